This is an optimization exercise on Yosys and OpenROAD, whose aim is small area, not a production implementation. At most, simulation tests tie the RTL to the original design; equivalence was not proved. The runs stand in the order in which they began. Some may have run side by side, so a run need not build on the results above it, and the first need not be the original design. Some runs may be left out. An edit can pass the tests and still lose a function that they never use. Function not checked in runs 4, 21 and 22: the RTL went through the layout flow alone. Power is estimated from default activity; no workload was simulated.

File: design/flow/design.v
`timescale 1us/1ns
module sd2(clk, rst, sd_in, bs_out);
parameter BW = 16;
input clk;
input rst;                       
input signed [BW-1:0] sd_in;     
output bs_out;                   
wire signed [BW-1:0] feedback;   
reg signed [BW+1:0] sd_reg1;
reg signed [BW+1:0] sd_reg2;
assign bs_out = sd_reg1[BW+1] ? 0 : 1;
assign feedback = sd_reg1[BW+1] ? -(2**(BW-1)) : (2**(BW-1) - 1);
always@(posedge clk) begin
	if (rst) begin
		sd_reg1 <= 0;
		sd_reg2 <= 0;
	end else begin
		sd_reg1 <= sd_reg1 + sd_reg2 + sd_in - (feedback <<< 1);
		sd_reg2 <= sd_reg2 + sd_in - feedback;
	end
end
endmodule
`timescale 1ns/1ps
module modulator #(
    parameter WIDTH = 16,        
    parameter THRESHOLD = 32   
)(
    input  wire              clk,
    input  wire              rst,      
    input  wire              sd_bs,    
    output reg               pwm
);
    reg signed [WIDTH-1:0] int1;
    reg signed [WIDTH-1:0] int2;
    reg signed [WIDTH-1:0] error;
    always @(posedge clk) begin
        if (rst) begin
            int1  <= 0;
            int2  <= 0;
            error <= 0;
            pwm   <= 1'b0;
        end else begin
            int1 <= int1 + (sd_bs ?    16'sd1 : - 16'sd1 );
            int2 <= int2 + (pwm ? 16'sd1: -16'sd1);
            error <= int1 - int2;
            if (error > THRESHOLD)
                pwm <= 1'b1;
            else if (error < THRESHOLD)
                pwm <= 1'b0;
        end
    end
endmodule
`timescale 1ns/1ps
module counter_modulator #(
    parameter PERIOD = 60
)(
    input  wire        clk,
    input  wire        rst,      
    input  wire        sd_bs,    
    output reg         count
);
    localparam WIDTH = 6;
    reg [WIDTH-1:0] sum;           
    reg [WIDTH-1:0] period_cnt;    
    reg [WIDTH-1:0] phase;         
    reg [WIDTH-1:0] latched_sum;   
    always @(posedge clk) begin
        if (rst) begin
            sum         <= 0;
            period_cnt  <= 0;
            latched_sum <= 0;
            count       <= 1'b0;
        end else begin
        if(period_cnt == PERIOD-1) begin
            latched_sum <= sum + sd_bs;
            sum         <= 0;
            period_cnt  <= 0;
        end else begin
            sum <= sum + sd_bs;
            period_cnt <= period_cnt + 1;
        end
        count <= (period_cnt < latched_sum);
        end
    end
endmodule
`timescale 1us/1ns
module three_phase_shape(
    clk, rst, omega, phaseA, phaseB, phaseC, phaseAx, phaseBx, phaseCx, pwmA, pwmB, pwmC, countA, countB, countC);
parameter SD_IN_BW = 16;                         
parameter INT_SCALE = 20;                        
parameter OMEGA_BW = 16;                         
localparam REG_BW = SD_IN_BW + INT_SCALE + 1;    
input clk;
input rst;                            
input signed [OMEGA_BW-1:0] omega;    
output phaseA, phaseB, phaseC;        
output signed [SD_IN_BW-1:0] phaseAx, phaseBx, phaseCx;  
output pwmA, pwmB, pwmC;
output countA, countB, countC;
wire signed [SD_IN_BW-1:0] sd_in_0, sd_in_1, sd_in_2;
wire signed [REG_BW-1:0] omega_gain;
wire signed [REG_BW-1:0] fbA, fbB, fbC;
wire signed [REG_BW-1:0] next_f0, next_f1, next_f2;
reg signed [REG_BW-1:0] f0, f1, f2;
sd2 #(.BW(SD_IN_BW)) sd_A (.clk(clk), .rst(rst), .sd_in(sd_in_0), .bs_out(phaseA));
sd2 #(.BW(SD_IN_BW)) sd_B (.clk(clk), .rst(rst), .sd_in(sd_in_1), .bs_out(phaseB));
sd2 #(.BW(SD_IN_BW)) sd_C (.clk(clk), .rst(rst), .sd_in(sd_in_2), .bs_out(phaseC));
modulator modulator_A (.clk(clk), .rst(rst), .sd_bs(phaseA), .pwm(pwmA));
modulator modulator_B (.clk(clk), .rst(rst), .sd_bs(phaseB), .pwm(pwmB));
modulator modulator_C (.clk(clk), .rst(rst), .sd_bs(phaseC), .pwm(pwmC));
counter_modulator modulator_Ac (.clk(clk), .rst(rst), .sd_bs(phaseA), .count(countA));
counter_modulator modulator_Bc (.clk(clk), .rst(rst), .sd_bs(phaseB), .count(countB));
counter_modulator modulator_Cc (.clk(clk), .rst(rst), .sd_bs(phaseC), .count(countC));
assign sd_in_0 = {f0[REG_BW-1], f0[REG_BW-3:INT_SCALE]};
assign sd_in_1 = {f1[REG_BW-1], f1[REG_BW-3:INT_SCALE]};
assign sd_in_2 = {f2[REG_BW-1], f2[REG_BW-3:INT_SCALE]};
assign phaseAx = sd_in_0;
assign phaseBx = sd_in_1;
assign phaseCx = sd_in_2;
assign omega_gain = omega <<< SD_IN_BW;
assign fbA = (phaseB ? omega_gain : -omega_gain) - (phaseC ? omega_gain : -omega_gain);
assign fbB = (phaseC ? omega_gain : -omega_gain) - (phaseA ? omega_gain : -omega_gain);
assign fbC = (phaseA ? omega_gain : -omega_gain) - (phaseB ? omega_gain : -omega_gain);
assign next_f0 = f0 + fbA;
assign next_f1 = f1 + fbB;
assign next_f2 = f2 + fbC;
always @(posedge clk) begin
  if (rst) begin
    f0 <=  (2**(REG_BW-3)) - 1;                      
    f1 <= -((2**(REG_BW-3)) - 1) >>> 1;              
    f2 <= -((2**(REG_BW-3)) - 1) >>> 1;              
  end else begin
    if (next_f0 > ((2**(REG_BW-3)) - 1))
        f0 <= (2**(REG_BW-3)) - 1;
    else if (next_f0 < -(2**(REG_BW-3)))
        f0 <= -(2**(REG_BW-3));
    else
        f0 <= next_f0;
    if (next_f1 > ((2**(REG_BW-3)) - 1))
        f1 <= (2**(REG_BW-3)) - 1;
    else if (next_f1 < -(2**(REG_BW-3)))
        f1 <= -(2**(REG_BW-3));
    else
        f1 <= next_f1;
    if (next_f2 > ((2**(REG_BW-3)) - 1))
        f2 <= (2**(REG_BW-3)) - 1;
    else if (next_f2 < -(2**(REG_BW-3)))
        f2 <= -(2**(REG_BW-3));
    else
        f2 <= next_f2;
  end
end
endmodule
File: design/flow/constraint.sdc
create_clock -name core_clock -period 10.0 [get_ports {clk}]
set_input_delay 2.0000 -clock core_clock [delete_from_list [all_inputs] [get_ports {clk}]]
set_output_delay 2.0000 -clock core_clock [all_outputs]
set_load 0.01 [all_outputs]
File: design/flow/config.mk
export PLATFORM = sky130hd
export DESIGN_NAME = three_phase_shape
export DESIGN_NICKNAME = three_phase_shape
export VERILOG_FILES = /design/flow/design.v
export SDC_FILE = /design/flow/constraint.sdc
export NUM_CORES = 4
export LEC_CHECK = 0
export CAP_MARGIN = 20
export CORE_MARGIN = 2
export CORE_UTILIZATION = 40
export SLEW_MARGIN = 20
File: design/flow/run.sh
#!/bin/bash
# synth_recipe.tcl (not shown) runs the flow's synth.tcl, then flattens the netlist and writes it again
# the make line also repeats each setting of config.mk as NAME=value (left out here)
make -C /OpenROAD-flow-scripts/flow DESIGN_CONFIG=/design/flow/config.mk WORK_HOME=/design/flow/orfs CLKGATE_MAP_FILE= SYNTH_SCRIPT=/design/flow/synth_recipe.tcl finish
==> results of run 1 <==
## Yosys cell counts (all sizes together), types with 98 or more instances
cell type	n	area share, %
a21o	105	2.3
a21oi	219	3.3
clkbuf	98	1.1
dfxtp	420	25
fa	163	9.7
ha	390	14
inv	329	3.7
nand2	267	3.0
nor2	438	4.9
nor3	119	1.8
o21ai	220	3.3
xnor2	160	4.2
xor2	159	4.1
## per-stage QoR
step           setup slack (ps)  std cells  area [µm²]  utilization, %
6_report                   1092       5061       36770           44.08
5_1_grt                   691.1       5061       36770           44.08
4_1_cts                    1126       5061       36770           44.08
3_5_place_dp              549.2       4968       35040           42.00
3_3_place_gp              615.7       4967       35030           41.99
2_1_floorplan              1623       3965       33660               -
## worst max-delay path, cell delays in order
cell and delay, ps:
clkdlybuf4s50_1 590, or3_1 510, or3_1 380, or3_1 370, or3_1 400, or3_1 400, or3_1 390, or3_1 380
nor2b_1 220, a21oi_1 370, fa_1 500, ha_1 470, nand2_1 150, o31a_1 330, xnor2_1 470, nand3_1 150
ha_1 320, or2_2 440, or3b_2 500, o21ai_1 80
## kinds of logic after synthesis
logic type | count (synthesis)
AND/OR/NAND/NOR | 1231
buffers and inverters | 495
adder cells (fa/ha/maj) | 553
AO/OA/AOI/OAI | 930
XOR/XNOR | 319
multiplexers | 17
flip-flops | 420
## registers in the layout, summed over array words and instances, names as in the netlist, 18 cells and up
register / count
f2: 36
sd_A.sd_reg2: 18
sd_B.sd_reg1: 18
sd_A.sd_reg1: 18
sd_C.sd_reg1: 18
sd_B.sd_reg2: 18
f1: 36
f0: 36
sd_C.sd_reg2: 18
## worst paths after layout
| path | startpoint | endpoint | slack (ps) | cells past startpoint |
|---|---|---|---|---|
| setup / recovery | omega[0] | f1[9] | 1090 | 20 |
| setup reg to reg | sd_B.sd_reg1[17] | f0[2] | 3880 | 16 |
| hold reg to reg | modulator_B.error[15] | modulator_B.pwm | 400 | 1 |
| hold / removal | modulator_B.error[15] | modulator_B.pwm | 400 | 1 |
## final cells by class
cell class                      instances  area, µm²
Fill cell                            8199      46650
Multi-Input combinational cell       3050      23170
Sequential cell                       420       8412
Clock buffer                           70       1486
Tap cell                             1080       1351
Inverter                              330       1239
Timing Repair Buffer                   88      863.3
Clock inverter                         23      244.0
## routing by layer
metal / wire [µm] / part of all wire, % / global-route usage (%)
met1: 40020 / 49 / 27.00
met3: 3974 / 4.8 / 2.606
met4: 1689 / 2.1 / 4.293
met2: 36300 / 44 / 30.61
met5: 0 / 0 / 0
==> impl_metrics.env, run 1 <==
export IMPL_outcome="no timing/DRC/antenna violations"
export IMPL_initial_core_util_pct=40.35
export IMPL_yosys_area_share_simple_pct=17.35
export IMPL_synthCells=3965
export IMPL_synth_mux_area_share_pct=0.5241
export IMPL_min_period_over_period_pct=89.09
export IMPL_worstPathArrival_ps=9450
export IMPL_yosys_warnings=4
export IMPL_critPathKind="in -> reg"
export IMPL_whs_ps=401.0
export IMPL_critPathCaptureType="flip-flop"
export IMPL_final_cell_mix="437 x nor2_1, 417 x dfxtp_1, 390 x ha_1, 328 x inv_1, 267 x nand2_1"
export IMPL_finClkSkew_ps=29.04
export IMPL_synth_top_family_by_area="adder cells"
export IMPL_die_h_um=294.1
export IMPL_cap_violations=0
export IMPL_final_common_cell="nor2_1"
export IMPL_slew_viol_final=0
export IMPL_max_slew_margin_pct=36.47
export IMPL_period_needed_ps=8909
export IMPL_setup_viol_count_final=0
export IMPL_antenna_found_initial=0
export IMPL_ys_ff_latch=420
export IMPL_clock_sinks=420
export IMPL_htreeDepth=2
export IMPL_die_w_um=294.1
export IMPL_grt_max_degree=179
export IMPL_path_clk_slew_ps=60
export IMPL_first_pass_iters=6
export IMPL_clk_path_buf_depth=3
export IMPL_overflow=0
export IMPL_gp_congestion=0.9068
export IMPL_required_ps=10540
export IMPL_viasPerCell=5.325
export IMPL_num_antenna_cells=0
export IMPL_hpwl_um=63100
export IMPL_fin_nets=4511
export IMPL_hold_viol=0
export IMPL_grt_pass1_vias=25890
export IMPL_synth_edff_count=0
export IMPL_cts_setup_buffers=0
export IMPL_tns_ps=0
export IMPL_async_reset_ff_share_pct=0
export IMPL_numCtsBuffers=50
export IMPL_synthDistinctLibCells=90
export IMPL_synth_nets=4536
export IMPL_synth_compound_area_share_pct=18.42
export IMPL_drive_above_1_share_pct=3.969
export IMPL_postRouteAntennaNets=0
export IMPL_yosysSeqAreaShare_pct=24.98
export IMPL_grt_pass1_wl_um=135000
export IMPL_grt_usage_pct=19.04
export IMPL_area_growth_pct=9.229
export IMPL_drc=0
export IMPL_fp_row_count=106
export IMPL_dieArea_um2=86490
export IMPL_rsz0062_at_grt="no"
export IMPL_io_buffers=74
export IMPL_startpoint_type="primary input"
export IMPL_wire_per_inst_um=16.20
export IMPL_clkLatencyLatePin_ps=610
export IMPL_wl_um=81990
export IMPL_cts_resized=0
export IMPL_core_area_um2=83420
export IMPL_path_max_fanout=11
export IMPL_syn_area_um2=33660
export IMPL_fmax_mhz=112.3
export IMPL_ys_flop_type="dfxtp_1"
export IMPL_cts_hold_buf=0
export IMPL_drtIter0Drc=1681
export IMPL_ioPinCount=75
export IMPL_synthAdderAreaFrac_pct=24.19
export IMPL_root_buffer="clkbuf_16"
export IMPL_cts_tree="done"
export IMPL_synth_xor_xnor_area_share_pct=8.300
export IMPL_synth_avg_cell_area_um2=8.490
export IMPL_hp_class="reg -> reg"
export IMPL_tightestPinTransition_ps=947.3
export IMPL_vias=26950
Power of run 1 is left out: the tool's default activity adds up to more than one toggle a clock period on the data nets, which glitch-free logic cannot reach.
==> run 2: changes to the inputs <==
==> design/flow/design.v (replaced) <==
`timescale 1us/1ns
module sd2(clk, rst, sd_in, bs_out);
input clk;
input rst;                       
input signed [15:0] sd_in;       
output bs_out;                   
reg signed [17:0] sd_reg1;
reg signed [17:0] sd_reg2;
wire s = sd_reg1[17];
assign bs_out = ~s;
wire signed [17:0] nfb = s ? 18'sd32768 : -18'sd32767;
wire signed [17:0] r2 = sd_reg2 + sd_in + nfb;
always @(posedge clk) begin
	if (rst) begin
		sd_reg1 <= 0;
		sd_reg2 <= 0;
	end else begin
		sd_reg1 <= sd_reg1 + r2 + nfb;
		sd_reg2 <= r2;
	end
end
endmodule
`timescale 1ns/1ps
module modulator(
    input  wire              clk,
    input  wire              rst,      
    input  wire              sd_bs,    
    output reg               pwm
);
    reg [4:0] dh;
    reg       gt, lt;
    always @(posedge clk) begin
        if (rst) begin
            dh  <= 0;
            gt  <= 1'b0;
            lt  <= 1'b1;
            pwm <= 1'b0;
        end else begin
            dh  <= dh + sd_bs - pwm;
            gt  <= dh > 5'd16;
            lt  <= dh < 5'd16;
            if (gt)
                pwm <= 1'b1;
            else if (lt)
                pwm <= 1'b0;
        end
    end
endmodule
`timescale 1ns/1ps
module counter_modulator(
    input  wire clk,
    input  wire rst,      
    input  wire sd_a, sd_b, sd_c,
    output wire count_a, count_b, count_c
);
    reg [5:0] period_cnt;
    wire last = (period_cnt == 6'd59);
    always @(posedge clk) begin
        if (rst)
            period_cnt <= 0;
        else if (last)
            period_cnt <= 0;
        else
            period_cnt <= period_cnt + 1'b1;
    end
    window_count wa (.clk(clk), .rst(rst), .sd_bs(sd_a), .last(last), .period_cnt(period_cnt), .count(count_a));
    window_count wb (.clk(clk), .rst(rst), .sd_bs(sd_b), .last(last), .period_cnt(period_cnt), .count(count_b));
    window_count wc (.clk(clk), .rst(rst), .sd_bs(sd_c), .last(last), .period_cnt(period_cnt), .count(count_c));
endmodule
module window_count(
    input  wire       clk,
    input  wire       rst,
    input  wire       sd_bs,
    input  wire       last,
    input  wire [5:0] period_cnt,
    output reg        count
);
    reg [5:0] sum;
    reg [5:0] latched_sum;
    always @(posedge clk) begin
        if (rst) begin
            sum         <= 0;
            latched_sum <= 0;
            count       <= 1'b0;
        end else begin
            if (last) begin
                latched_sum <= sum + sd_bs;
                sum         <= 0;
            end else begin
                sum <= sum + sd_bs;
            end
            count <= (period_cnt < latched_sum);
        end
    end
endmodule
`timescale 1us/1ns
module three_phase_shape(
    clk, rst, omega, phaseA, phaseB, phaseC, phaseAx, phaseBx, phaseCx, pwmA, pwmB, pwmC, countA, countB, countC);
input clk;
input rst;                            
input signed [15:0] omega;            
output phaseA, phaseB, phaseC;        
output signed [15:0] phaseAx, phaseBx, phaseCx;  
output pwmA, pwmB, pwmC;
output countA, countB, countC;
reg signed [17:0] g0, g1, g2;
wire [17:0] n0, n1, n2;
assign phaseAx = {g0[17], g0[17:3]};
assign phaseBx = {g1[17], g1[17:3]};
assign phaseCx = {g2[17], g2[17:3]};
sd2 sd_A (.clk(clk), .rst(rst), .sd_in(phaseAx), .bs_out(phaseA));
sd2 sd_B (.clk(clk), .rst(rst), .sd_in(phaseBx), .bs_out(phaseB));
sd2 sd_C (.clk(clk), .rst(rst), .sd_in(phaseCx), .bs_out(phaseC));
modulator modulator_A (.clk(clk), .rst(rst), .sd_bs(phaseA), .pwm(pwmA));
modulator modulator_B (.clk(clk), .rst(rst), .sd_bs(phaseB), .pwm(pwmB));
modulator modulator_C (.clk(clk), .rst(rst), .sd_bs(phaseC), .pwm(pwmC));
counter_modulator modulator_c (.clk(clk), .rst(rst), .sd_a(phaseA), .sd_b(phaseB), .sd_c(phaseC),
                               .count_a(countA), .count_b(countB), .count_c(countC));
integ i0 (.g(g0), .omega(omega), .up(phaseB & ~phaseC), .dn(~phaseB & phaseC), .g_next(n0));
integ i1 (.g(g1), .omega(omega), .up(phaseC & ~phaseA), .dn(~phaseC & phaseA), .g_next(n1));
integ i2 (.g(g2), .omega(omega), .up(phaseA & ~phaseB), .dn(~phaseA & phaseB), .g_next(n2));
always @(posedge clk) begin
  if (rst) begin
    g0 <= 18'sh1ffff;    
    g1 <= 18'sh30000;    
    g2 <= 18'sh30000;    
  end else begin
    g0 <= n0;
    g1 <= n1;
    g2 <= n2;
  end
end
endmodule
module integ(g, omega, up, dn, g_next);
input signed [17:0] g;
input signed [15:0] omega;
input up, dn;
output [17:0] g_next;
wire signed [18:0] step = up ? omega : dn ? -omega : 19'sd0;
wire signed [18:0] s = g + step;
assign g_next = (s[18] == s[17]) ? s[17:0] : {s[18], {17{~s[18]}}};
endmodule
==> impl_metrics.env, run 2 <==
export IMPL_startpoint_type="primary input"
export IMPL_gp_congestion=0.8711
export IMPL_fill_cells=4086
export IMPL_first_pass_iters=4
export IMPL_core_area_um2=41760
export IMPL_yosysMostFrequentCell="ha_1"
export IMPL_min_delay_path_depth=1
export IMPL_whs_ps=418.1
export IMPL_ioPinCount=75
export IMPL_antenna_found_initial=0
export IMPL_wire_per_inst_um=15.53
export IMPL_grt_max_degree=78
export IMPL_initial_core_util_pct=40.38
export IMPL_clkLatencyLatePin_ps=580
export IMPL_slew_viol_final=0
export IMPL_grt_pass1_wl_um=63540
export IMPL_place_worst_setup_slack_ps=2874
export IMPL_yosys_area_top_type="dfxtp_1"
export IMPL_met1_length_um=18490
export IMPL_final_common_cell="ha_1"
export IMPL_worst_path_largest_cell_delay_ps=700
export IMPL_ys_ff_latch=231
export IMPL_grt_pass1_vias=12680
export IMPL_die_w_um=209.3
export IMPL_overflow=0
export IMPL_cts_resized=0
export IMPL_path_max_fanout=16
export IMPL_yosys_area_share_simple_pct=13.27
export IMPL_final_cell_mix="287 x ha_1, 231 x dfxtp_1, 151 x nor2_1, 121 x inv_1, 110 x a21oi_1"
export IMPL_vias=13110
export IMPL_dpl_instance_area_um2=17830
export IMPL_area_growth_pct=11.41
export IMPL_cp_cell_sequence="clkdlybuf4s50_1 > or3_4 > nor3_1 > nand2b_1 > nor3_1 > xnor2_1 > a22o_1 > ha_1 > and3_1 > and3_1 > a211o_1 > a2111oi_0 > a311oi_2 > o21ai_2 > o31ai_1"
export IMPL_r2r_setup_slack_ps=4630
export IMPL_reg2reg_to="sd_C.sd_reg1[17]"
export IMPL_outcome="no timing/DRC/antenna violations"
export IMPL_tns_ps=0
export IMPL_htreeDepth=1
export IMPL_numCtsBuffers=28
export IMPL_hp_class="reg -> reg"
export IMPL_min_from="modulator_C.dh[4]"
export IMPL_synth_top_family_by_area="adder cells"
export IMPL_async_reset_ff_share_pct=0
export IMPL_synth_xor_xnor_area_share_pct=8.659
export IMPL_cap_violations=0
export IMPL_multi_input_area_um2=11260
export IMPL_r2r_start="sd_C.sd_reg1[17]"
export IMPL_finClkSkew_ps=17.77
export IMPL_synth_avg_cell_area_um2=9.046
export IMPL_synthDistinctLibCells=72
export IMPL_ys_top_cells_by_area="dfxtp_1 27%, ha_1 21%, xnor2_1 4.5%"
export IMPL_final_setup_worst_slack_ps=3454
export IMPL_num_antenna_cells=0
export IMPL_hpwl_um=29110
export IMPL_crit_start="omega[2]"
export IMPL_path_clk_slew_ps=60
export IMPL_critPathCaptureType="flip-flop"
export IMPL_fin_nets=2218
export IMPL_viasPerCell=5.348
export IMPL_yosys_warnings=5
export IMPL_drtIter0Drc=732
export IMPL_route_met2_wl_um=17260
export IMPL_required_ps=10410
export IMPL_drive_above_1_share_pct=4.969
export IMPL_period_needed_ps=6546
export IMPL_dieArea_um2=43810
export IMPL_synth_top_area_share_pct=27.42
export IMPL_clock_sinks=231
export IMPL_hold_viol=0
export IMPL_tightestPinTransition_ps=1127
export IMPL_critPathKind="in -> reg"
export IMPL_clk_path_buf_depth=3
export IMPL_fmax_mhz=152.8
export IMPL_worstPathArrival_ps=6960
export IMPL_min_period_over_period_pct=65.46
export IMPL_max_slew_margin_pct=24.17
export IMPL_drc=0
export IMPL_yosysSeqAreaShare_pct=27.42
export IMPL_postRouteAntennaNets=0
export IMPL_die_h_um=209.3
export IMPL_synth_mux_area_share_pct=0.8162
export IMPL_synth_compound_area_share_pct=20.15
export IMPL_netlist_top_cells_count="287 x ha_1, 231 x dfxtp_1, 152 x nor2_1, 122 x inv_1, 110 x a21oi_1"
export IMPL_dr_wl_met3_um=1498
export IMPL_ff2ff_path_depth=19
export IMPL_synth_edff_count=0
export IMPL_synthAdderAreaFrac_pct=23.79
export IMPL_cts_hold_buf=0
export IMPL_cp_slowest_cell="o21ai_2"
export IMPL_rsz0062_at_grt="no"
export IMPL_syn_area_um2=16860
export IMPL_setup_viol_count_final=0
export IMPL_min_to="modulator_C.lt"
export IMPL_cts_setup_buffers=0
export IMPL_regArea_um2=4624
export IMPL_grt_usage_pct=17.59
export IMPL_wl_um=38070
export IMPL_fp_row_count=75
export IMPL_synthCells=1864
export IMPL_highest_layer="met4"
export IMPL_final_area_um2=18790
export IMPL_root_buffer="clkbuf_16"
export IMPL_cts_tree="done"
export IMPL_io_buffers=74
export IMPL_ys_flop_type="dfxtp_1"
export IMPL_synth_nets=2190
[run 2: cell types whose count changed after synthesis, moves of 112 or more]
cell     change
dfxtp_1    -189
fa_1       -142
inv_1      -207
nand2_1    -227
nor2_1     -285
o21ai_0    -112
[run 2: layer usage]
metal / vias up / GRT usage (%)
met3: 44 / 2.828
met4: 0 / 4.310
met1: 6157 / 24.06
met2: 204 / 29.00
li1: 6704 / -
met5: - / 0
[run 2: final cells by class]
| class | instances | share of cell area (%) |
|---|---|---|
| clock buffer | 38 | 4.143 |
| clock inverter | 12 | 0.8791 |
| inverter | 122 | 2.438 |
| multi-input combinational | 1423 | 59.93 |
| sequential | 231 | 24.62 |
| tap | 539 | 3.590 |
| timing repair buffer | 86 | 4.409 |
[run 2: cells by family after synthesis]
family,after synthesis
AOI/OAI and AO/OA,502
xor gates and xnor gates,165
adders and majority gates,308
buffers and inverters,210
DFF,231
muxes,13
and+or+nand+nor,435
[run 2: critical path, delay by kind of cell]
family          cells  cell delay, ps
fa+ha+maj           1             340
xor+xnor            1             200
buf+inv             1             530
compound gates      6            2110
simple gates        6            1750
[run 2: how the worst max path moves through the flow]
stage	cells after the start	slack (ps)	end
finish	15	3450	g2[9]
global route	15	3070	g2[9]
CTS	17	3450	g0[2]
detailed placement	17	2870	g0[2]
global placement	17	2980	g0[2]
floorplan	18	4070	g0[11]
[run 2: stage by stage]
step / cells / util (%)
after floorplan: 1864 / -
after global placement: 2401 / 42.70
after detailed placement: 2401 / 42.70
after CTS: 2451 / 44.96
after global routing: 2451 / 44.99
final: 2451 / 44.99
Power of run 2 is left out for the same reason.
==> run 3: changes to the inputs <==
--- a/design/flow/design.v
+++ b/design/flow/design.v
@@ -5,10 +5,14 @@
 input signed [15:0] sd_in;       
 output bs_out;                   
-reg signed [17:0] sd_reg1;
-reg signed [17:0] sd_reg2;
+reg [17:0] sd_reg1;
+reg [17:0] sd_reg2;
 wire s = sd_reg1[17];
 assign bs_out = ~s;
-wire signed [17:0] nfb = s ? 18'sd32768 : -18'sd32767;
-wire signed [17:0] r2 = sd_reg2 + sd_in + nfb;
+wire [17:0] y = {~s, ~s, ~sd_in[15], sd_in[14:0]};
+wire [2:0] a_top = sd_reg1[17:15] + {~s, ~s, 1'b1};
+wire [17:0] a = {a_top, sd_reg1[14:0]};
+wire [17:0] r2, r1;
+rca #(18) add2 (.a(sd_reg2), .b(y), .ci(~s), .s(r2));
+rca #(18) add1 (.a(a), .b(r2), .ci(~s), .s(r1));
 always @(posedge clk) begin
 	if (rst) begin
@@ -16,8 +20,27 @@
 		sd_reg2 <= 0;
 	end else begin
-		sd_reg1 <= sd_reg1 + r2 + nfb;
+		sd_reg1 <= r1;
 		sd_reg2 <= r2;
 	end
 end
+endmodule
+module rca #(parameter W = 8) (
+    input  wire [W-1:0] a,
+    input  wire [W-1:0] b,
+    input  wire         ci,
+    output wire [W-1:0] s
+);
+    function [W-1:0] add;
+        input [W-1:0] x, y;
+        input         c;
+        integer i;
+        begin
+            for (i = 0; i < W; i = i + 1) begin
+                add[i] = x[i] ^ y[i] ^ c;
+                c      = (x[i] & y[i]) | (c & (x[i] ^ y[i]));
+            end
+        end
+    endfunction
+    assign s = add(a, b, ci);
 endmodule
 `timescale 1ns/1ps
@@ -137,6 +160,7 @@
 input up, dn;
 output [17:0] g_next;
-wire signed [18:0] step = up ? omega : dn ? -omega : 19'sd0;
-wire signed [18:0] s = g + step;
+wire [18:0] b = {19{up | dn}} & ({{3{omega[15]}}, omega} ^ {19{dn}});
+wire [18:0] s;
+rca #(19) add (.a({g[17], g}), .b(b), .ci(dn), .s(s));
 assign g_next = (s[18] == s[17]) ? s[17:0] : {s[18], {17{~s[18]}}};
 endmodule
==> impl_metrics.env, run 3 <==
export IMPL_outcome="no timing/DRC/antenna violations"
export IMPL_grt_pass1_wl_um=39450
export IMPL_async_reset_ff_share_pct=0
export IMPL_wire_per_inst_um=14.02
export IMPL_grt_max_degree=79
export IMPL_cts_tree="done"
export IMPL_numCtsBuffers=27
export IMPL_clk_path_buf_depth=3
export IMPL_synth_nets=1399
export IMPL_ys_top_cells_by_area="dfxtp_1 37%, fa_1 26%, inv_1 6.4%"
export IMPL_synthCells=1176
export IMPL_drive_above_1_share_pct=8.058
export IMPL_hpwl_um=17130
export IMPL_yosys_area_top_type="dfxtp_1"
export IMPL_synthAdderAreaFrac_pct=30.32
export IMPL_yosys_warnings=7
export IMPL_initial_core_util_pct=40.52
export IMPL_synth_edff_count=0
export IMPL_clkLatencyLatePin_ps=530
export IMPL_overflow=0
export IMPL_dieArea_um2=32410
export IMPL_wl_um=22950
export IMPL_synth_avg_cell_area_um2=10.54
export IMPL_area_growth_pct=15.31
export IMPL_max_slew_margin_pct=45.63
export IMPL_antenna_found_initial=0
export IMPL_core_area_um2=30590
export IMPL_tightestPinTransition_ps=815.6
export IMPL_ioPinCount=75
export IMPL_synth_xor_xnor_area_share_pct=6.218
export IMPL_grt_usage_pct=14.76
export IMPL_hold_viol=0
export IMPL_yosysMostFrequentCell="dfxtp_1"
export IMPL_cts_hold_buf=0
export IMPL_drtIter0Drc=305
export IMPL_root_buffer="clkbuf_16"
export IMPL_startpoint_type="primary input"
export IMPL_synth_top_family_by_area="adder cells"
export IMPL_die_h_um=180.0
export IMPL_postRouteAntennaNets=0
export IMPL_critPathKind="in -> reg"
export IMPL_first_pass_iters=4
export IMPL_cap_violations=0
export IMPL_fin_nets=1443
export IMPL_num_antenna_cells=0
export IMPL_path_clk_slew_ps=60
export IMPL_final_common_cell="dfxtp_1"
export IMPL_fmax_mhz=102.6
export IMPL_critPathCaptureType="flip-flop"
export IMPL_fp_row_count=64
export IMPL_ys_ff_latch=231
export IMPL_syn_area_um2=12400
export IMPL_slew_viol_final=0
export IMPL_cts_setup_buffers=0
export IMPL_whs_ps=433.9
export IMPL_synthDistinctLibCells=38
export IMPL_ys_flop_type="dfxtp_1"
export IMPL_finClkSkew_ps=17.04
export IMPL_viasPerCell=4.465
export IMPL_final_cell_mix="231 x dfxtp_1, 210 x inv_1, 147 x fa_1, 128 x nor2_1, 73 x clkdlybuf4s50_1"
export IMPL_drc=0
export IMPL_path_max_fanout=8
export IMPL_synth_top_area_share_pct=37.31
export IMPL_netlist_top_cells_count="231 x dfxtp_1, 210 x inv_1, 159 x fa_1, 128 x nor2_1, 61 x xor2_1"
export IMPL_min_period_over_period_pct=97.46
export IMPL_htreeDepth=1
export IMPL_clock_sinks=231
export IMPL_synth_mux_area_share_pct=0.2423
export IMPL_required_ps=10430
export IMPL_vias=7309
export IMPL_yosysSeqAreaShare_pct=37.31
export IMPL_grt_pass1_vias=7748
export IMPL_io_buffers=74
export IMPL_period_needed_ps=9746
export IMPL_gp_congestion=0.7708
export IMPL_yosys_area_share_simple_pct=9.771
export IMPL_setup_viol_count_final=0
export IMPL_worstPathArrival_ps=10170
export IMPL_hp_class="reg -> reg"
export IMPL_synth_compound_area_share_pct=5.481
export IMPL_die_w_um=180.0
[run 3: changes by cell type in the layout (fill, tap and decap cells not counted), sizes merged, moves of 49 or more]
cell and change:
inv +90, fa +138, and2 -49, xnor2 -60, o21ai -88, a21oi -61
a21o -68, ha -241
[run 3: path summary, 6_finish.rpt]
path / depth (start not counted) / end / start / slack [ps]
hold reg to reg: 1 / modulator_C.lt / modulator_C.dh[4] / 430
setup reg to reg: 24 / sd_C.sd_reg1[17] / sd_C.sd_reg1[17] / 1050
setup / recovery: 26 / g1[3] / omega[0] / 250
hold / removal: 1 / modulator_C.lt / modulator_C.dh[4] / 430
[run 3: worst max-delay path, stage by stage]
cell	delay, ps
clkdlybuf4s50_1	460
buf_4	140
xor2_1	160
nand2b_1	100
fa_1	390
fa_1	390
fa_1	390
fa_2	360
fa_1	400
fa_2	350
fa_1	380
fa_1	390
fa_1	380
fa_1	380
fa_1	390
fa_1	400
fa_1	390
fa_1	390
fa_1	390
fa_1	360
inv_1	80
fa_2	200
fa_2	480
o21bai_4	190
buf_6	160
a21oi_1	50
[run 3: cell families (layout without fill, tap and decap cells)]
kind of cell,count (synthesis),count (layout)
fa+ha+maj,205,205
mux,3,3
buf+inv,294,359
compound gates,105,105
simple gates,250,250
xor+xnor,88,88
flops,231,231
[run 3: area by class of cell]
type	instances	area (µm²)
fillers	2877	16300
multi-input cells	651	6499
well taps	396	495.5
clock inverters	15	163.9
inverters	210	788.3
repair buffers	99	967.2
clock buffers	35	755.7
flip-flops and latches	231	4624
[run 3: metrics by stage]
| stage | instance area (µm²) | TNS [ps] | worst slack (ps) | instances | utilization, % |
|---|---|---|---|---|---|
| 4_1_cts | 14200 | 0 | 199.4 | 1633 | 46.42 |
| 6_report | 14290 | 0 | 254.4 | 1637 | 46.73 |
| 3_5_place_dp | 13280 | -16920 | -356.5 | 1583 | 43.41 |
| 2_1_floorplan | 12400 | 0 | 247.5 | 1176 | - |
| 3_3_place_gp | 13280 | -9418 | -207.2 | 1583 | 43.41 |
| 5_1_grt | 14290 | -58.05 | -13.79 | 1637 | 46.73 |
[run 3: routing by layer]
| layer | global-route usage [%] | wire [µm] | up-vias |
|---|---|---|---|
| met4 | 3.452 | 465 | 0 |
| met3 | 2.162 | 897 | 36 |
| met5 | 0 | 0 | - |
| met1 | 19.48 | 10300 | 3590 |
| li1 | - | - | 3570 |
| met2 | 25.67 | 11280 | 113 |
[run 3: timing repair]
item / in CTS / in global routing
resized for setup: 0 / 29
endpoints found under the hold margin: 0 / 0
endpoints found under the setup margin: 0 / 50
Power of run 3 is not shown: the default activity estimate is doubtful for this run.
==> run 4: changes to the inputs <==
--- a/design/flow/design.v
+++ b/design/flow/design.v
@@ -45,26 +45,20 @@
 endmodule
 `timescale 1ns/1ps
-module modulator(
-    input  wire              clk,
-    input  wire              rst,      
-    input  wire              sd_bs,    
-    output reg               pwm
-);
-    reg [4:0] dh;
-    reg       gt, lt;
+module modulator(input wire clk, input wire rst, input wire sd_bs, output reg pwm);
+    reg [4:0] k;  
+    reg q;
+    wire en = sd_bs ^ pwm;
+    wire up = sd_bs;
+    wire t1 = en & (k[0] ~^ up);
+    wire t2 = t1 & (k[1] ~^ up);
+    wire t3 = t2 & (k[2] ~^ up);
+    wire t4 = t3 & (k[3] ~^ up);
     always @(posedge clk) begin
-        if (rst) begin
-            dh  <= 0;
-            gt  <= 1'b0;
-            lt  <= 1'b1;
-            pwm <= 1'b0;
-        end else begin
-            dh  <= dh + sd_bs - pwm;
-            gt  <= dh > 5'd16;
-            lt  <= dh < 5'd16;
-            if (gt)
-                pwm <= 1'b1;
-            else if (lt)
-                pwm <= 1'b0;
+        if (rst) begin k <= 5'b10000; q <= 0; pwm <= 0; end
+        else begin
+            k <= k ^ {t4, t3, t2, t1, en};
+            pwm <= q;
+            if (!k[4] && k != 0) q <= 1'b1;
+            else if (k[4]) q <= 1'b0;
         end
     end
@@ -73,5 +67,5 @@
 module counter_modulator(
     input  wire clk,
-    input  wire rst,      
+    input  wire rst,
     input  wire sd_a, sd_b, sd_c,
     output wire count_a, count_b, count_c
@@ -79,15 +73,12 @@
     reg [5:0] period_cnt;
     wire last = (period_cnt == 6'd59);
+    wire first = (period_cnt == 6'd0);
     always @(posedge clk) begin
-        if (rst)
-            period_cnt <= 0;
-        else if (last)
-            period_cnt <= 0;
-        else
-            period_cnt <= period_cnt + 1'b1;
+        if (rst | last) period_cnt <= 0;
+        else period_cnt <= period_cnt + 1'b1;
     end
-    window_count wa (.clk(clk), .rst(rst), .sd_bs(sd_a), .last(last), .period_cnt(period_cnt), .count(count_a));
-    window_count wb (.clk(clk), .rst(rst), .sd_bs(sd_b), .last(last), .period_cnt(period_cnt), .count(count_b));
-    window_count wc (.clk(clk), .rst(rst), .sd_bs(sd_c), .last(last), .period_cnt(period_cnt), .count(count_c));
+    window_count wa (.clk(clk), .rst(rst), .sd_bs(sd_a), .last(last), .first(first), .period_cnt(period_cnt), .count(count_a));
+    window_count wb (.clk(clk), .rst(rst), .sd_bs(sd_b), .last(last), .first(first), .period_cnt(period_cnt), .count(count_b));
+    window_count wc (.clk(clk), .rst(rst), .sd_bs(sd_c), .last(last), .first(first), .period_cnt(period_cnt), .count(count_c));
 endmodule
 module window_count(
@@ -96,4 +87,5 @@
     input  wire       sd_bs,
     input  wire       last,
+    input  wire       first,
     input  wire [5:0] period_cnt,
     output reg        count
@@ -103,15 +95,12 @@
     always @(posedge clk) begin
         if (rst) begin
-            sum         <= 0;
-            latched_sum <= 0;
-            count       <= 1'b0;
+            sum <= 0; latched_sum <= 0; count <= 1'b0;
         end else begin
             if (last) begin
                 latched_sum <= sum + sd_bs;
-                sum         <= 0;
-            end else begin
+                sum <= 0;
+            end else
                 sum <= sum + sd_bs;
-            end
-            count <= (period_cnt < latched_sum);
+            count <= first ? (latched_sum != 0) : (count & (period_cnt != latched_sum));
         end
     end
--- a/design/flow/config.mk
+++ b/design/flow/config.mk
@@ -6,4 +6,5 @@
 export NUM_CORES = 4
 export LEC_CHECK = 0
+export ABC_AREA = 1
 export CAP_MARGIN = 20
 export CORE_MARGIN = 2
==> impl_metrics.env, run 4 <==
export IMPL_outcome="no timing/DRC/antenna violations"
export IMPL_synth_nets=1522
export IMPL_dp_cells=1720
export IMPL_grt_usage_pct=15.50
export IMPL_synth_mux_area_share_pct=0
export IMPL_netlist_top_cells_count="252 x inv_1, 228 x dfxtp_1, 179 x nor2_1, 156 x fa_1, 133 x nand2_1"
export IMPL_io_buffers=74
export IMPL_vias=7928
export IMPL_final_area_um2=13910
export IMPL_ys_ff_latch=228
export IMPL_cap_violations=0
export IMPL_synthAdderAreaFrac_pct=27.04
export IMPL_final_cell_mix="252 x inv_1, 228 x dfxtp_1, 179 x nor2_1, 156 x fa_1, 133 x nand2_1"
export IMPL_dieArea_um2=31900
export IMPL_dpl_instance_area_um2=13000
export IMPL_cts_tree="done"
export IMPL_hold_viol=0
export IMPL_async_reset_ff_share_pct=0
export IMPL_rsz0062_at_grt="no"
export IMPL_fp_row_count=63
export IMPL_die_w_um=178.6
export IMPL_synthDistinctLibCells=30
export IMPL_yosysSeqAreaShare_pct=37.43
export IMPL_viasPerCell=4.482
export IMPL_yosys_warnings=7
export IMPL_clkLatencyLatePin_ps=520
export IMPL_drc=0
export IMPL_synth_compound_area_share_pct=8.259
export IMPL_ioPinCount=75
export IMPL_synthCells=1334
export IMPL_die_h_um=178.6
export IMPL_setup_viol_count_final=0
export IMPL_clk_path_buf_depth=3
export IMPL_drtIter0Drc=321
export IMPL_path_max_fanout=16
export IMPL_slew_viol_final=0
export IMPL_synth_top_area_share_pct=37.43
export IMPL_clock_sinks=228
export IMPL_synth_xor_xnor_area_share_pct=2.267
export IMPL_max_slew_margin_pct=41.87
export IMPL_grt_pass1_wl_um=39610
export IMPL_grt_pass1_vias=8088
export IMPL_ys_flop_type="dfxtp_1"
export IMPL_worst_path_largest_cell_delay_ps=520
export IMPL_route_met2_wl_um=11050
export IMPL_grt_max_degree=77
export IMPL_synth_avg_cell_area_um2=9.142
export IMPL_area_growth_pct=14.08
export IMPL_ys_top_cells_by_area="dfxtp_1 37%, fa_1 26%, inv_1 7.8%"
export IMPL_final_common_cell="inv_1"
export IMPL_critPathKind="in -> reg"
export IMPL_finClkSkew_ps=8.565
export IMPL_cp_common_cell="fa_1"
export IMPL_syn_area_um2=12200
export IMPL_synth_top_family_by_area="adder cells"
export IMPL_wire_per_inst_um=13.18
export IMPL_numCtsBuffers=27
export IMPL_tightestPinTransition_ps=871.9
export IMPL_yosys_area_share_simple_pct=12.29
export IMPL_hp_class="reg -> reg"
export IMPL_gp_congestion=0.8301
export IMPL_htreeDepth=1
export IMPL_path_clk_slew_ps=60
export IMPL_drive_above_1_share_pct=6.019
export IMPL_critPathCaptureType="flip-flop"
export IMPL_worstPathArrival_ps=10090
export IMPL_wl_um=23310
export IMPL_period_needed_ps=9680
export IMPL_overflow=0
export IMPL_min_period_over_period_pct=96.80
export IMPL_dr_wl_met3_um=1016
export IMPL_yosys_area_top_type="dfxtp_1"
export IMPL_postRouteAntennaNets=0
export IMPL_fin_nets=1547
export IMPL_highest_layer="met4"
export IMPL_initial_core_util_pct=40.93
export IMPL_cts_setup_buffers=0
export IMPL_synth_edff_count=0
export IMPL_startpoint_type="primary input"
export IMPL_antenna_found_initial=0
export IMPL_root_buffer="clkbuf_16"
export IMPL_first_pass_iters=4
export IMPL_num_antenna_cells=0
export IMPL_fmax_mhz=103.3
export IMPL_layoutNonFillerInstCount=1769
export IMPL_required_ps=10410
export IMPL_hpwl_um=17240
export IMPL_yosysMostFrequentCell="inv_1"
export IMPL_core_area_um2=29800
export IMPL_met1_length_um=10760
export IMPL_cts_hold_buf=0
export IMPL_cp_slowest_cell="clkdlybuf4s50_1"
run 4: cell count changes after synthesis, sizes merged, moves of 45 or more:
cell	change
nand2	+127
a21oi	+48
o21ai	+76
nand2b	-57
nor2	+53
inv	+45
run 4: kinds of logic after synthesis:
family          count (synthesis)
fa+ha+maj                     170
compound gates                193
flops                         228
simple gates                  367
buf+inv                       347
xor+xnor                       29
run 4: final timing paths:
kind                    start              end  slack (ps)  cells after the start
max                  omega[1]            g1[5]         320                     25
min             modulator_C.q  modulator_C.pwm         430                      2
max reg2reg  sd_A.sd_reg1[17]            g1[5]         630                     27
min reg2reg     modulator_C.q  modulator_C.pwm         430                      2
run 4: what timing repair did:
item                                    4_1_cts  5_1_grt
endpoints found under the setup margin        0       51
endpoints found under the hold margin         0        0
gates resized for setup                       0        1
run 4: stage by stage:
step	setup WS [ps]	hold WS (ps)	TNS, ps	utilization [%]
floorplan	272.8	410.5	0	-
global placement	-345.2	423.0	-15370	43.62
detailed placement	-512.8	420.6	-22010	43.62
CTS	38.15	434.0	0	46.68
global route	48.93	467.4	0	46.69
finish	319.7	434.3	0	46.69
run 4: layout make-up:
| cell class | instances | area, µm² |
|---|---|---|
| fill | 2864 | 15880 |
| clock inverter | 11 | 166.4 |
| tap | 390 | 488.0 |
| clock buffer | 38 | 747.0 |
| inverter | 255 | 957.2 |
| sequential | 228 | 4564 |
| multi-input combinational | 759 | 6081 |
| timing repair buffer | 88 | 908.4 |
run 4: per-layer routing:
layer / global-route usage [%] / vias up
li1: - / 4016
met1: 20.92 / 3765
met2: 26.14 / 111
met3: 2.558 / 36
met4: 3.523 / 0
met5: 0 / -
run 4: critical path, delay by kind of cell:
family | cells | cell delay, ps
AOI/OAI and AO/OA | 3 | 390
adders and majority gates | 17 | 6550
buffers and inverters | 3 | 760
and+or+nand+nor | 2 | 410
Power of run 4 is not shown: the default activity estimate is doubtful for this run.
==> run 5: changes to the inputs <==
--- a/design/flow/design.v
+++ b/design/flow/design.v
@@ -116,6 +116,5 @@
 output pwmA, pwmB, pwmC;
 output countA, countB, countC;
-reg signed [17:0] g0, g1, g2;
-wire [17:0] n0, n1, n2;
+wire [17:0] g0, g1, g2;
 assign phaseAx = {g0[17], g0[17:3]};
 assign phaseBx = {g1[17], g1[17:3]};
@@ -129,27 +128,31 @@
 counter_modulator modulator_c (.clk(clk), .rst(rst), .sd_a(phaseA), .sd_b(phaseB), .sd_c(phaseC),
                                .count_a(countA), .count_b(countB), .count_c(countC));
-integ i0 (.g(g0), .omega(omega), .up(phaseB & ~phaseC), .dn(~phaseB & phaseC), .g_next(n0));
-integ i1 (.g(g1), .omega(omega), .up(phaseC & ~phaseA), .dn(~phaseC & phaseA), .g_next(n1));
-integ i2 (.g(g2), .omega(omega), .up(phaseA & ~phaseB), .dn(~phaseA & phaseB), .g_next(n2));
+wire [15:0] om_n = ~omega;
+integ #(.RST(18'h1ffff)) i0 (.clk(clk), .rst(rst), .omega(omega), .omega_n(om_n),
+                             .up(phaseB & ~phaseC), .dn(~phaseB & phaseC), .g(g0));
+integ #(.RST(18'h30000)) i1 (.clk(clk), .rst(rst), .omega(omega), .omega_n(om_n),
+                             .up(phaseC & ~phaseA), .dn(~phaseC & phaseA), .g(g1));
+integ #(.RST(18'h30000)) i2 (.clk(clk), .rst(rst), .omega(omega), .omega_n(om_n),
+                             .up(phaseA & ~phaseB), .dn(~phaseA & phaseB), .g(g2));
+endmodule
+module integ #(parameter [17:0] RST = 18'h0) (
+    input  wire        clk,
+    input  wire        rst,
+    input  wire [15:0] omega,
+    input  wire [15:0] omega_n,
+    input  wire        up,
+    input  wire        dn,
+    output reg  [17:0] g
+);
+wire [15:0] b = ({16{up}} & omega) | ({16{dn}} & omega_n);
+wire [18:0] s;
+rca #(19) add (.a({g[17], g}), .b({{3{b[15]}}, b}), .ci(dn), .s(s));
+wire pos_ovf = ~s[18] & s[17];
+wire neg_ovf = s[18] & ~s[17];
 always @(posedge clk) begin
-  if (rst) begin
-    g0 <= 18'sh1ffff;    
-    g1 <= 18'sh30000;    
-    g2 <= 18'sh30000;    
-  end else begin
-    g0 <= n0;
-    g1 <= n1;
-    g2 <= n2;
-  end
+  if (rst)
+    g <= RST;
+  else
+    g <= {s[18], (s[16:0] & {17{~neg_ovf}}) | {17{pos_ovf}}};
 end
 endmodule
-module integ(g, omega, up, dn, g_next);
-input signed [17:0] g;
-input signed [15:0] omega;
-input up, dn;
-output [17:0] g_next;
-wire [18:0] b = {19{up | dn}} & ({{3{omega[15]}}, omega} ^ {19{dn}});
-wire [18:0] s;
-rca #(19) add (.a({g[17], g}), .b(b), .ci(dn), .s(s));
-assign g_next = (s[18] == s[17]) ? s[17:0] : {s[18], {17{~s[18]}}};
-endmodule
--- a/design/flow/config.mk
+++ b/design/flow/config.mk
@@ -6,7 +6,9 @@
 export NUM_CORES = 4
 export LEC_CHECK = 0
-export ABC_AREA = 1
 export CAP_MARGIN = 20
 export CORE_MARGIN = 2
 export CORE_UTILIZATION = 40
+export CTS_BUF_LIST = sky130_fd_sc_hd__clkbuf_4
+export CTS_CLUSTER_DIAMETER = 60
+export CTS_CLUSTER_SIZE = 10
 export SLEW_MARGIN = 20
==> impl_metrics.env, run 5 <==
export IMPL_worstPathArrival_ps=10230
export IMPL_critPathBufInv=5
export IMPL_finClkSkew_ps=41.49
export IMPL_yosys_warnings=8
export IMPL_startpoint_type="primary input"
export IMPL_yosys_area_top_type="dfxtp_1"
export IMPL_cap_violations=0
export IMPL_ys_ff_latch=228
export IMPL_r2r_setup_slack_ps=1140
export IMPL_ir_drop_mv=0.1147
export IMPL_critPathKind="in -> reg"
export IMPL_cp_common_cell="fa_1"
export IMPL_clock_sinks=228
export IMPL_rsz0062_at_grt="no"
export IMPL_final_cell_mix="228 x dfxtp_1, 160 x inv_1, 159 x fa_1, 158 x nor2_1, 73 x clkdlybuf4s50_1"
export IMPL_powerDensity_nw_per_um2=329.5
export IMPL_final_area_um2=13050
export IMPL_place_worst_setup_slack_ps=-261.1
export IMPL_dieArea_um2=31470
export IMPL_met1_length_um=10180
export IMPL_viasPerCell=4.574
export IMPL_crit_end="i2.g[10]"
export IMPL_async_reset_ff_share_pct=0
export IMPL_min_period_over_period_pct=96.03
export IMPL_grt_pass1_vias=7503
export IMPL_drc=0
export IMPL_max_slew_margin_pct=39.05
export IMPL_worst_path_largest_cell_delay_ps=580
export IMPL_cts_hold_buf=0
export IMPL_highest_layer="met4"
export IMPL_first_pass_iters=5
export IMPL_ys_top_cells_by_area="dfxtp_1 38%, fa_1 26%, inv_1 5.0%"
export IMPL_crit_start="omega[0]"
export IMPL_cp_num_cells=26
export IMPL_critPathCaptureType="flip-flop"
export IMPL_drive_above_1_share_pct=4.929
export IMPL_required_ps=10630
export IMPL_htreeDepth=1
export IMPL_overflow=0
export IMPL_layoutNonFillerInstCount=1588
export IMPL_period_needed_ps=9603
export IMPL_wire_per_inst_um=13.81
export IMPL_dpl_instance_area_um2=12820
export IMPL_area_growth_pct=8.480
export IMPL_r2r_start="sd_A.sd_reg1[17]"
export IMPL_initial_core_util_pct=40.57
export IMPL_wl_um=21930
export IMPL_drtIter0Drc=416
export IMPL_grt_usage_pct=14.83
export IMPL_synth_avg_cell_area_um2=10.30
export IMPL_ys_flop_type="dfxtp_1"
export IMPL_route_met2_wl_um=10250
export IMPL_fin_util_pct=44.01
export IMPL_clk_path_buf_depth=3
export IMPL_cts_setup_buffers=0
export IMPL_final_setup_worst_slack_ps=396.9
export IMPL_die_h_um=177.4
export IMPL_hp_class="reg -> reg"
export IMPL_netlist_top_cells_count="228 x dfxtp_1, 160 x inv_1, 159 x fa_1, 158 x nor2_1"
export IMPL_yosysSeqAreaShare_pct=37.96
export IMPL_reg2reg_to="sd_A.sd_reg1[17]"
export IMPL_synth_edff_count=0
export IMPL_path_clk_slew_ps=110
export IMPL_fin_nets=1383
export IMPL_synthDistinctLibCells=39
export IMPL_die_w_um=177.4
export IMPL_synth_top_area_share_pct=37.96
export IMPL_postRouteAntennaNets=0
export IMPL_synthCells=1167
export IMPL_vias=7264
export IMPL_core_area_um2=29640
export IMPL_yosysMostFrequentCell="dfxtp_1"
export IMPL_grt_pass1_wl_um=37810
export IMPL_hold_viol=0
export IMPL_fp_row_count=63
export IMPL_syn_area_um2=12030
export IMPL_fmax_mhz=104.1
export IMPL_tightestPinTransition_ps=911.0
export IMPL_p_leak_uw=0.005122
export IMPL_final_common_cell="dfxtp_1"
export IMPL_cts_tree="done"
export IMPL_dp_cells=1556
export IMPL_slew_viol_final=0
export IMPL_dr_wl_met3_um=1096
export IMPL_clkLatencyLatePin_ps=680
export IMPL_grt_max_degree=75
export IMPL_hpwl_um=16430
export IMPL_antenna_found_initial=1
export IMPL_cp_slowest_cell="clkdlybuf4s50_1"
export IMPL_io_buffers=74
export IMPL_synth_nets=1355
export IMPL_root_buffer="clkbuf_4"
export IMPL_setup_viol_count_final=0
export IMPL_gp_congestion=0.8091
export IMPL_outcome="no timing/DRC/antenna violations"
export IMPL_cts_resized=0
export IMPL_ioPinCount=75
export IMPL_ff2ff_path_depth=25
export IMPL_cp_top_family="adder cells"
export IMPL_numCtsBuffers=27
export IMPL_path_max_fanout=16
[run 5: changes by cell type after synthesis, sizes merged, moves of 8 or more]
cell	change
inv	-94
a21oi	-88
nand2	-82
o21ai	-37
xnor2	+37
o21a	+35
nor2	-23
nand3	-20
nor2b	+19
a21o	+17
a211oi	+15
nor4	+10
and2	+8
[run 5: kinds of logic (layout without fill, tap and decap cells)]
group                      after synthesis  after routing  synth area share [%]
AOI/OAI and AO/OA                      137            137                 7.179
xor gates and xnor gates                70             70                 5.098
adders and majority gates              170            170                 27.61
buffers and inverters                  254            284                 9.895
DFF                                    228            228                 37.96
muxes                                    6              6                0.4994
other                                    0              1                     0
and+or+nand+nor                        302            302                 11.76
[run 5: through the flow]
step	power, µW	setup TNS (ps)	hold WS [ps]
6_report	4298	0	446.1
5_1_grt	4859	0	469.3
4_1_cts	4401	0	453.8
3_5_place_dp	3936	-10410	439.2
3_3_place_gp	3863	-2743	432.5
2_1_floorplan	3351	0	416.8
[run 5: routing by layer]
metal,up-vias,global-route usage [%]
met5,-,0
met4,0,3.142
met3,44,2.785
met2,114,24.61
met1,3523,20.26
li1,3583,-
[run 5: power breakdown]
group	leakage, µW	switching (µW)	internal, µW
clock	0.000131	299	127
combinational	0.00311	1300	1200
sequential	0.00188	154	1210
[run 5: worst min-delay path by stage]
| stage | from | to | cells past startpoint |
|---|---|---|---|
| after detailed placement | modulator_B.k[4] | modulator_B.q | 1 |
| after global placement | modulator_C.k[4] | modulator_C.q | 1 |
| after floorplan | modulator_A.k[4] | modulator_A.q | 1 |
| after CTS | modulator_B.k[4] | modulator_B.q | 1 |
| after global routing | modulator_B.k[4] | modulator_B.q | 1 |
| final | modulator_B.k[4] | modulator_B.q | 1 |
[run 5: area by class of cell]
type                            instances  area (µm²)
Antenna cell                            1       2.502
Clock buffer                           27       202.7
Inverter                              161       604.3
Tap cell                              390       488.0
Clock inverter                          4       20.02
Sequential cell                       228        4564
Multi-Input combinational cell        685        6277
Timing Repair Buffer                   92       885.9
Fill cell                            2879       16590
==> run 6: changes to the inputs <==
==> design/flow/flow/run.sh (new file) <==
#!/bin/bash
# Standard layout, but with the smallest buffer on the ports.
set -euo pipefail
export BUFFER_PORTS_ARGS="-buffer_cell sky130_fd_sc_hd__buf_1"
bash standard.sh synth > synth.log 2>&1
bash standard.sh > layout.log 2>&1
==> design/flow/standard.sh (new file) <==
#!/bin/bash
# synth_recipe.tcl (not shown) runs the flow's synth.tcl, then flattens the netlist and writes it again
# the make line also repeats each setting of config.mk as NAME=value (left out here)
make -C /OpenROAD-flow-scripts/flow DESIGN_CONFIG=/design/flow/config.mk WORK_HOME=/design/flow/orfs CLKGATE_MAP_FILE= SYNTH_SCRIPT=/design/flow/synth_recipe.tcl "${@:-finish}"
removed: design/flow/run.sh
==> impl_metrics.env, run 6 <==
export IMPL_ys_top_cells_by_area="dfxtp_1 38%, fa_1 26%, inv_1 5.0%"
export IMPL_drtIter0Drc=386
export IMPL_fin_util_pct=42.45
export IMPL_wl_um=21860
export IMPL_grt_usage_pct=14.87
export IMPL_root_buffer="clkbuf_4"
export IMPL_drc=0
export IMPL_powerDensity_nw_per_um2=336.6
export IMPL_hpwl_um=16520
export IMPL_gp_congestion=0.7864
export IMPL_hold_viol=0
export IMPL_grt_pass1_vias=7731
export IMPL_whs_ps=443.7
export IMPL_fmax_mhz=108.3
export IMPL_htreeDepth=1
export IMPL_clk_path_buf_depth=3
export IMPL_io_buffers=74
export IMPL_worstPathArrival_ps=9860
export IMPL_outcome="no timing/DRC/antenna violations"
export IMPL_cts_hold_buf=0
export IMPL_max_slew_margin_pct=37.11
export IMPL_syn_area_um2=12030
export IMPL_netlist_top_cells_count="228 x dfxtp_1, 160 x inv_1, 159 x fa_1, 158 x nor2_1"
export IMPL_ioPinCount=75
export IMPL_cts_setup_buffers=0
export IMPL_viasPerCell=4.586
export IMPL_fin_nets=1378
export IMPL_dieArea_um2=31470
export IMPL_fp_row_count=63
export IMPL_path_clk_slew_ps=100
export IMPL_first_pass_iters=7
export IMPL_clock_sinks=228
export IMPL_slew_viol_final=0
export IMPL_synthDistinctLibCells=39
export IMPL_required_ps=10630
export IMPL_clkLatencyLatePin_ps=690
export IMPL_rsz0062_at_grt="no"
export IMPL_period_needed_ps=9232
export IMPL_yosys_area_top_type="dfxtp_1"
export IMPL_final_cell_mix="228 x dfxtp_1, 160 x inv_1, 159 x fa_1, 158 x nor2_1, 73 x buf_1"
export IMPL_cts_resized=0
export IMPL_synthCells=1167
export IMPL_finClkSkew_ps=58.57
export IMPL_numCtsBuffers=27
export IMPL_cap_violations=0
export IMPL_ys_ff_latch=228
export IMPL_core_area_um2=29640
export IMPL_p_leak_uw=0.004920
export IMPL_setup_viol_count_final=0
export IMPL_async_reset_ff_share_pct=0
export IMPL_overflow=0
export IMPL_postRouteAntennaNets=0
export IMPL_tns_ps=0
export IMPL_ys_flop_type="dfxtp_1"
export IMPL_final_common_cell="dfxtp_1"
export IMPL_die_w_um=177.4
export IMPL_critPathCaptureType="flip-flop"
export IMPL_yosysMostFrequentCell="dfxtp_1"
export IMPL_synth_edff_count=0
export IMPL_min_period_over_period_pct=92.32
export IMPL_cts_tree="done"
export IMPL_startpoint_type="primary input"
export IMPL_synth_top_area_share_pct=37.96
export IMPL_vias=7273
export IMPL_drive_above_1_share_pct=4.686
export IMPL_grt_max_degree=73
export IMPL_yosysSeqAreaShare_pct=37.96
export IMPL_grt_pass1_wl_um=38130
export IMPL_initial_core_util_pct=40.57
export IMPL_ir_drop_mv=0.1215
export IMPL_area_growth_pct=4.630
export IMPL_tightestPinTransition_ps=939.9
export IMPL_critPathKind="in -> reg"
export IMPL_path_max_fanout=16
export IMPL_hp_class="reg -> reg"
export IMPL_synth_avg_cell_area_um2=10.30
export IMPL_wire_per_inst_um=13.78
export IMPL_die_h_um=177.4
export IMPL_yosys_warnings=8
export IMPL_synth_nets=1355
export IMPL_antenna_found_initial=2
[run 6: cell count changes in the layout (fill, tap and decap cells not counted), sizes merged]
| cell | previous run | this run |
|---|---|---|
| buf | 19 | 86 |
| clkbuf | 27 | 30 |
| clkdlybuf4s50 | 73 | 0 |
| bufinv | 0 | 1 |
[run 6: path summary, 6_finish.rpt]
kind	startpoint	to	slack, ps	depth (start not counted)
worst max-delay path	omega[0]	i1.g[14]	770	26
worst min-delay path	modulator_B.k[4]	modulator_B.q	440	1
worst max register to register	sd_C.sd_reg1[17]	sd_C.sd_reg1[17]	1180	24
worst min register to register	modulator_B.k[4]	modulator_B.q	440	1
[run 6: final cells by class]
cell class	instances	area, µm²
Multi-Input combinational cell	685	6277
Clock inverter	5	48.80
Tap cell	390	488.0
Timing Repair Buffer	87	379.1
Sequential cell	228	4564
Clock buffer	29	217.7
Inverter	161	604.3
Antenna cell	1	2.502
Fill cell	2916	17060
[run 6: logic make-up after synthesis]
kind of cell,synth area share (%)
AO/OA/AOI/OAI,7.179
adder cells (fa/ha/maj),27.61
AND/OR/NAND/NOR,11.76
XOR/XNOR,5.098
flip-flops,37.96
multiplexers,0.4994
buffers and inverters,9.895
[run 6: critical path, cell delays in order]
cell	delay, ps
buf_1	190
o21ai_0	160
fa_1	440
fa_1	400
fa_1	400
fa_1	400
fa_1	400
fa_1	400
fa_1	390
fa_1	390
fa_1	390
fa_1	390
fa_1	390
fa_1	380
fa_1	410
fa_1	380
inv_1	70
fa_1	150
inv_1	50
fa_1	350
inv_1	70
fa_1	220
fa_1	470
a21oi_1	170
buf_4	230
and2_1	160
[run 6: layer usage]
| metal | vias up | track usage (%) | wire length, µm |
|---|---|---|---|
| met5 | - | 0 | 13 |
| met4 | 2 | 3.415 | 450 |
| met3 | 39 | 2.464 | 1086 |
| met2 | 124 | 25.00 | 10370 |
| met1 | 3537 | 20.13 | 9938 |
| li1 | 3571 | - | - |
[run 6: power by group]
| part | internal (µW) | switching, µW | total [µW] |
|---|---|---|---|
| combinational | 1110 | 1300 | 2410 |
| sequential | 1210 | 152 | 1360 |
| clock | 161 | 301 | 462 |
[run 6: stage by stage]
step / cells / total power (µW) / setup WS, ps / instance area [µm²]
detailed placement: 1551 / 3839 / 77.24 / 12310
finish: 1586 / 4235 / 767.7 / 12580
global placement: 1551 / 3769 / 257.3 / 12310
CTS: 1585 / 4342 / 822.0 / 12580
global route: 1586 / 4796 / 402.1 / 12580
floorplan: 1167 / 3351 / 327.9 / 12030
==> run 7: changes to the inputs <==
--- a/design/flow/config.mk
+++ b/design/flow/config.mk
@@ -6,4 +6,5 @@
 export NUM_CORES = 4
 export LEC_CHECK = 0
+export ABC_AREA = 1
 export CAP_MARGIN = 20
 export CORE_MARGIN = 2
==> impl_metrics.env, run 7 <==
export IMPL_outcome="no timing/DRC/antenna violations"
export IMPL_numCtsBuffers=26
export IMPL_async_reset_ff_share_pct=0
export IMPL_startpoint_type="primary input"
export IMPL_synthCells=1378
export IMPL_max_slew_margin_pct=42.71
export IMPL_hold_viol=0
export IMPL_dpl_instance_area_um2=12530
export IMPL_yosys_area_top_type="dfxtp_1"
export IMPL_overflow=0
export IMPL_yosysMostFrequentCell="inv_1"
export IMPL_required_ps=10570
export IMPL_route_met2_wl_um=10560
export IMPL_core_area_um2=30430
export IMPL_gp_congestion=0.8113
export IMPL_htreeDepth=1
export IMPL_synthDistinctLibCells=31
export IMPL_grt_pass1_vias=7995
export IMPL_antenna_found_initial=1
export IMPL_cts_resized=0
export IMPL_postRouteAntennaNets=0
export IMPL_r2r_start="sd_A.sd_reg1[17]"
export IMPL_fp_row_count=64
export IMPL_wire_per_inst_um=12.74
export IMPL_synth_edff_count=0
export IMPL_yosys_warnings=8
export IMPL_place_worst_setup_slack_ps=-5.054
export IMPL_fin_nets=1587
export IMPL_period_needed_ps=9374
export IMPL_finClkSkew_ps=25.98
export IMPL_area_growth_pct=3.760
export IMPL_worstPathArrival_ps=9940
export IMPL_highest_layer="met4"
export IMPL_ioPinCount=75
export IMPL_path_max_fanout=16
export IMPL_die_h_um=179.2
export IMPL_hpwl_um=17630
export IMPL_yosysSeqAreaShare_pct=37.17
export IMPL_cts_hold_buf=0
export IMPL_clkLatencyLatePin_ps=670
export IMPL_cap_violations=0
export IMPL_r2r_setup_slack_ps=950
export IMPL_vias=7970
export IMPL_drive_above_1_share_pct=4.146
export IMPL_viasPerCell=4.438
export IMPL_final_cell_mix="288 x inv_1, 228 x dfxtp_1, 204 x nand2_1, 169 x nor2_1, 159 x fa_1"
export IMPL_met1_length_um=10680
export IMPL_min_to="modulator_B.pwm"
export IMPL_final_area_um2=12740
export IMPL_grt_pass1_wl_um=38920
export IMPL_ys_ff_latch=228
export IMPL_io_buffers=74
export IMPL_drtIter0Drc=447
export IMPL_wl_um=22880
export IMPL_critPathCaptureType="flip-flop"
export IMPL_grt_usage_pct=15.20
export IMPL_slew_viol_final=0
export IMPL_die_w_um=179.2
export IMPL_dp_cells=1767
export IMPL_synth_avg_cell_area_um2=8.911
export IMPL_rsz0062_at_grt="no"
export IMPL_initial_core_util_pct=40.35
export IMPL_final_setup_worst_slack_ps=626.3
export IMPL_setup_viol_count_final=0
export IMPL_dieArea_um2=32120
export IMPL_dr_wl_met3_um=1113
export IMPL_first_pass_iters=5
export IMPL_drc=0
export IMPL_ys_flop_type="dfxtp_1"
export IMPL_final_common_cell="inv_1"
export IMPL_critPathKind="in -> reg"
export IMPL_grt_max_degree=66
export IMPL_clk_path_buf_depth=3
export IMPL_fmax_mhz=106.7
export IMPL_cts_tree="done"
export IMPL_root_buffer="clkbuf_4"
export IMPL_tightestPinTransition_ps=850.4
export IMPL_hp_class="reg -> reg"
export IMPL_min_period_over_period_pct=93.74
export IMPL_reg2reg_to="i2.g[14]"
export IMPL_netlist_top_cells_count="288 x inv_1, 228 x dfxtp_1, 204 x nand2_1, 169 x nor2_1, 159 x fa_1"
export IMPL_cts_setup_buffers=0
export IMPL_ff2ff_path_depth=27
export IMPL_synth_top_area_share_pct=37.17
export IMPL_clock_sinks=228
export IMPL_tns_ps=0
export IMPL_min_from="modulator_B.q"
export IMPL_ys_top_cells_by_area="dfxtp_1 37%, fa_1 26%, inv_1 8.8%"
export IMPL_synth_nets=1566
export IMPL_syn_area_um2=12280
export IMPL_path_clk_slew_ps=110
export IMPL_layoutNonFillerInstCount=1796
export IMPL_min_delay_path_depth=2
run 7: cell types whose count changed in the layout (fill, tap and decap cells not counted), sizes merged, moves of 26 or more:
cell	previous run	this run
xnor2	46	9
o21a	35	1
nand2	54	207
inv	161	294
o21ai	56	82
a21oi	9	53
run 7: worst max-delay path by stage:
| stage | start | to | slack, ps | depth (start not counted) |
|---|---|---|---|---|
| final | omega[0] | i1.g[2] | 630 | 27 |
| after floorplan | omega[0] | i1.g[14] | 370 | 27 |
| after detailed placement | omega[0] | i1.g[2] | -5 | 27 |
| after global placement | omega[0] | i1.g[10] | 140 | 27 |
| after global routing | omega[0] | i1.g[13] | 240 | 27 |
| after CTS | omega[0] | i1.g[2] | 710 | 27 |
run 7: stage by stage:
stage          hold slack, ps  utilization [%]
2_1_floorplan           410.5                -
3_3_place_gp            423.5            41.18
3_5_place_dp            423.4            41.18
4_1_cts                 438.0            41.86
5_1_grt                 451.6            41.87
6_report                434.8            41.87
run 7: cell families (layout without fill, tap and decap cells):
group	Yosys count	count (layout)	synth area share, %
AO/OA/AOI/OAI	141	141	5.900
buffers and inverters	379	400	13.52
XOR/XNOR	28	28	2.119
adder cells (fa/ha/maj)	170	170	27.04
flip-flops	228	228	37.17
other	0	1	0
AND/OR/NAND/NOR	432	432	14.24
run 7: cell type report:
class,instances,area (µm²)
Tap cell,396,495.5
Clock inverter,1,3.754
Timing Repair Buffer,78,311.5
Sequential cell,228,4564
Fill cell,3058,17690
Inverter,294,1106
Multi-Input combinational cell,771,6055
Clock buffer,27,202.7
Antenna cell,1,2.502
run 7: critical path: stages:
cell	delay [ps]
buf_1	70
inv_1	160
o21ai_0	170
fa_1	440
fa_1	390
fa_1	400
fa_1	430
fa_1	400
fa_1	390
fa_1	390
fa_1	390
fa_1	390
fa_1	390
fa_1	380
fa_1	390
fa_1	390
fa_1	360
inv_1	70
fa_1	150
inv_1	50
fa_1	350
inv_1	70
fa_1	220
fa_1	430
nand2_1	100
nand2_1	300
a21oi_1	250
run 7: per-layer routing:
layer	vias up	global-route usage [%]
li1	4019	-
met1	3802	20.88
met2	112	24.52
met3	37	3.053
met4	0	4.066
met5	-	0
Power of run 7 is not shown: the default activity estimate is doubtful for this run.
==> run 8: changes to the inputs <==
==> design/flow/flow/run.sh (replaced) <==
#!/bin/bash
# Standard synthesis, then the combinational logic between the registers
# (and the adder cells) re-mapped by ABC for area, then the standard layout
# with the smallest buffer on the ports.  Registers, adder cells and their
# names are kept as the standard synthesis made them.
set -euo pipefail
export BUFFER_PORTS_ARGS="-buffer_cell sky130_fd_sc_hd__buf_1"
bash standard.sh synth > synth.log 2>&1

R=orfs/results/${FLOW_PLATFORM}/three_phase_shape/base
LIB=$FLOW_HOME/platforms/sky130hd/lib/sky130_fd_sc_hd__tt_025C_1v80.lib
YOSYS=$FLOW_HOME/../tools/install/yosys/bin/yosys
[[ -x $YOSYS ]] || YOSYS=yosys
DU=$(sed -n '/DONT_USE_CELLS/,/^$/p' $FLOW_HOME/platforms/sky130hd/config.mk | grep -o "sky130_fd_sc_hd__[a-z0-9_]*" | sed 's/^/-dont_use /' | tr '\n' ' ')
cp $R/1_2_yosys.v std_synth.v
cat > reopt.ys <<EOS
read_liberty -ignore_miss_func $LIB
blackbox sky130_fd_sc_hd__dfxtp_1 sky130_fd_sc_hd__fa_1 sky130_fd_sc_hd__ha_1 sky130_fd_sc_hd__conb_1
read_verilog std_synth.v
hierarchy -top $FLOW_TOP
flatten
opt_clean -purge
abc -liberty $LIB $DU -script +strash;&get,-n;&dch,-f;&nf,-R,1000;&put;
opt_clean -purge
insbuf -buf sky130_fd_sc_hd__buf_1 A X
hilomap -singleton -hicell sky130_fd_sc_hd__conb_1 HI -locell sky130_fd_sc_hd__conb_1 LO
opt_clean -purge
tee -o reopt_stat.txt stat -liberty $LIB $FLOW_TOP
write_verilog -noattr -noexpr -nohex -nodec -selected reopt.v
EOS
$YOSYS -s reopt.ys > reopt.log 2>&1
cp reopt.v $R/1_2_yosys.v
rm -f $R/1_synth.odb $R/1_synth.sdc
bash standard.sh > layout.log 2>&1
--- a/design/flow/config.mk
+++ b/design/flow/config.mk
@@ -6,5 +6,4 @@
 export NUM_CORES = 4
 export LEC_CHECK = 0
-export ABC_AREA = 1
 export CAP_MARGIN = 20
 export CORE_MARGIN = 2
==> impl_metrics.env, run 8 <==
export IMPL_r2r_start="sd_C.sd_reg1[17]"
export IMPL_numCtsBuffers=28
export IMPL_core_area_um2=27930
export IMPL_whs_ps=456.6
export IMPL_overflow=0
export IMPL_first_pass_iters=5
export IMPL_viasPerCell=4.570
export IMPL_fmax_mhz=108.3
export IMPL_postRouteAntennaNets=0
export IMPL_die_w_um=173.0
export IMPL_dieArea_um2=29920
export IMPL_cts_hold_buf=0
export IMPL_min_period_over_period_pct=92.37
export IMPL_path_max_fanout=16
export IMPL_critPathKind="in -> reg"
export IMPL_fill_cells=2718
export IMPL_fp_row_count=61
export IMPL_ir_drop_mv=0.1501
export IMPL_grt_usage_pct=15.20
export IMPL_ioPinCount=75
export IMPL_wl_um=21510
export IMPL_drc=0
export IMPL_setup_viol_count_final=0
export IMPL_clock_sinks=228
export IMPL_grt_max_degree=58
export IMPL_hold_viol=0
export IMPL_synth_avg_cell_area_um2=10.28
export IMPL_startpoint_type="primary input"
export IMPL_area_growth_pct=8.961
export IMPL_worstPathArrival_ps=9840
export IMPL_initial_core_util_pct=40.89
export IMPL_cts_resized=0
export IMPL_vias=7202
export IMPL_cts_setup_buffers=0
export IMPL_finClkSkew_ps=21.67
export IMPL_critPathCaptureType="flip-flop"
export IMPL_synth_nets=1299
export IMPL_synthCells=1111
export IMPL_tns_ps=0
export IMPL_path_clk_slew_ps=100
export IMPL_io_buffers=74
export IMPL_multi_input_area_um2=6078
export IMPL_syn_area_um2=11420
export IMPL_period_needed_ps=9237
export IMPL_drive_above_1_share_pct=4.610
export IMPL_clkLatencyLatePin_ps=670
export IMPL_regArea_um2=4564
export IMPL_rsz0062_at_grt="no"
export IMPL_final_cell_mix="228 x dfxtp_1, 181 x nor2_1, 164 x clkinv_1, 159 x fa_1, 73 x buf_1"
export IMPL_wire_per_inst_um=13.65
export IMPL_root_buffer="clkbuf_4"
export IMPL_hpwl_um=16270
export IMPL_min_from="modulator_B.k[4]"
export IMPL_cts_tree="done"
export IMPL_htreeDepth=1
export IMPL_max_slew_margin_pct=32.90
export IMPL_grt_pass1_vias=7185
export IMPL_powerDensity_nw_per_um2=346.8
export IMPL_clk_path_buf_depth=3
export IMPL_outcome="no timing/DRC/antenna violations"
export IMPL_yosys_warnings=8
export IMPL_drtIter0Drc=352
export IMPL_fin_nets=1373
export IMPL_antenna_found_initial=1
export IMPL_gp_congestion=0.7792
export IMPL_crit_start="omega[0]"
export IMPL_die_h_um=173.0
export IMPL_slew_viol_final=0
export IMPL_tightestPinTransition_ps=1003
export IMPL_p_leak_uw=0.004851
export IMPL_cap_violations=0
export IMPL_grt_pass1_wl_um=37070
export IMPL_required_ps=10610
export IMPL_fin_util_pct=44.55
export IMPL_hp_class="reg -> reg"
export IMPL_final_common_cell="dfxtp_1"
## run 8: changes by cell type in the layout (fill, tap and decap cells not counted), moves of 12 or more
cell / previous run / this run
inv_1: 288 / 0
nor2b_1: 0 / 19
a21o_1: 0 / 45
nor2_1: 169 / 181
o21ai_0: 76 / 28
nand3_1: 28 / 12
clkinv_1: 1 / 164
xnor2_1: 7 / 40
buf_4: 4 / 18
nand2_1: 204 / 29
## run 8: metrics by stage
step                setup slack, ps  cell area, µm²  total power, µW  std cells
finish                        762.5           12440             4316       1576
global route                  423.9           12440             4879       1576
CTS                           827.4           12430             4421       1571
detailed placement            103.3           12130             3902       1533
global placement              228.6           12130             3823       1533
floorplan                     249.0           11420             3350       1111
## run 8: layout make-up
| cell class | count | share of cell area, % |
|---|---|---|
| sequential | 228 | 36.68 |
| inverter | 161 | 4.856 |
| clock buffer | 32 | 1.930 |
| tap | 378 | 3.801 |
| antenna | 5 | 0.1005 |
| clock inverter | 6 | 0.4424 |
| timing repair buffer | 92 | 3.348 |
| multi-input combinational | 674 | 48.84 |
## run 8: final timing paths
| path | cells after the start | slack, ps | to |
|---|---|---|---|
| hold reg to reg | 1 | 460 | modulator_B.q |
| hold / removal | 1 | 460 | modulator_B.q |
| setup reg to reg | 27 | 1080 | i1.g[9] |
| setup / recovery | 26 | 760 | i2.g[6] |
## run 8: worst max-delay path, stage by stage
cell      delay (ps)
buf_1            230
a21oi_1          140
fa_1             420
fa_1             400
fa_1             420
fa_1             410
fa_1             400
fa_1             390
fa_1             390
fa_1             380
fa_1             390
fa_1             390
fa_1             390
fa_1             380
fa_1             380
fa_1             380
clkinv_1          70
fa_1             160
clkinv_1          70
fa_1             360
clkinv_1          60
fa_1             210
fa_1             490
a21oi_1          170
buf_4            230
a21o_1           140
## run 8: routing by layer
layer | up-vias | part of all wire, % | global-route usage [%]
met3 | 39 | 4.9 | 3.100
met1 | 3485 | 47 | 21.28
met5 | - | 0 | 0
met4 | 0 | 2.2 | 3.743
li1 | 3555 | - | -
met2 | 123 | 45 | 24.23
## run 8: where the power goes
part           switching, µW  total (µW)  internal, µW
Combinational           1310        2440          1130
Sequential               176        1400          1220
Clock                    308         484           176
Total                   1790        4320          2520
==> run 9: changes to the inputs <==
--- a/design/flow/config.mk
+++ b/design/flow/config.mk
@@ -9,6 +9,6 @@
 export CORE_MARGIN = 2
 export CORE_UTILIZATION = 40
-export CTS_BUF_LIST = sky130_fd_sc_hd__clkbuf_4
+export CTS_BUF_LIST = sky130_fd_sc_hd__clkbuf_2 sky130_fd_sc_hd__clkbuf_4
 export CTS_CLUSTER_DIAMETER = 60
-export CTS_CLUSTER_SIZE = 10
+export CTS_CLUSTER_SIZE = 8
 export SLEW_MARGIN = 20
==> impl_metrics.env, run 9 <==
export IMPL_grt_pass1_vias=7244
export IMPL_finClkSkew_ps=39.32
export IMPL_fmax_mhz=107.5
export IMPL_fin_nets=1379
export IMPL_ir_drop_mv=0.1516
export IMPL_wl_um=21470
export IMPL_antenna_found_initial=1
export IMPL_synth_nets=1299
export IMPL_die_w_um=173.0
export IMPL_grt_usage_pct=15.36
export IMPL_cts_tree="done"
export IMPL_drc=0
export IMPL_clk_path_buf_depth=3
export IMPL_final_area_um2=12490
export IMPL_p_leak_uw=0.004877
export IMPL_synth_avg_cell_area_um2=10.28
export IMPL_swShare_pct=41.11
export IMPL_grt_pass1_wl_um=37180
export IMPL_first_pass_iters=4
export IMPL_syn_area_um2=11420
export IMPL_fin_util_pct=44.71
export IMPL_postRouteAntennaNets=0
export IMPL_path_clk_slew_ps=90
export IMPL_overflow=0
export IMPL_max_slew_margin_pct=34.19
export IMPL_synthCells=1111
export IMPL_tightestPinTransition_ps=983.5
export IMPL_worstPathArrival_ps=9860
export IMPL_ioPinCount=75
export IMPL_wire_per_inst_um=13.61
export IMPL_final_common_cell="dfxtp_1"
export IMPL_hpwl_um=16270
export IMPL_p_comb_share_pct=55.8
export IMPL_hold_viol=0
export IMPL_route_met2_wl_um=9718
export IMPL_regArea_um2=4564
export IMPL_cts_resized=0
export IMPL_rsz0062_at_grt="no"
export IMPL_slew_viol_final=0
export IMPL_hp_class="reg -> reg"
export IMPL_fp_row_count=61
export IMPL_die_h_um=173.0
export IMPL_htreeDepth=2
export IMPL_drive_above_1_share_pct=4.937
export IMPL_vias=7189
export IMPL_clkLatencyLatePin_ps=630
export IMPL_cts_hold_buf=0
export IMPL_intPower_uw=2570
export IMPL_final_cell_mix="228 x dfxtp_1, 181 x nor2_1, 162 x clkinv_1, 159 x fa_1, 73 x buf_1"
export IMPL_p_seq_share_pct=32.0
export IMPL_tns_ps=0
export IMPL_cap_violations=0
export IMPL_initial_core_util_pct=40.89
export IMPL_core_area_um2=27930
export IMPL_min_period_over_period_pct=93.03
export IMPL_startpoint_type="primary input"
export IMPL_numCtsBuffers=34
export IMPL_cts_setup_buffers=0
export IMPL_critPathKind="in -> reg"
export IMPL_multi_input_area_um2=6078
export IMPL_grt_max_degree=58
export IMPL_r2r_setup_slack_ps=1080
export IMPL_highest_layer="met4"
export IMPL_powerDensity_nw_per_um2=349.4
export IMPL_gp_congestion=0.7792
export IMPL_clock_sinks=228
export IMPL_fill_cells=2721
export IMPL_area_growth_pct=9.367
export IMPL_root_buffer="clkbuf_4"
export IMPL_dr_wl_met3_um=1073
export IMPL_period_needed_ps=9303
export IMPL_viasPerCell=4.556
export IMPL_outcome="no timing/DRC/antenna violations"
export IMPL_dpl_instance_area_um2=12130
export IMPL_dieArea_um2=29920
export IMPL_clkPwrFrac_pct=12.2
export IMPL_met1_length_um=10230
export IMPL_critPathCaptureType="flip-flop"
export IMPL_setup_viol_count_final=0
export IMPL_required_ps=10560
export IMPL_io_buffers=74
export IMPL_drtIter0Drc=423
export IMPL_switchingPower_uw=1794
export IMPL_path_max_fanout=16
export IMPL_yosys_warnings=8
[run 9: per-layer routing]
layer | vias to the layer above | track usage, %
met5 | - | 0
met4 | 0 | 4.343
met3 | 38 | 3.474
met2 | 113 | 24.20
met1 | 3462 | 21.29
li1 | 3576 | -
[run 9: critical path: stages]
cell and delay [ps]:
buf_1 230, a21oi_1 140, fa_1 420, fa_1 400
fa_1 420, fa_1 410, fa_1 400, fa_1 390
fa_1 390, fa_1 380, fa_1 390, fa_1 390
fa_1 390, fa_1 380, fa_1 380, fa_1 380
clkinv_1 70, fa_1 160, clkinv_1 70, fa_1 360
clkinv_1 60, fa_1 210, fa_1 490, a21oi_1 170
buf_4 220, a21o_1 140
[run 9: metrics by stage]
stage / hold WS, ps / setup WS, ps / power, µW / instances
6_report: 446.9 / 697.3 / 4365 / 1578
5_1_grt: 481.8 / 347.3 / 4930 / 1578
4_1_cts: 453.8 / 756.3 / 4471 / 1573
3_5_place_dp: 439.9 / 103.3 / 3902 / 1533
3_3_place_gp: 428.4 / 228.6 / 3823 / 1533
2_1_floorplan: 408.3 / 249.0 / 3350 / 1111
[run 9: layout make-up]
class | instances | share of cell area [%]
diodes | 5 | 0.1002
multi-input cells | 674 | 48.66
repair buffers | 92 | 3.336
clock inverters | 3 | 0.5109
inverters | 161 | 4.838
well taps | 378 | 3.786
flip-flops and latches | 228 | 36.54
clock buffers | 37 | 2.224
[run 9: final timing paths]
| kind | startpoint | endpoint | cells past startpoint |
|---|---|---|---|
| min | modulator_A.k[4] | modulator_A.q | 1 |
| min reg2reg | modulator_A.k[4] | modulator_A.q | 1 |
| max reg2reg | sd_C.sd_reg1[17] | i1.g[5] | 27 |
| max | omega[0] | i2.g[4] | 26 |
[run 9: power groups by stage]
| stage | combinational (µW) | sequential, µW | clock, µW |
|---|---|---|---|
| 2_1_floorplan | 1970 | 1380 | 0 |
| 3_3_place_gp | 2400 | 1420 | 0 |
| 3_5_place_dp | 2480 | 1420 | 0 |
| 4_1_cts | 2510 | 1400 | 562 |
| 5_1_grt | 2900 | 1440 | 596 |
| 6_report | 2430 | 1400 | 534 |
==> run 10: changes to the inputs <==
--- a/design/flow/config.mk
+++ b/design/flow/config.mk
@@ -9,6 +9,6 @@
 export CORE_MARGIN = 2
 export CORE_UTILIZATION = 40
-export CTS_BUF_LIST = sky130_fd_sc_hd__clkbuf_2 sky130_fd_sc_hd__clkbuf_4
-export CTS_CLUSTER_DIAMETER = 60
-export CTS_CLUSTER_SIZE = 8
+export CTS_BUF_LIST = sky130_fd_sc_hd__clkbuf_4
+export CTS_CLUSTER_DIAMETER = 40
+export CTS_CLUSTER_SIZE = 12
 export SLEW_MARGIN = 20
==> impl_metrics.env, run 10 <==
export IMPL_critPathCaptureType="flip-flop"
export IMPL_ioPinCount=75
export IMPL_place_worst_setup_slack_ps=103.3
export IMPL_tightestPinTransition_ps=1002
export IMPL_overflow=0
export IMPL_synth_nets=1299
export IMPL_synthCells=1111
export IMPL_crit_start="omega[0]"
export IMPL_ff2ff_path_depth=27
export IMPL_htreeDepth=2
export IMPL_hold_viol=0
export IMPL_grt_max_degree=58
export IMPL_die_h_um=173.0
export IMPL_rsz0062_at_grt="no"
export IMPL_p_leak_uw=0.004998
export IMPL_dp_cells=1533
export IMPL_area_growth_pct=11.66
export IMPL_hpwl_um=16270
export IMPL_viasPerCell=4.529
export IMPL_grt_usage_pct=15.48
export IMPL_postRouteAntennaNets=0
export IMPL_worst_path_largest_cell_delay_ps=480
export IMPL_clkLatencyLatePin_ps=640
export IMPL_yosys_warnings=8
export IMPL_period_needed_ps=9300
export IMPL_cts_setup_buffers=0
export IMPL_finClkSkew_ps=60.52
export IMPL_outcome="no timing/DRC/antenna violations"
export IMPL_initial_core_util_pct=40.89
export IMPL_required_ps=10570
export IMPL_antenna_found_initial=1
export IMPL_startpoint_type="primary input"
export IMPL_fin_nets=1382
export IMPL_cp_common_cell="fa_1"
export IMPL_reg2reg_to="i1.g[1]"
export IMPL_grt_pass1_wl_um=37550
export IMPL_min_period_over_period_pct=93.00
export IMPL_clk_path_buf_depth=3
export IMPL_clock_sinks=228
export IMPL_powerDensity_nw_per_um2=358.6
export IMPL_dieArea_um2=29920
export IMPL_r2r_setup_slack_ps=1070
export IMPL_numCtsBuffers=37
export IMPL_cts_tree="done"
export IMPL_r2r_start="sd_C.sd_reg1[17]"
export IMPL_io_buffers=74
export IMPL_fp_row_count=61
export IMPL_gp_congestion=0.7792
export IMPL_fill_cells=2719
export IMPL_setup_viol_count_final=0
export IMPL_fmax_mhz=107.5
export IMPL_cts_hold_buf=0
export IMPL_critPathKind="in -> reg"
export IMPL_layoutNonFillerInstCount=1602
export IMPL_syn_area_um2=11420
export IMPL_cp_slowest_cell="fa_1"
export IMPL_max_slew_margin_pct=33.19
export IMPL_synth_avg_cell_area_um2=10.28
export IMPL_ir_drop_mv=0.1509
export IMPL_final_cell_mix="228 x dfxtp_1, 181 x nor2_1, 163 x clkinv_1, 159 x fa_1, 73 x buf_1"
export IMPL_path_clk_slew_ps=110
export IMPL_drtIter0Drc=414
export IMPL_wl_um=21730
export IMPL_core_area_um2=27930
export IMPL_cap_violations=0
export IMPL_drc=0
export IMPL_root_buffer="clkbuf_4"
export IMPL_drive_above_1_share_pct=7.032
export IMPL_final_common_cell="dfxtp_1"
export IMPL_first_pass_iters=4
export IMPL_slew_viol_final=0
export IMPL_die_w_um=173.0
export IMPL_crit_end="i2.g[4]"
export IMPL_worstPathArrival_ps=9870
export IMPL_hp_class="reg -> reg"
export IMPL_tns_ps=0
export IMPL_min_delay_path_depth=1
export IMPL_path_max_fanout=16
export IMPL_wire_per_inst_um=13.56
export IMPL_vias=7255
export IMPL_final_setup_worst_slack_ps=700.3
export IMPL_whs_ps=448.9
export IMPL_grt_pass1_vias=7345
export IMPL_cts_resized=0
run 10: cell count changes in the layout (fill, tap and decap cells not counted):
cell	delta
clkinv_4	+5
inv_6	+4
inv_8	+1
clkinv_1	+1
diode_2	-4
clkbuf_4	+1
clkinv_2	+7
bufinv_16	+3
clkinvlp_4	+6
run 10: worst min path at each step:
| stage | endpoint | start | slack, ps |
|---|---|---|---|
| 3_3_place_gp | modulator_A.q | modulator_A.k[4] | 430 |
| 4_1_cts | modulator_A.q | modulator_A.k[4] | 460 |
| 5_1_grt | modulator_C.q | modulator_C.k[4] | 480 |
| 2_1_floorplan | modulator_A.q | modulator_A.k[4] | 410 |
| 6_report | modulator_A.q | modulator_A.k[4] | 450 |
| 3_5_place_dp | modulator_C.q | modulator_C.k[4] | 440 |
run 10: worst max-delay path, delay by kind of cell:
kind | cells | cell delay (ps)
AO/OA/AOI/OAI | 3 | 450
buffers and inverters | 5 | 660
adder cells (fa/ha/maj) | 18 | 6750
run 10: layout make-up:
type	instances	area [µm²]	share of cell area [%]
multi-input combinational	674	6078	47.66
sequential	228	4564	35.79
inverter	161	604.3	4.739
tap	378	473.0	3.709
timing repair buffer	92	416.7	3.267
clock inverter	30	327.8	2.571
clock buffer	38	285.3	2.237
antenna	1	2.502	0.01962
run 10: power by group:
group / internal (µW) / switching (µW)
Combinational: 1130 / 1310
Sequential: 1220 / 177
Clock: 342 / 390
run 10: through the flow:
stage / utilization [%] / total power [µW] / cell area [µm²]
6_report: 45.65 / 4573 / 12750
3_3_place_gp: 43.42 / 3823 / 12130
4_1_cts: 45.62 / 4680 / 12740
3_5_place_dp: 43.42 / 3902 / 12130
5_1_grt: 45.65 / 5148 / 12750
2_1_floorplan: - / 3350 / 11420
run 10: metal layers:
metal / global-route usage [%] / part of all wire [%]
met5: 0 / 0
met4: 4.838 / 2.2
met3: 3.584 / 5.8
met2: 24.33 / 46
met1: 21.26 / 46
==> run 11: changes to the inputs <==
--- a/design/flow/flow/run.sh
+++ b/design/flow/flow/run.sh
@@ -1,5 +1,5 @@
 #!/bin/bash
 # Standard synthesis, then the combinational logic between the registers
-# (and the adder cells) re-mapped by ABC for area, then the standard layout
+# (and the half adders) re-mapped by ABC for area, then the standard layout
 # with the smallest buffer on the ports.  Registers, adder cells and their
 # names are kept as the standard synthesis made them.
@@ -16,5 +16,5 @@
 cat > reopt.ys <<EOS
 read_liberty -ignore_miss_func $LIB
-blackbox sky130_fd_sc_hd__dfxtp_1 sky130_fd_sc_hd__fa_1 sky130_fd_sc_hd__ha_1 sky130_fd_sc_hd__conb_1
+blackbox sky130_fd_sc_hd__dfxtp_1 sky130_fd_sc_hd__fa_1 sky130_fd_sc_hd__conb_1
 read_verilog std_synth.v
 hierarchy -top $FLOW_TOP
--- a/design/flow/config.mk
+++ b/design/flow/config.mk
@@ -10,5 +10,5 @@
 export CORE_UTILIZATION = 40
 export CTS_BUF_LIST = sky130_fd_sc_hd__clkbuf_4
-export CTS_CLUSTER_DIAMETER = 40
-export CTS_CLUSTER_SIZE = 12
+export CTS_CLUSTER_DIAMETER = 60
+export CTS_CLUSTER_SIZE = 10
 export SLEW_MARGIN = 20
==> impl_metrics.env, run 11 <==
export IMPL_cts_setup_buffers=0
export IMPL_hold_viol=0
export IMPL_drc=0
export IMPL_intPower_uw=2518
export IMPL_area_growth_pct=8.755
export IMPL_clock_sinks=228
export IMPL_clkPwrFrac_pct=11.2
export IMPL_place_worst_setup_slack_ps=32.22
export IMPL_grtUsageMet3_pct=3.021
export IMPL_hp_class="reg -> reg"
export IMPL_p_leak_uw=0.004761
export IMPL_numCtsBuffers=27
export IMPL_worst_path_largest_cell_delay_ps=470
export IMPL_slew_viol_final=0
export IMPL_root_buffer="clkbuf_4"
export IMPL_path_max_fanout=15
export IMPL_antenna_found_initial=3
export IMPL_grt_pass1_wl_um=36030
export IMPL_die_h_um=172.4
export IMPL_vias=7108
export IMPL_worstPathArrival_ps=9810
export IMPL_p_comb_share_pct=56.1
export IMPL_yosys_warnings=8
export IMPL_wl_um=20840
export IMPL_htreeDepth=1
export IMPL_switchingPower_uw=1766
export IMPL_synthCells=1113
export IMPL_min_period_over_period_pct=92.03
export IMPL_startpoint_type="primary input"
export IMPL_core_area_um2=27860
export IMPL_final_common_cell="dfxtp_1"
export IMPL_cp_common_cell="fa_1"
export IMPL_tightestPinTransition_ps=837.4
export IMPL_cts_resized=0
export IMPL_wire_per_inst_um=13.30
export IMPL_max_slew_margin_pct=44.17
export IMPL_syn_area_um2=11350
export IMPL_grt_pass1_vias=7276
export IMPL_dieArea_um2=29730
export IMPL_swShare_pct=41.22
export IMPL_critPathCaptureType="flip-flop"
export IMPL_fmax_mhz=108.7
export IMPL_final_setup_worst_slack_ps=796.8
export IMPL_initial_core_util_pct=40.73
export IMPL_layoutNonFillerInstCount=1567
export IMPL_ioPinCount=75
export IMPL_fin_nets=1361
export IMPL_ir_drop_mv=0.1929
export IMPL_period_needed_ps=9203
export IMPL_fp_row_count=61
export IMPL_hpwl_um=16010
export IMPL_tns_ps=0
export IMPL_cts_hold_buf=0
export IMPL_die_w_um=172.4
export IMPL_final_cell_mix="228 x dfxtp_1, 183 x nor2_1, 160 x clkinv_1, 159 x fa_1, 73 x buf_1"
export IMPL_postRouteAntennaNets=0
export IMPL_cp_slowest_cell="fa_1"
export IMPL_grtUsageMet1_pct=21.22
export IMPL_critPathKind="in -> reg"
export IMPL_met2_usage_pct=24.14
export IMPL_setup_viol_count_final=0
export IMPL_drtIter0Drc=256
export IMPL_first_pass_iters=4
export IMPL_synth_avg_cell_area_um2=10.20
export IMPL_synth_nets=1290
export IMPL_drive_above_1_share_pct=4.212
export IMPL_clkLatencyLatePin_ps=660
export IMPL_grt_usage_pct=15.06
export IMPL_dp_cells=1533
export IMPL_fill_cells=2727
export IMPL_viasPerCell=4.536
export IMPL_p_seq_share_pct=32.7
export IMPL_path_clk_slew_ps=110
export IMPL_finClkSkew_ps=20.75
export IMPL_clk_path_buf_depth=3
export IMPL_cts_tree="done"
export IMPL_rsz0062_at_grt="no"
export IMPL_overflow=0
export IMPL_grt_busiest_layer="met2"
export IMPL_powerDensity_nw_per_um2=347.1
export IMPL_cap_violations=0
export IMPL_fin_util_pct=44.30
export IMPL_io_buffers=74
export IMPL_required_ps=10610
export IMPL_outcome="no timing/DRC/antenna violations"
export IMPL_p_total_uw=4284
export IMPL_grt_max_degree=79
export IMPL_gp_congestion=0.7418
run 11: layout make-up:
class                      instances  area (µm²)  area share [%]
antenna                            2       5.005         0.04056
clock buffer                      28       210.2           1.703
clock inverter                     4       68.82          0.5576
inverter                         160       600.6           4.867
multi-input combinational        677        6005           48.66
sequential                       228        4564           36.99
tap                              378       473.0           3.833
timing repair buffer              90       414.1           3.356
run 11: power groups by stage:
stage          registers, µW  logic [µW]  clock network [µW]
6_report                1400        2400                 481
5_1_grt                 1440        2840                 545
4_1_cts                 1410        2480                 506
3_3_place_gp            1420        2370                   0
2_1_floorplan           1380        1950                   0
3_5_place_dp            1430        2450                   0
run 11: final timing paths:
check	slack, ps	startpoint	end	cells past startpoint
max reg2reg	1110	sd_B.sd_reg1[17]	i0.g[15]	26
min reg2reg	450	modulator_B.k[4]	modulator_B.q	1
min	450	modulator_B.k[4]	modulator_B.q	1
max	800	omega[0]	i0.g[15]	25
run 11: worst max-delay path: cells and delay by family:
kind	cells	cell delay [ps]
adders and majority gates	18	6710
and+or+nand+nor	1	400
buffers and inverters	4	390
AOI/OAI and AO/OA	2	330
run 11: per-stage QoR:
stage               hold WS [ps]  area [µm²]
finish                     449.6       12340
CTS                        435.2       12340
detailed placement         435.8       12060
floorplan                  408.3       11350
global route               458.3       12340
global placement           428.2       12050
run 11: routing by layer:
metal	wire length [µm]	vias to the layer above
met1	9981	3413
met2	9482	105
met5	24	-
li1	-	3554
met3	1001	32
met4	347	4
==> run 12: changes to the inputs <==
--- a/design/flow/design.v
+++ b/design/flow/design.v
@@ -146,13 +146,13 @@
 );
 wire [15:0] b = ({16{up}} & omega) | ({16{dn}} & omega_n);
-wire [18:0] s;
-rca #(19) add (.a({g[17], g}), .b({{3{b[15]}}, b}), .ci(dn), .s(s));
-wire pos_ovf = ~s[18] & s[17];
-wire neg_ovf = s[18] & ~s[17];
+wire [17:0] s;
+rca #(18) add (.a(g), .b({{2{b[15]}}, b}), .ci(dn), .s(s));
+wire pos_ovf = ~g[17] & ~b[15] & s[17];
+wire neg_ovf = g[17] & b[15] & ~s[17];
 always @(posedge clk) begin
   if (rst)
     g <= RST;
   else
-    g <= {s[18], (s[16:0] & {17{~neg_ovf}}) | {17{pos_ovf}}};
+    g <= {(s[17] & ~pos_ovf) | neg_ovf, (s[16:0] & {17{~neg_ovf}}) | {17{pos_ovf}}};
 end
 endmodule
--- a/design/flow/flow/run.sh
+++ b/design/flow/flow/run.sh
@@ -2,6 +2,6 @@
 # Standard synthesis, then the combinational logic between the registers
 # (and the half adders) re-mapped by ABC for area, then the standard layout
-# with the smallest buffer on the ports.  Registers, adder cells and their
-# names are kept as the standard synthesis made them.
+# with the smallest buffer on the ports.  Registers, full-adder cells and
+# their names are kept as the standard synthesis made them.
 set -euo pipefail
 export BUFFER_PORTS_ARGS="-buffer_cell sky130_fd_sc_hd__buf_1"
==> impl_metrics.env, run 12 <==
export IMPL_outcome="no timing/DRC/antenna violations"
export IMPL_fin_nets=1351
export IMPL_overflow=0
export IMPL_synth_nets=1284
export IMPL_cts_setup_buffers=0
export IMPL_tns_ps=0
export IMPL_synth_avg_cell_area_um2=10.11
export IMPL_final_common_cell="dfxtp_1"
export IMPL_postRouteAntennaNets=0
export IMPL_hold_viol=0
export IMPL_worstPathArrival_ps=9540
export IMPL_first_pass_iters=4
export IMPL_cts_resized=0
export IMPL_max_slew_margin_pct=36.11
export IMPL_period_needed_ps=8981
export IMPL_cts_hold_buf=0
export IMPL_setup_viol_count_final=0
export IMPL_root_buffer="clkbuf_4"
export IMPL_multi_input_area_um2=5934
export IMPL_finClkSkew_ps=34.61
export IMPL_fp_row_count=61
export IMPL_rsz0062_at_grt="no"
export IMPL_dieArea_um2=29490
export IMPL_drtIter0Drc=359
export IMPL_die_h_um=171.7
export IMPL_htreeDepth=1
export IMPL_min_period_over_period_pct=89.81
export IMPL_final_cell_mix="228 x dfxtp_1, 179 x nor2_1, 161 x clkinv_1, 153 x fa_1, 73 x buf_1"
export IMPL_regArea_um2=4564
export IMPL_die_w_um=171.7
export IMPL_syn_area_um2=11250
export IMPL_synthCells=1113
export IMPL_wl_um=21760
export IMPL_cap_violations=0
export IMPL_numCtsBuffers=27
export IMPL_ioPinCount=75
export IMPL_grt_pass1_vias=7428
export IMPL_startpoint_type="primary input"
export IMPL_initial_core_util_pct=40.51
export IMPL_path_clk_slew_ps=110
export IMPL_fmax_mhz=111.3
export IMPL_critPathKind="in -> reg"
export IMPL_gp_congestion=0.7489
export IMPL_grt_usage_pct=16.07
export IMPL_clock_sinks=228
export IMPL_fill_cells=2750
export IMPL_cts_tree="done"
export IMPL_wire_per_inst_um=13.93
export IMPL_required_ps=10560
export IMPL_hpwl_um=16270
export IMPL_io_buffers=74
export IMPL_clk_path_buf_depth=3
export IMPL_drc=0
export IMPL_critPathCaptureType="flip-flop"
export IMPL_clkLatencyLatePin_ps=670
export IMPL_drive_above_1_share_pct=4.057
export IMPL_grt_max_degree=61
export IMPL_antenna_found_initial=1
export IMPL_yosys_warnings=7
export IMPL_tightestPinTransition_ps=954.8
export IMPL_viasPerCell=4.599
export IMPL_slew_viol_final=0
export IMPL_hp_class="reg -> reg"
export IMPL_area_growth_pct=8.371
export IMPL_path_max_fanout=15
export IMPL_core_area_um2=27780
export IMPL_grt_pass1_wl_um=37500
export IMPL_vias=7183
==> run 12: worst paths after layout <==
path / slack [ps] / cells past startpoint / startpoint / end
worst max-delay path: 1020 / 25 / omega[0] / i1.g[2]
worst min-delay path: 450 / 1 / modulator_C.k[4] / modulator_C.q
worst max register to register: 1210 / 24 / sd_C.sd_reg1[17] / sd_C.sd_reg1[17]
worst min register to register: 450 / 1 / modulator_C.k[4] / modulator_C.q
==> run 12: per-stage QoR <==
| step | utilization, % | instances | hold slack [ps] | cell area, µm² | worst slack, ps |
|---|---|---|---|---|---|
| after detailed placement | 42.98 | 1529 | 428.6 | 11940 | 361.1 |
| after global routing | 43.90 | 1562 | 478.1 | 12200 | 741.5 |
| final | 43.90 | 1562 | 446.8 | 12200 | 1019 |
| after global placement | 42.92 | 1529 | 425.6 | 11920 | 364.1 |
| after CTS | 43.88 | 1561 | 450.8 | 12190 | 1081 |
| after floorplan | - | 1113 | 408.3 | 11250 | 965.2 |
==> run 12: worst max-delay path: stages <==
cell      delay, ps
buf_1           250
a21oi_1         140
fa_1            430
fa_1            400
fa_1            390
fa_1            430
fa_1            410
fa_1            400
fa_1            390
fa_1            400
fa_1            390
fa_1            390
fa_1            390
fa_1            390
fa_1            390
fa_1            380
clkinv_1         60
fa_1            160
clkinv_1         70
fa_1            370
clkinv_1         60
fa_1            230
or3_1           170
nor2_1          210
a21o_1          240
==> run 12: area by class of cell <==
type	count	share of cell area (%)
clock inverter	5	0.3898
inverter	160	4.924
timing repair buffer	86	3.047
antenna	1	0.02052
sequential	228	37.42
tap	378	3.878
clock buffer	27	1.662
multi-input combinational	677	48.66
==> run 12: routing by layer <==
metal / global-route usage (%) / vias up / wire length [µm]
li1: - / 3578 / -
met1: 22.48 / 3463 / 10530
met2: 25.95 / 104 / 9827
met3: 2.715 / 38 / 974
met4: 4.238 / 0 / 426
met5: 0 / - / 0
Power of run 12 is not shown: the default activity estimate is doubtful for this run.
==> run 13: changes to the inputs <==
--- a/design/flow/design.v
+++ b/design/flow/design.v
@@ -67,5 +67,5 @@
 module counter_modulator(
     input  wire clk,
-    input  wire rst,
+    input  wire rst,      
     input  wire sd_a, sd_b, sd_c,
     output wire count_a, count_b, count_c
@@ -73,12 +73,15 @@
     reg [5:0] period_cnt;
     wire last = (period_cnt == 6'd59);
-    wire first = (period_cnt == 6'd0);
     always @(posedge clk) begin
-        if (rst | last) period_cnt <= 0;
-        else period_cnt <= period_cnt + 1'b1;
+        if (rst)
+            period_cnt <= 0;
+        else if (last)
+            period_cnt <= 0;
+        else
+            period_cnt <= period_cnt + 1'b1;
     end
-    window_count wa (.clk(clk), .rst(rst), .sd_bs(sd_a), .last(last), .first(first), .period_cnt(period_cnt), .count(count_a));
-    window_count wb (.clk(clk), .rst(rst), .sd_bs(sd_b), .last(last), .first(first), .period_cnt(period_cnt), .count(count_b));
-    window_count wc (.clk(clk), .rst(rst), .sd_bs(sd_c), .last(last), .first(first), .period_cnt(period_cnt), .count(count_c));
+    window_count wa (.clk(clk), .rst(rst), .sd_bs(sd_a), .last(last), .period_cnt(period_cnt), .count(count_a));
+    window_count wb (.clk(clk), .rst(rst), .sd_bs(sd_b), .last(last), .period_cnt(period_cnt), .count(count_b));
+    window_count wc (.clk(clk), .rst(rst), .sd_bs(sd_c), .last(last), .period_cnt(period_cnt), .count(count_c));
 endmodule
 module window_count(
@@ -87,5 +90,4 @@
     input  wire       sd_bs,
     input  wire       last,
-    input  wire       first,
     input  wire [5:0] period_cnt,
     output reg        count
@@ -95,12 +97,15 @@
     always @(posedge clk) begin
         if (rst) begin
-            sum <= 0; latched_sum <= 0; count <= 1'b0;
+            sum         <= 0;
+            latched_sum <= 0;
+            count       <= 1'b0;
         end else begin
             if (last) begin
                 latched_sum <= sum + sd_bs;
-                sum <= 0;
-            end else
+                sum         <= 0;
+            end else begin
                 sum <= sum + sd_bs;
-            count <= first ? (latched_sum != 0) : (count & (period_cnt != latched_sum));
+            end
+            count <= (period_cnt < latched_sum);
         end
     end
==> impl_metrics.env, run 13 <==
export IMPL_tightestPinTransition_ps=1071
export IMPL_grt_pass1_wl_um=35950
export IMPL_clkLatencyLatePin_ps=670
export IMPL_grt_pass1_vias=7100
export IMPL_syn_area_um2=11170
export IMPL_max_slew_margin_pct=28.34
export IMPL_vias=7125
export IMPL_path_clk_slew_ps=110
export IMPL_outcome="no timing/DRC/antenna violations"
export IMPL_initial_core_util_pct=40.42
export IMPL_yosys_warnings=7
export IMPL_wl_um=20940
export IMPL_antenna_found_initial=2
export IMPL_drc=0
export IMPL_cts_tree="done"
export IMPL_area_growth_pct=8.874
export IMPL_root_buffer="clkbuf_4"
export IMPL_htreeDepth=1
export IMPL_cts_setup_buffers=0
export IMPL_setup_viol_count_final=0
export IMPL_hpwl_um=15660
export IMPL_critPathCaptureType="flip-flop"
export IMPL_drive_above_1_share_pct=4.149
export IMPL_hp_class="reg -> reg"
export IMPL_path_max_fanout=15
export IMPL_fp_row_count=61
export IMPL_final_area_um2=12160
export IMPL_dp_cells=1526
export IMPL_slew_viol_final=0
export IMPL_min_period_over_period_pct=90.30
export IMPL_cap_violations=0
export IMPL_cp_slowest_cell="fa_1"
export IMPL_viasPerCell=4.564
export IMPL_grt_max_degree=85
export IMPL_finClkSkew_ps=22.63
export IMPL_cp_common_cell="fa_1"
export IMPL_fin_nets=1348
export IMPL_dpl_instance_area_um2=11860
export IMPL_clock_sinks=228
export IMPL_core_area_um2=27630
export IMPL_dieArea_um2=29270
export IMPL_final_common_cell="dfxtp_1"
export IMPL_fmax_mhz=110.7
export IMPL_min_delay_path_depth=1
export IMPL_die_h_um=171.1
export IMPL_startpoint_type="primary input"
export IMPL_drtIter0Drc=293
export IMPL_whs_ps=444.7
export IMPL_ioPinCount=75
export IMPL_critPathKind="in -> reg"
export IMPL_cts_resized=0
export IMPL_gp_congestion=0.7567
export IMPL_synthCells=1109
export IMPL_synth_nets=1280
export IMPL_layoutNonFillerInstCount=1561
export IMPL_hold_viol=0
export IMPL_numCtsBuffers=27
export IMPL_worstPathArrival_ps=9590
export IMPL_period_needed_ps=9030
export IMPL_ff2ff_path_depth=24
export IMPL_die_w_um=171.1
export IMPL_first_pass_iters=4
export IMPL_tns_ps=0
export IMPL_overflow=0
export IMPL_synth_avg_cell_area_um2=10.07
export IMPL_worst_path_largest_cell_delay_ps=470
export IMPL_clk_path_buf_depth=3
export IMPL_grt_usage_pct=15.26
export IMPL_postRouteAntennaNets=0
export IMPL_required_ps=10550
export IMPL_io_buffers=74
export IMPL_final_cell_mix="228 x dfxtp_1, 190 x nor2_1, 173 x clkinv_1, 153 x fa_1, 73 x buf_1"
export IMPL_rsz0062_at_grt="no"
export IMPL_cts_hold_buf=0
export IMPL_wire_per_inst_um=13.42
==> run 13: worst max-delay path: cells and delay by family <==
kind	cells	cell delay, ps
AO/OA/AOI/OAI	2	420
AND/OR/NAND/NOR	2	390
buffers and inverters	4	430
adder cells (fa/ha/maj)	17	6310
==> run 13: metrics by stage <==
step                utilization [%]  setup slack, ps
floorplan                         -            939.6
global placement              42.89            357.1
detailed placement            42.93            297.1
CTS                           43.96            999.7
global route                  44.00            722.1
finish                        44.00            969.5
==> run 13: final cells by class <==
| class | instances | area [µm²] |
|---|---|---|
| tap | 378 | 473.0 |
| sequential | 228 | 4564 |
| clock inverter | 4 | 67.56 |
| timing repair buffer | 87 | 379.1 |
| multi-input combinational | 661 | 5806 |
| inverter | 172 | 645.6 |
| clock buffer | 29 | 217.7 |
| antenna | 2 | 5.005 |
| fill | 2693 | 15470 |
==> run 13: metal layers <==
metal	up-vias	wire length [µm]	GRT usage (%)	share of wire (%)
met5	-	13	0	0.062
met4	2	336	3.574	1.6
met3	29	1109	2.984	5.3
met2	101	9342	23.67	45
met1	3448	10140	22.07	48
li1	3545	-	-	-
==> run 13: final timing paths <==
check,from,endpoint,slack (ps)
max,omega[0],i2.g[11],970
min,modulator_B.k[4],modulator_B.q,440
max reg2reg,sd_B.sd_reg1[17],sd_B.sd_reg1[17],1300
min reg2reg,modulator_B.k[4],modulator_B.q,440
Power of run 13 is not shown: the default activity estimate is doubtful for this run.
==> run 14: changes to the inputs <==
--- a/design/flow/flow/run.sh
+++ b/design/flow/flow/run.sh
@@ -2,8 +2,10 @@
 # Standard synthesis, then the combinational logic between the registers
 # (and the half adders) re-mapped by ABC for area, then the standard layout
-# with the smallest buffer on the ports.  Registers, full-adder cells and
+# with the smallest buffer on the ports and no clock-tree dummy loads.  Registers, full-adder cells and
 # their names are kept as the standard synthesis made them.
 set -euo pipefail
 export BUFFER_PORTS_ARGS="-buffer_cell sky130_fd_sc_hd__buf_1"
+# The clock tree as config.mk asks for, without dummy loads.
+export CTS_ARGS="-sink_clustering_enable -repair_clock_nets -sink_clustering_size 10 -sink_clustering_max_diameter 60 -buf_list sky130_fd_sc_hd__clkbuf_4 -dont_use_dummy_load"
 bash standard.sh synth > synth.log 2>&1
 
==> impl_metrics.env, run 14 <==
export IMPL_outcome="no timing/DRC/antenna violations"
export IMPL_die_h_um=171.1
export IMPL_required_ps=10530
export IMPL_core_area_um2=27630
export IMPL_first_pass_iters=4
export IMPL_htreeDepth=1
export IMPL_initial_core_util_pct=40.42
export IMPL_dieArea_um2=29270
export IMPL_final_common_cell="dfxtp_1"
export IMPL_finClkSkew_ps=40.77
export IMPL_synth_nets=1280
export IMPL_gp_congestion=0.7567
export IMPL_clkLatencyLatePin_ps=670
export IMPL_fmax_mhz=110.4
export IMPL_reg2reg_to="sd_B.sd_reg1[17]"
export IMPL_cts_resized=0
export IMPL_clock_sinks=228
export IMPL_die_w_um=171.1
export IMPL_whs_ps=444.3
export IMPL_cts_setup_buffers=0
export IMPL_ff2ff_path_depth=24
export IMPL_grt_max_degree=85
export IMPL_io_buffers=74
export IMPL_synth_avg_cell_area_um2=10.07
export IMPL_root_buffer="clkbuf_4"
export IMPL_tightestPinTransition_ps=1073
export IMPL_drc=0
export IMPL_wl_um=20940
export IMPL_ioPinCount=75
export IMPL_period_needed_ps=9058
export IMPL_antenna_found_initial=2
export IMPL_postRouteAntennaNets=0
export IMPL_tns_ps=0
export IMPL_rsz0062_at_grt="no"
export IMPL_grt_pass1_vias=7093
export IMPL_final_area_um2=12070
export IMPL_worstPathArrival_ps=9590
export IMPL_grt_pass1_wl_um=35920
export IMPL_critPathCaptureType="flip-flop"
export IMPL_min_period_over_period_pct=90.58
export IMPL_critPathKind="in -> reg"
export IMPL_cap_violations=0
export IMPL_fin_nets=1348
export IMPL_hold_viol=0
export IMPL_startpoint_type="primary input"
export IMPL_numCtsBuffers=27
export IMPL_cts_hold_buf=0
export IMPL_synthCells=1109
export IMPL_path_max_fanout=15
export IMPL_min_to="modulator_B.q"
export IMPL_setup_viol_count_final=0
export IMPL_yosys_warnings=7
export IMPL_viasPerCell=4.584
export IMPL_path_clk_slew_ps=110
export IMPL_final_cell_mix="228 x dfxtp_1, 190 x nor2_1, 172 x clkinv_1, 153 x fa_1, 73 x buf_1"
export IMPL_r2r_start="sd_B.sd_reg1[17]"
export IMPL_drive_above_1_share_pct=3.745
export IMPL_cts_tree="done"
export IMPL_overflow=0
export IMPL_min_delay_path_depth=1
export IMPL_fin_util_pct=43.70
export IMPL_min_from="modulator_B.k[4]"
export IMPL_area_growth_pct=8.112
export IMPL_r2r_setup_slack_ps=1290
export IMPL_wire_per_inst_um=13.47
export IMPL_fill_cells=2700
export IMPL_hpwl_um=15660
export IMPL_hp_class="reg -> reg"
export IMPL_max_slew_margin_pct=28.19
export IMPL_syn_area_um2=11170
export IMPL_drtIter0Drc=275
export IMPL_fp_row_count=61
export IMPL_slew_viol_final=0
export IMPL_dpl_instance_area_um2=11860
export IMPL_grt_usage_pct=15.24
export IMPL_clk_path_buf_depth=3
export IMPL_vias=7123
run 14: changes by cell type in the layout (fill, tap and decap cells not counted), sizes merged:
cell | previous run | this run
inv | 1 | 0
diode | 2 | 1
bufinv | 2 | 0
clkbuf | 30 | 28
clkinv | 173 | 172
run 14: worst max path at each step:
stage              from       end  slack, ps  cells after the start
2_1_floorplan  omega[0]  i1.g[16]        940                     24
3_3_place_gp   omega[0]   i2.g[4]        360                     24
3_5_place_dp   omega[0]   i2.g[8]        300                     25
4_1_cts        omega[0]  i2.g[11]        960                     25
5_1_grt        omega[0]   i2.g[6]        700                     25
6_report       omega[0]  i2.g[11]        940                     25
run 14: critical path, stage by stage:
cell      delay (ps)
buf_1            250
a21oi_1          150
fa_1             470
fa_1             430
fa_1             420
fa_1             410
fa_1             390
fa_1             390
fa_1             380
fa_1             380
fa_1             380
fa_1             380
fa_1             390
fa_1             390
fa_1             380
fa_1             370
clkinv_1          60
fa_1             150
clkinv_1          70
fa_1             370
clkinv_1          60
fa_1             230
or3_1            170
nor2_1           220
a21o_1           270
run 14: through the flow:
| stage | cells | setup slack (ps) |
|---|---|---|
| 2_1_floorplan | 1109 | 939.6 |
| 3_3_place_gp | 1526 | 357.1 |
| 3_5_place_dp | 1526 | 297.1 |
| 4_1_cts | 1553 | 959.8 |
| 5_1_grt | 1554 | 697.6 |
| 6_report | 1554 | 942.3 |
run 14: final cells by class:
type                    instances  area (µm²)  share of cell area [%]
well taps                     378       473.0                   3.918
inverters                     172       645.6                   5.348
repair buffers                 87       379.1                   3.140
clock buffers                  27       202.7                   1.679
flip-flops and latches        228        4564                   37.81
multi-input cells             661        5806                   48.09
diodes                          1       2.502                 0.02073
run 14: per-layer routing:
layer | track usage, % | part of all wire (%)
met5 | 0 | 0.062
met4 | 3.795 | 2.0
met3 | 2.799 | 5.2
met2 | 23.69 | 44
met1 | 22.03 | 48
Power of run 14 is not shown: the default activity estimate is doubtful for this run.
==> run 15: changes to the inputs <==
--- a/design/flow/config.mk
+++ b/design/flow/config.mk
@@ -8,5 +8,5 @@
 export CAP_MARGIN = 20
 export CORE_MARGIN = 2
-export CORE_UTILIZATION = 40
+export CORE_UTILIZATION = 65
 export CTS_BUF_LIST = sky130_fd_sc_hd__clkbuf_4
 export CTS_CLUSTER_DIAMETER = 60
==> impl_metrics.env, run 15 <==
export IMPL_outcome="no timing/DRC/antenna violations"
export IMPL_min_delay_path_depth=1
export IMPL_hpwl_um=15260
export IMPL_clk_path_buf_depth=3
export IMPL_drive_above_1_share_pct=3.827
export IMPL_tns_ps=0
export IMPL_period_needed_ps=8976
export IMPL_final_cell_mix="228 x dfxtp_1, 190 x nor2_1, 172 x clkinv_1, 153 x fa_1, 73 x buf_1"
export IMPL_slew_viol_final=0
export IMPL_hold_viol=0
export IMPL_cp_common_cell="fa_1"
export IMPL_max_slew_margin_pct=30.79
export IMPL_dieArea_um2=18240
export IMPL_initial_core_util_pct=66.86
export IMPL_core_area_um2=16700
export IMPL_finClkSkew_ps=53.29
export IMPL_io_buffers=74
export IMPL_grt_busiest_layer="met2"
export IMPL_cp_slowest_cell="fa_1"
export IMPL_cts_resized=0
export IMPL_required_ps=10540
export IMPL_rsz0062_at_grt="no"
export IMPL_tightestPinTransition_ps=1034
export IMPL_grt_pass1_wl_um=34420
export IMPL_area_growth_pct=6.409
export IMPL_ioPinCount=75
export IMPL_viasPerCell=5.042
export IMPL_grtUsageMet1_pct=35.25
export IMPL_drc=0
export IMPL_gp_congestion=0.7754
export IMPL_antenna_found_initial=1
export IMPL_cts_setup_buffers=0
export IMPL_path_max_fanout=15
export IMPL_fmax_mhz=111.4
export IMPL_hp_class="reg -> reg"
export IMPL_wl_um=20000
export IMPL_syn_area_um2=11170
export IMPL_critPathCaptureType="flip-flop"
export IMPL_die_w_um=135.1
export IMPL_first_pass_iters=4
export IMPL_grt_usage_pct=23.72
export IMPL_cap_violations=0
export IMPL_postRouteAntennaNets=0
export IMPL_die_h_um=135.1
export IMPL_path_clk_slew_ps=110
export IMPL_fin_util_pct=71.15
export IMPL_vias=7044
export IMPL_synthCells=1109
export IMPL_grtUsageMet3_pct=4.317
export IMPL_overflow=0
export IMPL_root_buffer="clkbuf_4"
export IMPL_fill_cells=1343
export IMPL_fp_row_count=47
export IMPL_setup_viol_count_final=0
export IMPL_startpoint_type="primary input"
export IMPL_worstPathArrival_ps=9510
export IMPL_cts_tree="done"
export IMPL_final_common_cell="dfxtp_1"
export IMPL_fin_nets=1349
export IMPL_yosys_warnings=7
export IMPL_htreeDepth=1
export IMPL_numCtsBuffers=26
export IMPL_ff2ff_path_depth=24
export IMPL_drtIter0Drc=313
export IMPL_wire_per_inst_um=14.31
export IMPL_critPathKind="in -> reg"
export IMPL_grt_max_degree=57
export IMPL_synth_avg_cell_area_um2=10.07
export IMPL_synth_nets=1280
export IMPL_grt_pass1_vias=7159
export IMPL_clock_sinks=228
export IMPL_met2_usage_pct=36.94
export IMPL_clkLatencyLatePin_ps=660
export IMPL_worst_path_largest_cell_delay_ps=460
export IMPL_min_period_over_period_pct=89.76
export IMPL_cts_hold_buf=0
-- run 15: changes by cell type in the layout (fill, tap and decap cells not counted), sizes merged --
| cell | delta |
|---|---|
| clkbuf | -1 |
| buf | +2 |
-- run 15: metrics by stage --
stage / instance area, µm² / std cells / hold WS [ps] / setup slack [ps]
finish: 11880 / 1397 / 441.6 / 1024
global route: 11880 / 1397 / 459.9 / 703.7
CTS: 11860 / 1396 / 443.9 / 1046
detailed placement: 11670 / 1370 / 434.3 / 335.7
global placement: 11670 / 1370 / 423.3 / 473.1
floorplan: 11170 / 1109 / 408.3 / 939.6
-- run 15: final timing paths --
check,startpoint,end,slack (ps)
hold / removal,modulator_A.k[4],modulator_A.q,440
setup / recovery,omega[0],i2.g[10],1020
hold reg to reg,modulator_A.k[4],modulator_A.q,440
setup reg to reg,sd_A.sd_reg1[17],sd_A.sd_reg1[17],1270
-- run 15: critical path, delay by kind of cell --
| kind | cells | cell delay, ps |
|---|---|---|
| AO/OA/AOI/OAI | 2 | 390 |
| buffers and inverters | 4 | 430 |
| AND/OR/NAND/NOR | 2 | 390 |
| adder cells (fa/ha/maj) | 17 | 6270 |
-- run 15: routing by layer --
metal	part of all wire (%)	vias up
met4	1.8	0
met1	47	3356
met5	0	-
met3	5.6	28
met2	45	123
li1	-	3537
-- run 15: area by class of cell --
class | count | area, µm² | share of cell area, %
tap | 220 | 275.3 | 2.317
sequential | 228 | 4564 | 38.41
clock buffer | 26 | 195.2 | 1.643
multi-input combinational | 661 | 5806 | 48.86
inverter | 172 | 645.6 | 5.433
timing repair buffer | 89 | 394.1 | 3.317
antenna | 1 | 2.502 | 0.02106
Power of run 15 is not shown: the default activity estimate is doubtful for this run.
==> run 16: changes to the inputs <==
--- a/design/flow/flow/run.sh
+++ b/design/flow/flow/run.sh
@@ -7,5 +7,5 @@
 export BUFFER_PORTS_ARGS="-buffer_cell sky130_fd_sc_hd__buf_1"
 # The clock tree as config.mk asks for, without dummy loads.
-export CTS_ARGS="-sink_clustering_enable -repair_clock_nets -sink_clustering_size 10 -sink_clustering_max_diameter 60 -buf_list sky130_fd_sc_hd__clkbuf_4 -dont_use_dummy_load"
+export CTS_ARGS="-sink_clustering_enable -repair_clock_nets -sink_clustering_size 12 -sink_clustering_max_diameter 40 -buf_list sky130_fd_sc_hd__clkbuf_4 -dont_use_dummy_load"
 bash standard.sh synth > synth.log 2>&1
 
--- a/design/flow/config.mk
+++ b/design/flow/config.mk
@@ -8,5 +8,5 @@
 export CAP_MARGIN = 20
 export CORE_MARGIN = 2
-export CORE_UTILIZATION = 65
+export CORE_UTILIZATION = 40
 export CTS_BUF_LIST = sky130_fd_sc_hd__clkbuf_4
 export CTS_CLUSTER_DIAMETER = 60
==> impl_metrics.env, run 16 <==
export IMPL_outcome="no timing/DRC/antenna violations"
export IMPL_initial_core_util_pct=40.42
export IMPL_die_w_um=171.1
export IMPL_cts_setup_buffers=0
export IMPL_layoutNonFillerInstCount=1562
export IMPL_yosys_warnings=7
export IMPL_drc=0
export IMPL_setup_viol_count_final=0
export IMPL_final_setup_worst_slack_ps=846.4
export IMPL_area_growth_pct=8.650
export IMPL_die_h_um=171.1
export IMPL_final_common_cell="dfxtp_1"
export IMPL_first_pass_iters=4
export IMPL_clock_sinks=228
export IMPL_multi_input_area_um2=5806
export IMPL_finClkSkew_ps=67.30
export IMPL_numCtsBuffers=35
export IMPL_cts_resized=0
export IMPL_whs_ps=439.9
export IMPL_synth_nets=1280
export IMPL_clkLatencyLatePin_ps=620
export IMPL_hp_class="reg -> reg"
export IMPL_slew_viol_final=0
export IMPL_grt_pass1_vias=7144
export IMPL_critPathKind="in -> reg"
export IMPL_rsz0062_at_grt="no"
export IMPL_dp_cells=1526
export IMPL_tns_ps=0
export IMPL_core_area_um2=27630
export IMPL_synthCells=1109
export IMPL_cts_hold_buf=0
export IMPL_ioPinCount=75
export IMPL_fill_cells=2711
export IMPL_period_needed_ps=9154
export IMPL_path_max_fanout=15
export IMPL_io_buffers=74
export IMPL_overflow=0
export IMPL_path_clk_slew_ps=80
export IMPL_hpwl_um=15660
export IMPL_wl_um=20790
export IMPL_place_worst_setup_slack_ps=297.1
export IMPL_grt_usage_pct=15.28
export IMPL_final_cell_mix="228 x dfxtp_1, 190 x nor2_1, 172 x clkinv_1, 153 x fa_1, 73 x buf_1"
export IMPL_cap_violations=0
export IMPL_syn_area_um2=11170
export IMPL_cts_tree="done"
export IMPL_vias=7119
export IMPL_synth_avg_cell_area_um2=10.07
export IMPL_max_slew_margin_pct=28.96
export IMPL_clk_path_buf_depth=3
export IMPL_postRouteAntennaNets=0
export IMPL_critPathCaptureType="flip-flop"
export IMPL_gp_congestion=0.7567
export IMPL_fin_nets=1356
export IMPL_regArea_um2=4564
export IMPL_fmax_mhz=109.2
export IMPL_dieArea_um2=29270
export IMPL_root_buffer="clkbuf_4"
export IMPL_fp_row_count=61
export IMPL_r2r_setup_slack_ps=1310
export IMPL_grt_max_degree=85
export IMPL_antenna_found_initial=2
export IMPL_drtIter0Drc=286
export IMPL_required_ps=10440
export IMPL_worstPathArrival_ps=9590
export IMPL_startpoint_type="primary input"
export IMPL_wire_per_inst_um=13.31
export IMPL_htreeDepth=2
export IMPL_grt_pass1_wl_um=35760
export IMPL_hold_viol=0
export IMPL_drive_above_1_share_pct=4.396
export IMPL_viasPerCell=4.558
export IMPL_min_period_over_period_pct=91.54
export IMPL_tightestPinTransition_ps=1062
-- run 16: worst max-delay path: stages --
cell and delay, ps:
buf_1 240, a21oi_1 150, fa_1 470, fa_1 430, fa_1 420, fa_1 410, fa_1 390, fa_1 390
fa_1 380, fa_1 380, fa_1 380, fa_1 380, fa_1 390, fa_1 380, fa_1 390, fa_1 370
clkinv_1 60, fa_1 160, clkinv_1 70, fa_1 360, clkinv_1 60, fa_1 230, or3_1 170, nor2_1 220
a21o_1 270
-- run 16: path summary, 6_finish.rpt --
kind | from | depth (start not counted) | end
max | omega[0] | 25 | i2.g[11]
min | modulator_B.k[4] | 1 | modulator_B.q
max reg2reg | sd_B.sd_reg1[17] | 24 | sd_B.sd_reg1[17]
min reg2reg | modulator_B.k[4] | 1 | modulator_B.q
-- run 16: metal layers --
| layer | vias to the layer above | global-route usage [%] | wire [µm] |
|---|---|---|---|
| met4 | 2 | 4.274 | 439 |
| met2 | 118 | 23.70 | 9247 |
| met1 | 3413 | 21.53 | 9985 |
| met3 | 35 | 3.447 | 1098 |
| li1 | 3551 | - | - |
| met5 | - | 0 | 13 |
-- run 16: cell type report --
class                   instances  area share [%]
well taps                     378           3.898
multi-input cells             661           47.85
clock buffers                  35           2.166
repair buffers                 87           3.125
flip-flops and latches        228           37.62
inverters                     172           5.321
diodes                          1         0.02062
-- run 16: through the flow --
stage / cell area (µm²) / util (%)
finish: 12130 / 43.91
global route: 12130 / 43.91
CTS: 12120 / 43.88
detailed placement: 11860 / 42.93
global placement: 11850 / 42.89
floorplan: 11170 / -
Power of run 16 is not shown: the default activity estimate is doubtful for this run.
==> run 17: changes to the inputs <==
--- a/design/flow/flow/run.sh
+++ b/design/flow/flow/run.sh
@@ -7,5 +7,5 @@
 export BUFFER_PORTS_ARGS="-buffer_cell sky130_fd_sc_hd__buf_1"
 # The clock tree as config.mk asks for, without dummy loads.
-export CTS_ARGS="-sink_clustering_enable -repair_clock_nets -sink_clustering_size 12 -sink_clustering_max_diameter 40 -buf_list sky130_fd_sc_hd__clkbuf_4 -dont_use_dummy_load"
+export CTS_ARGS="-sink_clustering_enable -repair_clock_nets -sink_clustering_size 10 -sink_clustering_max_diameter 60 -buf_list sky130_fd_sc_hd__clkbuf_4 -dont_use_dummy_load"
 bash standard.sh synth > synth.log 2>&1
 
--- a/design/flow/config.mk
+++ b/design/flow/config.mk
@@ -6,5 +6,5 @@
 export NUM_CORES = 4
 export LEC_CHECK = 0
-export CAP_MARGIN = 20
+export CAP_MARGIN = 0
 export CORE_MARGIN = 2
 export CORE_UTILIZATION = 40
@@ -12,3 +12,3 @@
 export CTS_CLUSTER_DIAMETER = 60
 export CTS_CLUSTER_SIZE = 10
-export SLEW_MARGIN = 20
+export SLEW_MARGIN = 0
==> impl_metrics.env, run 17 <==
export IMPL_antenna_found_initial=2
export IMPL_final_common_cell="dfxtp_1"
export IMPL_clkLatencyLatePin_ps=680
export IMPL_overflow=0
export IMPL_cts_setup_buffers=0
export IMPL_final_cell_mix="228 x dfxtp_1, 190 x nor2_1, 172 x clkinv_1, 153 x fa_1, 73 x buf_1"
export IMPL_synth_avg_cell_area_um2=10.07
export IMPL_fin_util_pct=43.66
export IMPL_hp_class="reg -> reg"
export IMPL_clock_sinks=228
export IMPL_dieArea_um2=29270
export IMPL_hpwl_um=15770
export IMPL_startpoint_type="primary input"
export IMPL_fill_cells=2724
export IMPL_r2r_start="sd_C.sd_reg1[17]"
export IMPL_max_slew_margin_pct=16.08
export IMPL_path_max_fanout=16
export IMPL_required_ps=10520
export IMPL_syn_area_um2=11170
export IMPL_r2r_setup_slack_ps=1290
export IMPL_slew_viol_final=0
export IMPL_rsz0062_at_grt="no"
export IMPL_grt_pass1_vias=7124
export IMPL_fp_row_count=61
export IMPL_viasPerCell=4.554
export IMPL_cp_common_cell="fa_1"
export IMPL_cap_violations=0
export IMPL_regArea_um2=4564
export IMPL_postRouteAntennaNets=0
export IMPL_core_area_um2=27630
export IMPL_layoutNonFillerInstCount=1555
export IMPL_drive_above_1_share_pct=3.741
export IMPL_vias=7081
export IMPL_critPathKind="in -> reg"
export IMPL_die_w_um=171.1
export IMPL_fin_nets=1349
export IMPL_fmax_mhz=110.4
export IMPL_cts_hold_buf=0
export IMPL_drtIter0Drc=276
export IMPL_numCtsBuffers=27
export IMPL_initial_core_util_pct=40.42
export IMPL_path_clk_slew_ps=100
export IMPL_worstPathArrival_ps=9580
export IMPL_cp_cell_sequence="buf_1 > a21oi_1 > fa_1 > fa_1 > fa_1 > fa_1 > fa_1 > fa_1 > fa_1 > fa_1 > fa_1 > fa_1 > fa_1 > fa_1 > fa_1 > fa_1 > clkinv_1 > fa_1 > clkinv_1 > fa_1 > clkinv_1 > fa_1 > a21oi_1 > a21o_1"
export IMPL_tns_ps=0
export IMPL_grt_pass1_wl_um=36060
export IMPL_hold_viol=0
export IMPL_first_pass_iters=4
export IMPL_area_growth_pct=8.011
export IMPL_dp_cells=1526
export IMPL_worst_path_largest_cell_delay_ps=470
export IMPL_grt_max_degree=85
export IMPL_drc=0
export IMPL_synth_nets=1280
export IMPL_min_delay_path_depth=1
export IMPL_tightestPinTransition_ps=1259
export IMPL_io_buffers=74
export IMPL_cp_slowest_cell="fa_1"
export IMPL_outcome="no timing/DRC/antenna violations"
export IMPL_wl_um=20990
export IMPL_min_to="modulator_B.q"
export IMPL_gp_congestion=0.7567
export IMPL_synthCells=1109
export IMPL_htreeDepth=1
export IMPL_wire_per_inst_um=13.50
export IMPL_cts_resized=0
export IMPL_min_from="modulator_B.k[4]"
export IMPL_reg2reg_to="sd_C.sd_reg1[17]"
export IMPL_die_h_um=171.1
export IMPL_multi_input_area_um2=5787
export IMPL_finClkSkew_ps=59.98
export IMPL_cts_tree="done"
export IMPL_whs_ps=445.5
export IMPL_min_period_over_period_pct=90.57
export IMPL_grt_usage_pct=15.33
export IMPL_period_needed_ps=9057
export IMPL_yosys_warnings=7
export IMPL_ioPinCount=75
export IMPL_clk_path_buf_depth=3
export IMPL_critPathCaptureType="flip-flop"
export IMPL_ff2ff_path_depth=24
export IMPL_setup_viol_count_final=0
export IMPL_root_buffer="clkbuf_4"
[run 17: cell count changes in the layout (fill, tap and decap cells not counted)]
cell	change
a21oi_1	+1
a21oi_2	-1
clkbuf_4	-8
o31ai_4	-1
nor3_4	-1
nor3_2	+1
buf_4	+1
o31ai_2	+1
[run 17: critical path, delay by kind of cell]
family	cells	cell delay, ps
AO/OA/AOI/OAI	3	820
adder cells (fa/ha/maj)	17	6310
buffers and inverters	4	430
[run 17: area by class of cell]
type / count / area share, %
Tap cell: 378 / 3.921
Sequential cell: 228 / 37.84
Timing Repair Buffer: 88 / 3.205
Clock buffer: 27 / 1.680
Antenna cell: 1 / 0.02075
Inverter: 172 / 5.353
Multi-Input combinational cell: 661 / 47.98
[run 17: per-stage QoR]
step / instance area (µm²) / worst slack [ps]
floorplan: 11170 / 939.6
global placement: 11850 / 357.1
detailed placement: 11850 / 314.6
CTS: 12050 / 972.3
global route: 12060 / 670.4
finish: 12060 / 942.8
[run 17: worst max path at each step]
stage | from | end | slack [ps] | depth (start not counted)
2_1_floorplan | omega[0] | i1.g[16] | 940 | 24
4_1_cts | omega[0] | i2.g[11] | 970 | 24
3_5_place_dp | omega[0] | i2.g[0] | 310 | 25
5_1_grt | omega[0] | i2.g[12] | 670 | 24
6_report | omega[0] | i2.g[11] | 940 | 24
3_3_place_gp | omega[0] | i2.g[4] | 360 | 24
[run 17: routing by layer]
| layer | vias up | GRT usage, % | wire [µm] |
|---|---|---|---|
| met5 | - | 0 | 16 |
| met2 | 102 | 23.95 | 9275 |
| met1 | 3396 | 21.94 | 10250 |
| met4 | 2 | 3.906 | 415 |
| li1 | 3543 | - | - |
| met3 | 38 | 2.961 | 1032 |
Power of run 17 is not shown: the default activity estimate is doubtful for this run.
==> run 18: changes to the inputs <==
--- a/design/flow/config.mk
+++ b/design/flow/config.mk
@@ -6,5 +6,5 @@
 export NUM_CORES = 4
 export LEC_CHECK = 0
-export CAP_MARGIN = 0
+export CAP_MARGIN = 20
 export CORE_MARGIN = 2
 export CORE_UTILIZATION = 40
@@ -12,3 +12,5 @@
 export CTS_CLUSTER_DIAMETER = 60
 export CTS_CLUSTER_SIZE = 10
-export SLEW_MARGIN = 0
+export GPL_ROUTABILITY_DRIVEN = 0
+export GPL_TIMING_DRIVEN = 0
+export SLEW_MARGIN = 20
==> impl_metrics.env, run 18 <==
export IMPL_grt_pass1_vias=7352
export IMPL_cts_hold_buf=0
export IMPL_htreeDepth=1
export IMPL_crit_start="sd_A.sd_reg1[17]"
export IMPL_drc=0
export IMPL_wire_per_inst_um=12.97
export IMPL_fin_util_pct=44.52
export IMPL_dpl_instance_area_um2=12080
export IMPL_area_growth_pct=10.15
export IMPL_r2r_setup_slack_ps=550
export IMPL_numCtsBuffers=28
export IMPL_synth_nets=1280
export IMPL_min_delay_path_depth=1
export IMPL_wl_um=20720
export IMPL_cts_setup_buffers=0
export IMPL_outcome="no timing/DRC/antenna violations"
export IMPL_overflow=0
export IMPL_fmax_mhz=105.9
export IMPL_drtIter0Drc=303
export IMPL_period_needed_ps=9447
export IMPL_cap_violations=0
export IMPL_fill_cells=2743
export IMPL_antenna_found_initial=3
export IMPL_fp_row_count=61
export IMPL_synth_avg_cell_area_um2=10.07
export IMPL_yosys_warnings=7
export IMPL_critPathKind="reg -> reg"
export IMPL_ff2ff_path_depth=26
export IMPL_grt_max_degree=40
export IMPL_first_pass_iters=4
export IMPL_setup_viol_count_final=0
export IMPL_vias=7236
export IMPL_required_ps=10560
export IMPL_final_area_um2=12300
export IMPL_dieArea_um2=29270
export IMPL_fin_nets=1391
export IMPL_viasPerCell=4.531
export IMPL_path_max_fanout=16
export IMPL_grt_pass1_wl_um=35960
export IMPL_syn_area_um2=11170
export IMPL_worstPathArrival_ps=10000
export IMPL_synthCells=1109
export IMPL_reg2reg_to="i2.g[0]"
export IMPL_drive_above_1_share_pct=3.859
export IMPL_initial_core_util_pct=40.42
export IMPL_clock_sinks=228
export IMPL_hpwl_um=15630
export IMPL_slew_viol_final=0
export IMPL_clkLatencyLatePin_ps=650
export IMPL_min_to="modulator_A.q"
export IMPL_tightestPinTransition_ps=1031
export IMPL_path_clk_slew_ps=110
export IMPL_ioPinCount=75
export IMPL_grt_usage_pct=15.19
export IMPL_startpoint_type="flip-flop"
export IMPL_final_cell_mix="227 x dfxtp_1, 187 x nor2_1, 171 x clkinv_1, 153 x fa_1, 121 x buf_1"
export IMPL_final_setup_worst_slack_ps=553.4
export IMPL_core_area_um2=27630
export IMPL_critPathCaptureType="flip-flop"
export IMPL_rsz0062_at_grt="no"
export IMPL_clk_path_buf_depth=3
export IMPL_die_h_um=171.1
export IMPL_cts_tree="done"
export IMPL_r2r_start="sd_A.sd_reg1[17]"
export IMPL_place_worst_setup_slack_ps=-47.57
export IMPL_io_buffers=74
export IMPL_finClkSkew_ps=62.16
export IMPL_max_slew_margin_pct=30.99
export IMPL_min_from="modulator_A.k[4]"
export IMPL_min_period_over_period_pct=94.47
export IMPL_postRouteAntennaNets=0
export IMPL_die_w_um=171.1
export IMPL_hp_class="reg -> reg"
export IMPL_regArea_um2=4566
export IMPL_hold_viol=0
export IMPL_final_common_cell="dfxtp_1"
export IMPL_root_buffer="clkbuf_4"
export IMPL_multi_input_area_um2=5819
## run 18: routing by layer
| metal | global-route usage, % | vias to the layer above | routed length, µm |
|---|---|---|---|
| li1 | - | 3625 | - |
| met1 | 21.82 | 3459 | 10240 |
| met2 | 23.69 | 114 | 9186 |
| met3 | 2.706 | 36 | 848 |
| met4 | 4.053 | 2 | 421 |
| met5 | 0 | - | 16 |
## run 18: worst max path at each step
| stage | slack (ps) | endpoint | cells after the start |
|---|---|---|---|
| 4_1_cts | 160 | i0.g[1] | 25 |
| 3_5_place_dp | -50 | i0.g[3] | 24 |
| 5_1_grt | 30 | i2.g[0] | 26 |
| 6_report | 550 | i2.g[0] | 26 |
| 2_1_floorplan | 940 | i1.g[16] | 24 |
| 3_3_place_gp | -1230 | modulator_c.wb.latched_sum[4] | 4 |
## run 18: area by class of cell
class / count / share of cell area [%]
timing repair buffer: 81 / 3.255
buffer: 48 / 1.465
antenna: 1 / 0.02034
sequential: 228 / 37.12
multi-input combinational: 661 / 47.31
inverter: 172 / 5.279
clock buffer: 28 / 1.709
tap: 378 / 3.845
## run 18: repair_timing
item	CTS	global route
endpoints found under the setup margin	15	17
gates resized for setup	1	2
endpoints found under the hold margin	0	0
## run 18: stage by stage
step	setup TNS [ps]	cells	hold WS (ps)
3_5_place_dp	-541.7	1568	425.3
3_3_place_gp	-38890	1561	422.8
4_1_cts	0	1596	440.5
5_1_grt	0	1597	455.0
2_1_floorplan	0	1109	408.3
6_report	0	1597	438.2
## run 18: worst max-delay path, cell delays in order (launching register included)
cell	delay (ps)
dfxtp_1	790
clkinv_1	580
nand2_1	580
a21oi_1	180
fa_1	480
fa_1	430
fa_1	390
fa_1	410
fa_1	390
fa_1	390
fa_1	380
fa_1	390
fa_1	390
fa_1	410
fa_1	400
fa_1	390
fa_1	380
fa_1	370
clkinv_1	60
fa_1	170
clkinv_1	70
fa_1	370
clkinv_1	60
fa_1	230
or3_1	170
nor2_1	220
a21o_1	240
Power of run 18 is not shown: the default activity estimate is doubtful for this run.
==> run 19: changes to the inputs <==
--- a/design/flow/design.v
+++ b/design/flow/design.v
@@ -5,5 +5,6 @@
 input signed [15:0] sd_in;       
 output bs_out;                   
-reg [17:0] sd_reg1;
+reg [17:0] n_reg1;    
+wire [17:0] sd_reg1 = ~n_reg1;
 reg [17:0] sd_reg2;
 wire s = sd_reg1[17];
@@ -17,8 +18,8 @@
 always @(posedge clk) begin
 	if (rst) begin
-		sd_reg1 <= 0;
+		n_reg1 <= 18'h3ffff;
 		sd_reg2 <= 0;
 	end else begin
-		sd_reg1 <= r1;
+		n_reg1 <= ~r1;
 		sd_reg2 <= r2;
 	end
--- a/design/flow/config.mk
+++ b/design/flow/config.mk
@@ -12,5 +12,3 @@
 export CTS_CLUSTER_DIAMETER = 60
 export CTS_CLUSTER_SIZE = 10
-export GPL_ROUTABILITY_DRIVEN = 0
-export GPL_TIMING_DRIVEN = 0
 export SLEW_MARGIN = 20
==> impl_metrics.env, run 19 <==
export IMPL_outcome="no timing/DRC/antenna violations"
export IMPL_clk_path_buf_depth=3
export IMPL_die_w_um=170.6
export IMPL_fmax_mhz=110.2
export IMPL_root_buffer="clkbuf_4"
export IMPL_grt_usage_pct=15.37
export IMPL_setup_viol_count_final=0
export IMPL_period_needed_ps=9073
export IMPL_fp_row_count=60
export IMPL_hpwl_um=15870
export IMPL_finClkSkew_ps=32.25
export IMPL_htreeDepth=1
export IMPL_startpoint_type="flip-flop"
export IMPL_final_cell_mix="228 x dfxtp_1, 153 x fa_1, 142 x nor2_1, 135 x clkinv_1, 73 x buf_1"
export IMPL_tightestPinTransition_ps=1021
export IMPL_synth_nets=1246
export IMPL_cts_setup_buffers=0
export IMPL_final_common_cell="dfxtp_1"
export IMPL_first_pass_iters=4
export IMPL_path_clk_slew_ps=110
export IMPL_cap_violations=0
export IMPL_clock_sinks=228
export IMPL_hold_viol=0
export IMPL_die_h_um=170.6
export IMPL_max_slew_margin_pct=31.55
export IMPL_fill_cells=2604
export IMPL_wl_um=21150
export IMPL_tns_ps=0
export IMPL_slew_viol_final=0
export IMPL_initial_core_util_pct=40.96
export IMPL_wire_per_inst_um=13.98
export IMPL_drive_above_1_share_pct=3.860
export IMPL_required_ps=10550
export IMPL_grt_max_degree=71
export IMPL_grt_pass1_wl_um=36000
export IMPL_hp_class="reg -> reg"
export IMPL_p_leak_uw=0.004376
export IMPL_clkLatencyLatePin_ps=670
export IMPL_vias=7090
export IMPL_grt_pass1_vias=7106
export IMPL_rsz0062_at_grt="no"
export IMPL_io_buffers=74
export IMPL_fin_nets=1313
export IMPL_cts_hold_buf=0
export IMPL_cts_tree="done"
export IMPL_area_growth_pct=7.902
export IMPL_worstPathArrival_ps=9620
export IMPL_critPathKind="reg -> reg"
export IMPL_drtIter0Drc=354
export IMPL_critPathCaptureType="flip-flop"
export IMPL_path_max_fanout=5
export IMPL_synthCells=1075
export IMPL_viasPerCell=4.686
export IMPL_overflow=0
export IMPL_antenna_found_initial=1
export IMPL_synth_avg_cell_area_um2=10.33
export IMPL_core_area_um2=27100
export IMPL_numCtsBuffers=27
export IMPL_ioPinCount=75
export IMPL_cts_resized=0
export IMPL_fin_util_pct=44.19
export IMPL_dieArea_um2=29100
export IMPL_ir_drop_mv=0.09156
export IMPL_gp_congestion=0.7756
export IMPL_postRouteAntennaNets=0
export IMPL_syn_area_um2=11100
export IMPL_powerDensity_nw_per_um2=339.2
export IMPL_drc=0
export IMPL_min_period_over_period_pct=90.73
export IMPL_yosys_warnings=7
run 19: layer usage:
layer  global-route usage [%]  up-vias  wire [µm]
met2                    25.68      135       9931
li1                         -     3480          -
met4                    3.270        0        449
met5                        0        -          0
met1                    20.98     3443       9733
met3                    2.706       32       1035
run 19: area by class of cell:
cell class | instances | area, µm² | area share, %
inverter | 135 | 506.7 | 4.231
antenna | 1 | 2.502 | 0.02089
timing repair buffer | 86 | 371.6 | 3.103
multi-input combinational | 664 | 5863 | 48.96
sequential | 228 | 4564 | 38.11
clock buffer | 27 | 202.7 | 1.692
tap | 372 | 465.4 | 3.886
run 19: worst paths after layout:
check                           cells after the start             start  slack, ps         endpoint
worst min register to register                      1  modulator_A.k[4]        440    modulator_A.q
worst min-delay path                                1  modulator_A.k[4]        440    modulator_A.q
worst max register to register                     22   sd_B.n_reg1[17]        930  sd_B.n_reg1[17]
worst max-delay path                               22   sd_B.n_reg1[17]        930  sd_B.n_reg1[17]
run 19: worst max-delay path: stages, from the launching register on:
cell,delay (ps)
dfxtp_1,350
clkinv_1,240
fa_1,520
fa_1,430
fa_1,450
fa_1,530
fa_1,480
fa_1,440
fa_1,430
fa_1,440
fa_1,430
fa_1,430
fa_1,430
fa_1,420
fa_1,430
fa_1,430
fa_1,420
fa_1,450
fa_1,430
fa_1,390
xnor2_1,150
a21oi_1,140
o21ai_0,110
run 19: where the power goes:
| group | internal (µW) | switching, µW |
|---|---|---|
| combinational | 1020 | 1200 |
| sequential | 1220 | 199 |
| clock | 124 | 295 |
run 19: stage by stage:
step                total power (µW)  hold WS (ps)  cells  instance area [µm²]  setup slack (ps)
floorplan                       3159         408.3   1075                11100             936.1
global route                    4569         456.8   1513                11980             490.2
CTS                             4156         447.1   1512                11970             815.9
global placement                3643         422.5   1484                11760             627.9
detailed placement              3697         424.3   1485                11770             467.6
finish                          4063         442.5   1513                11980             927.4
==> run 20: changes to the inputs <==
--- a/design/flow/design.v
+++ b/design/flow/design.v
@@ -95,13 +95,14 @@
 );
     reg [5:0] sum;
-    reg [5:0] latched_sum;
+    reg [5:0] n_latched;     
+    wire [5:0] latched_sum = ~n_latched;
     always @(posedge clk) begin
         if (rst) begin
             sum         <= 0;
-            latched_sum <= 0;
+            n_latched   <= 6'h3f;
             count       <= 1'b0;
         end else begin
             if (last) begin
-                latched_sum <= sum + sd_bs;
+                n_latched   <= ~(sum + sd_bs);
                 sum         <= 0;
             end else begin
==> impl_metrics.env, run 20 <==
export IMPL_min_period_over_period_pct=91.12
export IMPL_postRouteAntennaNets=0
export IMPL_place_worst_setup_slack_ps=198.0
export IMPL_grtUsageMet1_pct=20.96
export IMPL_core_area_um2=27030
export IMPL_fmax_mhz=109.7
export IMPL_reg2reg_to="sd_C.n_reg1[17]"
export IMPL_synth_avg_cell_area_um2=10.52
export IMPL_clkLatencyLatePin_ps=670
export IMPL_initial_core_util_pct=40.91
export IMPL_crit_start="omega[0]"
export IMPL_outcome="no timing/DRC/antenna violations"
export IMPL_required_ps=10540
export IMPL_io_buffers=74
export IMPL_synthCells=1051
export IMPL_met2_usage_pct=24.41
export IMPL_vias=6968
export IMPL_ir_drop_mv=0.1194
export IMPL_numCtsBuffers=27
export IMPL_tns_ps=0
export IMPL_grt_max_degree=52
export IMPL_viasPerCell=4.779
export IMPL_htreeDepth=1
export IMPL_synth_nets=1222
export IMPL_antenna_found_initial=1
export IMPL_drc=0
export IMPL_cts_resized=0
export IMPL_grtUsageMet3_pct=3.163
export IMPL_setup_viol_count_final=0
export IMPL_cts_tree="done"
export IMPL_clk_path_buf_depth=3
export IMPL_max_slew_margin_pct=33.67
export IMPL_cp_common_cell="fa_1"
export IMPL_p_leak_uw=0.004331
export IMPL_period_needed_ps=9112
export IMPL_powerDensity_nw_per_um2=340.9
export IMPL_cts_setup_buffers=0
export IMPL_hpwl_um=15510
export IMPL_drtIter0Drc=365
export IMPL_die_h_um=170.3
export IMPL_grt_pass1_wl_um=35170
export IMPL_grt_pass1_vias=7005
export IMPL_worst_path_largest_cell_delay_ps=460
export IMPL_r2r_start="sd_C.n_reg1[17]"
export IMPL_ioPinCount=75
export IMPL_ff2ff_path_depth=22
export IMPL_fin_nets=1288
export IMPL_final_common_cell="dfxtp_1"
export IMPL_critPathKind="in -> reg"
export IMPL_first_pass_iters=4
export IMPL_slew_viol_final=0
export IMPL_worstPathArrival_ps=9660
export IMPL_clock_sinks=228
export IMPL_path_max_fanout=15
export IMPL_die_w_um=170.3
export IMPL_path_clk_slew_ps=110
export IMPL_cp_slowest_cell="nand3_1"
export IMPL_rsz0062_at_grt="no"
export IMPL_drive_above_1_share_pct=3.857
export IMPL_overflow=0
export IMPL_finClkSkew_ps=34.49
export IMPL_final_setup_worst_slack_ps=887.9
export IMPL_startpoint_type="primary input"
export IMPL_wl_um=20720
export IMPL_fp_row_count=60
export IMPL_root_buffer="clkbuf_4"
export IMPL_tightestPinTransition_ps=991.3
export IMPL_r2r_setup_slack_ps=940
export IMPL_cp_cell_sequence="buf_1 > a21oi_1 > fa_1 > fa_1 > fa_1 > fa_1 > fa_1 > fa_1 > fa_1 > fa_1 > fa_1 > fa_1 > fa_1 > fa_1 > fa_1 > fa_1 > clkinv_1 > fa_1 > clkinv_1 > fa_1 > clkinv_1 > fa_1 > nand3_1 > a21o_1"
export IMPL_syn_area_um2=11060
export IMPL_yosys_warnings=7
export IMPL_critPathCaptureType="flip-flop"
export IMPL_min_from="modulator_A.k[4]"
export IMPL_wire_per_inst_um=14.21
export IMPL_dieArea_um2=28990
export IMPL_grt_busiest_layer="met2"
export IMPL_crit_end="i0.g[8]"
export IMPL_area_growth_pct=7.695
export IMPL_gp_congestion=0.8061
export IMPL_hold_viol=0
export IMPL_cts_hold_buf=0
export IMPL_hp_class="reg -> reg"
export IMPL_grt_usage_pct=15.11
export IMPL_final_cell_mix="228 x dfxtp_1, 153 x fa_1, 136 x nor2_1, 124 x clkinv_1, 74 x a21oi_1"
export IMPL_cap_violations=0
## run 20: metal layers
layer,up-vias,share of wire [%]
li1,3458,-
met1,3373,47
met2,106,46
met3,31,4.7
met4,0,2.0
met5,-,0
## run 20: power breakdown
group          switching, µW  internal (µW)
sequential               197           1220
combinational           1200           1020
clock                    292            124
total                   1690           2370
## run 20: worst min path at each step
| stage | end | slack, ps | cells past startpoint |
|---|---|---|---|
| 5_1_grt | modulator_A.pwm | 480 | 1 |
| 3_3_place_gp | modulator_A.q | 430 | 1 |
| 2_1_floorplan | modulator_A.q | 410 | 1 |
| 3_5_place_dp | modulator_A.q | 430 | 1 |
| 6_report | modulator_A.q | 440 | 1 |
| 4_1_cts | modulator_A.q | 450 | 1 |
## run 20: cell type report
cell class                      count  area, µm²
Antenna cell                        2      5.005
Timing Repair Buffer               85      364.1
Fill cell                        2584      15120
Tap cell                          341      426.7
Sequential cell                   228       4564
Multi-Input combinational cell    651       5879
Inverter                          124      465.4
Clock buffer                       27      202.7
## run 20: metrics by stage
| stage | utilization [%] | std cells | hold slack [ps] | instance area, µm² | power [µW] |
|---|---|---|---|---|---|
| finish | 44.06 | 1458 | 441.6 | 11910 | 4060 |
| global route | 44.06 | 1458 | 475.9 | 11910 | 4591 |
| CTS | 44.00 | 1456 | 447.5 | 11890 | 4161 |
| detailed placement | 43.25 | 1429 | 432.1 | 11690 | 3697 |
| global placement | 43.22 | 1429 | 434.2 | 11680 | 3641 |
| floorplan | - | 1051 | 408.3 | 11060 | 3166 |
## run 20: critical path: cells and delay by family
| kind | cells | cell delay, ps |
|---|---|---|
| AO/OA/AOI/OAI | 2 | 470 |
| AND/OR/NAND/NOR | 1 | 460 |
| buffers and inverters | 4 | 400 |
| adder cells (fa/ha/maj) | 17 | 6300 |
==> run 21: changes to the inputs <==
--- a/design/flow/design.v
+++ b/design/flow/design.v
@@ -150,6 +150,8 @@
     input  wire        up,
     input  wire        dn,
-    output reg  [17:0] g
+    output wire [17:0] g
 );
+reg [17:0] ng;    
+assign g = ~ng;
 wire [15:0] b = ({16{up}} & omega) | ({16{dn}} & omega_n);
 wire [17:0] s;
@@ -159,7 +161,7 @@
 always @(posedge clk) begin
   if (rst)
-    g <= RST;
+    ng <= ~RST;
   else
-    g <= {(s[17] & ~pos_ovf) | neg_ovf, (s[16:0] & {17{~neg_ovf}}) | {17{pos_ovf}}};
+    ng <= ~{(s[17] & ~pos_ovf) | neg_ovf, (s[16:0] & {17{~neg_ovf}}) | {17{pos_ovf}}};
 end
 endmodule
==> impl_metrics.env, run 21 <==
export IMPL_intPower_uw=2318
export IMPL_clkLatencyLatePin_ps=660
export IMPL_cap_violations=0
export IMPL_clock_sinks=228
export IMPL_core_area_um2=26880
export IMPL_first_pass_iters=4
export IMPL_r2r_start="i1.ng[3]"
export IMPL_initial_core_util_pct=40.73
export IMPL_cts_setup_buffers=0
export IMPL_period_needed_ps=9587
export IMPL_worstPathArrival_ps=10150
export IMPL_slew_viol_final=0
export IMPL_die_w_um=169.4
export IMPL_finClkSkew_ps=53.03
export IMPL_fin_util_pct=44.93
export IMPL_clkPwrFrac_pct=10.5
export IMPL_max_slew_margin_pct=33.83
export IMPL_path_max_fanout=15
export IMPL_outcome="no timing/DRC/antenna violations"
export IMPL_worst_path_largest_cell_delay_ps=450
export IMPL_fin_nets=1302
export IMPL_crit_start="omega[0]"
export IMPL_grt_pass1_vias=7155
export IMPL_drive_above_1_share_pct=4.517
export IMPL_min_period_over_period_pct=95.87
export IMPL_p_seq_share_pct=34.7
export IMPL_cts_tree="done"
export IMPL_fmax_mhz=104.3
export IMPL_critPathBufInv=4
export IMPL_clk_path_buf_depth=3
export IMPL_cp_slowest_cell="fa_1"
export IMPL_switchingPower_uw=1656
export IMPL_root_buffer="clkbuf_4"
export IMPL_hold_viol=0
export IMPL_final_common_cell="dfxtp_1"
export IMPL_required_ps=10560
export IMPL_synthCells=1010
export IMPL_viasPerCell=4.740
export IMPL_critPathCaptureType="flip-flop"
export IMPL_ioPinCount=75
export IMPL_wire_per_inst_um=13.86
export IMPL_fill_cells=2548
export IMPL_vias=6991
export IMPL_grt_max_degree=74
export IMPL_p_leak_uw=0.004465
export IMPL_hpwl_um=15320
export IMPL_numCtsBuffers=28
export IMPL_cts_hold_buf=0
export IMPL_crit_end="i1.ng[6]"
export IMPL_io_buffers=74
export IMPL_cp_cell_sequence="buf_1 > a21oi_1 > fa_1 > fa_1 > fa_1 > fa_1 > fa_1 > fa_1 > fa_1 > fa_1 > fa_1 > fa_1 > fa_1 > fa_1 > fa_1 > fa_1 > fa_1 > clkinv_1 > fa_1 > clkinv_1 > fa_1 > or2_0 > buf_4 > a21o_1"
export IMPL_yosys_warnings=7
export IMPL_swShare_pct=41.68
export IMPL_ir_drop_mv=0.09247
export IMPL_critPathKind="in -> reg"
export IMPL_cp_common_cell="fa_1"
export IMPL_setup_viol_count_final=0
export IMPL_die_h_um=169.4
export IMPL_postRouteAntennaNets=0
export IMPL_final_cell_mix="228 x dfxtp_1, 153 x fa_1, 152 x nor2_1, 124 x clkinv_1, 73 x buf_1"
export IMPL_grt_usage_pct=14.98
export IMPL_whs_ps=421.3
export IMPL_p_comb_share_pct=54.8
export IMPL_hp_class="reg -> reg"
export IMPL_wl_um=20440
export IMPL_grt_pass1_wl_um=35200
export IMPL_r2r_setup_slack_ps=480
export IMPL_cts_resized=0
export IMPL_fp_row_count=60
export IMPL_drtIter0Drc=298
export IMPL_synth_nets=1181
export IMPL_syn_area_um2=10950
export IMPL_ff2ff_path_depth=23
export IMPL_area_growth_pct=10.32
export IMPL_rsz0062_at_grt="no"
export IMPL_cp_num_cells=24
export IMPL_synth_avg_cell_area_um2=10.84
export IMPL_htreeDepth=1
export IMPL_antenna_found_initial=1
export IMPL_gp_congestion=0.8002
export IMPL_reg2reg_to="sd_B.n_reg1[17]"
export IMPL_tightestPinTransition_ps=991.9
export IMPL_cp_top_family="adder cells"
export IMPL_drc=0
export IMPL_powerDensity_nw_per_um2=329.1
export IMPL_startpoint_type="primary input"
export IMPL_overflow=0
export IMPL_dieArea_um2=28710
export IMPL_path_clk_slew_ps=110
run 21: layout make-up:
type	instances	area [µm²]	area share (%)
multi-input combinational	655	5916	48.98
sequential	228	4564	37.80
timing repair buffer	94	481.7	3.989
inverter	124	465.4	3.854
tap	341	426.7	3.533
clock buffer	28	210.2	1.741
antenna	5	12.51	0.1036
run 21: how the worst min path moves through the flow:
| stage | slack, ps | cells past startpoint | to | start |
|---|---|---|---|---|
| 2_1_floorplan | 400 | 2 | modulator_B.pwm | modulator_B.q |
| 3_3_place_gp | 410 | 2 | modulator_B.pwm | modulator_B.q |
| 3_5_place_dp | 410 | 2 | modulator_B.pwm | modulator_B.q |
| 4_1_cts | 430 | 2 | modulator_B.pwm | modulator_B.q |
| 5_1_grt | 450 | 1 | modulator_C.q | modulator_C.k[4] |
| 6_report | 420 | 2 | modulator_B.pwm | modulator_B.q |
run 21: power by group through the flow:
stage          logic [µW]  clock network (µW)  registers [µW]
2_1_floorplan        1690                   0            1380
3_3_place_gp         2170                   0            1400
3_5_place_dp         2220                   0            1400
4_1_cts              2260                 443            1390
5_1_grt              2610                 485            1420
6_report             2180                 417            1380
run 21: per-stage QoR:
stage / setup TNS, ps / instance area [µm²] / power (µW) / setup WS [ps] / cells
2_1_floorplan: 0 / 10950 / 3067 / 13.46 / 1010
3_3_place_gp: -6958 / 11850 / 3566 / -181.2 / 1442
3_5_place_dp: -13200 / 11850 / 3620 / -330.0 / 1442
4_1_cts: 0 / 12060 / 4083 / 392.9 / 1470
5_1_grt: 0 / 12070 / 4508 / 50.09 / 1474
6_report: 0 / 12080 / 3974 / 412.7 / 1475
run 21: layer usage:
layer	track usage (%)	vias up	wire (µm)
li1	-	3460	-
met1	20.87	3377	9399
met2	24.06	121	9410
met3	3.148	33	1174
met4	3.530	0	459
met5	0	-	0
run 21: worst register-to-register path: cells and delay by family (launching register included):
family / cells / cell delay (ps)
compound gates: 2 / 240
buf+inv: 2 / 240
flops: 1 / 410
xor+xnor: 1 / 150
fa+ha+maj: 18 / 8380
==> run 22: changes to the inputs <==
--- a/design/flow/design.v
+++ b/design/flow/design.v
@@ -7,5 +7,6 @@
 reg [17:0] n_reg1;    
 wire [17:0] sd_reg1 = ~n_reg1;
-reg [17:0] sd_reg2;
+reg [17:0] n_reg2;    
+wire [17:0] sd_reg2 = ~n_reg2;
 wire s = sd_reg1[17];
 assign bs_out = ~s;
@@ -19,8 +20,8 @@
 	if (rst) begin
 		n_reg1 <= 18'h3ffff;
-		sd_reg2 <= 0;
+		n_reg2 <= 18'h3ffff;
 	end else begin
 		n_reg1 <= ~r1;
-		sd_reg2 <= r2;
+		n_reg2 <= ~r2;
 	end
 end
@@ -47,5 +48,6 @@
 `timescale 1ns/1ps
 module modulator(input wire clk, input wire rst, input wire sd_bs, output reg pwm);
-    reg [4:0] k;  
+    reg [4:0] nk;  
+    wire [4:0] k = ~nk;
     reg q;
     wire en = sd_bs ^ pwm;
@@ -56,7 +58,7 @@
     wire t4 = t3 & (k[3] ~^ up);
     always @(posedge clk) begin
-        if (rst) begin k <= 5'b10000; q <= 0; pwm <= 0; end
+        if (rst) begin nk <= 5'b01111; q <= 0; pwm <= 0; end
         else begin
-            k <= k ^ {t4, t3, t2, t1, en};
+            nk <= ~(k ^ {t4, t3, t2, t1, en});
             pwm <= q;
             if (!k[4] && k != 0) q <= 1'b1;
@@ -94,10 +96,11 @@
     output reg        count
 );
-    reg [5:0] sum;
+    reg [5:0] n_sum;     
+    wire [5:0] sum = ~n_sum;
     reg [5:0] n_latched;     
     wire [5:0] latched_sum = ~n_latched;
     always @(posedge clk) begin
         if (rst) begin
-            sum         <= 0;
+            n_sum       <= 6'h3f;
             n_latched   <= 6'h3f;
             count       <= 1'b0;
@@ -105,7 +108,7 @@
             if (last) begin
                 n_latched   <= ~(sum + sd_bs);
-                sum         <= 0;
+                n_sum       <= 6'h3f;
             end else begin
-                sum <= sum + sd_bs;
+                n_sum <= ~(sum + sd_bs);
             end
             count <= (period_cnt < latched_sum);
==> impl_metrics.env, run 22 <==
export IMPL_outcome="no timing/DRC/antenna violations"
export IMPL_fin_util_pct=44.75
export IMPL_postRouteAntennaNets=0
export IMPL_fmax_mhz=104.5
export IMPL_die_w_um=168.6
export IMPL_drive_above_1_share_pct=5.059
export IMPL_finClkSkew_ps=94.97
export IMPL_fp_row_count=60
export IMPL_max_slew_margin_pct=49.98
export IMPL_cts_resized=0
export IMPL_core_area_um2=26800
export IMPL_p_comb_share_pct=53.5
export IMPL_root_buffer="clkbuf_4"
export IMPL_hpwl_um=15090
export IMPL_area_growth_pct=10.69
export IMPL_die_h_um=168.6
export IMPL_fin_nets=1280
export IMPL_cts_setup_buffers=0
export IMPL_swShare_pct=40.55
export IMPL_ioPinCount=75
export IMPL_grt_max_degree=88
export IMPL_numCtsBuffers=28
export IMPL_setup_viol_count_final=0
export IMPL_hold_viol=0
export IMPL_viasPerCell=4.685
export IMPL_p_seq_share_pct=35.7
export IMPL_drc=0
export IMPL_clk_path_buf_depth=3
export IMPL_vias=6802
export IMPL_overflow=0
export IMPL_startpoint_type="primary input"
export IMPL_required_ps=10600
export IMPL_synthCells=984
export IMPL_period_needed_ps=9574
export IMPL_p_total_uw=3878
export IMPL_worst_path_largest_cell_delay_ps=470
export IMPL_critPathCaptureType="flip-flop"
export IMPL_synth_avg_cell_area_um2=11.01
export IMPL_clkLatencyLatePin_ps=690
export IMPL_critPathBufInv=5
export IMPL_cap_violations=0
export IMPL_grt_pass1_vias=7137
export IMPL_min_period_over_period_pct=95.74
export IMPL_dpl_instance_area_um2=11770
export IMPL_final_cell_mix="228 x dfxtp_1, 153 x fa_1, 104 x nor2_1, 98 x or2_0, 97 x a21oi_1"
export IMPL_gp_congestion=0.7913
export IMPL_slew_viol_final=0
export IMPL_intPower_uw=2305
export IMPL_ir_drop_mv=0.08806
export IMPL_final_area_um2=11990
export IMPL_synth_nets=1155
export IMPL_grt_usage_pct=15.21
export IMPL_io_buffers=74
export IMPL_tightestPinTransition_ps=750.3
export IMPL_drtIter0Drc=252
export IMPL_cp_common_cell="fa_1"
export IMPL_wire_per_inst_um=14.14
export IMPL_final_common_cell="dfxtp_1"
export IMPL_cts_tree="done"
export IMPL_worstPathArrival_ps=10170
export IMPL_cp_top_family="adder cells"
export IMPL_p_leak_uw=0.004270
export IMPL_grt_pass1_wl_um=35240
export IMPL_yosys_warnings=7
export IMPL_path_max_fanout=17
export IMPL_switchingPower_uw=1572
export IMPL_antenna_found_initial=1
export IMPL_path_clk_slew_ps=110
export IMPL_rsz0062_at_grt="no"
export IMPL_clkPwrFrac_pct=10.9
export IMPL_initial_core_util_pct=40.43
export IMPL_wl_um=20540
export IMPL_hp_class="reg -> reg"
export IMPL_powerDensity_nw_per_um2=323.3
export IMPL_htreeDepth=1
export IMPL_first_pass_iters=5
export IMPL_cp_slowest_cell="fa_1"
export IMPL_whs_ps=471.2
export IMPL_syn_area_um2=10840
export IMPL_dieArea_um2=28420
export IMPL_cts_hold_buf=0
export IMPL_clock_sinks=228
export IMPL_critPathKind="in -> reg"
run 22: final cells by class:
| type | instances | area, µm² |
|---|---|---|
| inverter | 81 | 304.0 |
| timing repair buffer | 98 | 499.2 |
| fill | 2552 | 14810 |
| antenna | 4 | 10.01 |
| sequential | 228 | 4564 |
| tap | 341 | 426.7 |
| clock buffer | 28 | 210.2 |
| multi-input combinational | 672 | 5979 |
run 22: per-stage QoR:
stage | instances | setup slack [ps] | TNS (ps)
2_1_floorplan | 984 | 20.14 | 0
3_3_place_gp | 1420 | -244.5 | -11560
3_5_place_dp | 1420 | -371.1 | -15990
4_1_cts | 1448 | 390.4 | 0
5_1_grt | 1450 | 88.74 | 0
6_report | 1452 | 426.3 | 0
run 22: worst reg2reg max path: stages, from the launching register on:
cell,delay [ps]
dfxtp_1,340
clkinv_1,240
fa_1,570
fa_1,480
fa_1,460
fa_1,460
fa_1,460
fa_1,470
fa_1,460
fa_1,470
fa_1,460
fa_1,460
fa_1,460
fa_1,460
fa_1,460
fa_1,460
fa_1,460
fa_1,530
fa_1,450
fa_1,390
xor2_1,180
a21oi_1,140
o21ai_0,90
run 22: power by group through the flow:
stage	Sequential [µW]	Clock, µW	Combinational [µW]
floorplan	1380	0	1590
global placement	1400	0	2040
detailed placement	1410	0	2110
CTS	1390	448	2140
global route	1420	481	2480
finish	1380	422	2070
run 22: metal layers:
metal / track usage (%) / up-vias / wire [µm]
li1: - / 3415 / -
met1: 20.74 / 3247 / 9636
met2: 25.57 / 106 / 9576
met3: 2.572 / 34 / 903
met4: 3.448 / 0 / 420
met5: 0 / - / 0
run 22: path summary, 6_finish.rpt:
| path | start | endpoint | slack (ps) | cells after the start |
|---|---|---|---|---|
| setup reg to reg | sd_C.n_reg1[17] | sd_C.n_reg1[17] | 490 | 22 |
| setup / recovery | omega[0] | i0.ng[8] | 430 | 25 |
| hold / removal | modulator_C.q | modulator_C.pwm | 470 | 1 |
| hold reg to reg | modulator_C.q | modulator_C.pwm | 470 | 1 |

-- re-timing with driven ports --
The results above use ideal ports. As a check the final layouts listed here were re-extracted and re-timed, cells and wires unchanged. Step 1, drivers: a clkbuf_16 drives clk and a buf_2 each remaining input, both assumed. Step 2 also shifts input and output timing later by t, the mid clock arrival at the registers, as if the neighbouring blocks saw the same clock. Three values: ideal ports, drivers, drivers and shift; two values: the first two.
| run | t (ns) | setup slack, ns | latest minus earliest clock arrival (ns) | worst register clock-pin slew, ns |
|---|---|---|---|---|
| run 1 | 0.663 | 1.091 / 1.133 / 0.471 | 0.030 / 0.031 | 0.07 / 0.07 |
| run 2 | 0.621 | 3.454 / 3.486 / 2.864 | 0.019 / 0.019 | 0.06 / 0.06 |
| run 3 | 0.573 | 0.254 / 0.273 / -0.300 | 0.021 / 0.021 | 0.06 / 0.06 |
| run 4 | 0.569 | 0.320 / 0.328 / -0.242 | 0.009 / 0.009 | 0.06 / 0.06 |
| run 5 | 0.699 | 0.397 / 0.390 / -0.309 | 0.042 / 0.042 | 0.12 / 0.12 |
| run 6 | 0.697 | 0.768 / 0.744 / 0.047 | 0.059 / 0.059 | 0.12 / 0.12 |
| run 7 | 0.695 | 0.626 / 0.635 / -0.060 | 0.032 / 0.032 | 0.12 / 0.12 |
| run 8 | 0.708 | 0.763 / 0.754 / 0.047 | 0.027 / 0.027 | 0.12 / 0.12 |
| run 9 | 0.659 | 0.697 / 0.691 / 0.031 | 0.039 / 0.039 | 0.11 / 0.11 |
| run 10 | 0.655 | 0.700 / 0.684 / 0.029 | 0.061 / 0.060 | 0.13 / 0.13 |
| run 11 | 0.694 | 0.797 / 0.778 / 0.084 | 0.023 / 0.024 | 0.11 / 0.11 |
| run 12 | 0.703 | 1.019 / 1.043 / 0.340 | 0.036 / 0.036 | 0.11 / 0.11 |
| run 13 | 0.697 | 0.970 / 0.981 / 0.284 | 0.023 / 0.022 | 0.12 / 0.12 |
| run 14 | 0.682 | 0.942 / 0.954 / 0.271 | 0.045 / 0.045 | 0.12 / 0.12 |
| run 15 | 0.674 | 1.024 / 1.035 / 0.361 | 0.060 / 0.060 | 0.12 / 0.12 |
| run 16 | 0.623 | 0.846 / 0.858 / 0.235 | 0.086 / 0.086 | 0.11 / 0.11 |
| run 17 | 0.686 | 0.943 / 0.954 / 0.267 | 0.061 / 0.061 | 0.12 / 0.12 |
| run 18 | 0.681 | 0.553 / 0.553 / -0.012 | 0.102 / 0.102 | 0.12 / 0.12 |
| run 19 | 0.693 | 0.927 / 0.927 / 0.446 | 0.034 / 0.034 | 0.11 / 0.11 |
| run 20 | 0.697 | 0.888 / 0.893 / 0.196 | 0.034 / 0.034 | 0.12 / 0.12 |
| run 21 | 0.679 | 0.413 / 0.401 / -0.279 | 0.054 / 0.053 | 0.12 / 0.12 |
| run 22 | 0.683 | 0.426 / 0.397 / -0.286 | 0.095 / 0.095 | 0.11 / 0.11 |
With both steps, setup timing fails in 7 of these runs, where it was met with ideal ports. For run 6, which loses most, drivers alone change the setup slack by -0.024 ns; drivers and shift together by -0.721 ns.
